Source: an optimization exercise on an open RTL-to-GDS flow (aim: a short achievable clock period). Production flows keep margins and buffers that such runs may drop. At most, simulation tests tie the RTL to the original design; equivalence was not proved. The runs stand in the order in which they began. Some may have run side by side, so a run need not build on the results above it, and the first need not be the original design. Some runs may be left out. An edit can pass the tests and still lose a function that they never use. Only the layout flow was run in runs 2, 4, 12 and 15; the RTL was not checked for function there. Power figures rest on the tool's default switching activity, not on a simulated workload.

## design.v

```verilog
`timescale 1ns / 1ps
module timer( input  wire clk,
              input  wire rst,
              input  wire [31:0] addr,
              input  wire [31:0] wdata,
              input  wire [3:0]  wr,
              input  wire        rstrb,
              output reg  [31:0] rdata,
              output wire        irq);
   reg [63:0] mtime;
    reg [63:0] mtimecmp;
    wire timer_sel = (addr[31:16] == 16'h4000);
    wire [63:0] mtime_inc = mtime + 1;
    reg  [63:0] mtime_nxt;
    always @(*) begin
        mtime_nxt = mtime_inc;
        if (timer_sel) begin
            case (addr[3:2])
                2'b00: begin  
                    if (wr[0]) mtime_nxt[7:0]   = wdata[7:0];
                    if (wr[1]) mtime_nxt[15:8]  = wdata[15:8];
                    if (wr[2]) mtime_nxt[23:16] = wdata[23:16];
                    if (wr[3]) mtime_nxt[31:24] = wdata[31:24];
                end
                2'b01: begin  
                    if (wr[0]) mtime_nxt[39:32] = wdata[7:0];
                    if (wr[1]) mtime_nxt[47:40] = wdata[15:8];
                    if (wr[2]) mtime_nxt[55:48] = wdata[23:16];
                    if (wr[3]) mtime_nxt[63:56] = wdata[31:24];
                end
                default: ;
            endcase
        end
    end
    always @(posedge clk or posedge rst) begin
        if (rst)
            mtime <= 64'd0;
        else
            mtime <= mtime_nxt;
    end
    always @(posedge clk) begin
        if (timer_sel && |wr) begin
            case (addr[3:2])
                2'b10: begin  
                    if (wr[0]) mtimecmp[7:0]   <= wdata[7:0];
                    if (wr[1]) mtimecmp[15:8]  <= wdata[15:8];
                    if (wr[2]) mtimecmp[23:16] <= wdata[23:16];
                    if (wr[3]) mtimecmp[31:24] <= wdata[31:24];
                end
                2'b11: begin  
                    if (wr[0]) mtimecmp[39:32] <= wdata[7:0];
                    if (wr[1]) mtimecmp[47:40] <= wdata[15:8];
                    if (wr[2]) mtimecmp[55:48] <= wdata[23:16];
                    if (wr[3]) mtimecmp[63:56] <= wdata[31:24];
                end
                default: ;
            endcase
        end
    end
    always @(*) begin
        rdata = 32'd0;
        if (timer_sel && rstrb) begin
            case (addr[3:2])
                2'b00: rdata = mtime[31:0];
                2'b01: rdata = mtime[63:32];
                2'b10: rdata = mtimecmp[31:0];
                2'b11: rdata = mtimecmp[63:32];
            endcase
        end
    end
    assign irq = (mtime >= mtimecmp);
endmodule
```

## run.sh

```bash
#!/bin/bash
# synth_recipe.tcl (not shown) runs the flow's synth.tcl, then flattens the netlist and writes it again
# the make line also repeats each setting of config.mk as NAME=value (left out here)
make -C /OpenROAD-flow-scripts/flow DESIGN_CONFIG=/design/flow/config.mk WORK_HOME=/design/flow/orfs CLKGATE_MAP_FILE= SYNTH_SCRIPT=/design/flow/synth_recipe.tcl finish
```

## config.mk

```make
export PLATFORM = sky130hd
export DESIGN_NAME = timer
export DESIGN_NICKNAME = timer
export VERILOG_FILES = /design/flow/design.v
export SDC_FILE = /design/flow/constraint.sdc
export NUM_CORES = 4
export LEC_CHECK = 0
export CAP_MARGIN = 20
export CORE_MARGIN = 2
export CORE_UTILIZATION = 40
export SETUP_SLACK_MARGIN = 1.5
export SLEW_MARGIN = 20
```

## constraint.sdc

```tcl
create_clock -name core_clock -period 4.0 [get_ports {clk}]
set_input_delay 0.8000 -clock core_clock [delete_from_list [all_inputs] [get_ports {clk}]]
set_output_delay 0.8000 -clock core_clock [all_outputs]
set_load 0.01 [all_outputs]
```

==> impl_metrics.tcl, run 1 <==
set metrics [dict create \
    outcome "timing/DRC/antenna clean" \
    synthTopCellsByCount "sky130_fd_sc_hd__inv_1 (76), sky130_fd_sc_hd__a21oi_1 (66), sky130_fd_sc_hd__ha_1 (65)" \
    grt_start_max_net_pins 33 \
    proportion_of_synthesized_flip_flops_having_asynchronous_set_or_reset 0.500 \
    fin_crit_sh 0.931 \
    syn-mean-instance-area_sq_um 10.3 \
    port_buffers 89 \
    first_global_vias 6673 \
    transition_time_at_the_pin_with_the_least_slew_margin_ns 0.515 \
    worst_relative_slew_slack 0.656 \
    timing_hold_violations_final 0 \
    finalMaxSlewViolations 0 \
    criticalPathCategory "flop to output pin" \
    groute.layer.met3.usage 0.0506 \
    place_hpwl_mm 16.5 \
    critPathMaxFanout 3 \
    final_cell_count_no_fill 1233 \
    timing.critical_path.cells "ha_4, nand4_1, or4_4, a221oi_4, buf_6, a2111oi_4, o211a_1, o211ai_1, buf_2" \
    critical_path_buf_inv_count 2 \
    critical_path.startpoint_type "flop" \
    cp_data_arrival_time_ns 2.92 \
    design.core.area_sq_um 20100 \
    dieArea_sq_um 21500 \
    site_rows 52 \
    clock_insertion_delay_worst_skew_ns 0.42 \
    postSynthNetCount 927 \
    rsz_0062_raised_after_global_routing "true" \
    slowest_stage "sky130_fd_sc_hd__or4_4" \
    layout-area-overhead-vs-synth_pct 39.1 \
    cts.sinks 128 \
    peakVddDrop_v 0.000265 \
    die_x_microns 147 \
    critical_path.max_stage_delay_ns 0.60 \
    cts_tree "yes" \
    final_critical_path_time_including_i_o_delays_and_setup_ns 3.72 \
    cts_htree_levels 4 \
    global_route.usage.total 0.231 \
    dpl.cell_count 1153 \
    cts_made_buffers 17 \
    clk_root_buffer_cell "sky130_fd_sc_hd__clkbuf_16" \
    die-height_microns 147 \
    hold-worst-slack_ns 0.606 \
    worst_setup_path_end_kind "output pin" \
    totalWireLength_mm 24.1 \
    globalRouteMet2Util 0.373 \
    fin_setup_tns_ns 0 \
    maximum_clock_path_buffer_count 2 \
    grt.busiest_layer "met2" \
    fin_ws_ns 0.276 \
    detail-route-antenna-nets 0 \
    globalplace.congestion 0.840 \
    drt_iter0_drc 552 \
    fin_worst_skew_ns 0.0144 \
    yosysTopAreaCell "sky130_fd_sc_hd__edfxtp_1" \
    antenna_violations_before_repair 0 \
    design.final.nets 1086 \
    synth_cell_types 45 \
    seq_area_frac_synth 0.434 \
    dpl-instance-area_sq_um 9780 \
    wl_per_cell_microns 19.6 \
    achievable-frequency_mhz 269 \
    worst_ep_required_time_ns 3.20 \
    detail_route.drc_violations 0 \
    final_area_sq_um 11300 \
    pwr_density_cell_nw_per_um2 293 \
    postSynthCellCount 791 \
    yosysMostFrequentCell "sky130_fd_sc_hd__inv_1" \
    worst_setup_hold_path_clk_slew_ns 0.06 \
    grt_first_pass_wirelength_mm 37.5 \
    hold_class "flop to flop" \
    synth_enable_flop_cells 64 \
    yosys_warnings 1 \
    yosys_register_bits 128 \
    antennaDiodeCount 0 \
    drt_pre_antenna_iters 5 \
    cap_viol_max_count 0 \
    layout-drive-gt1-share 0.279 \
    grt_overflow 0 \
    cpLargestDelayFamily "simple AND/OR/NAND/NOR gates" \
    synth_largest_type_area_fraction 0.236 \
    ys_dominant_reg_cell "sky130_fd_sc_hd__edfxtp_1" \
    leakagePower_uw 0.00442 \
    syn-cell-area_sq_um 8130 \
    pin_count 104 \
    floorplan.initialDensity 0.404 \
    synth.area.top_cells "sky130_fd_sc_hd__edfxtp_1 (24%), sky130_fd_sc_hd__dfrtp_1 (20%), sky130_fd_sc_hd__ha_1 (10%)" \
    avgViaCountPerCell 5.46 \
    setup_viol 0 \
    detailedPlace.worstSlack_ns -0.00329 \
    use_met1 0.310 \
    routed-via-count 6737 \
]
==> cell families (layout without fill, tap and decap cells) <==
group	after synthesis	in the layout	synth area share
buffers and inverters	111	283	0.0533
flip-flops	128	128	0.434
adder cells (fa/ha/maj)	65	65	0.100
AO/OA/AOI/OAI	115	115	0.0765
XOR/XNOR	59	59	0.0636
multiplexers	35	35	0.0928
AND/OR/NAND/NOR	278	278	0.180
==> sequential cells by signal, indices dropped and copies added (netlist names) <==
name,cells
mtime,64
mtimecmp,64
==> cell type report <==
| class | count | area (sq um) |
|---|---|---|
| fillers | 1681 | 8800 |
| multi-input cells | 552 | 4600 |
| flip-flops and latches | 128 | 3520 |
| repair buffers | 175 | 1910 |
| clock buffers | 22 | 464 |
| well taps | 270 | 338 |
| inverters | 76 | 285 |
| clock inverters | 10 | 184 |
==> power breakdown <==
| part | leakage, uW | switching (uW) | internal [uW] |
|---|---|---|---|
| Clock | 0.000310 | 567 | 1140 |
| Combinational | 0.00290 | 105 | 108 |
| Sequential | 0.00121 | 3.27 | 1390 |
| Total | 0.00442 | 675 | 2640 |
==> worst min-delay path: stages (launching register included) <==
cell and delay [ns]:
sky130_fd_sc_hd__dfrtp_1 0.41, sky130_fd_sc_hd__o31ai_1 0.08, sky130_fd_sc_hd__a31oi_1 0.08
==> per-layer routing <==
metal / part of all wire / up-vias
li1: - / 3195
met5: 0 / -
met2: 0.48 / 198
met1: 0.44 / 3306
met3: 0.054 / 38
met4: 0.025 / 0
==> what timing repair did <==
action                     in CTS  in global routing
pin swaps                      20                 13
hold endpoints to repair        0                  0
hold buffers                    0                  0
resized for setup             271                 43
buffers inserted               34                 10
gates cloned                    4                  0
setup endpoints to repair     124                110
==> path summary, 6_finish.rpt <==
kind | from | end | slack (ns) | cells after the start
worst min register to register | mtime[63]$_DFF_PP0_ | mtime[63]$_DFF_PP0_ | 0.61 | 2
worst max register to register | mtime[1]$_DFF_PP0_ | mtime[22]$_DFF_PP0_ | 1.61 | 8
worst min-delay path | mtime[63]$_DFF_PP0_ | mtime[63]$_DFF_PP0_ | 0.61 | 2
min in group asynchronous | rst | mtime[61]$_DFF_PP0_ | 0.74 | 2
max in group asynchronous | rst | mtime[47]$_DFF_PP0_ | 2.46 | 3
worst max-delay path | mtime[13]$_DFF_PP0_ | irq | 0.28 | 9
==> through the flow <==
stage / power (uW) / utilization
2_1_floorplan: 1510 / -
3_3_place_gp: 1610 / 0.487
3_5_place_dp: 1610 / 0.487
4_1_cts: 3320 / 0.548
5_1_grt: 3400 / 0.562
6_report: 3310 / 0.562
==> cells in the final DEF, fill, tap and decap left out, types with 32 or more instances in the layout <==
cell type / instances
sky130_fd_sc_hd__nor2_1: 54
sky130_fd_sc_hd__buf_4: 46
sky130_fd_sc_hd__dfrtp_1: 64
sky130_fd_sc_hd__nand2_1: 55
sky130_fd_sc_hd__a21oi_1: 66
sky130_fd_sc_hd__o21ai_0: 32
sky130_fd_sc_hd__buf_6: 54
sky130_fd_sc_hd__inv_1: 73
sky130_fd_sc_hd__mux4_2: 32
sky130_fd_sc_hd__nand4_1: 35
sky130_fd_sc_hd__edfxtp_1: 64
sky130_fd_sc_hd__xor2_1: 47
sky130_fd_sc_hd__clkdlybuf4s50_1: 38
sky130_fd_sc_hd__ha_1: 60
==> run 2: changes to the inputs <==
==> design.v (replaced) <==
`timescale 1ns / 1ps
module tmr_cmp8(input wire [7:0] a, input wire [7:0] b, output wire gt, output wire eq);
    wire [7:0] g1 = a & ~b;
    wire [7:0] l1 = ~a & b;
    wire [3:0] g2, l2;
    wire [1:0] g4, l4;
    genvar i;
    generate
        for (i = 0; i < 4; i = i + 1) begin : t2
            assign g2[i] = g1[2*i+1] | ~l1[2*i+1] & g1[2*i];
            assign l2[i] = l1[2*i+1] | ~g1[2*i+1] & l1[2*i];
        end
        for (i = 0; i < 2; i = i + 1) begin : t4
            assign g4[i] = g2[2*i+1] | ~l2[2*i+1] & g2[2*i];
            assign l4[i] = l2[2*i+1] | ~g2[2*i+1] & l2[2*i];
        end
    endgenerate
    assign gt = g4[1] | ~l4[1] & g4[0];
    wire   lt = l4[1] | ~g4[1] & l4[0];
    assign eq = ~gt & ~lt;
endmodule
module tmr_xor(input wire a, input wire b, output wire y);
    assign y = a ^ b;
endmodule
module tmr_sel(input wire [15:0] ahi, output wire sel);
    assign sel = (ahi == 16'h4000);
endmodule
module tmr_rd4(input wire [15:0] ahi, input wire [1:0] aw, input wire rstrb,
               input wire [3:0] m0, input wire [3:0] m1,
               input wire [3:0] c0, input wire [3:0] c1,
               output wire [3:0] rd);
    wire en = (ahi == 16'h4000) & rstrb;
    wire e0 = en & (aw == 2'b00);
    wire e1 = en & (aw == 2'b01);
    wire e2 = en & (aw == 2'b10);
    wire e3 = en & (aw == 2'b11);
    assign rd = ({4{e0}} & m0) | ({4{e1}} & m1) | ({4{e2}} & c0) | ({4{e3}} & c1);
endmodule
module tmr_wdec #(parameter [1:0] W = 2'b00)
                (input wire [15:0] ahi, input wire [1:0] aw, input wire [3:0] wr,
                 output wire [3:0] we);
    assign we = {4{(ahi == 16'h4000) & (aw == W)}} & wr;
endmodule
module timer( input  wire clk,
              input  wire rst,
              input  wire [31:0] addr,
              input  wire [31:0] wdata,
              input  wire [3:0]  wr,
              input  wire        rstrb,
              output wire [31:0] rdata,
              output wire        irq);
    reg [63:0] mtime;
    reg [63:0] mtimecmp;
    reg        irq_q;      
    reg        zero_q;     
    reg        rst_q;      
    genvar k;
    generate
        for (k = 0; k < 8; k = k + 1) begin : rd
            tmr_rd4 u (.ahi(addr[31:16]), .aw(addr[3:2]), .rstrb(rstrb),
                       .m0(mtime[4*k +: 4]), .m1(mtime[32 + 4*k +: 4]),
                       .c0(mtimecmp[4*k +: 4]), .c1(mtimecmp[32 + 4*k +: 4]),
                       .rd(rdata[4*k +: 4]));
        end
    endgenerate
    wire [3:0] we_t0, we_t1, we_c0, we_c1;
    tmr_wdec #(.W(2'b00)) u_wt0 (.ahi(addr[31:16]), .aw(addr[3:2]), .wr(wr), .we(we_t0));
    tmr_wdec #(.W(2'b01)) u_wt1 (.ahi(addr[31:16]), .aw(addr[3:2]), .wr(wr), .we(we_t1));
    tmr_wdec #(.W(2'b10)) u_wc0 (.ahi(addr[31:16]), .aw(addr[3:2]), .wr(wr), .we(we_c0));
    tmr_wdec #(.W(2'b11)) u_wc1 (.ahi(addr[31:16]), .aw(addr[3:2]), .wr(wr), .we(we_c1));
    wire [7:0] wm_t = {we_t1, we_t0};
    wire [7:0] wm_c = {we_c1, we_c0};
    wire [7:0] cy;
    assign cy[0] = 1'b1;
    generate
        for (k = 1; k < 8; k = k + 1) begin : cyb
            assign cy[k] = &mtime[8*k-1:0];
        end
    endgenerate
    wire [63:0] mtime_nxt;
    wire [63:0] cmp_nxt;
    wire [7:0] pc_g, pc_e, wc_g, wc_e, pw_g, pw_e, zc, zw;
    generate
        for (k = 0; k < 8; k = k + 1) begin : byt
            wire [7:0] tb = mtime[8*k +: 8];
            wire [7:0] cb = mtimecmp[8*k +: 8];
            wire [7:0] wb = wdata[8*(k%4) +: 8];
            wire [7:0] ti;
            assign ti[0] = ~tb[0];
            genvar i;
            for (i = 1; i < 8; i = i + 1) begin : ib
                tmr_xor u_x (.a(tb[i]), .b(&tb[i-1:0]), .y(ti[i]));
            end
            assign mtime_nxt[8*k +: 8] = wm_t[k] ? wb : (cy[k] ? ti : tb);
            assign cmp_nxt[8*k +: 8]   = wm_c[k] ? wb : cb;
            wire g0, e0, g1, e1, g2, e2, g3, e3, g4, e4;
            tmr_cmp8 u_pc0 (.a(tb), .b(cb), .gt(g0), .eq(e0));
            tmr_cmp8 u_pc1 (.a(ti), .b(cb), .gt(g1), .eq(e1));
            tmr_cmp8 u_pw0 (.a(tb), .b(wb), .gt(g2), .eq(e2));
            tmr_cmp8 u_pw1 (.a(ti), .b(wb), .gt(g3), .eq(e3));
            tmr_cmp8 u_wc  (.a(wb), .b(cb), .gt(g4), .eq(e4));
            assign pc_g[k] = cy[k] ? g1 : g0;
            assign pc_e[k] = cy[k] ? e1 : e0;
            assign pw_g[k] = cy[k] ? g3 : g2;
            assign pw_e[k] = cy[k] ? e3 : e2;
            assign wc_g[k] = g4;
            assign wc_e[k] = e4;
            assign zc[k] = ~|cb;
            assign zw[k] = ~|wb;
        end
    endgenerate
    function [1:0] comb4(input [3:0] g, input [3:0] e);
        reg gh, eh, gl, el;
        begin
            gh = g[3] | e[3] & g[2];
            eh = e[3] & e[2];
            gl = g[1] | e[1] & g[0];
            el = e[1] & e[0];
            comb4[1] = gh | eh & gl;
            comb4[0] = eh & el;
        end
    endfunction
    wire [1:0] nlo = comb4(pc_g[3:0], pc_e[3:0]);
    wire [1:0] nhi = comb4(pc_g[7:4], pc_e[7:4]);
    wire [1:0] tlo = comb4((wr & wc_g[3:0]) | (~wr & pc_g[3:0]),
                           (wr & wc_e[3:0]) | (~wr & pc_e[3:0]));
    wire [1:0] thi = comb4((wr & wc_g[7:4]) | (~wr & pc_g[7:4]),
                           (wr & wc_e[7:4]) | (~wr & pc_e[7:4]));
    wire [1:0] clo = comb4((wr & pw_g[3:0]) | (~wr & pc_g[3:0]),
                           (wr & pw_e[3:0]) | (~wr & pc_e[3:0]));
    wire [1:0] chi = comb4((wr & pw_g[7:4]) | (~wr & pc_g[7:4]),
                           (wr & pw_e[7:4]) | (~wr & pc_e[7:4]));
    wire ge_none = nhi[1] | nhi[0] & (nlo[1] | nlo[0]);
    wire ge_t0   = nhi[1] | nhi[0] & (tlo[1] | tlo[0]);
    wire ge_t1   = thi[1] | thi[0] & (nlo[1] | nlo[0]);
    wire ge_c0   = nhi[1] | nhi[0] & (clo[1] | clo[0]);
    wire ge_c1   = chi[1] | chi[0] & (nlo[1] | nlo[0]);
    wire zn_lo = &zc[3:0];
    wire zn_hi = &zc[7:4];
    wire z_none = zn_lo & zn_hi;
    wire z_c0 = &((wr & zw[3:0]) | (~wr & zc[3:0])) & zn_hi;
    wire z_c1 = &((wr & zw[7:4]) | (~wr & zc[7:4])) & zn_lo;
    wire sel_i;
    tmr_sel u_seli (.ahi(addr[31:16]), .sel(sel_i));
    reg ge_nxt, z_nxt;
    always @(*) begin
        ge_nxt = ge_none;
        z_nxt  = z_none;
        if (sel_i) begin
            case (addr[3:2])
                2'b00: ge_nxt = ge_t0;
                2'b01: ge_nxt = ge_t1;
                2'b10: begin ge_nxt = ge_c0; z_nxt = z_c0; end
                default: begin ge_nxt = ge_c1; z_nxt = z_c1; end
            endcase
        end
    end
    always @(posedge clk or posedge rst) begin
        if (rst)
            mtime <= 64'd0;
        else
            mtime <= mtime_nxt;
    end
    always @(posedge clk or posedge rst) begin
        if (rst)
            rst_q <= 1'b1;
        else
            rst_q <= 1'b0;
    end
    always @(posedge clk) begin
        mtimecmp <= cmp_nxt;
        irq_q    <= ge_nxt;
        zero_q   <= z_nxt;
    end
    assign irq = rst_q ? zero_q : irq_q;
endmodule
--- a/config.mk
+++ b/config.mk
@@ -10,3 +10,4 @@
 export CORE_UTILIZATION = 40
 export SETUP_SLACK_MARGIN = 1.5
 export SLEW_MARGIN = 20
+export SYNTH_HIERARCHICAL = 1
==> run 2 against run 1 <==
Clock skew down 0.0057 ns; highest routed layer unchanged; routed wire length rose to 2.6 times the previous value; register-to-register slack worse by 1.4 ns; global-route usage up 4.6 points; clock power down 3%; largest cell class unchanged; sequential share of layout area down 15 points; largest power group unchanged; sequential power up 3%; combinational power rose to 3.7 times the previous value; cell count up 140%.
==> impl_metrics.tcl, run 2 <==
set metrics [dict create \
    worst_ep_required_time_ns 4.40 \
    power_frac_clock 0.427 \
    timing.hold.worst_endpoint "mtime[33]$_DFFE_PP0P_" \
    globalRouteMet2Util 0.447 \
    totalWireLength_mm 63.0 \
    pwr_density_cell_nw_per_um2 174 \
    final_critical_path_time_including_i_o_delays_and_setup_ns 3.74 \
    maximum_clock_path_buffer_count 2 \
    dpl.cell_count 2797 \
    grt_first_pass_wirelength_mm 96.3 \
    detail_route.drc_violations 0 \
    cts.sinks 131 \
    cts_made_buffers 17 \
    fin_worst_skew_ns 0.00870 \
    drt_pre_antenna_iters 5 \
    cts_tree "yes" \
    switching_portion_of_total_power 0.280 \
    dpl-instance-area_sq_um 19500 \
    use_met1 0.364 \
    global_route.usage.total 0.276 \
    synth_compound_area_frac 0.154 \
    fin_crit_sh 0.935 \
    synth_top_family_by_area "simple AND/OR/NAND/NOR gates" \
    layout-area-overhead-vs-synth_pct 30.4 \
    r2r-start "mtime[11]$_DFFE_PP0P_" \
    achievable-frequency_mhz 267 \
    floorplan.initialDensity 0.406 \
    synth_fa_ha_area_frac 0.0723 \
    proportion_of_synthesized_flip_flops_having_asynchronous_set_or_reset 0.496 \
    cap_viol_max_count 0 \
    r2r_setup_slack_ns 0.26 \
    syn-mean-instance-area_sq_um 8.24 \
    comb_power_share 0.205 \
    transition_time_at_the_pin_with_the_least_slew_margin_ns 1.05 \
    first_global_vias 17251 \
    groute.layer.met3.usage 0.0428 \
    cp_data_arrival_time_ns 4.14 \
    hold_path_startpoint "mtime[33]$_DFFE_PP0P_" \
    final_cell_count_no_fill 2965 \
    yosysTopAreaCell "sky130_fd_sc_hd__edfxtp_1" \
    clock_insertion_delay_worst_skew_ns 0.45 \
    criticalPathCategory "flop to flop" \
    design.core.area_sq_um 42000 \
    cts_hold_repair.buffers 0 \
    synth_enable_flop_cells 64 \
    grt.busiest_layer "met2" \
    power_report.internal_total_uw 2800 \
    yosysMostFrequentCell "sky130_fd_sc_hd__nor2b_1" \
    port_buffers 89 \
    timing_hold_violations_final 0 \
    antenna_violations_before_repair 1 \
    power_switching_uw 1090 \
    fillers 3804 \
    setup_viol 0 \
    seq_area_frac_synth 0.210 \
    syn-cell-area_sq_um 17100 \
    outcome "timing/DRC/antenna clean" \
    cts_htree_levels 4 \
    die-height_microns 211 \
    dieArea_sq_um 44400 \
    clk_root_buffer_cell "sky130_fd_sc_hd__clkbuf_16" \
    avgViaCountPerCell 6.06 \
    worst_setup_path_end_kind "flop" \
    routed-via-count 17970 \
    peakVddDrop_v 0.000318 \
    fin_setup_tns_ns 0 \
    synthXorXnorAreaFrac 0.0907 \
    final_cell_mix "sky130_fd_sc_hd__nor2b_1 (193), sky130_fd_sc_hd__nand2_1 (190), sky130_fd_sc_hd__inv_1 (169)" \
    critical_path.startpoint_type "flop" \
    pin_count 104 \
    grt_start_max_net_pins 36 \
    reg2regPathDepth 18 \
    place_hpwl_mm 43.7 \
    wl_per_cell_microns 21.2 \
    layout-drive-gt1-share 0.246 \
    site_rows 75 \
    ys_dominant_reg_cell "sky130_fd_sc_hd__edfxtp_1" \
    multiplexer_share_of_the_synthesized_area 0.100 \
    design.final.nets 2483 \
    postSynthNetCount 2146 \
    synth_cell_types 77 \
    die_x_microns 211 \
    finalMaxSlewViolations 0 \
    rsz_0062_raised_after_global_routing "true" \
    worst_setup_hold_path_clk_slew_ns 0.06 \
    yosys_warnings 7 \
    hold_class "flop to flop" \
    detail-route-antenna-nets 0 \
    mostFrequentLayoutCell "sky130_fd_sc_hd__nor2b_1" \
    yosys_register_bits 131 \
    leakagePower_uw 0.00831 \
    globalplace.congestion 0.887 \
    worst_relative_slew_slack 0.295 \
    worstReg2RegEnd "irq_q$_DFF_P_" \
    synth_largest_type_area_fraction 0.112 \
    fraction_of_the_mapped_netlist_area_in_simple_logic_gates 0.320 \
    synthTopCellsByCount "sky130_fd_sc_hd__nor2b_1 (194), sky130_fd_sc_hd__nand2_1 (191), sky130_fd_sc_hd__inv_1 (170)" \
    critPathMaxFanout 4 \
    drt_iter0_drc 1567 \
    top_regs "mtime (64), mtimecmp (64)" \
    power.share.sequential 0.368 \
    worstHoldPathCells 2 \
    synth.area.top_cells "sky130_fd_sc_hd__edfxtp_1 (11%), sky130_fd_sc_hd__dfrtp_1 (9.4%), sky130_fd_sc_hd__nor2b_1 (7.1%)" \
    postSynthCellCount 2075 \
    final_area_sq_um 22300 \
    grt_overflow 0 \
]
[run 2: cell count changes after synthesis, sizes merged, moves of 72 or more]
cell and change:
nor3b +72, inv +97, nand2b +117, o211ai +78
maj3 +114, nand2 +130, nor2b +193
[run 2: power by group through the flow]
stage | registers, uW | clock network [uW] | logic (uW)
3_5_place_dp | 1460 | 0 | 603
2_1_floorplan | 1450 | 0 | 279
6_report | 1430 | 1660 | 797
3_3_place_gp | 1460 | 0 | 590
4_1_cts | 1430 | 1660 | 733
5_1_grt | 1430 | 1720 | 840
[run 2: cells by family after synthesis]
group / Yosys count
AOI/OAI and AO/OA: 381
buffers and inverters: 232
other: 1
muxes: 113
adders and majority gates: 114
DFF: 131
and+or+nand+nor: 926
xor gates and xnor gates: 177
[run 2: modules after synthesis, one instance, submodules excluded, a selection]
module	area [sq um]	cells
tmr_xor	8.76	1
tmr_sel	42.5	5
timer	6700	608
tmr_rd4	171	14
tmr_cmp8	215	33
[run 2: layer usage]
metal / up-vias / share of wire
met5: - / 0
met4: 0 / 0.051
met3: 195 / 0.072
met2: 756 / 0.46
met1: 8664 / 0.42
li1: 8355 / -
[run 2: critical path, cell delays in order (launching register included)]
cell and delay, ns:
sky130_fd_sc_hd__dfrtp_1 0.39, sky130_fd_sc_hd__nand4_4 0.18, sky130_fd_sc_hd__inv_4 0.13, sky130_fd_sc_hd__and2_1 0.18
sky130_fd_sc_hd__xor2_2 0.20, sky130_fd_sc_hd__clkinv_1 0.13, sky130_fd_sc_hd__maj3_2 0.30, sky130_fd_sc_hd__a21o_1 0.20
sky130_fd_sc_hd__maj3_2 0.30, sky130_fd_sc_hd__nand2_1 0.15, sky130_fd_sc_hd__a2111o_1 0.19, sky130_fd_sc_hd__buf_4 0.13
sky130_fd_sc_hd__nand3_1 0.11, sky130_fd_sc_hd__a21oi_4 0.28, sky130_fd_sc_hd__a21oi_2 0.11, sky130_fd_sc_hd__a22oi_1 0.18
sky130_fd_sc_hd__o211ai_1 0.15, sky130_fd_sc_hd__o31ai_2 0.19, sky130_fd_sc_hd__o211a_1 0.17
[run 2: timing repair]
action / 4_1_cts / 5_1_grt
gates cloned: 3 / 0
setup buffers: 88 / 44
gates resized for setup: 378 / 111
setup endpoints to repair: 147 / 102
pin swaps: 48 / 53
endpoints found under the hold margin: 0 / 0
[run 2: metrics by stage]
stage	total power, uW	hold WS [ns]	worst slack (ns)	utilization
finish	3890	0.658	0.259	0.530
CTS	3830	0.674	0.456	0.511
global route	3990	0.743	0.161	0.530
detailed placement	2060	0.660	0.0487	0.463
global placement	2050	0.623	0.0444	0.463
floorplan	1730	0.627	0.652	-
[run 2: final cells by class]
| type | instances | area, sq um | share of cell area |
|---|---|---|---|
| Sequential cell | 131 | 3620 | 0.162 |
| Multi-Input combinational cell | 1712 | 13500 | 0.605 |
| Clock buffer | 26 | 480 | 0.0216 |
| Clock inverter | 6 | 104 | 0.00466 |
| Inverter | 211 | 800 | 0.0359 |
| Antenna cell | 1 | 2.50 | 0.000112 |
| Timing Repair Buffer | 339 | 3120 | 0.140 |
| Tap cell | 539 | 674 | 0.0303 |
[run 2: worst max-delay path by stage]
stage | startpoint | to | slack, ns | cells after the start
after global routing | mtime[0]$_DFF_PP0_ | irq_q$_DFF_P_ | 0.16 | 16
after floorplan | mtime[0]$_DFF_PP0_ | irq_q$_DFF_P_ | 0.65 | 18
after CTS | mtime[2]$_DFF_PP0_ | irq_q$_DFF_P_ | 0.46 | 18
after detailed placement | wdata[12] | irq_q$_DFF_P_ | 0.05 | 13
final | mtime[11]$_DFFE_PP0P_ | irq_q$_DFF_P_ | 0.26 | 18
after global placement | wdata[12] | irq_q$_DFF_P_ | 0.04 | 13
==> run 3: changes to the inputs <==
==> design.v (replaced) <==
`timescale 1ns / 1ps
module tmr_cmp8(input wire [7:0] a, input wire [7:0] b, output wire gt, output wire eq);
    wire [7:0] g1 = a & ~b;
    wire [7:0] l1 = ~a & b;
    wire [3:0] g2, l2;
    wire [1:0] g4, l4;
    genvar i;
    generate
        for (i = 0; i < 4; i = i + 1) begin : t2
            assign g2[i] = g1[2*i+1] | ~l1[2*i+1] & g1[2*i];
            assign l2[i] = l1[2*i+1] | ~g1[2*i+1] & l1[2*i];
        end
        for (i = 0; i < 2; i = i + 1) begin : t4
            assign g4[i] = g2[2*i+1] | ~l2[2*i+1] & g2[2*i];
            assign l4[i] = l2[2*i+1] | ~g2[2*i+1] & l2[2*i];
        end
    endgenerate
    assign gt = g4[1] | ~l4[1] & g4[0];
    wire   lt = l4[1] | ~g4[1] & l4[0];
    assign eq = ~gt & ~lt;
endmodule
module tmr_xor(input wire a, input wire b, output wire y);
    assign y = a ^ b;
endmodule
module tmr_rd4(input wire [15:0] ahi, input wire [1:0] aw, input wire rstrb,
               input wire [3:0] m0, input wire [3:0] m1,
               input wire [3:0] c0, input wire [3:0] c1,
               output wire [3:0] rd);
    wire en = (ahi == 16'h4000) & rstrb;
    wire e0 = en & (aw == 2'b00);
    wire e1 = en & (aw == 2'b01);
    wire e2 = en & (aw == 2'b10);
    wire e3 = en & (aw == 2'b11);
    assign rd = ({4{e0}} & m0) | ({4{e1}} & m1) | ({4{e2}} & c0) | ({4{e3}} & c1);
endmodule
module tmr_wdec #(parameter [1:0] W = 2'b00)
                (input wire [15:0] ahi, input wire [1:0] aw, input wire [3:0] wr,
                 output wire [3:0] we);
    assign we = {4{(ahi == 16'h4000) & (aw == W)}} & wr;
endmodule
module timer( input  wire clk,
              input  wire rst,
              input  wire [31:0] addr,
              input  wire [31:0] wdata,
              input  wire [3:0]  wr,
              input  wire        rstrb,
              output wire [31:0] rdata,
              output wire        irq);
    reg [63:0] mtime;
    reg [63:0] mtimecmp;
    reg [7:0]  gt_q;       
    reg [7:0]  eq_q;       
    reg        zero_q;     
    reg        rst_q;      
    genvar k;
    generate
        for (k = 0; k < 8; k = k + 1) begin : rd
            tmr_rd4 u (.ahi(addr[31:16]), .aw(addr[3:2]), .rstrb(rstrb),
                       .m0(mtime[4*k +: 4]), .m1(mtime[32 + 4*k +: 4]),
                       .c0(mtimecmp[4*k +: 4]), .c1(mtimecmp[32 + 4*k +: 4]),
                       .rd(rdata[4*k +: 4]));
        end
    endgenerate
    wire [3:0] we_t0, we_t1, we_c0, we_c1;
    tmr_wdec #(.W(2'b00)) u_wt0 (.ahi(addr[31:16]), .aw(addr[3:2]), .wr(wr), .we(we_t0));
    tmr_wdec #(.W(2'b01)) u_wt1 (.ahi(addr[31:16]), .aw(addr[3:2]), .wr(wr), .we(we_t1));
    tmr_wdec #(.W(2'b10)) u_wc0 (.ahi(addr[31:16]), .aw(addr[3:2]), .wr(wr), .we(we_c0));
    tmr_wdec #(.W(2'b11)) u_wc1 (.ahi(addr[31:16]), .aw(addr[3:2]), .wr(wr), .we(we_c1));
    wire [7:0] wm_t = {we_t1, we_t0};
    wire [7:0] wm_c = {we_c1, we_c0};
    wire [7:0] cy;
    assign cy[0] = 1'b1;
    generate
        for (k = 1; k < 8; k = k + 1) begin : cyb
            assign cy[k] = &mtime[8*k-1:0];
        end
    endgenerate
    wire [63:0] mtime_nxt;
    wire [63:0] cmp_nxt;
    wire [7:0]  gt_nxt, eq_nxt, z_nxt;
    generate
        for (k = 0; k < 8; k = k + 1) begin : byt
            wire [7:0] tb = mtime[8*k +: 8];
            wire [7:0] cb = mtimecmp[8*k +: 8];
            wire [7:0] wb = wdata[8*(k%4) +: 8];
            wire [7:0] ti;
            assign ti[0] = ~tb[0];
            genvar i;
            for (i = 1; i < 8; i = i + 1) begin : ib
                tmr_xor u_x (.a(tb[i]), .b(&tb[i-1:0]), .y(ti[i]));
            end
            assign mtime_nxt[8*k +: 8] = wm_t[k] ? wb : (cy[k] ? ti : tb);
            assign cmp_nxt[8*k +: 8]   = wm_c[k] ? wb : cb;
            tmr_cmp8 u_c (.a(mtime_nxt[8*k +: 8]), .b(cmp_nxt[8*k +: 8]),
                          .gt(gt_nxt[k]), .eq(eq_nxt[k]));
            assign z_nxt[k] = ~|cmp_nxt[8*k +: 8];
        end
    endgenerate
    always @(posedge clk or posedge rst) begin
        if (rst)
            mtime <= 64'd0;
        else
            mtime <= mtime_nxt;
    end
    always @(posedge clk or posedge rst) begin
        if (rst)
            rst_q <= 1'b1;
        else
            rst_q <= 1'b0;
    end
    always @(posedge clk) begin
        mtimecmp <= cmp_nxt;
        gt_q     <= gt_nxt;
        eq_q     <= eq_nxt;
        zero_q   <= &z_nxt;
    end
    wire [3:0] g2, e2;
    wire [1:0] g4, e4;
    generate
        for (k = 0; k < 4; k = k + 1) begin : ci2
            assign g2[k] = gt_q[2*k+1] | eq_q[2*k+1] & gt_q[2*k];
            assign e2[k] = eq_q[2*k+1] & eq_q[2*k];
        end
        for (k = 0; k < 2; k = k + 1) begin : ci4
            assign g4[k] = g2[2*k+1] | e2[2*k+1] & g2[2*k];
            assign e4[k] = e2[2*k+1] & e2[2*k];
        end
    endgenerate
    wire ge = g4[1] | e4[1] & (g4[0] | e4[0]);
    assign irq = rst_q ? zero_q : ge;
endmodule
--- a/config.mk
+++ b/config.mk
@@ -7,7 +7,7 @@
 export LEC_CHECK = 0
 export CAP_MARGIN = 20
 export CORE_MARGIN = 2
-export CORE_UTILIZATION = 40
+export CORE_UTILIZATION = 55
 export SETUP_SLACK_MARGIN = 1.5
 export SLEW_MARGIN = 20
 export SYNTH_HIERARCHICAL = 1
==> run 3 against run 2 <==
Clock power increased by 2%; critical endpoint is now gt_q[4]$_DFF_P_; combinational power decreased by 47%; fmax increased by 18%; still clean on timing, DRC and antenna; register-to-register slack improved by 0.64 ns.
==> impl_metrics.tcl, run 3 <==
set metrics [dict create \
    peakVddDrop_v 0.000246 \
    detail_route.drc_violations 0 \
    critPathMaxFanout 4 \
    fin_setup_tns_ns 0 \
    postSynthCellCount 1065 \
    site_rows 49 \
    power_frac_clock 0.471 \
    syn-mean-instance-area_sq_um 9.63 \
    place_hpwl_mm 23.6 \
    global_route.usage.total 0.363 \
    layout-drive-gt1-share 0.445 \
    critical_path.startpoint_type "input pin" \
    dpl-instance-area_sq_um 12100 \
    postSynthNetCount 1136 \
    fillers 1029 \
    criticalPathCategory "input pin to flop" \
    critical_path.max_stage_delay_ns 0.57 \
    hold_class "flop to flop" \
    pin_count 104 \
    detail-route-antenna-nets 0 \
    yosys_register_bits 146 \
    synth_cell_types 66 \
    hold-worst-slack_ns 0.547 \
    cp_data_arrival_time_ns 3.54 \
    syn-cell-area_sq_um 10300 \
    worst_ep_required_time_ns 4.38 \
    worstHoldPathCells 1 \
    synth_enable_flop_cells 0 \
    final_cell_count_no_fill 1590 \
    grt_first_pass_wirelength_mm 55.5 \
    synthTopCellsByCount "sky130_fd_sc_hd__nand2_1 (82), sky130_fd_sc_hd__dfxtp_1 (81), sky130_fd_sc_hd__mux2_2 (69)" \
    proportion_of_synthesized_flip_flops_having_asynchronous_set_or_reset 0.445 \
    power_report.internal_total_uw 2690 \
    clock_insertion_delay_worst_skew_ns 0.44 \
    antenna_violations_before_repair 2 \
    drt_pre_antenna_iters 6 \
    maximum_clock_path_buffer_count 2 \
    power.share.sequential 0.410 \
    cts_htree_levels 4 \
    routed-via-count 10614 \
    synth_largest_type_area_fraction 0.158 \
    worst_setup_hold_path_clk_slew_ns 0.07 \
    avgViaCountPerCell 6.68 \
    clk_root_buffer_cell "sky130_fd_sc_hd__clkbuf_16" \
    switching_portion_of_total_power 0.254 \
    detailedPlace.worstSlack_ns -0.0894 \
    comb_power_share 0.118 \
    die-height_microns 141 \
    cts_tree "yes" \
    timing_hold_violations_final 0 \
    mostFrequentLayoutCell "sky130_fd_sc_hd__buf_4" \
    drt_iter0_drc 1203 \
    fin_crit_sh 0.789 \
    dieArea_sq_um 19700 \
    totalWireLength_mm 39.3 \
    transition_time_at_the_pin_with_the_least_slew_margin_ns 0.730 \
    worst_setup_path_end_kind "flop" \
    seq_area_frac_synth 0.317 \
    final_critical_path_time_including_i_o_delays_and_setup_ns 3.16 \
    layout-area-overhead-vs-synth_pct 47.0 \
    slowest_stage "sky130_fd_sc_hd__or4_4" \
    synth.area.top_cells "sky130_fd_sc_hd__dfxtp_1 (16%), sky130_fd_sc_hd__dfrtp_1 (16%), sky130_fd_sc_hd__mux4_1 (8.2%)" \
    fin_ws_ns 0.842 \
    first_global_vias 9967 \
    finalMaxSlewViolations 0 \
    port_buffers 89 \
    dpl.cell_count 1437 \
    fin_worst_skew_ns 0.0143 \
    rsz_0062_raised_after_global_routing "true" \
    achievable-frequency_mhz 317 \
    floorplan.initialDensity 0.565 \
    power_switching_uw 916 \
    cts.sinks 146 \
    final_cell_mix "sky130_fd_sc_hd__buf_4 (124), sky130_fd_sc_hd__dfxtp_1 (79), sky130_fd_sc_hd__nand2_1 (72)" \
    leakagePower_uw 0.00603 \
    top_regs "mtime (64), mtimecmp (64)" \
    worst_relative_slew_slack 0.513 \
    design.core.area_sq_um 18100 \
    wl_per_cell_microns 24.7 \
    pwr_density_cell_nw_per_um2 239 \
    outcome "timing/DRC/antenna clean" \
    reg2regPathDepth 11 \
    die_x_microns 141 \
    cap_viol_max_count 0 \
    grt_start_max_net_pins 40 \
    yosys_warnings 7 \
    cts_hold_repair.buffers 0 \
    setup_viol 0 \
    ys_dominant_reg_cell "sky130_fd_sc_hd__dfxtp_1" \
    cts_made_buffers 17 \
    timing.critical_path.cells "buf_8, or4_4, nor4_4, buf_4, buf_4, and3_4, mux2_4, nand2b_4, maj3_2, a21o_1, maj3_2, nand2_2" \
    yosysMostFrequentCell "sky130_fd_sc_hd__nand2_1" \
    grt_overflow 0 \
    design.final.nets 1417 \
    final_area_sq_um 15100 \
    yosysTopAreaCell "sky130_fd_sc_hd__dfxtp_1" \
    globalplace.congestion 0.913 \
]
[run 3: cells by family (layout without fill, tap and decap cells)]
group           count (synthesis)  in the layout  synth area share
compound gates                164            164            0.0997
xor+xnor                       86             86            0.0735
fa+ha+maj                      24             24            0.0254
buf+inv                        72            363            0.0337
flops                         146            146             0.317
mux                           131            131             0.187
other cells                     1              3          0.000366
simple gates                  441            444             0.263
[run 3: metrics by stage]
stage                     power (uW)  utilization
after floorplan                 1590            -
after global placement          1760        0.668
after detailed placement        1770        0.668
after CTS                       3540        0.785
after global routing            3660        0.830
final                           3600        0.830
[run 3: worst max-delay path: cells and delay by family]
kind	cells	cell delay, ns
buffers and inverters	3	0.37
adders and majority gates	2	0.61
and+or+nand+nor	5	1.22
muxes	1	0.33
AOI/OAI and AO/OA	1	0.20
[run 3: worst paths after layout]
path,start,end,slack [ns]
max in group asynchronous,rst,mtime[14]$_DFF_PP0_,2.47
min in group asynchronous,rst,mtime[33]$_DFF_PP0_,0.80
min reg2reg,mtimecmp[30]$_DFF_P_,mtimecmp[30]$_DFF_P_,0.55
min,mtimecmp[30]$_DFF_P_,mtimecmp[30]$_DFF_P_,0.55
max,addr[22],gt_q[4]$_DFF_P_,0.84
max reg2reg,mtime[8]$_DFF_PP0_,gt_q[4]$_DFF_P_,0.90
[run 3: what timing repair did]
action	in CTS	in global routing
gates cloned	12	1
setup buffers	63	43
gates resized for setup	496	115
endpoints found under the setup margin	168	60
pin swaps	112	63
[run 3: layout make-up]
type,instances,area (sq um),area share
multi-input combinational,850,7940,0.527
sequential,146,3250,0.216
timing repair buffer,288,2820,0.187
clock buffer,20,447,0.0296
tap,229,287,0.0190
inverter,43,166,0.0110
clock inverter,12,159,0.0105
antenna,2,5.00,0.000332
[run 3: modules after synthesis (local to each module, per instance), a selection]
module | flops+latches | cell area, sq um | times used | cells
timer | 146 | 6360 | 1 | 593
tmr_xor | 0 | 8.76 | 56 | 1
tmr_cmp8 | 0 | 215 | 8 | 33
tmr_rd4 | 0 | 171 | 8 | 14
[run 3: power groups by stage]
stage | clock network [uW] | registers [uW] | logic [uW]
2_1_floorplan | 0 | 1510 | 89.0
3_3_place_gp | 0 | 1510 | 255
3_5_place_dp | 0 | 1510 | 258
4_1_cts | 1690 | 1480 | 373
5_1_grt | 1750 | 1480 | 438
6_report | 1700 | 1480 | 426
[run 3: layer usage]
metal	vias to the layer above	share of wire	global-route usage
met2	668	0.46	0.578
met3	202	0.082	0.0701
met5	-	0	0
li1	4584	-	-
met4	0	0.063	0.184
met1	5160	0.39	0.473
==> run 4: changes to the inputs <==
--- a/design.v
+++ b/design.v
@@ -22,16 +22,16 @@
 module tmr_xor(input wire a, input wire b, output wire y);
     assign y = a ^ b;
 endmodule
-module tmr_rd4(input wire [15:0] ahi, input wire [1:0] aw, input wire rstrb,
-               input wire [3:0] m0, input wire [3:0] m1,
-               input wire [3:0] c0, input wire [3:0] c1,
-               output wire [3:0] rd);
+module tmr_rd2(input wire [15:0] ahi, input wire [1:0] aw, input wire rstrb,
+               input wire [1:0] m0, input wire [1:0] m1,
+               input wire [1:0] c0, input wire [1:0] c1,
+               output wire [1:0] rd);
     wire en = (ahi == 16'h4000) & rstrb;
     wire e0 = en & (aw == 2'b00);
     wire e1 = en & (aw == 2'b01);
     wire e2 = en & (aw == 2'b10);
     wire e3 = en & (aw == 2'b11);
-    assign rd = ({4{e0}} & m0) | ({4{e1}} & m1) | ({4{e2}} & c0) | ({4{e3}} & c1);
+    assign rd = ({2{e0}} & m0) | ({2{e1}} & m1) | ({2{e2}} & c0) | ({2{e3}} & c1);
 endmodule
 module tmr_wdec #(parameter [1:0] W = 2'b00)
                 (input wire [15:0] ahi, input wire [1:0] aw, input wire [3:0] wr,
@@ -54,11 +54,11 @@
     reg        rst_q;      
     genvar k;
     generate
-        for (k = 0; k < 8; k = k + 1) begin : rd
-            tmr_rd4 u (.ahi(addr[31:16]), .aw(addr[3:2]), .rstrb(rstrb),
-                       .m0(mtime[4*k +: 4]), .m1(mtime[32 + 4*k +: 4]),
-                       .c0(mtimecmp[4*k +: 4]), .c1(mtimecmp[32 + 4*k +: 4]),
-                       .rd(rdata[4*k +: 4]));
+        for (k = 0; k < 16; k = k + 1) begin : rd
+            tmr_rd2 u (.ahi(addr[31:16]), .aw(addr[3:2]), .rstrb(rstrb),
+                       .m0(mtime[2*k +: 2]), .m1(mtime[32 + 2*k +: 2]),
+                       .c0(mtimecmp[2*k +: 2]), .c1(mtimecmp[32 + 2*k +: 2]),
+                       .rd(rdata[2*k +: 2]));
         end
     endgenerate
     wire [3:0] we_t0, we_t1, we_c0, we_c1;
@@ -91,9 +91,19 @@
             end
             assign mtime_nxt[8*k +: 8] = wm_t[k] ? wb : (cy[k] ? ti : tb);
             assign cmp_nxt[8*k +: 8]   = wm_c[k] ? wb : cb;
-            tmr_cmp8 u_c (.a(mtime_nxt[8*k +: 8]), .b(cmp_nxt[8*k +: 8]),
-                          .gt(gt_nxt[k]), .eq(eq_nxt[k]));
-            assign z_nxt[k] = ~|cmp_nxt[8*k +: 8];
+            wire g0, e0, g1, e1, g2, e2, g3, e3, g4, e4;
+            tmr_cmp8 u_pc0 (.a(tb), .b(cb), .gt(g0), .eq(e0));
+            tmr_cmp8 u_pc1 (.a(ti), .b(cb), .gt(g1), .eq(e1));
+            tmr_cmp8 u_pw0 (.a(tb), .b(wb), .gt(g2), .eq(e2));
+            tmr_cmp8 u_pw1 (.a(ti), .b(wb), .gt(g3), .eq(e3));
+            tmr_cmp8 u_wc  (.a(wb), .b(cb), .gt(g4), .eq(e4));
+            wire pc_g = cy[k] ? g1 : g0;
+            wire pc_e = cy[k] ? e1 : e0;
+            wire pw_g = cy[k] ? g3 : g2;
+            wire pw_e = cy[k] ? e3 : e2;
+            assign gt_nxt[k] = wm_t[k] ? g4 : (wm_c[k] ? pw_g : pc_g);
+            assign eq_nxt[k] = wm_t[k] ? e4 : (wm_c[k] ? pw_e : pc_e);
+            assign z_nxt[k] = wm_c[k] ? ~|wb : ~|cb;
         end
     endgenerate
     always @(posedge clk or posedge rst) begin
--- a/config.mk
+++ b/config.mk
@@ -7,7 +7,7 @@
 export LEC_CHECK = 0
 export CAP_MARGIN = 20
 export CORE_MARGIN = 2
-export CORE_UTILIZATION = 55
+export CORE_UTILIZATION = 40
 export SETUP_SLACK_MARGIN = 1.5
 export SLEW_MARGIN = 20
 export SYNTH_HIERARCHICAL = 1
==> run 4 against run 3 <==
Fmax decreased by 0.47%; sequential share of layout area decreased by 5.7 points; critical path type is now input pin to output pin; worst setup slack got worse by 0.015 ns; critical path depth decreased by 5; critical endpoint is now rdata[31]; sequential power increased by 7%.
==> impl_metrics.tcl, run 4 <==
set metrics [dict create \
    peakVddDrop_v 0.000377 \
    dieArea_sq_um 44600 \
    yosys_warnings 7 \
    totalWireLength_mm 72.9 \
    synth_top_family_by_area "simple AND/OR/NAND/NOR gates" \
    mostFrequentLayoutCell "sky130_fd_sc_hd__buf_4" \
    r2r_setup_slack_ns 1.30 \
    grt_start_max_net_pins 34 \
    cts_htree_levels 4 \
    synth.area.top_cells "sky130_fd_sc_hd__edfxtp_1 (11%), sky130_fd_sc_hd__dfrtp_1 (9.3%), sky130_fd_sc_hd__nor2b_1 (7.2%)" \
    outcome "timing/DRC/antenna clean" \
    place_hpwl_mm 41.8 \
    yosysMostFrequentCell "sky130_fd_sc_hd__nor2b_1" \
    floorplan.initialDensity 0.408 \
    worst_ep_required_time_ns 3.20 \
    dpl-instance-area_sq_um 19400 \
    achievable-frequency_mhz 315 \
    avgViaCountPerCell 6.37 \
    synth_compound_area_frac 0.149 \
    multi_input_comb_area_sq_um 14500 \
    fin_worst_skew_ns 0.0122 \
    cts_made_buffers 17 \
    wl_per_cell_microns 24.0 \
    top_regs "mtime (64), mtimecmp (64)" \
    synthXorXnorAreaFrac 0.0892 \
    routed-via-count 19325 \
    pin_count 104 \
    antenna_violations_before_repair 0 \
    final_area_sq_um 24700 \
    worst_setup_hold_path_clk_slew_ns 0.07 \
    maximum_clock_path_buffer_count 2 \
    cap_viol_max_count 0 \
    cts.sinks 146 \
    timing.hold.worst_endpoint "mtime[0]$_DFF_PP0_" \
    timing_hold_violations_final 0 \
    cts_tree "yes" \
    final_cell_mix "sky130_fd_sc_hd__buf_4 (199), sky130_fd_sc_hd__nor2b_1 (192), sky130_fd_sc_hd__nand2_1 (168), sky130_fd_sc_hd__inv_1 (168), sky130_fd_sc_hd__nand2b_1 (115)" \
    synth_largest_type_area_fraction 0.112 \
    synth_cell_types 61 \
    syn-mean-instance-area_sq_um 8.21 \
    synth_enable_flop_cells 64 \
    clk_root_buffer_cell "sky130_fd_sc_hd__clkbuf_16" \
    fin_crit_sh 0.793 \
    globalplace.congestion 0.887 \
    grt_overflow 0 \
    worst_setup_path_end_kind "output pin" \
    pwr_density_cell_nw_per_um2 171 \
    final_critical_path_time_including_i_o_delays_and_setup_ns 3.17 \
    detail-route-antenna-nets 0 \
    die-height_microns 211 \
    global_route.usage.total 0.313 \
    postSynthCellCount 2093 \
    drt_iter0_drc 2201 \
    fin_setup_tns_ns 0 \
    first_global_vias 18395 \
    criticalPathCategory "input pin to output pin" \
    drt_pre_antenna_iters 6 \
    synth_fa_ha_area_frac 0.0720 \
    cp_data_arrival_time_ns 2.37 \
    layout-drive-gt1-share 0.337 \
    yosysTopAreaCell "sky130_fd_sc_hd__edfxtp_1" \
    layout-area-overhead-vs-synth_pct 43.9 \
    transition_time_at_the_pin_with_the_least_slew_margin_ns 0.876 \
    clock_insertion_delay_worst_skew_ns 0.51 \
    synthTopCellsByCount "sky130_fd_sc_hd__nor2b_1 (198), sky130_fd_sc_hd__inv_1 (172), sky130_fd_sc_hd__nand2_1 (170)" \
    reg2regPathDepth 11 \
    detail_route.drc_violations 0 \
    worst_relative_slew_slack 0.414 \
    seq_area_frac_synth 0.226 \
    rsz_0062_raised_after_global_routing "true" \
    finalMaxSlewViolations 0 \
    final_core_utilization 0.587 \
    postSynthNetCount 2164 \
    hold_class "flop to flop" \
    port_buffers 89 \
    design.core.area_sq_um 42100 \
    die_x_microns 211 \
    site_rows 75 \
    syn-cell-area_sq_um 17200 \
    antennaDiodeCount 0 \
    multiplexer_share_of_the_synthesized_area 0.0834 \
    r2r-start "mtime[8]$_DFFE_PP0P_" \
    leakagePower_uw 0.00913 \
    worstReg2RegEnd "eq_q[1]$_DFF_P_" \
    design.final.nets 2553 \
    ys_dominant_reg_cell "sky130_fd_sc_hd__edfxtp_1" \
    setup_viol 0 \
    yosys_register_bits 146 \
    fraction_of_the_mapped_netlist_area_in_simple_logic_gates 0.327 \
    critical_path.startpoint_type "input pin" \
    worstHoldPathCells 1 \
    proportion_of_synthesized_flip_flops_having_asynchronous_set_or_reset 0.445 \
    hold_path_startpoint "mtime[0]$_DFF_PP0_" \
    ff_latch_area_sq_um 3940 \
    fillers 3455 \
    grt_first_pass_wirelength_mm 107 \
    critPathMaxFanout 6 \
]
## run 4: layer usage
metal,share of wire,up-vias,GRT usage
met4,0.056,2,0.145
li1,-,8527,-
met2,0.44,1055,0.476
met5,0.0013,-,0.00667
met3,0.10,306,0.0852
met1,0.40,9435,0.412
## run 4: critical path: stages
cell	delay [ns]
sky130_fd_sc_hd__buf_12	0.12
sky130_fd_sc_hd__buf_16	0.14
sky130_fd_sc_hd__nor4_2	0.56
sky130_fd_sc_hd__nand4_1	0.23
sky130_fd_sc_hd__buf_6	0.20
sky130_fd_sc_hd__nor3b_2	0.16
sky130_fd_sc_hd__buf_2	0.15
## run 4: worst max-delay path by stage
stage,end,startpoint,depth (start not counted)
6_report,rdata[31],addr[17],7
5_1_grt,rdata[31],addr[17],7
4_1_cts,rdata[26],addr[20],7
3_5_place_dp,rdata[13],addr[26],6
3_3_place_gp,rdata[22],addr[17],6
2_1_floorplan,gt_q[1]$_DFF_P_,addr[29],5
## run 4: modules after synthesis, one instance, submodules excluded, a selection
module	cells	flip-flops and latches	cell area, sq um
tmr_xor	1	0	8.76
tmr_cmp8	33	0	215
tmr_rd2	10	0	96.3
timer	583	146	6660
## run 4: kinds of logic after synthesis
logic type | after synthesis
mux | 96
fa+ha+maj | 114
simple gates | 955
flops | 146
buf+inv | 238
compound gates | 368
xor+xnor | 175
other cells | 1
## run 4: cell type report
class,instances,area share
Timing Repair Buffer,394,0.173
Multi-Input combinational cell,1713,0.584
Tap cell,539,0.0273
Sequential cell,146,0.159
Clock buffer,19,0.0184
Inverter,210,0.0326
Clock inverter,13,0.00501
## run 4: timing repair
item                       4_1_cts  5_1_grt
pin swaps                      110       74
gates cloned                    29        4
setup endpoints to repair      138      115
gates resized for setup        620      182
buffers inserted               150       48
hold buffers                     0        0
## run 4: report_power, final
part | switching [uW] | total [uW] | internal [uW]
sequential | 19.1 | 1590 | 1570
clock | 802 | 1700 | 898
combinational | 518 | 944 | 426
total | 1340 | 4240 | 2900
## run 4: through the flow
stage | total power, uW | instances | setup WS [ns] | hold WS, ns
after global placement | 2210 | 2771 | 0.230 | 0.634
after detailed placement | 2220 | 2771 | 0.244 | 0.635
final | 4240 | 3034 | 0.827 | 0.583
after CTS | 4140 | 2982 | 1.12 | 0.595
after floorplan | 1890 | 2093 | 1.40 | 0.553
after global routing | 4330 | 3034 | 0.794 | 0.617
==> run 5: changes to the inputs <==
==> design.v: back to that of run 3 <==
==> run 5 against run 4 <==
Still clean; clock power barely moved; power is 15% lower; non-clock buffer count is 142 lower; clock skew is 0.0020 ns lower; largest cell class unchanged; largest power group unchanged.
==> impl_metrics.tcl, run 5 <==
set metrics [dict create \
    peakVddDrop_v 0.000271 \
    criticalPathCategory "input pin to flop" \
    layout-drive-gt1-share 0.417 \
    synth_cell_types 66 \
    die_x_microns 164 \
    port_buffers 89 \
    hold_class "flop to flop" \
    die-height_microns 164 \
    rsz_0062_raised_after_global_routing "true" \
    transition_time_at_the_pin_with_the_least_slew_margin_ns 0.776 \
    fin_worst_skew_ns 0.0102 \
    cts.sinks 146 \
    grt_first_pass_wirelength_mm 55.2 \
    avgViaCountPerCell 5.93 \
    hold-worst-slack_ns 0.530 \
    outcome "timing/DRC/antenna clean" \
    wl_per_cell_microns 22.1 \
    multi_input_comb_area_sq_um 7930 \
    ys_dominant_reg_cell "sky130_fd_sc_hd__dfxtp_1" \
    fin_ws_ns 0.947 \
    cp_data_arrival_time_ns 3.43 \
    detail_route.drc_violations 0 \
    drt_iter0_drc 847 \
    synth_largest_type_area_fraction 0.158 \
    slowest_stage "sky130_fd_sc_hd__or4_4" \
    drt_pre_antenna_iters 5 \
    syn-cell-area_sq_um 10300 \
    final_critical_path_time_including_i_o_delays_and_setup_ns 3.05 \
    totalWireLength_mm 36.6 \
    setup_viol 0 \
    critical_path.startpoint_type "input pin" \
    pin_count 104 \
    worst_ep_required_time_ns 4.38 \
    maximum_clock_path_buffer_count 2 \
    site_rows 58 \
    global_route.usage.total 0.269 \
    fillers 2107 \
    critPathMaxFanout 6 \
    place_hpwl_mm 25.1 \
    cts_tree "yes" \
    top_regs "mtime (64), mtimecmp (64)" \
    grt_overflow 0 \
    synthTopCellsByCount "sky130_fd_sc_hd__nand2_1 (82), sky130_fd_sc_hd__dfxtp_1 (81), sky130_fd_sc_hd__mux2_2 (69)" \
    worst_setup_hold_path_clk_slew_ns 0.07 \
    proportion_of_synthesized_flip_flops_having_asynchronous_set_or_reset 0.445 \
    final_cell_mix "sky130_fd_sc_hd__buf_4 (105), sky130_fd_sc_hd__dfxtp_1 (77), sky130_fd_sc_hd__nand2_1 (74)" \
    timing.critical_path.cells "buf_8, buf_8, or4_4, nor2_4, buf_4, and3_4, buf_6, mux2_4, nand2b_4, maj3_2, a21o_1, maj3_2, nand2_1" \
    grt_start_max_net_pins 38 \
    yosys_warnings 7 \
    globalplace.congestion 0.986 \
    seq_area_frac_synth 0.317 \
    synth_enable_flop_cells 0 \
    detail-route-antenna-nets 0 \
    design.final.nets 1383 \
    yosysMostFrequentCell "sky130_fd_sc_hd__nand2_1" \
    mostFrequentLayoutCell "sky130_fd_sc_hd__buf_4" \
    postSynthNetCount 1136 \
    clk_root_buffer_cell "sky130_fd_sc_hd__clkbuf_16" \
    cpLargestDelayFamily "simple AND/OR/NAND/NOR gates" \
    critical_path.max_stage_delay_ns 0.53 \
    achievable-frequency_mhz 328 \
    cts_hold_repair.buffers 0 \
    design.core.area_sq_um 25200 \
    critical_path_buf_inv_count 4 \
    finalMaxSlewViolations 0 \
    leakagePower_uw 0.00586 \
    layout-area-overhead-vs-synth_pct 44.0 \
    yosysTopAreaCell "sky130_fd_sc_hd__dfxtp_1" \
    fin_setup_tns_ns 0 \
    routed-via-count 9820 \
    cts_htree_levels 4 \
    postSynthCellCount 1065 \
    clock_insertion_delay_worst_skew_ns 0.43 \
    fin_crit_sh 0.763 \
    cap_viol_max_count 0 \
    antenna_violations_before_repair 0 \
    floorplan.initialDensity 0.407 \
    first_global_vias 9492 \
    ff_latch_area_sq_um 3250 \
    syn-mean-instance-area_sq_um 9.63 \
    worst_setup_path_end_kind "flop" \
    timing_hold_violations_final 0 \
    worst_relative_slew_slack 0.482 \
    synth.area.top_cells "sky130_fd_sc_hd__dfxtp_1 (16%), sky130_fd_sc_hd__dfrtp_1 (16%), sky130_fd_sc_hd__mux4_1 (8.2%)" \
    dieArea_sq_um 26900 \
    yosys_register_bits 146 \
    detailedPlace.worstSlack_ns 0.00630 \
    pwr_density_cell_nw_per_um2 243 \
    cts_made_buffers 17 \
    antennaDiodeCount 0 \
]
==> run 5: cell count changes after synthesis, sizes merged, moves of 64 or more <==
cell	previous run	this run
dfxtp	17	81
edfxtp	64	0
inv	172	34
maj3	114	24
nand2	170	82
nand2b	115	27
nor2b	198	55
==> run 5: cell families after synthesis <==
| kind of cell | count (synthesis) | share of synthesized area |
|---|---|---|
| AND/OR/NAND/NOR | 441 | 0.263 |
| XOR/XNOR | 86 | 0.0735 |
| multiplexers | 131 | 0.187 |
| flip-flops | 146 | 0.317 |
| buffers and inverters | 72 | 0.0337 |
| AO/OA/AOI/OAI | 164 | 0.0997 |
| adder cells (fa/ha/maj) | 24 | 0.0254 |
| other | 1 | 0.000366 |
==> run 5: routing by layer <==
layer	share of wire	up-vias	GRT usage
li1	-	4520	-
met1	0.43	4887	0.362
met2	0.48	356	0.445
met3	0.063	57	0.0417
met4	0.024	0	0.0833
met5	0	-	0
==> run 5: worst reg2reg max path, delay by kind of cell (launching register included) <==
family,cells,cell delay [ns]
buf+inv,1,0.17
mux,1,0.11
flops,1,0.42
simple gates,4,1.09
fa+ha+maj,2,0.62
compound gates,2,0.44
==> run 5: metrics by stage <==
| step | area (sq um) | cells | power [uW] | utilization |
|---|---|---|---|---|
| after floorplan | 10500 | 1065 | 1590 | - |
| after global placement | 12200 | 1531 | 1770 | 0.483 |
| after detailed placement | 12200 | 1531 | 1770 | 0.483 |
| after CTS | 14100 | 1634 | 3570 | 0.561 |
| after global routing | 14800 | 1655 | 3670 | 0.586 |
| final | 14800 | 1655 | 3590 | 0.586 |
==> run 5: worst paths after layout <==
check	from	to	slack [ns]	cells past startpoint
max	addr[16]	gt_q[7]$_DFF_P_	0.95	13
min in group asynchronous	rst	mtime[38]$_DFF_PP0_	0.82	2
max reg2reg	mtime[30]$_DFF_PP0_	gt_q[4]$_DFF_P_	1.09	10
min	mtimecmp[60]$_DFF_P_	mtimecmp[60]$_DFF_P_	0.53	1
min reg2reg	mtimecmp[60]$_DFF_P_	mtimecmp[60]$_DFF_P_	0.53	1
max in group asynchronous	rst	rst_q$_DFF_PP1_	2.40	3
==> run 5: cell type report <==
class	count	area share
Inverter	43	0.0115
Timing Repair Buffer	252	0.162
Sequential cell	146	0.220
Multi-Input combinational cell	852	0.537
Clock buffer	19	0.0293
Tap cell	330	0.0280
Clock inverter	13	0.0125
==> run 5: power breakdown <==
part,internal (uW),total (uW),switching [uW],leakage (uW)
combinational,189,380,190,0.00432
sequential,1470,1480,7.23,0.00125
clock,1050,1730,689,0.000294
==> run 5: Yosys stat by module (local to each module, per instance), a selection <==
module    cell area (sq um)  times used  cells  flops+latches
tmr_xor                8.76          56      1              0
timer                  6360           1    593            146
tmr_cmp8                215           8     33              0
tmr_rd4                 171           8     14              0
==> run 5: what timing repair did <==
action,in CTS,in global routing
hold endpoints to repair,0,0
resized for setup,462,114
gates cloned,8,1
setup endpoints to repair,171,56
buffers inserted,63,20
pin swaps,83,73
==> run 6: changes to the inputs <==
--- a/config.mk
+++ b/config.mk
@@ -8,6 +8,7 @@
 export CAP_MARGIN = 20
 export CORE_MARGIN = 2
 export CORE_UTILIZATION = 40
+export PLACE_DENSITY = 0.85
 export SETUP_SLACK_MARGIN = 1.5
 export SLEW_MARGIN = 20
 export SYNTH_HIERARCHICAL = 1
==> run 6 against run 5 <==
First-iteration DRC count increased by 80%; cell count is 0.73% lower; critical path depth is 4 lower; clock-buffer cell count decreased by 1; flip-flop and latch count stayed put; final area fell by 0.33%; synthesized cell count unchanged; core utilization fell by 0.19 points; power fell by 0.47%; critical path type is now flop to flop; critical endpoint is now gt_q[6]$_DFF_P_; largest power group unchanged.
==> impl_metrics.tcl, run 6 <==
set metrics [dict create \
    dpl-instance-area_sq_um 12100 \
    syn-cell-area_sq_um 10300 \
    timing.critical_path.cells "and4_1, and4_4, and3_2, a31oi_1, a21oi_1, nor2b_1, a21o_1, maj3_2, nand2_1" \
    synth_largest_type_area_fraction 0.158 \
    cts.sinks 146 \
    critical_path.startpoint_type "flop" \
    port_buffers 89 \
    yosysTopAreaCell "sky130_fd_sc_hd__dfxtp_1" \
    die-height_microns 164 \
    synth_cell_types 66 \
    worst_ep_required_time_ns 4.39 \
    pwr_density_cell_nw_per_um2 243 \
    cp_data_arrival_time_ns 3.65 \
    drt_iter0_drc 1528 \
    fin_ws_ns 0.737 \
    peakVddDrop_v 0.000307 \
    criticalPathCategory "flop to flop" \
    outcome "timing/DRC/antenna clean" \
    power_report.internal_total_uw 2660 \
    first_global_vias 10741 \
    power_switching_uw 917 \
    worstSetupEndpoint "gt_q[6]$_DFF_P_" \
    pin_count 104 \
    final_area_sq_um 14700 \
    proportion_of_synthesized_flip_flops_having_asynchronous_set_or_reset 0.445 \
    comb_power_share 0.109 \
    finalMaxSlewViolations 0 \
    detail_route.drc_violations 0 \
    worst_setup_hold_path_clk_slew_ns 0.07 \
    achievable-frequency_mhz 306 \
    totalPowerFinal_uw 3580 \
    final_critical_path_time_including_i_o_delays_and_setup_ns 3.26 \
    critical_path_buf_inv_count 0 \
    detail-route-antenna-nets 0 \
    avgViaCountPerCell 6.66 \
    dpl.cell_count 1519 \
    synth.area.top_cells "sky130_fd_sc_hd__dfxtp_1 (16%), sky130_fd_sc_hd__dfrtp_1 (16%), sky130_fd_sc_hd__mux4_1 (8.2%)" \
    cpLargestDelayFamily "simple AND/OR/NAND/NOR gates" \
    yosysMostFrequentCell "sky130_fd_sc_hd__nand2_1" \
    critical_path_origin "mtime[15]$_DFF_PP0_" \
    mostFrequentLayoutCell "sky130_fd_sc_hd__buf_4" \
    leakagePower_uw 0.00571 \
    floorplan.initialDensity 0.407 \
    globalplace.congestion 0.952 \
    die_x_microns 164 \
    cp.depth 9 \
    r2r-start "mtime[15]$_DFF_PP0_" \
    wl_per_cell_microns 25.9 \
    seq_area_frac_synth 0.317 \
    hold_class "flop to flop" \
    layout-area-overhead-vs-synth_pct 43.6 \
    totalWireLength_mm 42.5 \
    rsz_0062_raised_after_global_routing "true" \
    antennaDiodeCount 0 \
    global_route.usage.total 0.288 \
    clk_root_buffer_cell "sky130_fd_sc_hd__clkbuf_16" \
    final_cell_count_no_fill 1643 \
    power_frac_clock 0.477 \
    antenna_violations_before_repair 1 \
    layout-drive-gt1-share 0.417 \
    design.final.nets 1371 \
    cts_hold_repair.buffers 0 \
    slowest_stage "sky130_fd_sc_hd__dfrtp_1" \
    postSynthNetCount 1136 \
    grt_first_pass_wirelength_mm 59.7 \
    final_core_utilization 0.584 \
    power.share.sequential 0.413 \
    fin_crit_sh 0.816 \
    reg2regPathDepth 9 \
    worstReg2RegEnd "gt_q[6]$_DFF_P_" \
    maximum_clock_path_buffer_count 2 \
    syn-mean-instance-area_sq_um 9.63 \
    critPathMaxFanout 13 \
    ys_dominant_reg_cell "sky130_fd_sc_hd__dfxtp_1" \
    timing_hold_violations_final 0 \
    switching_portion_of_total_power 0.257 \
    clock_insertion_delay_worst_skew_ns 0.45 \
    synth_enable_flop_cells 0 \
    drt_pre_antenna_iters 7 \
    grt_start_max_net_pins 66 \
    design.core.area_sq_um 25200 \
    place_hpwl_mm 24.0 \
    synthTopCellsByCount "sky130_fd_sc_hd__nand2_1 (82), sky130_fd_sc_hd__dfxtp_1 (81), sky130_fd_sc_hd__mux2_2 (69)" \
    worst_relative_slew_slack 0.320 \
    final_cell_mix "sky130_fd_sc_hd__buf_4 (99), sky130_fd_sc_hd__dfxtp_1 (80), sky130_fd_sc_hd__nand2_1 (74)" \
    worst_setup_path_end_kind "flop" \
    cts_made_buffers 17 \
    cts_tree "yes" \
    detailedPlace.worstSlack_ns -0.0193 \
    cap_viol_max_count 0 \
    setup_viol 0 \
    r2r_setup_slack_ns 0.74 \
    critical_path.max_stage_delay_ns 0.55 \
    yosys_register_bits 146 \
    transition_time_at_the_pin_with_the_least_slew_margin_ns 1.02 \
    postSynthCellCount 1065 \
    fin_worst_skew_ns 0.0112 \
    site_rows 58 \
    routed-via-count 10940 \
    top_regs "mtime (64), mtimecmp (64)" \
    cts_htree_levels 4 \
    yosys_warnings 7 \
    worstHoldPathCells 2 \
    grt_overflow 0 \
    dieArea_sq_um 26900 \
]
## run 6: cell counts after synthesis
No cell type changed its count.
## run 6: through the flow
step	setup TNS, ns	hold slack [ns]
3_3_place_gp	0	0.503
2_1_floorplan	0	0.467
3_5_place_dp	-0.0210	0.514
4_1_cts	0	0.539
5_1_grt	0	0.574
6_report	0	0.540
## run 6: how the worst min path moves through the flow
| stage | from | end | slack [ns] |
|---|---|---|---|
| finish | mtimecmp[19]$_DFF_P_ | mtimecmp[19]$_DFF_P_ | 0.54 |
| detailed placement | mtimecmp[19]$_DFF_P_ | mtimecmp[19]$_DFF_P_ | 0.51 |
| CTS | mtimecmp[36]$_DFF_P_ | mtimecmp[36]$_DFF_P_ | 0.54 |
| global placement | mtimecmp[60]$_DFF_P_ | mtimecmp[60]$_DFF_P_ | 0.50 |
| floorplan | mtimecmp[51]$_DFF_P_ | mtimecmp[51]$_DFF_P_ | 0.47 |
| global route | mtimecmp[46]$_DFF_P_ | mtimecmp[46]$_DFF_P_ | 0.57 |
## run 6: power groups by stage
stage | Clock [uW] | Sequential, uW | Combinational, uW
3_5_place_dp | 0 | 1510 | 262
3_3_place_gp | 0 | 1510 | 258
6_report | 1710 | 1480 | 391
2_1_floorplan | 0 | 1510 | 89.0
4_1_cts | 1680 | 1480 | 341
5_1_grt | 1760 | 1480 | 401
## run 6: what timing repair did
| item | CTS | global route |
|---|---|---|
| endpoints found under the setup margin | 170 | 63 |
| pin swaps | 89 | 76 |
| gates resized for setup | 443 | 121 |
| setup buffers | 53 | 32 |
| cloned | 6 | 1 |
## run 6: worst min-delay path: cells and delay by family (launching register included)
| kind | cells | cell delay, ns |
|---|---|---|
| DFF | 1 | 0.32 |
| and+or+nand+nor | 2 | 0.16 |
## run 6: per-module statistics from Yosys (local to each module, per instance), excerpt
| module | flip-flops and latches | cells | times used |
|---|---|---|---|
| timer | 146 | 593 | 1 |
| tmr_cmp8 | 0 | 33 | 8 |
| tmr_rd4 | 0 | 14 | 8 |
| tmr_xor | 0 | 1 | 56 |
## run 6: final cells by class
| class | instances | area, sq um |
|---|---|---|
| multi-input cells | 849 | 7900 |
| repair buffers | 243 | 2370 |
| clock buffers | 18 | 439 |
| clock inverters | 14 | 179 |
| fillers | 1813 | 10500 |
| well taps | 330 | 413 |
| inverters | 43 | 165 |
| flip-flops and latches | 146 | 3250 |
## run 6: cells by family (layout without fill, tap and decap cells)
kind of cell | Yosys count | in the layout | share of synthesized area
AOI/OAI and AO/OA | 164 | 164 | 0.0997
and+or+nand+nor | 441 | 443 | 0.263
xor gates and xnor gates | 86 | 86 | 0.0735
buffers and inverters | 72 | 318 | 0.0337
adders and majority gates | 24 | 24 | 0.0254
DFF | 146 | 146 | 0.317
other | 1 | 1 | 0.000366
muxes | 131 | 131 | 0.187
## run 6: layer usage
metal  share of wire  up-vias  track usage
li1                -     4479            -
met1            0.34     5233        0.332
met2            0.46      894        0.469
met3            0.12      332       0.0949
met4           0.084        2        0.165
met5         0.00038        -            0
==> run 7: changes to the inputs <==
--- a/design.v
+++ b/design.v
@@ -22,16 +22,19 @@
 module tmr_xor(input wire a, input wire b, output wire y);
     assign y = a ^ b;
 endmodule
-module tmr_rd4(input wire [15:0] ahi, input wire [1:0] aw, input wire rstrb,
-               input wire [3:0] m0, input wire [3:0] m1,
-               input wire [3:0] c0, input wire [3:0] c1,
-               output wire [3:0] rd);
+module tmr_rd2(input wire [15:0] ahi, input wire [1:0] aw, input wire rstrb,
+               input wire [1:0] m0, input wire [1:0] m1,
+               input wire [1:0] c0, input wire [1:0] c1,
+               output wire [1:0] rd);
     wire en = (ahi == 16'h4000) & rstrb;
     wire e0 = en & (aw == 2'b00);
     wire e1 = en & (aw == 2'b01);
     wire e2 = en & (aw == 2'b10);
     wire e3 = en & (aw == 2'b11);
-    assign rd = ({4{e0}} & m0) | ({4{e1}} & m1) | ({4{e2}} & c0) | ({4{e3}} & c1);
+    assign rd = ({2{e0}} & m0) | ({2{e1}} & m1) | ({2{e2}} & c0) | ({2{e3}} & c1);
+endmodule
+module tmr_mux8(input wire s, input wire [7:0] a, input wire [7:0] b, output wire [7:0] y);
+    assign y = s ? a : b;
 endmodule
 module tmr_wdec #(parameter [1:0] W = 2'b00)
                 (input wire [15:0] ahi, input wire [1:0] aw, input wire [3:0] wr,
@@ -54,11 +57,11 @@
     reg        rst_q;      
     genvar k;
     generate
-        for (k = 0; k < 8; k = k + 1) begin : rd
-            tmr_rd4 u (.ahi(addr[31:16]), .aw(addr[3:2]), .rstrb(rstrb),
-                       .m0(mtime[4*k +: 4]), .m1(mtime[32 + 4*k +: 4]),
-                       .c0(mtimecmp[4*k +: 4]), .c1(mtimecmp[32 + 4*k +: 4]),
-                       .rd(rdata[4*k +: 4]));
+        for (k = 0; k < 16; k = k + 1) begin : rd
+            tmr_rd2 u (.ahi(addr[31:16]), .aw(addr[3:2]), .rstrb(rstrb),
+                       .m0(mtime[2*k +: 2]), .m1(mtime[32 + 2*k +: 2]),
+                       .c0(mtimecmp[2*k +: 2]), .c1(mtimecmp[32 + 2*k +: 2]),
+                       .rd(rdata[2*k +: 2]));
         end
     endgenerate
     wire [3:0] we_t0, we_t1, we_c0, we_c1;
@@ -90,10 +93,20 @@
                 tmr_xor u_x (.a(tb[i]), .b(&tb[i-1:0]), .y(ti[i]));
             end
             assign mtime_nxt[8*k +: 8] = wm_t[k] ? wb : (cy[k] ? ti : tb);
-            assign cmp_nxt[8*k +: 8]   = wm_c[k] ? wb : cb;
-            tmr_cmp8 u_c (.a(mtime_nxt[8*k +: 8]), .b(cmp_nxt[8*k +: 8]),
-                          .gt(gt_nxt[k]), .eq(eq_nxt[k]));
-            assign z_nxt[k] = ~|cmp_nxt[8*k +: 8];
+            tmr_mux8 u_cn (.s(wm_c[k]), .a(wb), .b(cb), .y(cmp_nxt[8*k +: 8]));
+            wire g0, e0, g1, e1, g2, e2, g3, e3, g4, e4;
+            tmr_cmp8 u_pc0 (.a(tb), .b(cb), .gt(g0), .eq(e0));
+            tmr_cmp8 u_pc1 (.a(ti), .b(cb), .gt(g1), .eq(e1));
+            tmr_cmp8 u_pw0 (.a(tb), .b(wb), .gt(g2), .eq(e2));
+            tmr_cmp8 u_pw1 (.a(ti), .b(wb), .gt(g3), .eq(e3));
+            tmr_cmp8 u_wc  (.a(wb), .b(cb), .gt(g4), .eq(e4));
+            wire pc_g = cy[k] ? g1 : g0;
+            wire pc_e = cy[k] ? e1 : e0;
+            wire pw_g = cy[k] ? g3 : g2;
+            wire pw_e = cy[k] ? e3 : e2;
+            assign gt_nxt[k] = wm_t[k] ? g4 : (wm_c[k] ? pw_g : pc_g);
+            assign eq_nxt[k] = wm_t[k] ? e4 : (wm_c[k] ? pw_e : pc_e);
+            assign z_nxt[k] = wm_c[k] ? ~|wb : ~|cb;
         end
     endgenerate
     always @(posedge clk or posedge rst) begin
--- a/config.mk
+++ b/config.mk
@@ -8,7 +8,6 @@
 export CAP_MARGIN = 20
 export CORE_MARGIN = 2
 export CORE_UTILIZATION = 40
-export PLACE_DENSITY = 0.85
 export SETUP_SLACK_MARGIN = 1.5
 export SLEW_MARGIN = 20
 export SYNTH_HIERARCHICAL = 1
==> run 7 against run 6 <==
Still clean on timing, DRC and antenna; routed wire length rose by 65%; cell count increased by 89%; core utilization down 1.1 points; power increased by 17%; fmax shrank 1.3%; clock power is 5% higher; sequential share of layout area down 8.7 points; flip-flop and latch count unchanged; worst setup slack got worse by 0.042 ns; synthesized cell count is 100% higher; synthesized area is 70% higher; largest cell class unchanged; largest power group unchanged; highest routed layer is now met4.
==> impl_metrics.tcl, run 7 <==
set metrics [dict create \
    outcome "timing/DRC/antenna clean" \
    syn-mean-instance-area_sq_um 8.22 \
    worst_setup_hold_path_clk_slew_ns 0.06 \
    critPathMaxFanout 8 \
    finalMaxSlewViolations 0 \
    antenna_violations_before_repair 2 \
    setup_viol 0 \
    yosys_warnings 7 \
    wl_per_cell_microns 22.7 \
    leakagePower_uw 0.00949 \
    synth.area.top_cells "sky130_fd_sc_hd__dfxtp_1 (9.3%), sky130_fd_sc_hd__dfrtp_1 (9.2%), sky130_fd_sc_hd__nor2b_1 (6.9%)" \
    design.core.area_sq_um 43100 \
    dpl-instance-area_sq_um 19700 \
    transition_time_at_the_pin_with_the_least_slew_margin_ns 1.01 \
    grt_first_pass_wirelength_mm 105 \
    drt_pre_antenna_iters 8 \
    top_regs "mtime (64), mtimecmp (64)" \
    postSynthCellCount 2125 \
    totalWireLength_mm 70.3 \
    worstHoldPathCells 2 \
    synth_enable_flop_cells 0 \
    worst_relative_slew_slack 0.329 \
    cts_tree "yes" \
    final_critical_path_time_including_i_o_delays_and_setup_ns 3.31 \
    site_rows 76 \
    maximum_clock_path_buffer_count 2 \
    floorplan.initialDensity 0.406 \
    worst_ep_required_time_ns 3.20 \
    die_x_microns 213 \
    fin_worst_skew_ns 0.0154 \
    cp_data_arrival_time_ns 2.51 \
    r2r_setup_slack_ns 1.28 \
    detail-route-antenna-nets 0 \
    final_cell_mix "sky130_fd_sc_hd__buf_4 (210), sky130_fd_sc_hd__nor2b_1 (182), sky130_fd_sc_hd__nand2_1 (178)" \
    pwr_density_cell_nw_per_um2 169 \
    peakVddDrop_v 0.000333 \
    cap_viol_max_count 0 \
    fin_setup_tns_ns 0 \
    achievable-frequency_mhz 303 \
    proportion_of_synthesized_flip_flops_having_asynchronous_set_or_reset 0.445 \
    grt_overflow 0 \
    avgViaCountPerCell 6.12 \
    ys_dominant_reg_cell "sky130_fd_sc_hd__dfxtp_1" \
    design.final.nets 2573 \
    final_area_sq_um 24700 \
    pin_count 104 \
    mostFrequentLayoutCell "sky130_fd_sc_hd__buf_4" \
    worst_setup_path_end_kind "output pin" \
    rsz_0062_raised_after_global_routing "true" \
    yosysTopAreaCell "sky130_fd_sc_hd__dfxtp_1" \
    clock_insertion_delay_worst_skew_ns 0.49 \
    critical_path.startpoint_type "input pin" \
    postSynthNetCount 2196 \
    grt_start_max_net_pins 36 \
    reg2regPathDepth 10 \
    port_buffers 89 \
    cts_made_buffers 17 \
    final_core_utilization 0.574 \
    place_hpwl_mm 41.7 \
    cts_hold_repair.buffers 0 \
    fin_crit_sh 0.826 \
    global_route.usage.total 0.302 \
    globalplace.congestion 0.916 \
    yosysMostFrequentCell "sky130_fd_sc_hd__nor2b_1" \
    timing_hold_violations_final 0 \
    dpl.cell_count 2857 \
    hold_class "flop to flop" \
    syn-cell-area_sq_um 17500 \
    drt_iter0_drc 1870 \
    seq_area_frac_synth 0.186 \
    layout-area-overhead-vs-synth_pct 41.5 \
    detail_route.drc_violations 0 \
    cts.sinks 146 \
    cts_htree_levels 4 \
    synthTopCellsByCount "sky130_fd_sc_hd__nor2b_1 (193), sky130_fd_sc_hd__nand2_1 (180), sky130_fd_sc_hd__inv_1 (170)" \
    clk_root_buffer_cell "sky130_fd_sc_hd__clkbuf_16" \
    die-height_microns 213 \
    synth_cell_types 61 \
    layout-drive-gt1-share 0.354 \
    routed-via-count 18970 \
    yosys_register_bits 146 \
    criticalPathCategory "input pin to output pin" \
    dieArea_sq_um 45400 \
    first_global_vias 18467 \
    synth_largest_type_area_fraction 0.0928 \
    final_cell_count_no_fill 3102 \
]
-- run 7: cell type report --
class,instances,area [sq um]
flip-flops and latches,146,3300
diodes,2,5.00
clock buffers,20,458
well taps,585,732
multi-input cells,1744,15100
repair buffers,385,4130
inverters,208,805
clock inverters,12,166
fillers,3574,18400
-- run 7: modules after synthesis (local to each module, per instance), excerpt --
module    flip-flops and latches  cell area (sq um)  times used
timer                        146               5900           1
tmr_rd2                        0               96.3          16
tmr_cmp8                       0                215          38
tmr_xor                        0               8.76          56
tmr_mux8                       0                131           8
-- run 7: stage by stage --
step / power, uW / setup WS, ns / hold WS [ns]
floorplan: 1780 / 1.47 / 0.535
finish: 4190 / 0.694 / 0.593
CTS: 4090 / 1.09 / 0.563
detailed placement: 2100 / 0.137 / 0.602
global route: 4300 / 0.729 / 0.633
global placement: 2090 / 0.162 / 0.604
-- run 7: path summary, 6_finish.rpt --
path / startpoint / to
setup / recovery: addr[18] / rdata[13]
hold / removal: mtime[0]$_DFF_PP0_ / mtime[0]$_DFF_PP0_
setup reg to reg: mtime[16]$_DFFE_PP0P_ / eq_q[2]$_DFF_P_
hold reg to reg: mtime[0]$_DFF_PP0_ / mtime[0]$_DFF_PP0_
max in group asynchronous: rst / rst_q$_DFF_PP1_
min in group asynchronous: rst / mtime[42]$_DFFE_PP0P_
-- run 7: kinds of logic (layout without fill, tap and decap cells) --
family / Yosys count / after routing / share of synthesized area
adders and majority gates: 114 / 114 / 0.0708
muxes: 183 / 183 / 0.152
and+or+nand+nor: 913 / 914 / 0.307
xor gates and xnor gates: 177 / 177 / 0.0887
buffers and inverters: 236 / 625 / 0.0556
DFF: 146 / 146 / 0.186
AOI/OAI and AO/OA: 355 / 355 / 0.140
other: 1 / 3 / 0.000215
-- run 7: timing repair --
action,4_1_cts,5_1_grt
gates resized for setup,555,181
gates cloned,27,3
endpoints found under the setup margin,165,127
pin swaps,85,89
endpoints found under the hold margin,0,0
setup buffers,122,59
-- run 7: per-layer routing --
| metal | part of all wire | track usage | wire [microns] |
|---|---|---|---|
| met2 | 0.45 | 0.474 | 31500 |
| met5 | 0 | 0 | 0 |
| met3 | 0.087 | 0.0715 | 6110 |
| met4 | 0.066 | 0.177 | 4620 |
| met1 | 0.40 | 0.378 | 28100 |
-- run 7: report_power, final --
part | switching, uW | internal, uW
clock | 761 | 1030
sequential | 8.46 | 1470
combinational | 502 | 418
total | 1270 | 2920
-- run 7: worst max-delay path: stages --
cell                      delay, ns
sky130_fd_sc_hd__buf_8         0.11
sky130_fd_sc_hd__buf_12        0.14
sky130_fd_sc_hd__buf_12        0.14
sky130_fd_sc_hd__nor4_4        0.42
sky130_fd_sc_hd__nand4_1       0.24
sky130_fd_sc_hd__buf_6         0.20
sky130_fd_sc_hd__nor3b_4       0.26
sky130_fd_sc_hd__buf_2         0.18
==> run 8: changes to the inputs <==
==> flow/run.sh (new file) <==
#!/bin/bash
# The standard layout, with the read-path pins grouped on one edge of the die
# (flow/io.tcl, sourced just before the pins are placed).
set -euo pipefail
echo "export PRE_IO_PLACEMENT_TCL = $PWD/flow/io.tcl" >> config.mk
bash standard.sh > standard.log 2>&1
==> flow/io.tcl (new file) <==
# Pin placement: the bus inputs that decide the read data (addr[31:16],
# addr[3:2], rstrb) and the read data itself share the bottom edge, so that
# the combinational read path does not have to cross the die.
set crit {}
for {set i 16} {$i < 32} {incr i} { lappend crit "addr\[$i\]" }
lappend crit "addr\[2\]" "addr\[3\]" rstrb
for {set i 0} {$i < 32} {incr i} { lappend crit "rdata\[$i\]" }
set_io_pin_constraint -pin_names $crit -region bottom:*
==> standard.sh (new file) <==
#!/bin/bash
# synth_recipe.tcl (not shown) runs the flow's synth.tcl, then flattens the netlist and writes it again
# the make line also repeats each setting of config.mk as NAME=value (left out here)
make -C /OpenROAD-flow-scripts/flow DESIGN_CONFIG=/design/flow/config.mk WORK_HOME=/design/flow/orfs CLKGATE_MAP_FILE= SYNTH_SCRIPT=/design/flow/synth_recipe.tcl "${@:-finish}"
--- a/config.mk
+++ b/config.mk
@@ -11,3 +11,4 @@
 export SETUP_SLACK_MARGIN = 1.5
 export SLEW_MARGIN = 20
 export SYNTH_HIERARCHICAL = 1
+export PRE_IO_PLACEMENT_TCL = /design/flow/flow/io.tcl
removed: run.sh
==> run 8 against run 7 <==
Worst setup slack worse by 0.066 ns; first-iteration DRC count down 14%; final area is 1.5% lower; combinational power fell by 5.8%; clock-buffer cell count shrank 3; still clean; synthesized area unchanged; fmax decreased by 2.0%; highest routed layer is now met5; synthesized cell count unchanged; clock skew is 0.0014 ns higher; global-route usage fell by 2.0 points; hold slack improved by 0.019 ns.
==> impl_metrics.tcl, run 8 <==
set metrics [dict create \
    outcome "timing/DRC/antenna clean" \
    layout-area-overhead-vs-synth_pct 39.4 \
    fin_ws_ns 0.629 \
    ys_dominant_reg_cell "sky130_fd_sc_hd__dfxtp_1" \
    critPathMaxFanout 5 \
    drt_pre_antenna_iters 6 \
    timing_hold_violations_final 0 \
    place_hpwl_mm 41.7 \
    syn-cell-area_sq_um 17500 \
    top_regs "mtime (64), mtimecmp (64)" \
    cts_made_buffers 17 \
    synth_enable_flop_cells 0 \
    detail_route.drc_violations 0 \
    grt_overflow 0 \
    slowest_stage "sky130_fd_sc_hd__nor4_4" \
    routed-via-count 18715 \
    transition_time_at_the_pin_with_the_least_slew_margin_ns 0.830 \
    port_buffers 89 \
    cts.sinks 146 \
    synthTopCellsByCount "sky130_fd_sc_hd__nor2b_1 (193), sky130_fd_sc_hd__nand2_1 (180), sky130_fd_sc_hd__inv_1 (170)" \
    design.core.area_sq_um 43100 \
    syn-mean-instance-area_sq_um 8.22 \
    reg2regPathDepth 10 \
    detailedPlace.worstSlack_ns 0.301 \
    yosys_register_bits 146 \
    hold_class "flop to flop" \
    cts_tree "yes" \
    first_global_vias 17725 \
    grt_first_pass_wirelength_mm 99.6 \
    power_report.internal_total_uw 2740 \
    critical_path.startpoint_type "input pin" \
    hold-worst-slack_ns 0.612 \
    power_switching_uw 1310 \
    cp_data_arrival_time_ns 2.57 \
    timing.critical_path.cells "buf_12, buf_12, buf_4, nor4_4, nand4_1, buf_6, buf_4, nor3b_2, buf_2" \
    yosysMostFrequentCell "sky130_fd_sc_hd__nor2b_1" \
    grt_start_max_net_pins 42 \
    criticalPathCategory "input pin to output pin" \
    drt_iter0_drc 1604 \
    postSynthCellCount 2125 \
    antenna_violations_before_repair 4 \
    comb_power_share 0.214 \
    fin_worst_skew_ns 0.0168 \
    globalplace.congestion 0.877 \
    critical_path.max_stage_delay_ns 0.42 \
    worst_relative_slew_slack 0.447 \
    leakagePower_uw 0.00928 \
    site_rows 76 \
    synth.area.top_cells "sky130_fd_sc_hd__dfxtp_1 (9.3%), sky130_fd_sc_hd__dfrtp_1 (9.2%), sky130_fd_sc_hd__nor2b_1 (6.9%)" \
    peakVddDrop_v 0.000308 \
    mostFrequentLayoutCell "sky130_fd_sc_hd__buf_4" \
    final_critical_path_time_including_i_o_delays_and_setup_ns 3.37 \
    rsz_0062_raised_after_global_routing "true" \
    synth_largest_type_area_fraction 0.0928 \
    synth_cell_types 61 \
    clock_insertion_delay_worst_skew_ns 0.50 \
    fin_setup_tns_ns 0 \
    global_route.usage.total 0.282 \
    power_frac_clock 0.420 \
    die-height_microns 213 \
    fillers 3704 \
    setup_viol 0 \
    wl_per_cell_microns 22.1 \
    proportion_of_synthesized_flip_flops_having_asynchronous_set_or_reset 0.445 \
    design.final.nets 2567 \
    worst_setup_path_end_kind "output pin" \
    achievable-frequency_mhz 297 \
    fin_crit_sh 0.843 \
    worstHoldPathCells 1 \
    detail-route-antenna-nets 0 \
    power.share.sequential 0.366 \
    yosys_warnings 7 \
    postSynthNetCount 2196 \
    cap_viol_max_count 0 \
    floorplan.initialDensity 0.406 \
    avgViaCountPerCell 6.04 \
    yosysTopAreaCell "sky130_fd_sc_hd__dfxtp_1" \
    pin_count 104 \
    die_x_microns 213 \
    worst_setup_hold_path_clk_slew_ns 0.06 \
    layout-drive-gt1-share 0.350 \
    pwr_density_cell_nw_per_um2 166 \
    finalMaxSlewViolations 0 \
    switching_portion_of_total_power 0.323 \
    clk_root_buffer_cell "sky130_fd_sc_hd__clkbuf_16" \
    dieArea_sq_um 45400 \
    cts_htree_levels 4 \
    final_cell_mix "sky130_fd_sc_hd__buf_4 (200), sky130_fd_sc_hd__nor2b_1 (188), sky130_fd_sc_hd__nand2_1 (176)" \
    worst_ep_required_time_ns 3.20 \
    totalWireLength_mm 68.3 \
    maximum_clock_path_buffer_count 2 \
    seq_area_frac_synth 0.186 \
]
==> run 8: cell type report <==
type	count	area, sq um	share of cell area
clock buffer	17	425	0.0175
clock inverter	15	163	0.00668
multi-input combinational	1743	15100	0.619
antenna	2	5.00	0.000206
sequential	146	3300	0.136
inverter	208	798	0.0328
timing repair buffer	380	3840	0.158
tap	585	732	0.0301
==> run 8: power by group through the flow <==
stage,clock network [uW],logic [uW],registers (uW)
2_1_floorplan,0,272,1510
4_1_cts,1730,748,1480
3_3_place_gp,0,587,1510
6_report,1700,867,1480
5_1_grt,1780,905,1480
3_5_place_dp,0,601,1510
==> run 8: per-stage QoR <==
stage,instances,area [sq um],utilization,total power [uW]
final,3096,24300,0.565,4050
after global routing,3095,24300,0.565,4160
after CTS,3028,23000,0.534,3960
after detailed placement,2852,19700,0.456,2110
after global placement,2852,19700,0.456,2100
after floorplan,2125,17600,-,1780
==> run 8: timing repair <==
action / CTS / global route
cloned: 21 / 4
setup endpoints to repair: 160 / 95
endpoints found under the hold margin: 0 / 0
setup buffers: 123 / 62
pin swaps: 101 / 73
gates resized for setup: 566 / 169
hold buffers: 0 / 0
==> run 8: path summary, 6_finish.rpt <==
kind / start / endpoint / slack (ns)
setup reg to reg: mtime[27]$_DFFE_PP0P_ / eq_q[3]$_DFF_P_ / 1.27
max in group asynchronous: rst / rst_q$_DFF_PP1_ / 2.46
min in group asynchronous: rst / mtime[27]$_DFFE_PP0P_ / 0.80
setup / recovery: addr[26] / rdata[2] / 0.63
hold / removal: mtime[0]$_DFF_PP0_ / mtime[0]$_DFF_PP0_ / 0.61
hold reg to reg: mtime[0]$_DFF_PP0_ / mtime[0]$_DFF_PP0_ / 0.61
==> run 8: layer usage <==
metal | share of wire | vias up | GRT usage
met5 | 0.00038 | - | 0
met4 | 0.063 | 4 | 0.155
met3 | 0.080 | 266 | 0.0510
met2 | 0.46 | 809 | 0.451
met1 | 0.40 | 9101 | 0.361
li1 | - | 8535 | -
==> run 8: cell families after synthesis <==
| group | count (synthesis) | synth area share |
|---|---|---|
| DFF | 146 | 0.186 |
| muxes | 183 | 0.152 |
| and+or+nand+nor | 913 | 0.307 |
| other | 1 | 0.000215 |
| xor gates and xnor gates | 177 | 0.0887 |
| buffers and inverters | 236 | 0.0556 |
| AOI/OAI and AO/OA | 355 | 0.140 |
| adders and majority gates | 114 | 0.0708 |
==> run 8: Yosys stat by module (local to each module, per instance), a selection <==
module    times used  cell area [sq um]
timer              1               5900
tmr_cmp8          38                215
tmr_mux8           8                131
tmr_rd2           16               96.3
tmr_xor           56               8.76
==> run 8: critical path, delay by kind of cell <==
kind	cells	cell delay, ns
buffers and inverters	6	0.93
AND/OR/NAND/NOR	3	0.83
==> run 9: changes to the inputs <==
==> run.sh (new file) <==
#!/bin/bash
# synth_recipe.tcl (not shown) runs the flow's synth.tcl, then flattens the netlist and writes it again
# the make line also repeats each setting of config.mk as NAME=value (left out here)
make -C /OpenROAD-flow-scripts/flow DESIGN_CONFIG=/design/flow/config.mk WORK_HOME=/design/flow/orfs CLKGATE_MAP_FILE= SYNTH_SCRIPT=/design/flow/synth_recipe.tcl finish
--- a/config.mk
+++ b/config.mk
@@ -8,7 +8,6 @@
 export CAP_MARGIN = 20
 export CORE_MARGIN = 2
 export CORE_UTILIZATION = 40
-export SETUP_SLACK_MARGIN = 1.5
+export SETUP_SLACK_MARGIN = 3.5
 export SLEW_MARGIN = 20
 export SYNTH_HIERARCHICAL = 1
-export PRE_IO_PLACEMENT_TCL = /design/flow/flow/io.tcl
removed: flow/run.sh
removed: flow/io.tcl
removed: standard.sh
==> run 9 against run 8 <==
Core utilization increased by 3.7 points; still clean; die area is the same; global-route usage grew 1.9 points; final area increased by 6.5%; critical path type unchanged.
==> impl_metrics.tcl, run 9 <==
set metrics [dict create \
    outcome "timing/DRC/antenna clean" \
    final_critical_path_time_including_i_o_delays_and_setup_ns 2.90 \
    dieArea_sq_um 45400 \
    floorplan.initialDensity 0.406 \
    ys_dominant_reg_cell "sky130_fd_sc_hd__dfxtp_1" \
    port_buffers 89 \
    clk_root_buffer_cell "sky130_fd_sc_hd__clkbuf_16" \
    design.core.area_sq_um 43100 \
    worstHoldPathCells 2 \
    layout-area-overhead-vs-synth_pct 48.4 \
    rsz_0062_raised_after_global_routing "true" \
    postSynthCellCount 2125 \
    critPathMaxFanout 5 \
    cts.sinks 146 \
    proportion_of_synthesized_flip_flops_having_asynchronous_set_or_reset 0.445 \
    cts_hold_repair.buffers 0 \
    die-height_microns 213 \
    final_cell_mix "sky130_fd_sc_hd__nor2b_1 (191), sky130_fd_sc_hd__buf_4 (175), sky130_fd_sc_hd__inv_1 (165)" \
    transition_time_at_the_pin_with_the_least_slew_margin_ns 0.902 \
    worst_ep_required_time_ns 3.20 \
    pwr_density_cell_nw_per_um2 162 \
    mostFrequentLayoutCell "sky130_fd_sc_hd__nor2b_1" \
    globalplace.congestion 0.843 \
    fin_worst_skew_ns 0.0145 \
    yosys_warnings 7 \
    wl_per_cell_microns 22.3 \
    synth.area.top_cells "sky130_fd_sc_hd__dfxtp_1 (9.3%), sky130_fd_sc_hd__dfrtp_1 (9.2%), sky130_fd_sc_hd__nor2b_1 (6.9%)" \
    fin_setup_tns_ns 0 \
    detail-route-antenna-nets 0 \
    synth_largest_type_area_fraction 0.0928 \
    clock_insertion_delay_worst_skew_ns 0.47 \
    worst_setup_path_end_kind "output pin" \
    hold_class "flop to flop" \
    reg2regPathDepth 11 \
    avgViaCountPerCell 6.01 \
    yosysTopAreaCell "sky130_fd_sc_hd__dfxtp_1" \
    synthTopCellsByCount "sky130_fd_sc_hd__nor2b_1 (193), sky130_fd_sc_hd__nand2_1 (180), sky130_fd_sc_hd__inv_1 (170)" \
    fillers 3450 \
    grt_overflow 0 \
    layout-drive-gt1-share 0.389 \
    pin_count 104 \
    dpl-instance-area_sq_um 20400 \
    synth_enable_flop_cells 0 \
    cap_viol_max_count 0 \
    setup_viol 0 \
    drt_iter0_drc 1543 \
    seq_area_frac_synth 0.186 \
    worst_setup_hold_path_clk_slew_ns 0.07 \
    cts_made_buffers 17 \
    postSynthNetCount 2196 \
    fin_crit_sh 0.726 \
    critical_path.startpoint_type "input pin" \
    achievable-frequency_mhz 344 \
    cts_tree "yes" \
    syn-mean-instance-area_sq_um 8.22 \
    maximum_clock_path_buffer_count 2 \
    timing_hold_violations_final 0 \
    die_x_microns 213 \
    detail_route.drc_violations 0 \
    routed-via-count 18921 \
    place_hpwl_mm 40.6 \
    antennaDiodeCount 0 \
    peakVddDrop_v 0.000283 \
    antenna_violations_before_repair 0 \
    drt_pre_antenna_iters 5 \
    synth_cell_types 61 \
    yosysMostFrequentCell "sky130_fd_sc_hd__nor2b_1" \
    final_area_sq_um 25900 \
    grt_start_max_net_pins 23 \
    cp_data_arrival_time_ns 2.10 \
    totalWireLength_mm 70.2 \
    top_regs "mtime (64), mtimecmp (64)" \
    design.final.nets 2619 \
    syn-cell-area_sq_um 17500 \
    leakagePower_uw 0.00998 \
    site_rows 76 \
    yosys_register_bits 146 \
    worst_relative_slew_slack 0.399 \
    global_route.usage.total 0.302 \
    totalPowerFinal_uw 4210 \
    cts_htree_levels 4 \
    criticalPathCategory "input pin to output pin" \
    first_global_vias 18220 \
    finalMaxSlewViolations 0 \
    grt_first_pass_wirelength_mm 106 \
]
-- run 9: worst paths after layout --
check,endpoint,startpoint,slack [ns]
worst min-delay path,mtime[0]$_DFF_PP0_,mtime[0]$_DFF_PP0_,0.58
worst max register to register,eq_q[1]$_DFF_P_,mtime[9]$_DFFE_PP0P_,1.33
worst min register to register,mtime[0]$_DFF_PP0_,mtime[0]$_DFF_PP0_,0.58
min in group asynchronous,mtime[47]$_DFFE_PP0P_,rst,0.60
worst max-delay path,rdata[6],addr[17],1.10
max in group asynchronous,rst_q$_DFF_PP1_,rst,3.16
-- run 9: worst max-delay path, stage by stage --
cell	delay (ns)
sky130_fd_sc_hd__buf_12	0.12
sky130_fd_sc_hd__buf_12	0.14
sky130_fd_sc_hd__nor4_4	0.26
sky130_fd_sc_hd__nand4_1	0.20
sky130_fd_sc_hd__buf_4	0.20
sky130_fd_sc_hd__nor3b_4	0.20
sky130_fd_sc_hd__buf_2	0.17
-- run 9: cell families (layout without fill, tap and decap cells) --
family,after synthesis,after routing,synth area share
other,1,1,0.000215
adder cells (fa/ha/maj),114,114,0.0708
buffers and inverters,236,667,0.0556
flip-flops,146,146,0.186
AO/OA/AOI/OAI,355,355,0.140
multiplexers,183,183,0.152
XOR/XNOR,177,177,0.0887
AND/OR/NAND/NOR,913,918,0.307
-- run 9: final cells by class --
class / instances / area, sq um / area share
well taps: 585 / 732 / 0.0282
clock buffers: 18 / 439 / 0.0169
repair buffers: 427 / 4740 / 0.183
clock inverters: 14 / 185 / 0.00714
flip-flops and latches: 146 / 3300 / 0.127
multi-input cells: 1748 / 15700 / 0.606
inverters: 208 / 803 / 0.0310
-- run 9: layer usage --
layer | wire length (microns) | up-vias | track usage | share of wire
met5 | 0 | - | 0 | 0
met4 | 2650 | 0 | 0.105 | 0.038
met3 | 5010 | 171 | 0.0479 | 0.071
met2 | 33600 | 766 | 0.503 | 0.48
met1 | 29000 | 9343 | 0.395 | 0.41
li1 | - | 8641 | - | -
-- run 9: where the power goes --
| part | leakage (uW) | switching (uW) | internal, uW |
|---|---|---|---|
| registers | 0.00124 | 13.0 | 1470 |
| logic | 0.00844 | 499 | 412 |
| clock network | 0.000302 | 761 | 1060 |
| total | 0.00998 | 1270 | 2940 |
-- run 9: repair_timing --
item,CTS,global route
resized for setup,544,172
setup endpoints to repair,243,243
cloned,33,3
setup buffers,190,64
pin swaps,123,99
-- run 9: through the flow --
step	utilization	setup WS [ns]	instances	hold WS, ns
after floorplan	-	1.47	2125	0.520
final	0.602	1.10	3146	0.583
after global placement	0.474	0.209	2824	0.580
after detailed placement	0.474	0.191	2824	0.608
after global routing	0.602	1.06	3146	0.589
after CTS	0.572	1.10	3079	0.545
-- run 9: Yosys stat by module, one instance, submodules excluded, excerpt --
module    area (sq um)  times used  cells
timer             5900           1    543
tmr_cmp8           215          38     33
tmr_mux8           131           8      9
tmr_rd2           96.3          16     10
tmr_xor           8.76          56      1
==> run 10: changes to the inputs <==
--- a/config.mk
+++ b/config.mk
@@ -8,6 +8,6 @@
 export CAP_MARGIN = 20
 export CORE_MARGIN = 2
 export CORE_UTILIZATION = 40
-export SETUP_SLACK_MARGIN = 3.5
+export SETUP_SLACK_MARGIN = 2.5
 export SLEW_MARGIN = 20
 export SYNTH_HIERARCHICAL = 1
==> run 10 against run 9 <==
Sequential share of layout area increased by 0.33 points; clock power hardly changed; cell count down 1.3%; routed wire length shrank 4.8%; worst setup slack gained 0.024 ns; combinational power decreased by 7.9%; highest routed layer unchanged.
==> impl_metrics.tcl, run 10 <==
set metrics [dict create \
    avgViaCountPerCell 5.96 \
    port_buffers 89 \
    grt_overflow 0 \
    ys_dominant_reg_cell "sky130_fd_sc_hd__dfxtp_1" \
    outcome "timing/DRC/antenna clean" \
    top_regs "mtime (64), mtimecmp (64)" \
    drt_pre_antenna_iters 6 \
    antenna_violations_before_repair 0 \
    fin_crit_sh 0.720 \
    wl_per_cell_microns 21.5 \
    synth.area.top_cells "sky130_fd_sc_hd__dfxtp_1 (9.3%), sky130_fd_sc_hd__dfrtp_1 (9.2%), sky130_fd_sc_hd__nor2b_1 (6.9%)" \
    finalMaxSlewViolations 0 \
    worst_setup_path_end_kind "output pin" \
    pin_count 104 \
    detailedPlace.worstSlack_ns 0.191 \
    layout-drive-gt1-share 0.376 \
    syn-mean-instance-area_sq_um 8.22 \
    seq_area_frac_synth 0.186 \
    synth_cell_types 61 \
    synth_largest_type_area_fraction 0.0928 \
    critical_path_origin "addr[26]" \
    peakVddDrop_v 0.000286 \
    fin_ws_ns 1.12 \
    grt_start_max_net_pins 55 \
    routed-via-count 18516 \
    synthTopCellsByCount "sky130_fd_sc_hd__nor2b_1 (193), sky130_fd_sc_hd__nand2_1 (180), sky130_fd_sc_hd__inv_1 (170)" \
    global_route.usage.total 0.292 \
    proportion_of_synthesized_flip_flops_having_asynchronous_set_or_reset 0.445 \
    hold_class "flop to flop" \
    rsz_0062_raised_after_global_routing "true" \
    r2r-start "mtime[18]$_DFFE_PP0P_" \
    maximum_clock_path_buffer_count 2 \
    yosys_warnings 7 \
    cts.sinks 146 \
    critical_path.startpoint_type "input pin" \
    leakagePower_uw 0.00964 \
    floorplan.initialDensity 0.406 \
    ff_latch_area_sq_um 3300 \
    fin_setup_tns_ns 0 \
    fin_worst_skew_ns 0.0135 \
    die_x_microns 213 \
    clk_root_buffer_cell "sky130_fd_sc_hd__clkbuf_16" \
    final_core_utilization 0.587 \
    detail_route.drc_violations 0 \
    worst_setup_hold_path_clk_slew_ns 0.07 \
    mostFrequentLayoutCell "sky130_fd_sc_hd__nor2b_1" \
    worst_ep_required_time_ns 3.20 \
    transition_time_at_the_pin_with_the_least_slew_margin_ns 0.892 \
    timing_hold_violations_final 0 \
    yosys_register_bits 146 \
    cap_viol_max_count 0 \
    multi_input_comb_area_sq_um 15700 \
    drt_iter0_drc 1430 \
    worst_relative_slew_slack 0.406 \
    first_global_vias 18044 \
    final_critical_path_time_including_i_o_delays_and_setup_ns 2.88 \
    synth_enable_flop_cells 0 \
    cts_made_buffers 17 \
    cts_tree "yes" \
    grt_first_pass_wirelength_mm 103 \
    cp_data_arrival_time_ns 2.08 \
    design.core.area_sq_um 43100 \
    detail-route-antenna-nets 0 \
    hold-worst-slack_ns 0.585 \
    achievable-frequency_mhz 347 \
    clock_insertion_delay_worst_skew_ns 0.46 \
    die-height_microns 213 \
    place_hpwl_mm 40.6 \
    yosysMostFrequentCell "sky130_fd_sc_hd__nor2b_1" \
    layout-area-overhead-vs-synth_pct 44.7 \
    totalWireLength_mm 66.9 \
    pwr_density_cell_nw_per_um2 164 \
    postSynthNetCount 2196 \
    final_cell_mix "sky130_fd_sc_hd__nor2b_1 (190), sky130_fd_sc_hd__buf_4 (170), sky130_fd_sc_hd__inv_1 (165)" \
    criticalPathCategory "input pin to output pin" \
    design.final.nets 2578 \
    dieArea_sq_um 45400 \
    site_rows 76 \
    cts_htree_levels 4 \
    syn-cell-area_sq_um 17500 \
    globalplace.congestion 0.843 \
    postSynthCellCount 2125 \
    critPathMaxFanout 20 \
    yosysTopAreaCell "sky130_fd_sc_hd__dfxtp_1" \
    antennaDiodeCount 0 \
    setup_viol 0 \
    fillers 3564 \
    hold_path_startpoint "mtime[0]$_DFF_PP0_" \
]
## run 10: cell count changes in the layout (fill, tap and decap cells not counted), moves of 5 or more
cell                      before  now
sky130_fd_sc_hd__buf_6        98   78
sky130_fd_sc_hd__buf_16       28   20
sky130_fd_sc_hd__nand2_1     149  157
sky130_fd_sc_hd__nand2_2      23   15
sky130_fd_sc_hd__buf_12       39   34
sky130_fd_sc_hd__buf_4       175  170
## run 10: cell type report
class                      count  share of cell area
timing repair buffer         386               0.162
inverter                     208              0.0319
clock buffer                  18              0.0174
sequential                   146               0.131
tap                          585              0.0290
multi-input combinational   1748               0.622
clock inverter                14             0.00732
## run 10: power breakdown
part / internal, uW / total (uW) / switching [uW]
registers: 1470 / 1480 / 12.9
clock network: 1060 / 1820 / 759
logic: 368 / 839 / 471
## run 10: worst paths after layout
check                                        end  depth (start not counted)  slack (ns)
setup / recovery                       rdata[15]                          6        1.12
hold / removal                mtime[0]$_DFF_PP0_                          2        0.58
setup reg to reg                 eq_q[2]$_DFF_P_                          9        1.30
hold reg to reg               mtime[0]$_DFF_PP0_                          2        0.58
max in group asynchronous        rst_q$_DFF_PP1_                          3        2.64
min in group asynchronous  mtime[54]$_DFFE_PP0P_                          2        0.65
## run 10: logic make-up after synthesis
| family | share of synthesized area |
|---|---|
| xor+xnor | 0.0887 |
| simple gates | 0.307 |
| compound gates | 0.140 |
| other cells | 0.000215 |
| fa+ha+maj | 0.0708 |
| buf+inv | 0.0556 |
| mux | 0.152 |
| flops | 0.186 |
## run 10: what timing repair did
item	4_1_cts	5_1_grt
hold buffers	0	0
cloned	26	2
gates resized for setup	526	143
setup endpoints to repair	178	178
buffers inserted	180	41
pin swaps	123	82
## run 10: worst max-delay path, cell delays in order
cell and delay, ns:
sky130_fd_sc_hd__buf_8 0.19, sky130_fd_sc_hd__nor4_4 0.30, sky130_fd_sc_hd__nand4_1 0.19, sky130_fd_sc_hd__buf_4 0.20, sky130_fd_sc_hd__nor3b_4 0.21, sky130_fd_sc_hd__buf_2 0.17
## run 10: stage by stage
stage               instances  instance area (sq um)  power [uW]
floorplan                2125                  18800        1800
global placement         2824                  20400        2140
detailed placement       2824                  20400        2150
CTS                      3062                  24300        4110
global route             3105                  25300        4260
finish                   3105                  25300        4140
## run 10: Yosys stat by module, one instance, submodules excluded, excerpt
module    times used  cells inside  cell area, sq um  flip-flops and latches
tmr_rd2           16            10              96.3                       0
timer              1           543              5900                     146
tmr_cmp8          38            33               215                       0
tmr_mux8           8             9               131                       0
tmr_xor           56             1              8.76                       0
## run 10: routing by layer
metal	global-route usage	wire (microns)	vias to the layer above
met1	0.385	28100	9144
met3	0.0425	4400	133
met2	0.488	32000	702
li1	-	-	8537
met5	0	0	-
met4	0.0962	2340	0
==> run 11: changes to the inputs <==
==> flow/run.sh (new file) <==
#!/bin/bash
# The standard layout, with the read-path pins grouped on one edge of the die
# (flow/io.tcl, sourced just before the pins are placed).
set -euo pipefail
echo "export PRE_IO_PLACEMENT_TCL = $PWD/flow/io.tcl" >> config.mk
bash standard.sh > standard.log 2>&1
==> flow/io.tcl (new file) <==
# Pin placement: the bus inputs that decide the read data (addr[31:16],
# addr[3:2], rstrb) and the read data itself share the bottom edge, so that
# the combinational read path does not have to cross the die.
set crit {}
for {set i 16} {$i < 32} {incr i} { lappend crit "addr\[$i\]" }
lappend crit "addr\[2\]" "addr\[3\]" rstrb
for {set i 0} {$i < 32} {incr i} { lappend crit "rdata\[$i\]" }
set_io_pin_constraint -pin_names $crit -region bottom:*
==> standard.sh (new file) <==
#!/bin/bash
# synth_recipe.tcl (not shown) runs the flow's synth.tcl, then flattens the netlist and writes it again
# the make line also repeats each setting of config.mk as NAME=value (left out here)
make -C /OpenROAD-flow-scripts/flow DESIGN_CONFIG=/design/flow/config.mk WORK_HOME=/design/flow/orfs CLKGATE_MAP_FILE= SYNTH_SCRIPT=/design/flow/synth_recipe.tcl "${@:-finish}"
--- a/config.mk
+++ b/config.mk
@@ -11,3 +11,4 @@
 export SETUP_SLACK_MARGIN = 2.5
 export SLEW_MARGIN = 20
 export SYNTH_HIERARCHICAL = 1
+export PRE_IO_PLACEMENT_TCL = /design/flow/flow/io.tcl
removed: run.sh
==> run 11 against run 10 <==
Fmax fell by 0.42%; largest power group unchanged; first-iteration DRC count decreased by 7.3%; non-clock buffer count is 8 lower; cell count down 0.19%; clock power fell by 6%; clock-buffer cell count is 3 higher; still clean on timing, DRC and antenna; sequential share of layout area up 0.18 points; routed wire length is 3.2% lower; hold slack lost 0.048 ns; combinational power shrank 2%; sequential power about the same.
==> impl_metrics.tcl, run 11 <==
set metrics [dict create \
    wl_met3_mm 2.96 \
    maximum_clock_path_buffer_count 2 \
    die_x_microns 213 \
    final_area_sq_um 24900 \
    cap_viol_max_count 0 \
    hold_path_startpoint "mtime[0]$_DFF_PP0_" \
    worst_setup_path_end_kind "output pin" \
    dpl-instance-area_sq_um 20500 \
    totalWireLength_mm 64.7 \
    hold_class "flop to flop" \
    design.final.nets 2572 \
    proportion_of_synthesized_flip_flops_having_asynchronous_set_or_reset 0.445 \
    worstHoldPathCells 1 \
    final_cell_count_no_fill 3099 \
    setup_viol 0 \
    detail_route.drc_violations 0 \
    yosysTopAreaCell "sky130_fd_sc_hd__dfxtp_1" \
    cp_data_arrival_time_ns 2.09 \
    critical_path_origin "addr[17]" \
    top_regs "mtime (64), mtimecmp (64)" \
    outcome "timing/DRC/antenna clean" \
    totalPowerFinal_uw 4020 \
    fin_crit_sh 0.723 \
    postSynthNetCount 2196 \
    grt_first_pass_wirelength_mm 99.9 \
    worst_setup_hold_path_clk_slew_ns 0.06 \
    syn-mean-instance-area_sq_um 8.22 \
    syn-cell-area_sq_um 17500 \
    reg2regPathDepth 11 \
    final_cell_mix "sky130_fd_sc_hd__nor2b_1 (190), sky130_fd_sc_hd__buf_4 (184), sky130_fd_sc_hd__inv_1 (162)" \
    site_rows 76 \
    slowest_stage "sky130_fd_sc_hd__nor4_4" \
    finalMaxSlewViolations 0 \
    cts_htree_levels 4 \
    synth_cell_types 61 \
    fin_ws_ns 1.11 \
    leakagePower_uw 0.00943 \
    peakVddDrop_v 0.000309 \
    seq_area_frac_synth 0.186 \
    achievable-frequency_mhz 346 \
    cpLargestDelayFamily "buffers and inverters" \
    timing.critical_path.cells "buf_12, buf_16, nor4_4, nand4_1, buf_4, nor3b_2, buf_2" \
    rsz_0062_raised_after_global_routing "true" \
    fillers 3670 \
    cts_hold_repair.buffers 0 \
    metal_1_wl_mm 27.4 \
    synth.area.top_cells "sky130_fd_sc_hd__dfxtp_1 (9.3%), sky130_fd_sc_hd__dfrtp_1 (9.2%), sky130_fd_sc_hd__nor2b_1 (6.9%)" \
    r2r_setup_slack_ns 1.32 \
    antenna_violations_before_repair 1 \
    routed-via-count 18210 \
    postSynthCellCount 2125 \
    first_global_vias 17909 \
    fin_setup_tns_ns 0 \
    cts_made_buffers 17 \
    worstReg2RegEnd "eq_q[1]$_DFF_P_" \
    global_route.usage.total 0.283 \
    dpl.cell_count 2833 \
    layout-drive-gt1-share 0.363 \
    cts_tree "yes" \
    fin_worst_skew_ns 0.00885 \
    yosys_register_bits 146 \
    drt_iter0_drc 1326 \
    design.core.area_sq_um 43100 \
    cts.sinks 146 \
    critical_path.max_stage_delay_ns 0.26 \
    clock_insertion_delay_worst_skew_ns 0.47 \
    avgViaCountPerCell 5.88 \
    synth_enable_flop_cells 0 \
    detail-route-antenna-nets 0 \
    critical_path.startpoint_type "input pin" \
    grt_overflow 0 \
    synth_largest_type_area_fraction 0.0928 \
    globalplace.congestion 0.873 \
    die-height_microns 213 \
    ys_dominant_reg_cell "sky130_fd_sc_hd__dfxtp_1" \
    wl_per_cell_microns 20.9 \
    yosys_warnings 7 \
    worst_ep_required_time_ns 3.20 \
    dieArea_sq_um 45400 \
    detailedPlace.worstSlack_ns 0.391 \
    timing.hold.worst_endpoint "mtime[0]$_DFF_PP0_" \
    transition_time_at_the_pin_with_the_least_slew_margin_ns 0.903 \
    met2WireLength_mm 32.1 \
    r2r-start "mtime[9]$_DFFE_PP0P_" \
    timing_hold_violations_final 0 \
    critical_path_buf_inv_count 4 \
    criticalPathCategory "input pin to output pin" \
    layout-area-overhead-vs-synth_pct 42.2 \
    drt_pre_antenna_iters 5 \
    maxUsedRoutingLayer "met4" \
    pin_count 104 \
    worst_relative_slew_slack 0.398 \
    mostFrequentLayoutCell "sky130_fd_sc_hd__nor2b_1" \
    pwr_density_cell_nw_per_um2 162 \
    clk_root_buffer_cell "sky130_fd_sc_hd__clkbuf_16" \
    floorplan.initialDensity 0.406 \
    final_critical_path_time_including_i_o_delays_and_setup_ns 2.89 \
    grt_start_max_net_pins 38 \
    synthTopCellsByCount "sky130_fd_sc_hd__nor2b_1 (193), sky130_fd_sc_hd__nand2_1 (180), sky130_fd_sc_hd__inv_1 (170)" \
    port_buffers 89 \
    critPathMaxFanout 5 \
    place_hpwl_mm 42.1 \
    yosysMostFrequentCell "sky130_fd_sc_hd__nor2b_1" \
]
-- run 11: layer usage --
layer | track usage | vias up
li1 | - | 8537
met1 | 0.358 | 9040
met2 | 0.491 | 507
met3 | 0.0379 | 126
met4 | 0.0998 | 0
met5 | 0 | -
-- run 11: cell type report --
cell class / count / area, sq um / area share
clock inverters: 10 / 135 / 0.00544
clock buffers: 21 / 460 / 0.0185
well taps: 585 / 732 / 0.0295
inverters: 208 / 803 / 0.0323
repair buffers: 378 / 3840 / 0.154
flip-flops and latches: 146 / 3290 / 0.132
multi-input cells: 1749 / 15600 / 0.627
diodes: 1 / 2.50 / 0.000101
repair inverters: 1 / 7.51 / 0.000302
-- run 11: stage by stage --
step | util | hold slack [ns]
3_3_place_gp | 0.476 | 0.594
2_1_floorplan | - | 0.520
4_1_cts | 0.555 | 0.547
5_1_grt | 0.577 | 0.571
6_report | 0.577 | 0.536
3_5_place_dp | 0.476 | 0.598
-- run 11: repair_timing --
action | 4_1_cts | 5_1_grt
cloned | 20 | 2
setup endpoints to repair | 215 | 192
resized for setup | 490 | 114
buffers inserted | 160 | 52
pin swaps | 119 | 74
-- run 11: cells by family after synthesis --
family          count (synthesis)  synth area share
compound gates                355             0.140
xor+xnor                      177            0.0887
fa+ha+maj                     114            0.0708
buf+inv                       236            0.0556
flops                         146             0.186
mux                           183             0.152
other cells                     1          0.000215
simple gates                  913             0.307
-- run 11: worst max path at each step --
| stage | to | slack (ns) | cells past startpoint |
|---|---|---|---|
| 3_3_place_gp | eq_q[2]$_DFF_P_ | 0.44 | 7 |
| 5_1_grt | rdata[25] | 1.06 | 7 |
| 3_5_place_dp | rdata[24] | 0.39 | 6 |
| 6_report | rdata[6] | 1.11 | 7 |
| 4_1_cts | rdata[11] | 1.09 | 6 |
| 2_1_floorplan | gt_q[2]$_DFF_P_ | 1.47 | 5 |
-- run 11: modules after synthesis, one instance, submodules excluded, excerpt --
module	copies in the design	cells	flops+latches
timer	1	543	146
tmr_cmp8	38	33	0
tmr_rd2	16	10	0
tmr_mux8	8	9	0
tmr_xor	56	1	0
-- run 11: where the power goes --
| part | total [uW] | leakage, uW | internal (uW) | switching, uW |
|---|---|---|---|---|
| clock network | 1710 | 0.000293 | 1010 | 707 |
| logic | 823 | 0.00789 | 359 | 464 |
| registers | 1480 | 0.00124 | 1470 | 12.9 |
| total | 4020 | 0.00943 | 2840 | 1180 |
==> run 12: changes to the inputs <==
--- a/design.v
+++ b/design.v
@@ -22,16 +22,20 @@
 module tmr_xor(input wire a, input wire b, output wire y);
     assign y = a ^ b;
 endmodule
-module tmr_rd2(input wire [15:0] ahi, input wire [1:0] aw, input wire rstrb,
-               input wire [1:0] m0, input wire [1:0] m1,
-               input wire [1:0] c0, input wire [1:0] c1,
-               output wire [1:0] rd);
+module tmr_rd1(input wire [15:0] ahi, input wire [1:0] aw, input wire rstrb,
+               input wire m0, input wire m1, input wire c0, input wire c1,
+               output wire rd);
     wire en = (ahi == 16'h4000) & rstrb;
-    wire e0 = en & (aw == 2'b00);
-    wire e1 = en & (aw == 2'b01);
-    wire e2 = en & (aw == 2'b10);
-    wire e3 = en & (aw == 2'b11);
-    assign rd = ({2{e0}} & m0) | ({2{e1}} & m1) | ({2{e2}} & c0) | ({2{e3}} & c1);
+    reg  d;
+    always @(*) begin
+        case (aw)
+            2'b00: d = m0;
+            2'b01: d = m1;
+            2'b10: d = c0;
+            default: d = c1;
+        endcase
+    end
+    assign rd = en & d;
 endmodule
 module tmr_mux8(input wire s, input wire [7:0] a, input wire [7:0] b, output wire [7:0] y);
     assign y = s ? a : b;
@@ -57,11 +61,11 @@
     reg        rst_q;      
     genvar k;
     generate
-        for (k = 0; k < 16; k = k + 1) begin : rd
-            tmr_rd2 u (.ahi(addr[31:16]), .aw(addr[3:2]), .rstrb(rstrb),
-                       .m0(mtime[2*k +: 2]), .m1(mtime[32 + 2*k +: 2]),
-                       .c0(mtimecmp[2*k +: 2]), .c1(mtimecmp[32 + 2*k +: 2]),
-                       .rd(rdata[2*k +: 2]));
+        for (k = 0; k < 32; k = k + 1) begin : rd
+            tmr_rd1 u (.ahi(addr[31:16]), .aw(addr[3:2]), .rstrb(rstrb),
+                       .m0(mtime[k]), .m1(mtime[32 + k]),
+                       .c0(mtimecmp[k]), .c1(mtimecmp[32 + k]),
+                       .rd(rdata[k]));
         end
     endgenerate
     wire [3:0] we_t0, we_t1, we_c0, we_c1;
==> run.sh (new file) <==
#!/bin/bash
# synth_recipe.tcl (not shown) runs the flow's synth.tcl, then flattens the netlist and writes it again
# the make line also repeats each setting of config.mk as NAME=value (left out here)
make -C /OpenROAD-flow-scripts/flow DESIGN_CONFIG=/design/flow/config.mk WORK_HOME=/design/flow/orfs CLKGATE_MAP_FILE= SYNTH_SCRIPT=/design/flow/synth_recipe.tcl finish
--- a/config.mk
+++ b/config.mk
@@ -11,4 +11,3 @@
 export SETUP_SLACK_MARGIN = 2.5
 export SLEW_MARGIN = 20
 export SYNTH_HIERARCHICAL = 1
-export PRE_IO_PLACEMENT_TCL = /design/flow/flow/io.tcl
removed: flow/run.sh
removed: flow/io.tcl
removed: standard.sh
==> run 12 against run 11 <==
Still clean; first-iteration DRC count grew 59%; hold slack better by 0.063 ns; power grew 6.3%; final area increased by 5.5%.
==> impl_metrics.tcl, run 12 <==
set metrics [dict create \
    cts_made_buffers 17 \
    final_critical_path_time_including_i_o_delays_and_setup_ns 3.15 \
    metal_1_wl_mm 30.4 \
    syn-mean-instance-area_sq_um 8.15 \
    final_core_utilization 0.590 \
    drt_iter0_drc 2111 \
    first_global_vias 19461 \
    fin_crit_sh 0.787 \
    criticalPathCategory "input pin to output pin" \
    proportion_of_synthesized_flip_flops_having_asynchronous_set_or_reset 0.445 \
    fin_worst_skew_ns 0.0125 \
    finalMaxSlewViolations 0 \
    leakagePower_uw 0.0100 \
    floorplan.initialDensity 0.407 \
    met2WireLength_mm 34.4 \
    cp_data_arrival_time_ns 2.35 \
    ys_dominant_reg_cell "sky130_fd_sc_hd__dfxtp_1" \
    worst_ep_required_time_ns 3.20 \
    grt_first_pass_wirelength_mm 111 \
    yosysTopAreaCell "sky130_fd_sc_hd__dfxtp_1" \
    critical_path.max_stage_delay_ns 0.40 \
    global_route.usage.total 0.300 \
    synthTopCellsByCount "sky130_fd_sc_hd__nor2b_1 (193), sky130_fd_sc_hd__nand2_1 (180), sky130_fd_sc_hd__inv_1 (170)" \
    layout-area-overhead-vs-synth_pct 44.9 \
    fin_setup_tns_ns 0 \
    hold_class "flop to flop" \
    port_buffers 89 \
    critical_path.startpoint_type "input pin" \
    place_hpwl_mm 43.0 \
    peakVddDrop_v 0.000238 \
    slowest_stage "sky130_fd_sc_hd__and4b_1" \
    synth_enable_flop_cells 0 \
    yosysMostFrequentCell "sky130_fd_sc_hd__nor2b_1" \
    worst_setup_hold_path_clk_slew_ns 0.06 \
    switching_portion_of_total_power 0.318 \
    dieArea_sq_um 46900 \
    power.share.sequential 0.347 \
    power_report.internal_total_uw 2910 \
    cts_tree "yes" \
    wl_met3_mm 6.76 \
    synth_cell_types 60 \
    globalplace.congestion 0.851 \
    synth.area.top_cells "sky130_fd_sc_hd__dfxtp_1 (9.0%), sky130_fd_sc_hd__dfrtp_1 (8.9%), sky130_fd_sc_hd__nor2b_1 (6.7%)" \
    detail-route-antenna-nets 0 \
    cts.sinks 146 \
    critical_path_buf_inv_count 3 \
    design.core.area_sq_um 44400 \
    die-height_microns 217 \
    site_rows 77 \
    wl_per_cell_microns 23.6 \
    layout-drive-gt1-share 0.362 \
    achievable-frequency_mhz 318 \
    grt_overflow 0 \
    design.final.nets 2675 \
    timing_hold_violations_final 0 \
    grt_start_max_net_pins 44 \
    clk_root_buffer_cell "sky130_fd_sc_hd__clkbuf_16" \
    pin_count 104 \
    power_switching_uw 1360 \
    avgViaCountPerCell 6.30 \
    worst_setup_path_end_kind "output pin" \
    transition_time_at_the_pin_with_the_least_slew_margin_ns 0.875 \
    seq_area_frac_synth 0.180 \
    power_frac_clock 0.413 \
    cpLargestDelayFamily "simple AND/OR/NAND/NOR gates" \
    cap_viol_max_count 0 \
    comb_power_share 0.240 \
    pwr_density_cell_nw_per_um2 163 \
    synth_largest_type_area_fraction 0.0896 \
    postSynthNetCount 2292 \
    syn-cell-area_sq_um 18100 \
    antenna_violations_before_repair 3 \
    maxUsedRoutingLayer "met5" \
    cts_htree_levels 4 \
    rsz_0062_raised_after_global_routing "true" \
    critPathMaxFanout 9 \
    mostFrequentLayoutCell "sky130_fd_sc_hd__nor2b_1" \
    worst_relative_slew_slack 0.417 \
    fillers 3604 \
    routed-via-count 20234 \
    ff_latch_area_sq_um 3300 \
    multi_input_comb_area_sq_um 16100 \
    drt_pre_antenna_iters 6 \
    detail_route.drc_violations 0 \
    die_x_microns 217 \
    yosys_register_bits 146 \
    postSynthCellCount 2221 \
    totalWireLength_mm 75.7 \
    final_cell_mix "sky130_fd_sc_hd__nor2b_1 (187), sky130_fd_sc_hd__inv_1 (164), sky130_fd_sc_hd__nand2_1 (162)" \
    yosys_warnings 8 \
    fin_ws_ns 0.851 \
    maximum_clock_path_buffer_count 2 \
    timing.critical_path.cells "buf_8, buf_12, nor4_2, nand4_1, and4b_1, buf_2" \
    setup_viol 0 \
    top_regs "mtime (64), mtimecmp (64)" \
    outcome "timing/DRC/antenna clean" \
    clock_insertion_delay_worst_skew_ns 0.48 \
    detailedPlace.worstSlack_ns 0.251 \
]
run 12: changes by cell type after synthesis, sizes merged:
cell and delta:
nand4 +16, and4b +32, nand3b -16, nor4 +16, nor4b +32, nor3b -32
nor2 +48
run 12: logic make-up (layout without fill, tap and decap cells):
group / after synthesis / in the layout / share of synthesized area
xor gates and xnor gates: 177 / 178 / 0.0857
other: 1 / 3 / 0.000207
and+or+nand+nor: 1009 / 1013 / 0.330
DFF: 146 / 146 / 0.180
adders and majority gates: 114 / 114 / 0.0683
AOI/OAI and AO/OA: 355 / 355 / 0.135
buffers and inverters: 236 / 627 / 0.0537
muxes: 183 / 183 / 0.147
run 12: what timing repair did:
item,in CTS,in global routing
cloned,36,12
resized for setup,586,171
endpoints found under the setup margin,217,178
buffers inserted,140,45
pin swaps,99,83
hold buffers,0,0
hold endpoints to repair,0,0
run 12: area by class of cell:
| class | instances | area share |
|---|---|---|
| Antenna cell | 2 | 0.000191 |
| Clock buffer | 18 | 0.0168 |
| Clock inverter | 14 | 0.00621 |
| Inverter | 208 | 0.0306 |
| Multi-Input combinational cell | 1844 | 0.616 |
| Sequential cell | 146 | 0.126 |
| Tap cell | 592 | 0.0283 |
| Timing Repair Buffer | 386 | 0.176 |
| Timing Repair inverter | 1 | 0.000191 |
run 12: worst min-delay path: cells and delay by family, from the launching register on:
family	cells	cell delay [ns]
AO/OA/AOI/OAI	1	0.06
buffers and inverters	1	0.12
flip-flops	1	0.38
run 12: power by group through the flow:
stage | clock network (uW) | registers, uW | logic (uW)
3_3_place_gp | 0 | 1510 | 651
4_1_cts | 1770 | 1480 | 893
5_1_grt | 1840 | 1480 | 1060
6_report | 1770 | 1480 | 1020
3_5_place_dp | 0 | 1510 | 668
2_1_floorplan | 0 | 1510 | 291
run 12: Yosys stat by module (local to each module, per instance), a selection:
module / times used / cells inside / flip-flops and latches
tmr_xor: 56 / 1 / 0
tmr_rd1: 32 / 8 / 0
tmr_mux8: 8 / 9 / 0
timer: 1 / 543 / 146
tmr_cmp8: 38 / 33 / 0
run 12: per-layer routing:
layer	track usage	up-vias
met1	0.389	9862
met2	0.483	1054
met3	0.0648	328
met5	0	-
met4	0.126	4
li1	-	8986
run 12: final timing paths:
kind	from	to	cells past startpoint	slack, ns
setup reg to reg	mtime[34]$_DFFE_PP0P_	gt_q[4]$_DFF_P_	12	1.28
setup / recovery	addr[17]	rdata[7]	6	0.85
min in group asynchronous	rst	mtime[61]$_DFFE_PP0P_	2	0.88
hold / removal	mtime[0]$_DFF_PP0_	mtime[0]$_DFF_PP0_	2	0.60
hold reg to reg	mtime[0]$_DFF_PP0_	mtime[0]$_DFF_PP0_	2	0.60
max in group asynchronous	rst	mtime[16]$_DFFE_PP0P_	2	2.72
run 12: per-stage QoR:
step	hold slack [ns]	instances	power, uW	area (sq um)
2_1_floorplan	0.520	2221	1800	18900
3_3_place_gp	0.584	2944	2160	20700
3_5_place_dp	0.611	2944	2180	20700
4_1_cts	0.592	3152	4150	24800
5_1_grt	0.609	3210	4390	26200
6_report	0.600	3211	4270	26200
==> run 13: changes to the inputs <==
==> design.v: back to that of run 3 <==
==> run 13 against run 12 <==
First-iteration DRC count shrank 71%; still clean on timing, DRC and antenna; flip-flop and latch count is the same; clock-buffer cell count grew 2; register-to-register slack lost 0.26 ns; final area shrank 35%.
==> impl_metrics.tcl, run 13 <==
set metrics [dict create \
    proportion_of_synthesized_flip_flops_having_asynchronous_set_or_reset 0.445 \
    detail-route-antenna-nets 0 \
    synth.area.top_cells "sky130_fd_sc_hd__dfxtp_1 (16%), sky130_fd_sc_hd__dfrtp_1 (16%), sky130_fd_sc_hd__mux4_1 (8.2%)" \
    design.core.area_sq_um 25200 \
    hold_class "flop to flop" \
    cpLargestDelayFamily "simple AND/OR/NAND/NOR gates" \
    routed-via-count 10218 \
    worst_setup_hold_path_clk_slew_ns 0.07 \
    setup_viol 0 \
    worst_setup_path_end_kind "flop" \
    critPathMaxFanout 7 \
    ff_latch_area_sq_um 3260 \
    hold-worst-slack_ns 0.513 \
    reg2regPathDepth 12 \
    grt_first_pass_wirelength_mm 56.9 \
    cp_data_arrival_time_ns 3.40 \
    criticalPathCategory "input pin to flop" \
    worst_ep_required_time_ns 4.37 \
    antennaDiodeCount 0 \
    pin_count 104 \
    fin_crit_sh 0.757 \
    leakagePower_uw 0.00679 \
    totalWireLength_mm 39.0 \
    first_global_vias 9736 \
    grt_overflow 0 \
    floorplan.initialDensity 0.407 \
    place_hpwl_mm 25.4 \
    synthTopCellsByCount "sky130_fd_sc_hd__nand2_1 (82), sky130_fd_sc_hd__dfxtp_1 (81), sky130_fd_sc_hd__mux2_2 (69)" \
    final_cell_count_no_fill 1741 \
    cts_htree_levels 4 \
    drt_pre_antenna_iters 8 \
    layout-area-overhead-vs-synth_pct 66.6 \
    r2r-start "mtime[28]$_DFF_PP0_" \
    transition_time_at_the_pin_with_the_least_slew_margin_ns 0.557 \
    globalplace.congestion 0.843 \
    multi_input_comb_area_sq_um 8970 \
    detail_route.drc_violations 0 \
    r2r_setup_slack_ns 1.02 \
    ys_dominant_reg_cell "sky130_fd_sc_hd__dfxtp_1" \
    dieArea_sq_um 26900 \
    outcome "timing/DRC/antenna clean" \
    maximum_clock_path_buffer_count 2 \
    top_regs "mtime (64), mtimecmp (64)" \
    dpl-instance-area_sq_um 13200 \
    layout-drive-gt1-share 0.524 \
    synth_enable_flop_cells 0 \
    syn-cell-area_sq_um 10300 \
    dpl.cell_count 1517 \
    final_critical_path_time_including_i_o_delays_and_setup_ns 3.03 \
    site_rows 58 \
    postSynthNetCount 1136 \
    critical_path_origin "addr[23]" \
    final_area_sq_um 17100 \
    yosysTopAreaCell "sky130_fd_sc_hd__dfxtp_1" \
    cts_hold_repair.buffers 0 \
    critical_path_buf_inv_count 2 \
    yosys_register_bits 146 \
    fillers 1801 \
    timing.critical_path.cells "buf_4, or4_4, nor4_4, buf_4, and3_4, mux2_4, nand2b_4, maj3_2, a21o_1, maj3_2, nand2_1" \
    antenna_violations_before_repair 0 \
    cap_viol_max_count 0 \
    rsz_0062_raised_after_global_routing "true" \
    clk_root_buffer_cell "sky130_fd_sc_hd__clkbuf_16" \
    clock_insertion_delay_worst_skew_ns 0.44 \
    fin_setup_tns_ns 0 \
    worstReg2RegEnd "gt_q[6]$_DFF_P_" \
    achievable-frequency_mhz 330 \
    worstSetupEndpoint "gt_q[6]$_DFF_P_" \
    postSynthCellCount 1065 \
    pwr_density_cell_nw_per_um2 226 \
    critical_path.startpoint_type "input pin" \
    grt_start_max_net_pins 27 \
    fin_worst_skew_ns 0.0103 \
    final_cell_mix "sky130_fd_sc_hd__buf_4 (125), sky130_fd_sc_hd__buf_6 (85), sky130_fd_sc_hd__dfxtp_1 (78)" \
    critical_path.max_stage_delay_ns 0.49 \
    cts_made_buffers 17 \
    worst_relative_slew_slack 0.625 \
    yosysMostFrequentCell "sky130_fd_sc_hd__nand2_1" \
    seq_area_frac_synth 0.317 \
    global_route.usage.total 0.278 \
    yosys_warnings 7 \
    totalPowerFinal_uw 3860 \
    synth_cell_types 66 \
    cts.sinks 146 \
    mostFrequentLayoutCell "sky130_fd_sc_hd__buf_4" \
    synth_largest_type_area_fraction 0.158 \
    die-height_microns 164 \
    wl_per_cell_microns 22.4 \
    design.final.nets 1469 \
    syn-mean-instance-area_sq_um 9.63 \
    cts_tree "yes" \
    port_buffers 89 \
    drt_iter0_drc 617 \
    finalMaxSlewViolations 0 \
    slowest_stage "sky130_fd_sc_hd__or4_4" \
    timing_hold_violations_final 0 \
    cp.depth 11 \
    peakVddDrop_v 0.000199 \
    avgViaCountPerCell 5.87 \
    die_x_microns 164 \
]
==> run 13: what timing repair did <==
action,4_1_cts,5_1_grt
endpoints found under the setup margin,204,228
setup buffers,101,80
resized for setup,407,194
gates cloned,9,2
pin swaps,64,67
==> run 13: metrics by stage <==
stage | worst slack (ns) | util
floorplan | 0.753 | -
global placement | -0.00460 | 0.526
detailed placement | -0.00481 | 0.526
CTS | 0.919 | 0.619
global route | 0.923 | 0.678
finish | 0.974 | 0.678
==> run 13: routing by layer <==
metal,GRT usage,wire (microns),part of all wire,up-vias
met4,0.0869,1290,0.033,0
met2,0.444,18600,0.48,346
met3,0.0462,2060,0.053,73
met1,0.383,17100,0.44,5098
li1,-,-,-,4701
met5,0,0,0,-
==> run 13: cell type report <==
cell class	instances	area share
timing repair buffer	341	0.208
sequential	146	0.191
inverter	43	0.0105
multi-input combinational	849	0.525
clock inverter	12	0.0146
tap	330	0.0242
clock buffer	20	0.0262
==> run 13: worst min path at each step <==
stage,start,end,slack (ns),depth (start not counted)
CTS,mtimecmp[59]$_DFF_P_,mtimecmp[59]$_DFF_P_,0.53,1
detailed placement,mtimecmp[59]$_DFF_P_,mtimecmp[59]$_DFF_P_,0.51,1
finish,mtimecmp[51]$_DFF_P_,mtimecmp[51]$_DFF_P_,0.51,2
global route,mtimecmp[51]$_DFF_P_,mtimecmp[51]$_DFF_P_,0.53,2
floorplan,mtimecmp[22]$_DFF_P_,mtimecmp[22]$_DFF_P_,0.47,1
global placement,mtimecmp[59]$_DFF_P_,mtimecmp[59]$_DFF_P_,0.50,1
==> run 13: logic make-up after synthesis <==
kind of cell               synth area share
AOI/OAI and AO/OA                    0.0997
xor gates and xnor gates             0.0735
adders and majority gates            0.0254
buffers and inverters                0.0337
DFF                                   0.317
muxes                                 0.187
other                              0.000366
and+or+nand+nor                       0.263
==> run 13: worst min-delay path: cells and delay by family, from the launching register on <==
family,cells,cell delay [ns]
flip-flops,1,0.33
AND/OR/NAND/NOR,2,0.14
==> run 13: Yosys stat by module (local to each module, per instance), a selection <==
| module | cells inside | flip-flops and latches |
|---|---|---|
| tmr_rd4 | 14 | 0 |
| tmr_xor | 1 | 0 |
| timer | 593 | 146 |
| tmr_cmp8 | 33 | 0 |
==> run 13: where the power goes <==
group	internal, uW	total, uW	switching, uW
clock network	1260	1950	696
registers	1470	1480	7.50
logic	217	429	213
==> run 14: changes to the inputs <==
==> design.v: back to that of run 7 <==
--- a/config.mk
+++ b/config.mk
@@ -7,7 +7,7 @@
 export LEC_CHECK = 0
 export CAP_MARGIN = 20
 export CORE_MARGIN = 2
-export CORE_UTILIZATION = 40
+export CORE_UTILIZATION = 50
 export SETUP_SLACK_MARGIN = 2.5
 export SLEW_MARGIN = 20
 export SYNTH_HIERARCHICAL = 1
==> run 14 against run 13 <==
Clock power decreased by 6%; sequential share of layout area down 5.8 points; flip-flop and latch count did not move; cell count grew 71%; critical path depth shrank 4; routed wire length grew 64%; combinational power increased by 88%; critical path type is now input pin to output pin; critical endpoint is now rdata[14].
==> impl_metrics.tcl, run 14 <==
set metrics [dict create \
    outcome "timing/DRC/antenna clean" \
    dieArea_sq_um 36500 \
    die-height_microns 191 \
    routed-via-count 18349 \
    grt_start_max_net_pins 66 \
    timing_hold_violations_final 0 \
    worstReg2RegEnd "eq_q[2]$_DFF_P_" \
    synth_enable_flop_cells 0 \
    critical_path_origin "addr[31]" \
    floorplan.initialDensity 0.507 \
    multi_input_comb_area_sq_um 15500 \
    proportion_of_synthesized_flip_flops_having_asynchronous_set_or_reset 0.445 \
    top_regs "mtime (64), mtimecmp (64)" \
    worst_setup_hold_path_clk_slew_ns 0.06 \
    drt_iter0_drc 1428 \
    leakagePower_uw 0.00946 \
    clock_insertion_delay_worst_skew_ns 0.46 \
    yosys_register_bits 146 \
    cts_made_buffers 17 \
    postSynthNetCount 2196 \
    final_cell_mix "sky130_fd_sc_hd__nor2b_1 (187), sky130_fd_sc_hd__buf_4 (178), sky130_fd_sc_hd__nand2_1 (175)" \
    antenna_violations_before_repair 2 \
    critPathMaxFanout 20 \
    transition_time_at_the_pin_with_the_least_slew_margin_ns 0.793 \
    critical_path.startpoint_type "input pin" \
    layout-drive-gt1-share 0.359 \
    layout-area-overhead-vs-synth_pct 41.9 \
    cap_viol_max_count 0 \
    design.core.area_sq_um 34500 \
    synth_largest_type_area_fraction 0.0928 \
    peakVddDrop_v 0.000319 \
    globalplace.congestion 0.820 \
    cp.depth 7 \
    criticalPathCategory "input pin to output pin" \
    fillers 2650 \
    critical_path_buf_inv_count 4 \
    detailedPlace.worstSlack_ns 0.293 \
    pin_count 104 \
    reg2regPathDepth 10 \
    site_rows 68 \
    cts_htree_levels 4 \
    yosysTopAreaCell "sky130_fd_sc_hd__dfxtp_1" \
    grt_overflow 0 \
    detail_route.drc_violations 0 \
    achievable-frequency_mhz 340 \
    worstSetupEndpoint "rdata[14]" \
    clk_root_buffer_cell "sky130_fd_sc_hd__clkbuf_16" \
    worst_setup_path_end_kind "output pin" \
    fin_crit_sh 0.735 \
    totalWireLength_mm 63.9 \
    cp_data_arrival_time_ns 2.14 \
    r2r-start "mtime[19]$_DFFE_PP0P_" \
    setup_viol 0 \
    slowest_stage "sky130_fd_sc_hd__buf_4" \
    fin_ws_ns 1.06 \
    port_buffers 89 \
    ys_dominant_reg_cell "sky130_fd_sc_hd__dfxtp_1" \
    ff_latch_area_sq_um 3300 \
    worst_ep_required_time_ns 3.20 \
    mostFrequentLayoutCell "sky130_fd_sc_hd__nor2b_1" \
    cpLargestDelayFamily "buffers and inverters" \
    hold_class "flop to flop" \
    finalMaxSlewViolations 0 \
    r2r_setup_slack_ns 1.35 \
    pwr_density_cell_nw_per_um2 167 \
    postSynthCellCount 2125 \
    seq_area_frac_synth 0.186 \
    maximum_clock_path_buffer_count 2 \
    final_critical_path_time_including_i_o_delays_and_setup_ns 2.94 \
    global_route.usage.total 0.343 \
    first_global_vias 17518 \
    rsz_0062_raised_after_global_routing "true" \
    crit_top_cell "sky130_fd_sc_hd__buf_4" \
    yosysMostFrequentCell "sky130_fd_sc_hd__nor2b_1" \
    wl_per_cell_microns 21.5 \
    drt_pre_antenna_iters 6 \
    synthTopCellsByCount "sky130_fd_sc_hd__nor2b_1 (193), sky130_fd_sc_hd__nand2_1 (180), sky130_fd_sc_hd__inv_1 (170)" \
    fin_worst_skew_ns 0.0135 \
    worst_relative_slew_slack 0.471 \
    timing.critical_path.cells "buf_4, nor4_4, nand4_1, buf_4, buf_6, nor3b_2, buf_2" \
    design.final.nets 2576 \
    avgViaCountPerCell 6.17 \
    cts.sinks 146 \
    syn-cell-area_sq_um 17500 \
    fin_setup_tns_ns 0 \
    detail-route-antenna-nets 0 \
    syn-mean-instance-area_sq_um 8.22 \
    critical_path.max_stage_delay_ns 0.26 \
    cts_tree "yes" \
    synth_cell_types 61 \
    cts_hold_repair.buffers 0 \
    place_hpwl_mm 39.0 \
    die_x_microns 191 \
    grt_first_pass_wirelength_mm 98.2 \
    synth.area.top_cells "sky130_fd_sc_hd__dfxtp_1 (9.3%), sky130_fd_sc_hd__dfrtp_1 (9.2%), sky130_fd_sc_hd__nor2b_1 (6.9%)" \
    yosys_warnings 7 \
]
[run 14: changes by cell type after synthesis, sizes merged, moves of 30 or more]
cell    change
nand2     +100
a21o       +30
nand2b     +88
a41oi      +30
inv       +136
xnor2      +64
o21ai      +43
o211ai     +60
maj3       +90
nand4      +36
o221ai     +30
nor2b     +138
nor4       +43
[run 14: modules after synthesis (local to each module, per instance), excerpt]
module	cell area, sq um	flops+latches	cells inside
tmr_xor	8.76	0	1
tmr_mux8	131	0	9
tmr_rd2	96.3	0	10
tmr_cmp8	215	0	33
timer	5900	146	543
[run 14: worst min-delay path by stage]
stage                                  start                 end  slack, ns  cells past startpoint
after floorplan           mtime[0]$_DFF_PP0_  mtime[0]$_DFF_PP0_       0.52                      1
after global placement    mtime[0]$_DFF_PP0_  mtime[0]$_DFF_PP0_       0.57                      1
after detailed placement  mtime[0]$_DFF_PP0_  mtime[0]$_DFF_PP0_       0.58                      1
after CTS                 mtime[0]$_DFF_PP0_  mtime[0]$_DFF_PP0_       0.61                      2
after global routing      mtime[0]$_DFF_PP0_  mtime[0]$_DFF_PP0_       0.66                      2
final                     mtime[0]$_DFF_PP0_  mtime[0]$_DFF_PP0_       0.63                      2
[run 14: cell type report]
cell class	instances	area share
Tap cell	455	0.0230
Clock buffer	20	0.0176
Multi-Input combinational cell	1748	0.624
Sequential cell	146	0.133
Antenna cell	2	0.000202
Timing Repair Buffer	384	0.162
Clock inverter	12	0.00767
Inverter	208	0.0326
[run 14: per-layer routing]
| metal | share of wire | GRT usage | up-vias |
|---|---|---|---|
| met5 | 0 | 0 | - |
| met4 | 0.034 | 0.134 | 0 |
| met3 | 0.058 | 0.0461 | 137 |
| met2 | 0.48 | 0.564 | 654 |
| met1 | 0.43 | 0.456 | 8991 |
| li1 | - | - | 8567 |
[run 14: logic make-up (layout without fill, tap and decap cells)]
family | count (synthesis) | count (layout) | share of synthesized area
flip-flops | 146 | 146 | 0.186
buffers and inverters | 236 | 624 | 0.0556
multiplexers | 183 | 183 | 0.152
AO/OA/AOI/OAI | 355 | 355 | 0.140
adder cells (fa/ha/maj) | 114 | 114 | 0.0708
other | 1 | 3 | 0.000215
AND/OR/NAND/NOR | 913 | 918 | 0.307
XOR/XNOR | 177 | 177 | 0.0887
[run 14: metrics by stage]
| stage | util | power (uW) | hold slack (ns) | cells | area (sq um) |
|---|---|---|---|---|---|
| after floorplan | - | 1800 | 0.520 | 2125 | 18800 |
| after global placement | 0.588 | 2130 | 0.572 | 2693 | 20300 |
| after detailed placement | 0.588 | 2140 | 0.584 | 2693 | 20300 |
| after CTS | 0.689 | 4080 | 0.613 | 2918 | 23700 |
| after global routing | 0.719 | 4230 | 0.656 | 2975 | 24800 |
| final | 0.719 | 4130 | 0.626 | 2975 | 24800 |
[run 14: power breakdown]
group          switching [uW]  internal (uW)  total, uW
Clock                     739           1100       1840
Combinational             450            355        805
Sequential               12.0           1470       1480
[run 14: timing repair]
item	4_1_cts	5_1_grt
setup buffers	171	52
pin swaps	90	95
gates cloned	22	3
resized for setup	475	136
hold endpoints to repair	0	0
endpoints found under the setup margin	178	178
[run 14: worst register-to-register path: stages (launching register included)]
cell and delay (ns):
sky130_fd_sc_hd__dfrtp_2 0.43, sky130_fd_sc_hd__and4_4 0.29, sky130_fd_sc_hd__and2_4 0.19, sky130_fd_sc_hd__xor2_4 0.20
sky130_fd_sc_hd__clkinv_2 0.09, sky130_fd_sc_hd__maj3_2 0.29, sky130_fd_sc_hd__a21o_1 0.18, sky130_fd_sc_hd__nand2_1 0.07
sky130_fd_sc_hd__nor3_1 0.04, sky130_fd_sc_hd__mux4_2 0.47, sky130_fd_sc_hd__mux2_4 0.30
==> run 15: changes to the inputs <==
--- a/design.v
+++ b/design.v
@@ -22,16 +22,29 @@
 module tmr_xor(input wire a, input wire b, output wire y);
     assign y = a ^ b;
 endmodule
+module tmr_selh(input wire [7:0] a, output wire y);
+    assign y = (a == 8'h40);
+endmodule
+module tmr_sell(input wire [7:0] a, input wire rstrb, output wire y);
+    assign y = (a == 8'h00) & rstrb;
+endmodule
 module tmr_rd2(input wire [15:0] ahi, input wire [1:0] aw, input wire rstrb,
                input wire [1:0] m0, input wire [1:0] m1,
                input wire [1:0] c0, input wire [1:0] c1,
                output wire [1:0] rd);
-    wire en = (ahi == 16'h4000) & rstrb;
-    wire e0 = en & (aw == 2'b00);
-    wire e1 = en & (aw == 2'b01);
-    wire e2 = en & (aw == 2'b10);
-    wire e3 = en & (aw == 2'b11);
-    assign rd = ({2{e0}} & m0) | ({2{e1}} & m1) | ({2{e2}} & c0) | ({2{e3}} & c1);
+    wire sh, sl;
+    tmr_selh u_h (.a(ahi[15:8]), .y(sh));
+    tmr_sell u_l (.a(ahi[7:0]), .rstrb(rstrb), .y(sl));
+    reg [1:0] d;
+    always @(*) begin
+        case (aw)
+            2'b00: d = m0;
+            2'b01: d = m1;
+            2'b10: d = c0;
+            default: d = c1;
+        endcase
+    end
+    assign rd = {2{sh & sl}} & d;
 endmodule
 module tmr_mux8(input wire s, input wire [7:0] a, input wire [7:0] b, output wire [7:0] y);
     assign y = s ? a : b;
--- a/config.mk
+++ b/config.mk
@@ -7,7 +7,7 @@
 export LEC_CHECK = 0
 export CAP_MARGIN = 20
 export CORE_MARGIN = 2
-export CORE_UTILIZATION = 50
+export CORE_UTILIZATION = 40
 export SETUP_SLACK_MARGIN = 2.5
 export SLEW_MARGIN = 20
 export SYNTH_HIERARCHICAL = 1
==> run 15 against run 14 <==
Critical path depth up 1; synthesized area is 2.0% higher; cell count is 4.5% higher; largest power group unchanged.
==> impl_metrics.tcl, run 15 <==
set metrics [dict create \
    fin_crit_sh 0.787 \
    synthXorXnorAreaFrac 0.0870 \
    fin_setup_tns_ns 0 \
    totalWireLength_mm 68.2 \
    final_cell_mix "sky130_fd_sc_hd__nor2b_1 (187), sky130_fd_sc_hd__nand2_1 (167), sky130_fd_sc_hd__inv_1 (165)" \
    fraction_of_the_mapped_netlist_area_in_simple_logic_gates 0.314 \
    postSynthCellCount 2142 \
    critical_path.startpoint_type "input pin" \
    grt_first_pass_wirelength_mm 103 \
    syn-mean-instance-area_sq_um 8.32 \
    cap_viol_max_count 0 \
    synth_compound_area_frac 0.138 \
    synth_enable_flop_cells 0 \
    top_regs "mtime (64), mtimecmp (64)" \
    worst_setup_path_end_kind "output pin" \
    syn-cell-area_sq_um 17800 \
    yosysTopAreaCell "sky130_fd_sc_hd__dfxtp_1" \
    layout-area-overhead-vs-synth_pct 39.2 \
    antennaDiodeCount 0 \
    place_hpwl_mm 41.4 \
    critPathMaxFanout 3 \
    finalMaxSlewViolations 0 \
    dieArea_sq_um 46200 \
    worst_relative_slew_slack 0.444 \
    design.core.area_sq_um 44100 \
    avgViaCountPerCell 6.03 \
    hold-worst-slack_ns 0.529 \
    cts_htree_levels 4 \
    grt_overflow 0 \
    yosys_warnings 8 \
    cts_made_buffers 17 \
    multiplexer_share_of_the_synthesized_area 0.154 \
    die-height_microns 215 \
    global_route.usage.total 0.282 \
    totalPowerFinal_uw 3930 \
    transition_time_at_the_pin_with_the_least_slew_margin_ns 0.834 \
    clk_root_buffer_cell "sky130_fd_sc_hd__clkbuf_16" \
    pin_count 104 \
    final_cell_count_no_fill 3108 \
    detail_route.drc_violations 0 \
    rsz_0062_raised_after_global_routing "true" \
    drt_iter0_drc 1782 \
    fin_worst_skew_ns 0.0162 \
    setup_viol 0 \
    ys_dominant_reg_cell "sky130_fd_sc_hd__dfxtp_1" \
    peakVddDrop_v 0.000316 \
    hold_class "flop to flop" \
    worst_setup_hold_path_clk_slew_ns 0.07 \
    die_x_microns 215 \
    design.final.nets 2574 \
    dpl.cell_count 2856 \
    achievable-frequency_mhz 317 \
    port_buffers 89 \
    clock_insertion_delay_worst_skew_ns 0.47 \
    postSynthNetCount 2213 \
    synth_top_family_by_area "simple AND/OR/NAND/NOR gates" \
    floorplan.initialDensity 0.404 \
    first_global_vias 18037 \
    criticalPathCategory "input pin to output pin" \
    yosysMostFrequentCell "sky130_fd_sc_hd__nor2b_1" \
    drt_pre_antenna_iters 7 \
    cts.sinks 146 \
    proportion_of_synthesized_flip_flops_having_asynchronous_set_or_reset 0.445 \
    timing_hold_violations_final 0 \
    leakagePower_uw 0.00972 \
    synth_fa_ha_area_frac 0.0694 \
    seq_area_frac_synth 0.182 \
    final_critical_path_time_including_i_o_delays_and_setup_ns 3.15 \
    synth_cell_types 69 \
    worst_ep_required_time_ns 3.20 \
    globalplace.congestion 0.861 \
    routed-via-count 18726 \
    yosys_register_bits 146 \
    synth_largest_type_area_fraction 0.0910 \
    wl_per_cell_microns 22.0 \
    mostFrequentLayoutCell "sky130_fd_sc_hd__nor2b_1" \
    synthTopCellsByCount "sky130_fd_sc_hd__nor2b_1 (191), sky130_fd_sc_hd__nand2_1 (183), sky130_fd_sc_hd__inv_1 (171)" \
    outcome "timing/DRC/antenna clean" \
    grt_start_max_net_pins 66 \
    synth.area.top_cells "sky130_fd_sc_hd__dfxtp_1 (9.1%), sky130_fd_sc_hd__dfrtp_1 (9.0%), sky130_fd_sc_hd__nor2b_1 (6.7%)" \
    antenna_violations_before_repair 2 \
    layout-drive-gt1-share 0.348 \
    site_rows 77 \
    maximum_clock_path_buffer_count 2 \
    detail-route-antenna-nets 0 \
    pwr_density_cell_nw_per_um2 158 \
    cp_data_arrival_time_ns 2.35 \
    cts_tree "yes" \
]
==> run 15: routing by layer <==
| metal | vias up | part of all wire | global-route usage |
|---|---|---|---|
| li1 | 8606 | - | - |
| met1 | 9162 | 0.42 | 0.374 |
| met2 | 809 | 0.46 | 0.449 |
| met3 | 143 | 0.095 | 0.0780 |
| met4 | 6 | 0.025 | 0.0791 |
| met5 | - | 0.0012 | 0 |
==> run 15: worst max-delay path, cell delays in order <==
cell and delay, ns:
sky130_fd_sc_hd__clkbuf_4 0.17, sky130_fd_sc_hd__buf_8 0.17, sky130_fd_sc_hd__or3_4 0.40, sky130_fd_sc_hd__nor4_4 0.26
sky130_fd_sc_hd__buf_4 0.16, sky130_fd_sc_hd__buf_6 0.08, sky130_fd_sc_hd__and3_4 0.21, sky130_fd_sc_hd__buf_6 0.10
==> run 15: cell families after synthesis <==
family,Yosys count
AOI/OAI and AO/OA,360
and+or+nand+nor,921
DFF,146
adders and majority gates,114
xor gates and xnor gates,177
buffers and inverters,241
other,1
muxes,182
==> run 15: through the flow <==
step	instance area, sq um	setup slack [ns]	utilization
floorplan	18400	1.25	-
global placement	20200	0.0771	0.457
detailed placement	20200	0.0559	0.457
CTS	23500	0.917	0.533
global route	24800	0.833	0.562
finish	24800	0.850	0.562
==> run 15: per-module statistics from Yosys (local to each module, per instance), a selection <==
module / flip-flops and latches / copies in the design / cell area (sq um)
timer: 146 / 1 / 5970
tmr_cmp8: 0 / 38 / 215
tmr_mux8: 0 / 8 / 131
tmr_rd2: 0 / 16 / 65.1
tmr_sell: 0 / 16 / 28.8
tmr_selh: 0 / 16 / 20.0
tmr_xor: 0 / 56 / 8.76
==> run 15: timing repair <==
action / 4_1_cts / 5_1_grt
setup endpoints to repair: 178 / 178
pin swaps: 136 / 92
resized for setup: 552 / 177
gates cloned: 29 / 8
hold buffers: 0 / 0
buffers inserted: 131 / 52
==> run 15: worst paths after layout <==
check / cells past startpoint / end / from / slack [ns]
hold / removal: 1 / mtime[0]$_DFF_PP0_ / mtime[0]$_DFF_PP0_ / 0.53
min in group asynchronous: 3 / mtime[25]$_DFFE_PP0P_ / rst / 0.75
setup reg to reg: 10 / eq_q[2]$_DFF_P_ / mtime[16]$_DFFE_PP0P_ / 1.32
max in group asynchronous: 3 / mtime[11]$_DFFE_PP0P_ / rst / 2.79
hold reg to reg: 1 / mtime[0]$_DFF_PP0_ / mtime[0]$_DFF_PP0_ / 0.53
setup / recovery: 8 / rdata[12] / addr[17] / 0.85
==> run 15: area by class of cell <==
cell class              instances  area (sq um)
fillers                      3863         19300
multi-input cells            1761         15400
repair buffers                368          3980
flip-flops and latches        146          3300
inverters                     209           805
well taps                     592           741
clock buffers                  18           450
clock inverters                14           125
==> run 15: where the power goes <==
group	total, uW	switching [uW]	internal (uW)
clock network	1670	769	897
registers	1480	11.4	1470
logic	784	439	345
total	3930	1220	2710
==> run 16: changes to the inputs <==
--- a/design.v
+++ b/design.v
@@ -22,29 +22,16 @@
 module tmr_xor(input wire a, input wire b, output wire y);
     assign y = a ^ b;
 endmodule
-module tmr_selh(input wire [7:0] a, output wire y);
-    assign y = (a == 8'h40);
-endmodule
-module tmr_sell(input wire [7:0] a, input wire rstrb, output wire y);
-    assign y = (a == 8'h00) & rstrb;
-endmodule
 module tmr_rd2(input wire [15:0] ahi, input wire [1:0] aw, input wire rstrb,
                input wire [1:0] m0, input wire [1:0] m1,
                input wire [1:0] c0, input wire [1:0] c1,
                output wire [1:0] rd);
-    wire sh, sl;
-    tmr_selh u_h (.a(ahi[15:8]), .y(sh));
-    tmr_sell u_l (.a(ahi[7:0]), .rstrb(rstrb), .y(sl));
-    reg [1:0] d;
-    always @(*) begin
-        case (aw)
-            2'b00: d = m0;
-            2'b01: d = m1;
-            2'b10: d = c0;
-            default: d = c1;
-        endcase
-    end
-    assign rd = {2{sh & sl}} & d;
+    wire en = (ahi == 16'h4000) & rstrb;
+    wire e0 = en & (aw == 2'b00);
+    wire e1 = en & (aw == 2'b01);
+    wire e2 = en & (aw == 2'b10);
+    wire e3 = en & (aw == 2'b11);
+    assign rd = ({2{e0}} & m0) | ({2{e1}} & m1) | ({2{e2}} & c0) | ({2{e3}} & c1);
 endmodule
 module tmr_mux8(input wire s, input wire [7:0] a, input wire [7:0] b, output wire [7:0] y);
     assign y = s ? a : b;
--- a/config.mk
+++ b/config.mk
@@ -8,6 +8,6 @@
 export CAP_MARGIN = 20
 export CORE_MARGIN = 2
 export CORE_UTILIZATION = 40
-export SETUP_SLACK_MARGIN = 2.5
+export SETUP_SLACK_MARGIN = 3.0
 export SLEW_MARGIN = 20
 export SYNTH_HIERARCHICAL = 1
==> run 16 against run 15 <==
Clock-buffer cell count is the same; clock power up 8%; sequential power is essentially flat; core utilization is 2.8 points higher; critical path depth shrank 1; worst setup slack improved by 0.27 ns; still clean on timing, DRC and antenna; critical path type unchanged; flip-flop and latch count stayed put; non-clock buffer count grew 27; register-to-register slack worse by 0.03 ns; sequential share of layout area down 0.28 points; clock skew decreased by 0.0031 ns.
==> impl_metrics.tcl, run 16 <==
set metrics [dict create \
    outcome "timing/DRC/antenna clean" \
    fin_ws_ns 1.12 \
    antenna_violations_before_repair 2 \
    layout-area-overhead-vs-synth_pct 45.4 \
    syn-mean-instance-area_sq_um 8.22 \
    antennaDiodeCount 0 \
    cp.depth 7 \
    achievable-frequency_mhz 347 \
    crit_top_cell "sky130_fd_sc_hd__buf_12" \
    maximum_clock_path_buffer_count 2 \
    synth.area.top_cells "sky130_fd_sc_hd__dfxtp_1 (9.3%), sky130_fd_sc_hd__dfrtp_1 (9.2%), sky130_fd_sc_hd__nor2b_1 (6.9%)" \
    critical_path.max_stage_delay_ns 0.25 \
    floorplan.initialDensity 0.406 \
    worstHoldPathCells 2 \
    detail_route.drc_violations 0 \
    first_global_vias 18162 \
    timing.hold.worst_endpoint "mtime[0]$_DFF_PP0_" \
    global_route.usage.total 0.297 \
    slowest_stage "sky130_fd_sc_hd__nor4_4" \
    detailedPlace.worstSlack_ns 0.191 \
    cp_data_arrival_time_ns 2.08 \
    fin_setup_tns_ns 0 \
    cts_hold_repair.buffers 0 \
    r2r-start "mtime[18]$_DFFE_PP0P_" \
    yosysTopAreaCell "sky130_fd_sc_hd__dfxtp_1" \
    worst_ep_required_time_ns 3.20 \
    transition_time_at_the_pin_with_the_least_slew_margin_ns 0.883 \
    dieArea_sq_um 45400 \
    ys_dominant_reg_cell "sky130_fd_sc_hd__dfxtp_1" \
    grt_start_max_net_pins 28 \
    yosysMostFrequentCell "sky130_fd_sc_hd__nor2b_1" \
    r2r_setup_slack_ns 1.29 \
    reg2regPathDepth 9 \
    peakVddDrop_v 0.000298 \
    cap_viol_max_count 0 \
    leakagePower_uw 0.00972 \
    final_cell_mix "sky130_fd_sc_hd__nor2b_1 (190), sky130_fd_sc_hd__buf_4 (179), sky130_fd_sc_hd__inv_1 (165)" \
    design.core.area_sq_um 43100 \
    worst_setup_hold_path_clk_slew_ns 0.07 \
    pin_count 104 \
    top_regs "mtime (64), mtimecmp (64)" \
    globalplace.congestion 0.843 \
    proportion_of_synthesized_flip_flops_having_asynchronous_set_or_reset 0.445 \
    worstReg2RegEnd "eq_q[2]$_DFF_P_" \
    critPathMaxFanout 5 \
    finalMaxSlewViolations 0 \
    design.final.nets 2587 \
    critical_path_buf_inv_count 4 \
    fillers 3552 \
    critical_path.startpoint_type "input pin" \
    site_rows 76 \
    hold_class "flop to flop" \
    totalPowerFinal_uw 4160 \
    clock_insertion_delay_worst_skew_ns 0.46 \
    avgViaCountPerCell 5.97 \
    port_buffers 89 \
    worst_relative_slew_slack 0.411 \
    timing_hold_violations_final 0 \
    drt_pre_antenna_iters 5 \
    postSynthCellCount 2125 \
    synth_largest_type_area_fraction 0.0928 \
    routed-via-count 18599 \
    criticalPathCategory "input pin to output pin" \
    yosys_register_bits 146 \
    timing.critical_path.cells "buf_12, buf_12, nor4_4, nand4_1, buf_4, nor3b_4, buf_2" \
    drt_iter0_drc 1396 \
    setup_viol 0 \
    grt_first_pass_wirelength_mm 104 \
    hold-worst-slack_ns 0.583 \
    seq_area_frac_synth 0.186 \
    cts_htree_levels 4 \
    synth_enable_flop_cells 0 \
    cpLargestDelayFamily "simple AND/OR/NAND/NOR gates" \
    synthTopCellsByCount "sky130_fd_sc_hd__nor2b_1 (193), sky130_fd_sc_hd__nand2_1 (180), sky130_fd_sc_hd__inv_1 (170)" \
    wl_per_cell_microns 21.8 \
    final_critical_path_time_including_i_o_delays_and_setup_ns 2.88 \
    layout-drive-gt1-share 0.378 \
    yosys_warnings 7 \
    die_x_microns 213 \
    cts_tree "yes" \
    worst_setup_path_end_kind "output pin" \
    place_hpwl_mm 40.6 \
    syn-cell-area_sq_um 17500 \
    cts.sinks 146 \
    detail-route-antenna-nets 0 \
    postSynthNetCount 2196 \
    rsz_0062_raised_after_global_routing "true" \
    fin_worst_skew_ns 0.0131 \
    fin_crit_sh 0.720 \
    totalWireLength_mm 68.0 \
    final_core_utilization 0.590 \
    synth_cell_types 61 \
    clk_root_buffer_cell "sky130_fd_sc_hd__clkbuf_16" \
    grt_overflow 0 \
    cts_made_buffers 17 \
    pwr_density_cell_nw_per_um2 164 \
    hold_path_startpoint "mtime[0]$_DFF_PP0_" \
    die-height_microns 213 \
    mostFrequentLayoutCell "sky130_fd_sc_hd__nor2b_1" \
]
## run 16: changes by cell type after synthesis, moves of 6 or more
cell,before,now
sky130_fd_sc_hd__and3_1,68,38
sky130_fd_sc_hd__nor3b_1,40,70
sky130_fd_sc_hd__nor4_1,46,78
sky130_fd_sc_hd__mux2_2,17,23
sky130_fd_sc_hd__or3_1,54,38
sky130_fd_sc_hd__mux4_2,4,38
sky130_fd_sc_hd__or4b_1,17,1
sky130_fd_sc_hd__nand4_1,44,60
sky130_fd_sc_hd__mux4_1,32,0
sky130_fd_sc_hd__nand3b_1,0,16
sky130_fd_sc_hd__and4b_1,18,2
sky130_fd_sc_hd__nor4_2,18,2
## run 16: timing repair
item | in CTS | in global routing
gates resized for setup | 528 | 138
pin swaps | 123 | 81
endpoints found under the setup margin | 232 | 179
buffers inserted | 183 | 44
cloned | 29 | 2
## run 16: cell families after synthesis
kind of cell | synth area share
AOI/OAI and AO/OA | 0.140
xor gates and xnor gates | 0.0887
adders and majority gates | 0.0708
buffers and inverters | 0.0556
DFF | 0.186
muxes | 0.152
other | 0.000215
and+or+nand+nor | 0.307
## run 16: how the worst max path moves through the flow
stage	slack (ns)	endpoint	from
global placement	0.21	rdata[16]	addr[17]
global route	1.07	rdata[6]	addr[17]
floorplan	1.47	gt_q[2]$_DFF_P_	addr[29]
finish	1.12	rdata[6]	addr[17]
CTS	1.10	rdata[14]	addr[16]
detailed placement	0.19	rdata[19]	addr[17]
## run 16: modules after synthesis, one instance, submodules excluded, a selection
module	times used	cells
tmr_mux8	8	9
tmr_rd2	16	10
timer	1	543
tmr_xor	56	1
tmr_cmp8	38	33
## run 16: worst reg2reg max path, stage by stage (launching register included)
cell and delay, ns:
sky130_fd_sc_hd__dfrtp_2 0.43, sky130_fd_sc_hd__and4_4 0.27, sky130_fd_sc_hd__and3_1 0.21, sky130_fd_sc_hd__xor2_1 0.42, sky130_fd_sc_hd__nand2b_1 0.16, sky130_fd_sc_hd__a21o_1 0.22, sky130_fd_sc_hd__nand2_1 0.07, sky130_fd_sc_hd__nor3_1 0.05
sky130_fd_sc_hd__mux4_2 0.46, sky130_fd_sc_hd__mux2_4 0.30
## run 16: stage by stage
step / instances / area [sq um]
after global routing: 3114 / 25400
after detailed placement: 2824 / 20400
after CTS: 3068 / 24400
final: 3114 / 25400
after global placement: 2824 / 20400
after floorplan: 2125 / 18800
## run 16: layout make-up
class,count,area [sq um],area share
Multi-Input combinational cell,1748,15700,0.618
Timing Repair Buffer,395,4240,0.167
Sequential cell,146,3300,0.130
Inverter,208,806,0.0317
Tap cell,585,732,0.0288
Clock buffer,18,439,0.0173
Clock inverter,14,185,0.00729
## run 16: metal layers
layer	track usage	vias up	wire (microns)
li1	-	8568	-
met1	0.389	9220	28600
met2	0.495	675	32500
met3	0.0478	134	4560
met4	0.102	2	2300
met5	0	-	11
## run 16: power breakdown
group          internal, uW  switching [uW]  total (uW)
clock network          1060             754        1810
registers              1470            12.9        1480
logic                   385             479         864
total                  2910            1250        4160

==> port drivers added, routing unchanged <==
How much do the figures lean on ideal ports? The routed layouts below were timed once more, with nothing changed but the port constraints.
Step 1, drivers: a clkbuf_16 drives clk and a buf_2 each remaining input, both assumed.
Step 2 also shifts input and output timing later by t, the mid clock arrival at the registers, as if the neighbouring blocks saw the same clock.
Slacks: ideal / step 1 / step 2; pairs: ideal / step 1.
run	t (ns)	setup slack, ns	worst setup path at the end	worst data-port slew with drivers (ns)
run 1	0.457	0.276 / 0.234 / 0.690	register to output	0.09
run 2	0.506	0.259 / 0.259 / -0.060	input to register	0.14
run 3	0.481	0.842 / 0.836 / 0.355	input to register	0.09
run 4	0.573	0.827 / 0.775 / 0.726	input to register	0.11
run 5	0.476	0.947 / 0.956 / 0.480	input to register	0.08
run 6	0.490	0.737 / 0.737 / 0.273	input to register	0.15
run 7	0.540	0.694 / 0.656 / 0.656	input to output	0.12
run 8	0.542	0.629 / 0.567 / 0.567	input to output	0.21
run 9	0.515	1.096 / 1.039 / 0.695	input to register	0.08
run 10	0.514	1.120 / 1.045 / 0.944	input to register	0.08
run 11	0.516	1.108 / 1.027 / 0.806	input to register	0.20
run 12	0.536	0.851 / 0.811 / 0.808	input to register	0.22
run 13	0.481	0.974 / 0.945 / 0.466	input to register	0.11
run 14	0.506	1.059 / 1.006 / 0.851	input to register	0.09
run 15	0.518	0.850 / 0.808 / 0.525	input to register	0.10
run 16	0.514	1.122 / 1.046 / 0.902	input to register	0.08
Met with ideal ports but missed after step 2: setup timing in run 2. The setup slack of run 13, which loses most, moves by -0.029 ns with the drivers and by -0.508 ns with both steps.
